Context: an optimization exercise on an open-source flow, tuned for small area. The choices shown serve that exercise and are no tape-out recipe.
RTL that was checked went through simulation tests only; none was proved equivalent to the original.
The runs stand in the order in which they began. Some may have run side by side, so a run need not build on the results above it, and the first need not be the original design.
The series may have gaps, and a smaller design here may also do less where the tests do not look.
The RTL of run 8 was laid out without a check of its function.
Power and IR drop assume default switching activity.

==> design.v <==
 module eight_bit_exponential_decay_lookup (
   input wire [7:0] din,
   output wire [7:0] dout
 );
    assign dout = (
        (din == 8'b00000000) ? 8'hFF : (
        (din == 8'b00000001) ? 8'hF9 : (
        (din == 8'b00000010) ? 8'hF4 : (
        (din == 8'b00000011) ? 8'hEE : (
        (din == 8'b00000100) ? 8'hE9 : (
        (din == 8'b00000101) ? 8'hE4 : (
        (din == 8'b00000110) ? 8'hDF : (
        (din == 8'b00000111) ? 8'hDA : (
        (din == 8'b00001000) ? 8'hD6 : (
        (din == 8'b00001001) ? 8'hD1 : (
        (din == 8'b00001010) ? 8'hCD : (
        (din == 8'b00001011) ? 8'hC8 : (
        (din == 8'b00001100) ? 8'hC4 : (
        (din == 8'b00001101) ? 8'hC0 : (
        (din == 8'b00001110) ? 8'hBB : (
        (din == 8'b00001111) ? 8'hB7 : (
        (din == 8'b00010000) ? 8'hB3 : (
        (din == 8'b00010001) ? 8'hB0 : (
        (din == 8'b00010010) ? 8'hAC : (
        (din == 8'b00010011) ? 8'hA8 : (
        (din == 8'b00010100) ? 8'hA4 : (
        (din == 8'b00010101) ? 8'hA1 : (
        (din == 8'b00010110) ? 8'h9D : (
        (din == 8'b00010111) ? 8'h9A : (
        (din == 8'b00011000) ? 8'h97 : (
        (din == 8'b00011001) ? 8'h93 : (
        (din == 8'b00011010) ? 8'h90 : (
        (din == 8'b00011011) ? 8'h8D : (
        (din == 8'b00011100) ? 8'h8A : (
        (din == 8'b00011101) ? 8'h87 : (
        (din == 8'b00011110) ? 8'h84 : (
        (din == 8'b00011111) ? 8'h81 : (
        (din == 8'b00100000) ? 8'h7E : (
        (din == 8'b00100001) ? 8'h7C : (
        (din == 8'b00100010) ? 8'h79 : (
        (din == 8'b00100011) ? 8'h76 : (
        (din == 8'b00100100) ? 8'h74 : (
        (din == 8'b00100101) ? 8'h71 : (
        (din == 8'b00100110) ? 8'h6F : (
        (din == 8'b00100111) ? 8'h6D : (
        (din == 8'b00101000) ? 8'h6A : (
        (din == 8'b00101001) ? 8'h68 : (
        (din == 8'b00101010) ? 8'h66 : (
        (din == 8'b00101011) ? 8'h63 : (
        (din == 8'b00101100) ? 8'h61 : (
        (din == 8'b00101101) ? 8'h5F : (
        (din == 8'b00101110) ? 8'h5D : (
        (din == 8'b00101111) ? 8'h5B : (
        (din == 8'b00110000) ? 8'h59 : (
        (din == 8'b00110001) ? 8'h57 : (
        (din == 8'b00110010) ? 8'h55 : (
        (din == 8'b00110011) ? 8'h53 : (
        (din == 8'b00110100) ? 8'h52 : (
        (din == 8'b00110101) ? 8'h50 : (
        (din == 8'b00110110) ? 8'h4E : (
        (din == 8'b00110111) ? 8'h4C : (
        (din == 8'b00111000) ? 8'h4B : (
        (din == 8'b00111001) ? 8'h49 : (
        (din == 8'b00111010) ? 8'h48 : (
        (din == 8'b00111011) ? 8'h46 : (
        (din == 8'b00111100) ? 8'h44 : (
        (din == 8'b00111101) ? 8'h43 : (
        (din == 8'b00111110) ? 8'h42 : (
        (din == 8'b00111111) ? 8'h40 : (
        (din == 8'b01000000) ? 8'h3F : (
        (din == 8'b01000001) ? 8'h3D : (
        (din == 8'b01000010) ? 8'h3C : (
        (din == 8'b01000011) ? 8'h3B : (
        (din == 8'b01000100) ? 8'h39 : (
        (din == 8'b01000101) ? 8'h38 : (
        (din == 8'b01000110) ? 8'h37 : (
        (din == 8'b01000111) ? 8'h36 : (
        (din == 8'b01001000) ? 8'h35 : (
        (din == 8'b01001001) ? 8'h33 : (
        (din == 8'b01001010) ? 8'h32 : (
        (din == 8'b01001011) ? 8'h31 : (
        (din == 8'b01001100) ? 8'h30 : (
        (din == 8'b01001101) ? 8'h2F : (
        (din == 8'b01001110) ? 8'h2E : (
        (din == 8'b01001111) ? 8'h2D : (
        (din == 8'b01010000) ? 8'h2C : (
        (din == 8'b01010001) ? 8'h2B : (
        (din == 8'b01010010) ? 8'h2A : (
        (din == 8'b01010011) ? 8'h29 : (
        (din == 8'b01010100) ? 8'h28 : (
        (din == 8'b01010101) ? 8'h28 : (
        (din == 8'b01010110) ? 8'h27 : (
        (din == 8'b01010111) ? 8'h26 : (
        (din == 8'b01011000) ? 8'h25 : (
        (din == 8'b01011001) ? 8'h24 : (
        (din == 8'b01011010) ? 8'h23 : (
        (din == 8'b01011011) ? 8'h23 : (
        (din == 8'b01011100) ? 8'h22 : (
        (din == 8'b01011101) ? 8'h21 : (
        (din == 8'b01011110) ? 8'h20 : (
        (din == 8'b01011111) ? 8'h20 : (
        (din == 8'b01100000) ? 8'h1F : (
        (din == 8'b01100001) ? 8'h1E : (
        (din == 8'b01100010) ? 8'h1E : (
        (din == 8'b01100011) ? 8'h1D : (
        (din == 8'b01100100) ? 8'h1C : (
        (din == 8'b01100101) ? 8'h1C : (
        (din == 8'b01100110) ? 8'h1B : (
        (din == 8'b01100111) ? 8'h1B : (
        (din == 8'b01101000) ? 8'h1A : (
        (din == 8'b01101001) ? 8'h19 : (
        (din == 8'b01101010) ? 8'h19 : (
        (din == 8'b01101011) ? 8'h18 : (
        (din == 8'b01101100) ? 8'h18 : (
        (din == 8'b01101101) ? 8'h17 : (
        (din == 8'b01101110) ? 8'h17 : (
        (din == 8'b01101111) ? 8'h16 : (
        (din == 8'b01110000) ? 8'h16 : (
        (din == 8'b01110001) ? 8'h15 : (
        (din == 8'b01110010) ? 8'h15 : (
        (din == 8'b01110011) ? 8'h14 : (
        (din == 8'b01110100) ? 8'h14 : (
        (din == 8'b01110101) ? 8'h13 : (
        (din == 8'b01110110) ? 8'h13 : (
        (din == 8'b01110111) ? 8'h13 : (
        (din == 8'b01111000) ? 8'h12 : (
        (din == 8'b01111001) ? 8'h12 : (
        (din == 8'b01111010) ? 8'h11 : (
        (din == 8'b01111011) ? 8'h11 : (
        (din == 8'b01111100) ? 8'h11 : (
        (din == 8'b01111101) ? 8'h10 : (
        (din == 8'b01111110) ? 8'h10 : (
        (din == 8'b01111111) ? 8'h10 : (
        (din == 8'b10000000) ? 8'h0F : (
        (din == 8'b10000001) ? 8'h0F : (
        (din == 8'b10000010) ? 8'h0F : (
        (din == 8'b10000011) ? 8'h0E : (
        (din == 8'b10000100) ? 8'h0E : (
        (din == 8'b10000101) ? 8'h0E : (
        (din == 8'b10000110) ? 8'h0D : (
        (din == 8'b10000111) ? 8'h0D : (
        (din == 8'b10001000) ? 8'h0D : (
        (din == 8'b10001001) ? 8'h0C : (
        (din == 8'b10001010) ? 8'h0C : (
        (din == 8'b10001011) ? 8'h0C : (
        (din == 8'b10001100) ? 8'h0C : (
        (din == 8'b10001101) ? 8'h0B : (
        (din == 8'b10001110) ? 8'h0B : (
        (din == 8'b10001111) ? 8'h0B : (
        (din == 8'b10010000) ? 8'h0B : (
        (din == 8'b10010001) ? 8'h0A : (
        (din == 8'b10010010) ? 8'h0A : (
        (din == 8'b10010011) ? 8'h0A : (
        (din == 8'b10010100) ? 8'h0A : (
        (din == 8'b10010101) ? 8'h09 : (
        (din == 8'b10010110) ? 8'h09 : (
        (din == 8'b10010111) ? 8'h09 : (
        (din == 8'b10011000) ? 8'h09 : (
        (din == 8'b10011001) ? 8'h09 : (
        (din == 8'b10011010) ? 8'h08 : (
        (din == 8'b10011011) ? 8'h08 : (
        (din == 8'b10011100) ? 8'h08 : (
        (din == 8'b10011101) ? 8'h08 : (
        (din == 8'b10011110) ? 8'h08 : (
        (din == 8'b10011111) ? 8'h07 : (
        (din == 8'b10100000) ? 8'h07 : (
        (din == 8'b10100001) ? 8'h07 : (
        (din == 8'b10100010) ? 8'h07 : (
        (din == 8'b10100011) ? 8'h07 : (
        (din == 8'b10100100) ? 8'h07 : (
        (din == 8'b10100101) ? 8'h07 : (
        (din == 8'b10100110) ? 8'h06 : (
        (din == 8'b10100111) ? 8'h06 : (
        (din == 8'b10101000) ? 8'h06 : (
        (din == 8'b10101001) ? 8'h06 : (
        (din == 8'b10101010) ? 8'h06 : (
        (din == 8'b10101011) ? 8'h06 : (
        (din == 8'b10101100) ? 8'h06 : (
        (din == 8'b10101101) ? 8'h05 : (
        (din == 8'b10101110) ? 8'h05 : (
        (din == 8'b10101111) ? 8'h05 : (
        (din == 8'b10110000) ? 8'h05 : (
        (din == 8'b10110001) ? 8'h05 : (
        (din == 8'b10110010) ? 8'h05 : (
        (din == 8'b10110011) ? 8'h05 : (
        (din == 8'b10110100) ? 8'h05 : (
        (din == 8'b10110101) ? 8'h04 : (
        (din == 8'b10110110) ? 8'h04 : (
        (din == 8'b10110111) ? 8'h04 : (
        (din == 8'b10111000) ? 8'h04 : (
        (din == 8'b10111001) ? 8'h04 : (
        (din == 8'b10111010) ? 8'h04 : (
        (din == 8'b10111011) ? 8'h04 : (
        (din == 8'b10111100) ? 8'h04 : (
        (din == 8'b10111101) ? 8'h04 : (
        (din == 8'b10111110) ? 8'h04 : (
        (din == 8'b10111111) ? 8'h03 : (
        (din == 8'b11000000) ? 8'h03 : (
        (din == 8'b11000001) ? 8'h03 : (
        (din == 8'b11000010) ? 8'h03 : (
        (din == 8'b11000011) ? 8'h03 : (
        (din == 8'b11000100) ? 8'h03 : (
        (din == 8'b11000101) ? 8'h03 : (
        (din == 8'b11000110) ? 8'h03 : (
        (din == 8'b11000111) ? 8'h03 : (
        (din == 8'b11001000) ? 8'h03 : (
        (din == 8'b11001001) ? 8'h03 : (
        (din == 8'b11001010) ? 8'h03 : (
        (din == 8'b11001011) ? 8'h03 : (
        (din == 8'b11001100) ? 8'h02 : (
        (din == 8'b11001101) ? 8'h02 : (
        (din == 8'b11001110) ? 8'h02 : (
        (din == 8'b11001111) ? 8'h02 : (
        (din == 8'b11010000) ? 8'h02 : (
        (din == 8'b11010001) ? 8'h02 : (
        (din == 8'b11010010) ? 8'h02 : (
        (din == 8'b11010011) ? 8'h02 : (
        (din == 8'b11010100) ? 8'h02 : (
        (din == 8'b11010101) ? 8'h02 : (
        (din == 8'b11010110) ? 8'h02 : (
        (din == 8'b11010111) ? 8'h02 : (
        (din == 8'b11011000) ? 8'h02 : (
        (din == 8'b11011001) ? 8'h02 : (
        (din == 8'b11011010) ? 8'h02 : (
        (din == 8'b11011011) ? 8'h02 : (
        (din == 8'b11011100) ? 8'h02 : (
        (din == 8'b11011101) ? 8'h02 : (
        (din == 8'b11011110) ? 8'h02 : (
        (din == 8'b11011111) ? 8'h01 : (
        (din == 8'b11100000) ? 8'h01 : (
        (din == 8'b11100001) ? 8'h01 : (
        (din == 8'b11100010) ? 8'h01 : (
        (din == 8'b11100011) ? 8'h01 : (
        (din == 8'b11100100) ? 8'h01 : (
        (din == 8'b11100101) ? 8'h01 : (
        (din == 8'b11100110) ? 8'h01 : (
        (din == 8'b11100111) ? 8'h01 : (
        (din == 8'b11101000) ? 8'h01 : (
        (din == 8'b11101001) ? 8'h01 : (
        (din == 8'b11101010) ? 8'h01 : (
        (din == 8'b11101011) ? 8'h01 : (
        (din == 8'b11101100) ? 8'h01 : (
        (din == 8'b11101101) ? 8'h01 : (
        (din == 8'b11101110) ? 8'h01 : (
        (din == 8'b11101111) ? 8'h01 : (
        (din == 8'b11110000) ? 8'h01 : (
        (din == 8'b11110001) ? 8'h01 : (
        (din == 8'b11110010) ? 8'h01 : (
        (din == 8'b11110011) ? 8'h01 : (
        (din == 8'b11110100) ? 8'h01 : (
        (din == 8'b11110101) ? 8'h01 : (
        (din == 8'b11110110) ? 8'h01 : (
        (din == 8'b11110111) ? 8'h01 : (
        (din == 8'b11111000) ? 8'h01 : (
        (din == 8'b11111001) ? 8'h01 : (
        (din == 8'b11111010) ? 8'h01 : (
        (din == 8'b11111011) ? 8'h01 : (
        (din == 8'b11111100) ? 8'h01 : (
        (din == 8'b11111101) ? 8'h01 : (
        (din == 8'b11111110) ? 8'h01 : (
        (din == 8'b11111111) ? 8'h00 : 0
        ))))))))))))))))))))))))))))))))))))))))))))))))))))))))))))))))))))))))))))))))))))))))))))))))))))))))))))))))))))))))))))))))))))))))))))))))))))))))))))))))))))))))))))))))))))))))))))))))))))))))))))))))))))))))))))))))))))))))))))))))))))))))))))))));
endmodule
module ADSR_envelope #(
  parameter SAMPLE_CLK_FREQ = 48000,
  parameter ACCUMULATOR_BITS = 26
)
(
  input clk,
  input rst,
  input gate,
  input [3:0] a,
  input [3:0] d,
  input [3:0] s,
  input [3:0] r,
  output active,
  output reg [7:0] amplitude);
  localparam  ACCUMULATOR_SIZE = 2**ACCUMULATOR_BITS;
  localparam  ACCUMULATOR_MAX  = ACCUMULATOR_SIZE-1;
  reg [ACCUMULATOR_BITS:0] accumulator;
  reg [16:0] accumulator_inc;   
  function [16:0] attack_table;
    input [3:0] param;
    begin
      case(param)
        4'b0000: attack_table = 699050;
        4'b0001: attack_table = 174762;
        4'b0010: attack_table = 87381;
        4'b0011: attack_table = 58254;
        4'b0100: attack_table = 36792;
        4'b0101: attack_table = 24966;
        4'b0110: attack_table = 20560;
        4'b0111: attack_table = 17476;
        4'b1000: attack_table = 13981;
        4'b1001: attack_table = 5592;
        4'b1010: attack_table = 2796;
        4'b1011: attack_table = 1747;
        4'b1100: attack_table = 1398;
        4'b1101: attack_table = 466;
        4'b1110: attack_table = 279;
        4'b1111: attack_table = 174;
        default: attack_table = 65535;
      endcase
    end
  endfunction
  function [16:0] decay_release_table;
    input [3:0] param;
    begin
      case(param)
        4'b0000: decay_release_table = 233016;
        4'b0001: decay_release_table = 58254;
        4'b0010: decay_release_table = 29127;
        4'b0011: decay_release_table = 19418;
        4'b0100: decay_release_table = 12264;
        4'b0101: decay_release_table = 8322;
        4'b0110: decay_release_table = 6853;
        4'b0111: decay_release_table = 5825;
        4'b1000: decay_release_table = 4660;
        4'b1001: decay_release_table = 1864;
        4'b1010: decay_release_table = 932;
        4'b1011: decay_release_table = 582;
        4'b1100: decay_release_table = 466;
        4'b1101: decay_release_table = 155;
        4'b1110: decay_release_table = 93;
        4'b1111: decay_release_table = 58;
        default: decay_release_table = 65535;
      endcase
    end
  endfunction
  localparam OFF     = 3'd0;
  localparam ATTACK  = 3'd1;
  localparam DECAY   = 3'd2;
  localparam SUSTAIN = 3'd3;
  localparam RELEASE = 3'd4;
  reg[2:0] state;
  assign active = (state == OFF) ? 0 : 1;
  reg [16:0] attack_inc;
  always @(*) begin
    attack_inc <= attack_table(a);  
  end
  reg [16:0] decay_inc;
  always @(*) begin
      decay_inc <= decay_release_table(d);  
  end
  wire [7:0] sustain_volume;   
  wire [7:0] sustain_gap;      
  assign sustain_volume = { s, 4'b0000 };
  assign sustain_gap = 255 - sustain_volume;
  reg [16:0] release_inc;
  always @(*) begin
      release_inc <= decay_release_table(r);  
  end
  reg [16:0] dectmp;   
  reg [16:0] reltmp;   
  wire [7:0] exp_out;   
  eight_bit_exponential_decay_lookup exp_lookup(
      .din(accumulator[ACCUMULATOR_BITS-1 -: 8]),
      .dout(exp_out)
    );
  function [2:0] next_state;
    input [2:0] s;
    input g;
    begin
      case ({ s, g })
        { ATTACK,  1'b0 }: next_state = RELEASE;   
        { ATTACK,  1'b1 }: next_state = DECAY;     
        { DECAY,   1'b0 }: next_state = RELEASE;   
        { DECAY,   1'b1 }: next_state = SUSTAIN;   
        { SUSTAIN, 1'b0 }: next_state = RELEASE;   
        { SUSTAIN, 1'b1 }: next_state = SUSTAIN;   
        { RELEASE, 1'b0 }: next_state = OFF;       
        { RELEASE, 1'b1 }: next_state = ATTACK;    
        { OFF,     1'b0 }: next_state = OFF;       
        { OFF,     1'b1 }: next_state = ATTACK;    
        default: next_state = OFF;   
      endcase
    end
  endfunction
  wire overflow;
  assign overflow = accumulator[ACCUMULATOR_BITS];
  reg prev_gate;
  always @(posedge clk)
    if (rst)
      begin
        state <= OFF;
        amplitude <= 0;
        accumulator <= 0;
        prev_gate <= 0;
        dectmp <= 0;
        reltmp <= 0;
      end
    else
    begin
      prev_gate <= gate;
      if (gate && !prev_gate)
        begin
          accumulator <= 0;
          state <= ATTACK;
        end
      if (overflow)
        begin
          accumulator <= 0;
          dectmp <= 8'd255;
          state <= next_state(state, gate);
        end
      else begin
        case (state)
          ATTACK:
            begin
              accumulator <= accumulator + attack_inc;
              amplitude <= accumulator[ACCUMULATOR_BITS-1 -: 8];
            end
          DECAY:
            begin
              accumulator <= accumulator + decay_inc;
              dectmp <= ((exp_out * sustain_gap) >> 8) + sustain_volume;
              amplitude <= dectmp;
            end
          SUSTAIN:
          begin
            amplitude <= sustain_volume;
            state <= next_state(state, gate);
          end
          RELEASE:
            begin
              accumulator <= accumulator + release_inc;
              reltmp <= ((exp_out * sustain_volume) >> 8);
              amplitude <= reltmp;
              if (gate) begin
                amplitude <= 0;
                accumulator <= 0;
                state <= next_state(state, gate);
              end
            end
          default:
            begin
              amplitude <= 0;
              accumulator <= 0;
              state <= next_state(state, gate);
            end
        endcase
    end
  end
endmodule
==> run.sh <==
#!/bin/bash
# synth_recipe.tcl (not shown) runs the flow's synth.tcl, then flattens the netlist and writes it again
# the make line also repeats each setting of config.mk as NAME=value (left out here)
make -C /OpenROAD-flow-scripts/flow DESIGN_CONFIG=/design/flow/config.mk WORK_HOME=/design/flow/orfs CLKGATE_MAP_FILE= SYNTH_SCRIPT=/design/flow/synth_recipe.tcl finish
==> config.mk <==
export PLATFORM = sky130hd
export DESIGN_NAME = ADSR_envelope
export DESIGN_NICKNAME = ADSR_envelope
export VERILOG_FILES = /design/flow/design.v
export SDC_FILE = /design/flow/constraint.sdc
export NUM_CORES = 4
export LEC_CHECK = 0
export CAP_MARGIN = 20
export CORE_MARGIN = 2
export CORE_UTILIZATION = 40
export SLEW_MARGIN = 20
==> constraint.sdc <==
create_clock -name core_clock -period 10.0 [get_ports {clk}]
set_input_delay 2.0000 -clock core_clock [delete_from_list [all_inputs] [get_ports {clk}]]
set_output_delay 2.0000 -clock core_clock [all_outputs]
set_load 0.01 [all_outputs]
==> results of run 1 <==
[metal layers]
layer | vias to the layer above | GRT usage, %
met1 | 4806 | 30.08
met2 | 403 | 37.52
met5 | - | 0
met4 | 0 | 8.063
met3 | 76 | 2.536
li1 | 5017 | -
[cells in the final DEF, fill, tap and decap left out, types with 9 or more instances in the layout]
cell	Yosys	routed
a211oi_1	21	21
a21o_1	10	10
a21oi_1	122	122
a22oi_1	19	19
a31oi_1	19	19
and2_1	12	12
and3_1	13	13
buf_4	2	18
clkdlybuf4s50_1	0	27
dfxtp_1	55	52
fa_1	49	49
ha_1	106	106
inv_1	110	110
nand2_1	142	142
nand2b_1	22	22
nand3_1	30	30
nand4_1	9	9
nor2_1	148	148
nor2b_1	21	20
nor3_1	32	32
o211ai_1	10	10
o21a_1	11	11
o21ai_0	101	101
o22ai_1	13	13
o32ai_1	9	9
or3_1	9	9
xnor2_1	29	29
xor2_1	14	14
[through the flow]
step                area [µm²]  total power [mW]  std cells  util (%)
CTS                      10780            0.9698       1709     42.55
detailed placement       10630            0.7817       1701     41.96
global placement         10630            0.7795       1701     41.96
finish                   10780            0.9595       1709     42.55
global route             10780             1.057       1709     42.55
floorplan                10370            0.6634       1425         -
[worst paths after layout]
kind / startpoint / end / slack, ps / cells after the start
worst max-delay path: accumulator[24] / dectmp[7] / 1450 / 36
worst min-delay path: reltmp[0] / reltmp[0] / 460 / 2
worst max register to register: accumulator[24] / dectmp[7] / 1450 / 36
worst min register to register: reltmp[0] / reltmp[0] / 460 / 2
[cell families (layout without fill, tap and decap cells)]
kind of cell | Yosys count | in the layout | share of synthesized area, %
compound gates | 439 | 439 | 27.83
xor+xnor | 43 | 43 | 3.633
mux | 9 | 9 | 0.8932
fa+ha+maj | 156 | 156 | 22.35
buf+inv | 217 | 171 | 9.765
simple gates | 506 | 506 | 24.90
flops | 55 | 55 | 10.62
[state kept, by name, indices dropped and copies added, names as in the netlist]
signal	count
dectmp	8
prev_gate	1
reltmp	8
accumulator	27
amplitude	8
state	3
[power breakdown]
part	switching [mW]	internal, mW	total, mW
sequential	0.00559	0.223	0.228
clock	0.0863	0.0939	0.180
combinational	0.306	0.245	0.551
[final cells by class]
type | instances | share of cell area (%)
multi-input cells | 1153 | 76.66
flip-flops and latches | 55 | 10.25
inverters | 118 | 4.110
well taps | 330 | 3.831
repair buffers | 45 | 3.762
clock buffers | 5 | 1.161
clock inverters | 3 | 0.2206
[critical path, delay by kind of cell (launching register included)]
kind                     cells  cell delay (ps)
flip-flops                   1              860
XOR/XNOR                     2              380
adder cells (fa/ha/maj)      6             2060
buffers and inverters        6              770
AND/OR/NAND/NOR              6             1160
AO/OA/AOI/OAI               16             3170
==> impl_metrics.toml, run 1 <==
[run_status]
status = "complete, no violations"

[timing]
hold_slack_ps = 461.2
relSlewSlack_pct = 35.98
finalSetupViolations = 0
rsz0062_at_grt = "no"
skew_ps = 7.707
fmax_mhz = 117.0
hold_viol_final = 0
tns_ps = 0
min_period_ps = 8550
worst_pin_slew_ps = 960.2
maxSlewViolCount = 0
fin_ws_ps = 1450
timing.final.crit_share_pct = 85.50

[die]
ios = 28
rows = 58
initial_core_util_pct = 40.93
fp.coreArea_mm2 = 0.02533
die_w_um = 165.0
die_h_um = 165.0
die-area_mm2 = 0.02722

[placed_design]
io_buffers = 27
place.gp.congestion = 0.9380
place_ws_ps = 1427
dp_hpwl_um = 22900

[synthesis]
ys_ff_latch = 55
synth_top_flop_cell = "dfxtp_1"
yosysUniqueCellTypes = 105
synth_top_area_cell = "ha_1"
synth_nets = 1599
syn_area_mm2 = 0.01037
synth.yosys.seq_area_share_pct = 10.62
post_synth_inst_count = 1425
yosys-top-cells-area = "ha_1, dfxtp_1, fa_1"
ys_warn_count = 1
synthMostInstantiatedCell = "nor2_1"
yosysTopAreaCellShare_pct = 12.79
synth-async-reset-ratio_pct = 0
synth_common_cells = "nor2_1, nand2_1, a21oi_1"
synth_edf_count = 0
avgSynthCellArea_um2 = 7.275

[detailed_routing]
num_vias = 10300
routed_via_density = 6.028
firstDrtPassIters = 5
route.top_layer_used = "met4"
met3_length_um = 2040
wl_per_cell_um = 17.86
m1WireLength_um = 13470
dr_wl_met2_um = 14050
drt_iter0_drc = 994
wirelength_um = 30530
drc = 0
ant_nets = 0

[finish]
regArea_mm2 = 0.001105
drive_gt1_share_pct = 5.439
area_delta_synth_final_pct = 3.959
multi_input_area_mm2 = 0.008262
diodes = 0
nFillCells = 2584
nets = 1552

[power]
power.leakage_nw = 4.484
power_density_mw_per_mm2 = 89.04
vdd_drop_max_mv = 0.1190

[cts]
root_buffer = "clkbuf_16"
cts_sinks = 55
clockBufferDepth = 2
numCtsBuffers = 5
clk-insertion-delay-late_ps = 300
clkTransAtPathRegs_ps = 80
tritoncts = "built"
h-tree-depth = 2
post_cts_buffers = 0
cts_resized = 0
hold_buffers = 0

[global_route]
grt_pass1_wl_um = 49760
grt_pass1_vias = 9645
grt_overflow = 0
antenna_found_initial = 0
grt_max_degree = 50
grtUsageTotal_pct = 22.54

[worst_setup_path]
slowest_stage = "dfxtp_1"
critPathArrivalTime_ps = 8740
critPathKind = "flip-flop to flip-flop"
required_ps = 10190
crit_fanout = 21
cp-end-kind = "flip-flop"
slowest_delay_ps = 860
startpoint_type = "flip-flop"

[hold_path]
hold_path_class = "flip-flop to flip-flop"

[flow_run]
max_cap_violations = 0
==> run 2: changes to the inputs <==
==> design.v (replaced) <==
module eight_bit_exponential_decay_lookup (
  input wire [7:0] din,
  output wire [7:0] dout
);
  assign dout[0] = (din[7] ? (din[6] ? (din[5] ? (din[4] ? (din[3] ? (din[2] ? (din[1] ? (din[0] ? 1'b0 : 1'b1) : 1'b1) : 1'b1) : 1'b1) : 1'b1) : (din[4] ? (din[3] ? (din[2] ? (din[1] ? (din[0] ? 1'b1 : 1'b0) : 1'b0) : 1'b0) : 1'b0) : (din[3] ? (din[2] ? 1'b0 : 1'b1) : 1'b1))) : (din[5] ? (din[4] ? (din[3] ? (din[2] ? (din[1] ? (din[0] ? 1'b1 : 1'b0) : 1'b0) : 1'b0) : (din[2] ? (din[1] ? 1'b0 : (din[0] ? 1'b0 : 1'b1)) : 1'b1)) : (din[3] ? (din[2] ? (din[1] ? 1'b1 : (din[0] ? 1'b1 : 1'b0)) : 1'b0) : (din[2] ? (din[1] ? 1'b0 : 1'b1) : 1'b1))) : (din[4] ? (din[3] ? (din[2] ? (din[1] ? (din[0] ? 1'b1 : 1'b0) : 1'b0) : (din[1] ? 1'b0 : 1'b1)) : (din[2] ? (din[1] ? 1'b1 : (din[0] ? 1'b1 : 1'b0)) : (din[1] ? 1'b0 : (din[0] ? 1'b0 : 1'b1)))) : (din[3] ? (din[2] ? (din[1] ? 1'b1 : (din[0] ? 1'b1 : 1'b0)) : (din[1] ? 1'b0 : (din[0] ? 1'b0 : 1'b1))) : (din[2] ? (din[1] ? 1'b1 : 1'b0) : (din[1] ? (din[0] ? 1'b0 : 1'b1) : 1'b1)))))) : (din[6] ? (din[5] ? (din[4] ? (din[3] ? (din[2] ? (din[1] ? 1'b0 : (din[0] ? 1'b0 : 1'b1)) : (din[1] ? 1'b1 : 1'b0)) : (din[2] ? (din[1] ? 1'b1 : (din[0] ? 1'b1 : 1'b0)) : (din[1] ? (din[0] ? 1'b0 : 1'b1) : (din[0] ? 1'b1 : 1'b0)))) : (din[3] ? (din[2] ? (din[1] ? (din[0] ? 1'b0 : 1'b1) : (din[0] ? 1'b1 : 1'b0)) : (din[1] ? (din[0] ? 1'b0 : 1'b1) : (din[0] ? 1'b1 : 1'b0))) : (din[2] ? (din[1] ? 1'b1 : 1'b0) : (din[1] ? (din[0] ? 1'b1 : 1'b0) : (din[0] ? 1'b0 : 1'b1))))) : (din[4] ? (din[3] ? (din[2] ? (din[1] ? 1'b0 : (din[0] ? 1'b1 : 1'b0)) : (din[1] ? 1'b1 : (din[0] ? 1'b0 : 1'b1))) : (din[2] ? (din[1] ? (din[0] ? 1'b0 : 1'b1) : 1'b0) : (din[1] ? (din[0] ? 1'b1 : 1'b0) : (din[0] ? 1'b1 : 1'b0)))) : (din[3] ? (din[2] ? (din[1] ? (din[0] ? 1'b1 : 1'b0) : (din[0] ? 1'b1 : 1'b0)) : (din[1] ? (din[0] ? 1'b1 : 1'b0) : 1'b1)) : (din[2] ? (din[1] ? (din[0] ? 1'b0 : 1'b1) : (din[0] ? 1'b0 : 1'b1)) : (din[1] ? (din[0] ? 1'b1 : 1'b0) : 1'b1))))) : (din[5] ? (din[4] ? (din[3] ? (din[2] ? (din[1] ? 1'b0 : (din[0] ? 1'b1 : 1'b0)) : (din[1] ? 1'b0 : 1'b1)) : (din[2] ? 1'b0 : 1'b1)) : (din[3] ? (din[2] ? 1'b1 : (din[1] ? (din[0] ? 1'b1 : 1'b0) : 1'b0)) : (din[2] ? (din[1] ? 1'b1 : (din[0] ? 1'b1 : 1'b0)) : (din[1] ? (din[0] ? 1'b0 : 1'b1) : 1'b0)))) : (din[4] ? (din[3] ? (din[2] ? (din[1] ? (din[0] ? 1'b1 : 1'b0) : (din[0] ? 1'b1 : 1'b0)) : (din[1] ? (din[0] ? 1'b1 : 1'b0) : 1'b1)) : (din[2] ? (din[1] ? (din[0] ? 1'b0 : 1'b1) : (din[0] ? 1'b1 : 1'b0)) : (din[1] ? 1'b0 : (din[0] ? 1'b0 : 1'b1)))) : (din[3] ? (din[2] ? (din[1] ? 1'b1 : 1'b0) : (din[1] ? (din[0] ? 1'b0 : 1'b1) : (din[0] ? 1'b1 : 1'b0))) : (din[2] ? (din[1] ? (din[0] ? 1'b0 : 1'b1) : (din[0] ? 1'b0 : 1'b1)) : (din[1] ? 1'b0 : 1'b1)))))));
  assign dout[1] = (din[7] ? (din[6] ? (din[5] ? 1'b0 : (din[4] ? (din[3] ? (din[2] ? (din[1] ? (din[0] ? 1'b0 : 1'b1) : 1'b1) : 1'b1) : 1'b1) : 1'b1)) : (din[5] ? (din[4] ? (din[3] ? (din[2] ? (din[1] ? (din[0] ? 1'b1 : 1'b0) : 1'b0) : 1'b0) : 1'b0) : (din[3] ? (din[2] ? (din[1] ? 1'b0 : (din[0] ? 1'b0 : 1'b1)) : 1'b1) : 1'b1)) : (din[4] ? (din[3] ? (din[2] ? (din[1] ? (din[0] ? 1'b1 : 1'b0) : 1'b0) : 1'b0) : (din[2] ? (din[1] ? 1'b0 : (din[0] ? 1'b0 : 1'b1)) : 1'b1)) : (din[3] ? (din[2] ? (din[1] ? 1'b1 : (din[0] ? 1'b1 : 1'b0)) : 1'b0) : (din[2] ? (din[1] ? 1'b0 : 1'b1) : 1'b1))))) : (din[6] ? (din[5] ? (din[4] ? (din[3] ? (din[2] ? 1'b0 : (din[1] ? 1'b0 : 1'b1)) : (din[2] ? (din[1] ? 1'b1 : (din[0] ? 1'b1 : 1'b0)) : (din[1] ? 1'b0 : (din[0] ? 1'b0 : 1'b1)))) : (din[3] ? (din[2] ? (din[1] ? 1'b1 : (din[0] ? 1'b1 : 1'b0)) : (din[1] ? 1'b0 : (din[0] ? 1'b0 : 1'b1))) : (din[2] ? (din[1] ? 1'b1 : 1'b0) : (din[1] ? (din[0] ? 1'b0 : 1'b1) : 1'b1)))) : (din[4] ? (din[3] ? (din[2] ? (din[1] ? 1'b0 : (din[0] ? 1'b0 : 1'b1)) : (din[1] ? 1'b1 : 1'b0)) : (din[2] ? (din[1] ? 1'b1 : 1'b0) : (din[1] ? (din[0] ? 1'b0 : 1'b1) : (din[0] ? 1'b1 : 1'b0)))) : (din[3] ? (din[2] ? (din[1] ? (din[0] ? 1'b0 : 1'b1) : (din[0] ? 1'b1 : 1'b0)) : (din[1] ? (din[0] ? 1'b0 : 1'b1) : (din[0] ? 1'b1 : 1'b0))) : (din[2] ? (din[1] ? 1'b1 : 1'b0) : (din[1] ? (din[0] ? 1'b1 : 1'b0) : (din[0] ? 1'b0 : 1'b1)))))) : (din[5] ? (din[4] ? (din[3] ? (din[2] ? (din[1] ? (din[0] ? 1'b0 : 1'b1) : (din[0] ? 1'b1 : 1'b0)) : (din[1] ? (din[0] ? 1'b1 : 1'b0) : (din[0] ? 1'b0 : 1'b1))) : (din[2] ? (din[1] ? (din[0] ? 1'b0 : 1'b1) : (din[0] ? 1'b0 : 1'b1)) : (din[1] ? (din[0] ? 1'b1 : 1'b0) : (din[0] ? 1'b1 : 1'b0)))) : (din[3] ? (din[2] ? (din[1] ? (din[0] ? 1'b1 : 1'b0) : (din[0] ? 1'b1 : 1'b0)) : (din[1] ? 1'b1 : (din[0] ? 1'b0 : 1'b1))) : (din[2] ? (din[1] ? (din[0] ? 1'b0 : 1'b1) : 1'b0) : (din[1] ? (din[0] ? 1'b1 : 1'b0) : (din[0] ? 1'b0 : 1'b1))))) : (din[4] ? (din[3] ? (din[2] ? (din[1] ? 1'b0 : 1'b1) : (din[1] ? 1'b0 : 1'b1)) : (din[2] ? (din[1] ? (din[0] ? 1'b1 : 1'b0) : 1'b0) : (din[1] ? 1'b0 : (din[0] ? 1'b0 : 1'b1)))) : (din[3] ? (din[2] ? (din[1] ? 1'b1 : 1'b0) : (din[1] ? 1'b0 : (din[0] ? 1'b0 : 1'b1))) : (din[2] ? (din[1] ? 1'b1 : 1'b0) : (din[1] ? (din[0] ? 1'b1 : 1'b0) : (din[0] ? 1'b0 : 1'b1))))))));
  assign dout[2] = (din[7] ? (din[6] ? 1'b0 : (din[5] ? (din[4] ? (din[3] ? (din[2] ? (din[1] ? (din[0] ? 1'b0 : 1'b1) : 1'b1) : 1'b1) : 1'b1) : 1'b1) : (din[4] ? (din[3] ? (din[2] ? (din[1] ? (din[0] ? 1'b1 : 1'b0) : 1'b0) : 1'b0) : 1'b0) : (din[3] ? (din[2] ? (din[1] ? 1'b0 : (din[0] ? 1'b0 : 1'b1)) : 1'b1) : 1'b1)))) : (din[6] ? (din[5] ? (din[4] ? (din[3] ? 1'b0 : (din[2] ? (din[1] ? 1'b0 : (din[0] ? 1'b0 : 1'b1)) : 1'b1)) : (din[3] ? (din[2] ? (din[1] ? 1'b1 : (din[0] ? 1'b1 : 1'b0)) : 1'b0) : (din[2] ? (din[1] ? 1'b0 : 1'b1) : 1'b1))) : (din[4] ? (din[3] ? (din[2] ? 1'b0 : (din[1] ? 1'b0 : 1'b1)) : (din[2] ? (din[1] ? 1'b1 : 1'b0) : (din[1] ? 1'b0 : (din[0] ? 1'b0 : 1'b1)))) : (din[3] ? (din[2] ? (din[1] ? 1'b1 : (din[0] ? 1'b1 : 1'b0)) : (din[1] ? 1'b0 : (din[0] ? 1'b0 : 1'b1))) : (din[2] ? (din[1] ? 1'b1 : 1'b0) : (din[1] ? (din[0] ? 1'b0 : 1'b1) : 1'b1))))) : (din[5] ? (din[4] ? (din[3] ? (din[2] ? (din[1] ? 1'b0 : (din[0] ? 1'b0 : 1'b1)) : (din[1] ? (din[0] ? 1'b1 : 1'b0) : 1'b0)) : (din[2] ? (din[1] ? 1'b1 : 1'b0) : (din[1] ? (din[0] ? 1'b0 : 1'b1) : (din[0] ? 1'b1 : 1'b0)))) : (din[3] ? (din[2] ? (din[1] ? (din[0] ? 1'b0 : 1'b1) : (din[0] ? 1'b1 : 1'b0)) : (din[1] ? (din[0] ? 1'b0 : 1'b1) : 1'b0)) : (din[2] ? (din[1] ? 1'b1 : (din[0] ? 1'b0 : 1'b1)) : (din[1] ? (din[0] ? 1'b1 : 1'b0) : 1'b1)))) : (din[4] ? (din[3] ? (din[2] ? (din[1] ? (din[0] ? 1'b0 : 1'b1) : (din[0] ? 1'b1 : 1'b0)) : (din[1] ? (din[0] ? 1'b1 : 1'b0) : (din[0] ? 1'b0 : 1'b1))) : (din[2] ? (din[1] ? (din[0] ? 1'b0 : 1'b1) : (din[0] ? 1'b0 : 1'b1)) : (din[1] ? (din[0] ? 1'b0 : 1'b1) : 1'b0))) : (din[3] ? (din[2] ? (din[1] ? (din[0] ? 1'b1 : 1'b0) : (din[0] ? 1'b0 : 1'b1)) : (din[1] ? (din[0] ? 1'b0 : 1'b1) : (din[0] ? 1'b0 : 1'b1))) : (din[2] ? (din[1] ? (din[0] ? 1'b0 : 1'b1) : (din[0] ? 1'b1 : 1'b0)) : (din[1] ? 1'b1 : (din[0] ? 1'b0 : 1'b1))))))));
  assign dout[3] = (din[7] ? (din[6] ? 1'b0 : (din[5] ? 1'b0 : (din[4] ? (din[3] ? (din[2] ? (din[1] ? (din[0] ? 1'b0 : 1'b1) : 1'b1) : 1'b1) : 1'b1) : 1'b1))) : (din[6] ? (din[5] ? (din[4] ? 1'b0 : (din[3] ? (din[2] ? (din[1] ? 1'b0 : (din[0] ? 1'b0 : 1'b1)) : 1'b1) : 1'b1)) : (din[4] ? (din[3] ? 1'b0 : (din[2] ? (din[1] ? 1'b0 : 1'b1) : 1'b1)) : (din[3] ? (din[2] ? (din[1] ? 1'b1 : (din[0] ? 1'b1 : 1'b0)) : 1'b0) : (din[2] ? (din[1] ? 1'b0 : 1'b1) : 1'b1)))) : (din[5] ? (din[4] ? (din[3] ? (din[2] ? 1'b0 : (din[1] ? (din[0] ? 1'b0 : 1'b1) : 1'b1)) : (din[2] ? (din[1] ? 1'b1 : 1'b0) : (din[1] ? 1'b0 : (din[0] ? 1'b0 : 1'b1)))) : (din[3] ? (din[2] ? (din[1] ? 1'b1 : (din[0] ? 1'b1 : 1'b0)) : (din[1] ? 1'b0 : 1'b1)) : (din[2] ? (din[1] ? 1'b1 : 1'b0) : (din[1] ? (din[0] ? 1'b0 : 1'b1) : 1'b1)))) : (din[4] ? (din[3] ? (din[2] ? (din[1] ? 1'b0 : (din[0] ? 1'b0 : 1'b1)) : (din[1] ? (din[0] ? 1'b1 : 1'b0) : 1'b0)) : (din[2] ? (din[1] ? 1'b1 : 1'b0) : (din[1] ? 1'b1 : 1'b0))) : (din[3] ? (din[2] ? (din[1] ? (din[0] ? 1'b0 : 1'b1) : 1'b0) : (din[1] ? 1'b1 : 1'b0)) : (din[2] ? (din[1] ? 1'b1 : (din[0] ? 1'b0 : 1'b1)) : (din[1] ? (din[0] ? 1'b1 : 1'b0) : 1'b1)))))));
  assign dout[4] = (din[7] ? 1'b0 : (din[6] ? (din[5] ? 1'b1 : (din[4] ? 1'b0 : (din[3] ? (din[2] ? (din[1] ? 1'b0 : (din[0] ? 1'b0 : 1'b1)) : 1'b1) : 1'b1))) : (din[5] ? (din[4] ? (din[3] ? 1'b0 : (din[2] ? (din[1] ? 1'b0 : 1'b1) : 1'b1)) : (din[3] ? (din[2] ? (din[1] ? 1'b1 : (din[0] ? 1'b1 : 1'b0)) : 1'b0) : (din[2] ? (din[1] ? 1'b0 : 1'b1) : 1'b1))) : (din[4] ? (din[3] ? (din[2] ? 1'b0 : (din[1] ? (din[0] ? 1'b0 : 1'b1) : 1'b1)) : (din[2] ? (din[1] ? 1'b1 : 1'b0) : (din[1] ? 1'b0 : 1'b1))) : (din[3] ? (din[2] ? (din[1] ? 1'b1 : 1'b0) : (din[1] ? 1'b0 : 1'b1)) : (din[2] ? (din[1] ? 1'b1 : 1'b0) : (din[1] ? (din[0] ? 1'b0 : 1'b1) : 1'b1)))))));
  assign dout[5] = (din[7] ? 1'b0 : (din[6] ? (din[5] ? 1'b0 : 1'b1) : (din[5] ? (din[4] ? 1'b0 : (din[3] ? (din[2] ? (din[1] ? 1'b0 : (din[0] ? 1'b0 : 1'b1)) : 1'b1) : 1'b1)) : (din[4] ? (din[3] ? 1'b0 : (din[2] ? (din[1] ? 1'b0 : 1'b1) : 1'b1)) : (din[3] ? (din[2] ? (din[1] ? 1'b1 : 1'b0) : 1'b0) : (din[2] ? (din[1] ? 1'b0 : 1'b1) : 1'b1))))));
  assign dout[6] = (din[7] ? 1'b0 : (din[6] ? 1'b0 : (din[5] ? 1'b1 : (din[4] ? 1'b0 : (din[3] ? (din[2] ? (din[1] ? 1'b0 : 1'b1) : 1'b1) : 1'b1)))));
  assign dout[7] = (din[7] ? 1'b0 : (din[6] ? 1'b0 : (din[5] ? 1'b0 : 1'b1)));
endmodule
module ADSR_envelope (
  input clk,
  input rst,
  input gate,
  input [3:0] a,
  input [3:0] d,
  input [3:0] s,
  input [3:0] r,
  output active,
  output reg [7:0] amplitude);
  localparam OFF     = 3'd0;
  localparam ATTACK  = 3'd1;
  localparam DECAY   = 3'd2;
  localparam SUSTAIN = 3'd3;
  localparam RELEASE = 3'd4;
  reg [2:0]  state;
  reg [26:0] accumulator;
  reg        prev_gate;
  reg [7:0]  dectmp;
  reg [7:0]  reltmp;
  function [16:0] attack_table;
    input [3:0] p;
    case (p)
      4'd0:  attack_table = 17'd43690;
      4'd1:  attack_table = 17'd43690;
      4'd2:  attack_table = 17'd87381;
      4'd3:  attack_table = 17'd58254;
      4'd4:  attack_table = 17'd36792;
      4'd5:  attack_table = 17'd24966;
      4'd6:  attack_table = 17'd20560;
      4'd7:  attack_table = 17'd17476;
      4'd8:  attack_table = 17'd13981;
      4'd9:  attack_table = 17'd5592;
      4'd10: attack_table = 17'd2796;
      4'd11: attack_table = 17'd1747;
      4'd12: attack_table = 17'd1398;
      4'd13: attack_table = 17'd466;
      4'd14: attack_table = 17'd279;
      default: attack_table = 17'd174;
    endcase
  endfunction
  function [16:0] decay_release_table;
    input [3:0] p;
    case (p)
      4'd0:  decay_release_table = 17'd101944;
      4'd1:  decay_release_table = 17'd58254;
      4'd2:  decay_release_table = 17'd29127;
      4'd3:  decay_release_table = 17'd19418;
      4'd4:  decay_release_table = 17'd12264;
      4'd5:  decay_release_table = 17'd8322;
      4'd6:  decay_release_table = 17'd6853;
      4'd7:  decay_release_table = 17'd5825;
      4'd8:  decay_release_table = 17'd4660;
      4'd9:  decay_release_table = 17'd1864;
      4'd10: decay_release_table = 17'd932;
      4'd11: decay_release_table = 17'd582;
      4'd12: decay_release_table = 17'd466;
      4'd13: decay_release_table = 17'd155;
      4'd14: decay_release_table = 17'd93;
      default: decay_release_table = 17'd58;
    endcase
  endfunction
  wire st_off = (state == OFF);
  wire st_a   = (state == ATTACK);
  wire st_d   = (state == DECAY);
  wire st_r   = (state == RELEASE);
  assign active = !st_off;
  wire overflow = accumulator[26];
  wire rise = gate & ~prev_gate;
  wire [16:0] inc = st_a ? attack_table(a) : decay_release_table(st_d ? d : r);
  wire acc_add = (st_a | st_d | (st_r & ~gate)) & ~overflow;
  wire [17:0] acc_lo;    
  wire [9:0] ones;
  assign ones[0] = 1'b1;
  genvar gk;
  generate for (gk = 0; gk < 9; gk = gk + 1) begin : g_ones
    assign ones[gk+1] = ones[gk] & accumulator[17+gk];
  end endgenerate
  wire [9:0] cy = {10{acc_lo[17]}} & ones;
  wire [26:0] acc_sum = {cy[9], accumulator[25:17] ^ cy[8:0], acc_lo[16:0]};
  wire [7:0] e;
  eight_bit_exponential_decay_lookup exp_lookup(.din(accumulator[25:18]), .dout(e));
  wire [3:0]  u   = s ^ {4{st_d}};
  wire [31:0] pp;
  genvar gi, gj;
  generate for (gi = 0; gi < 8; gi = gi + 1) begin : g_pp
    for (gj = 0; gj < 4; gj = gj + 1) begin : g_ppj
      assign pp[gi*4+gj] = e[gi] & u[gj];
    end
  end endgenerate
  wire [7:0] de  = e & {8{st_d}};
  wire       dnz = st_d & (|e[3:0]);
  wire [3:0] ds  = s & {4{st_d}};
  wire [7:0] g;
  wire ac_1;
  wire ac_2;
  wire ac_3;
  wire ac_4;
  wire ac_5;
  wire ac_6;
  wire ac_7;
  wire ac_8;
  wire ac_9;
  wire ac_10;
  wire ac_11;
  wire ac_12;
  wire ac_13;
  wire ac_14;
  wire ac_15;
  wire ac_16;
  wire ac_17;
  wire ac_18;
  wire ac_19;
  wire ac_20;
  wire ac_21;
  wire ac_22;
  wire ac_23;
  wire ac_24;
  wire ac_25;
  wire ac_26;
  wire ac_27;
  wire ac_28;
  wire ac_29;
  wire ac_30;
  wire ac_31;
  wire ac_32;
  wire ac_33;
  wire ac_34;
  assign ac_1 = accumulator[0] ^ inc[0];
  assign ac_2 = accumulator[0] & inc[0];
  assign ac_3 = accumulator[1] ^ inc[1] ^ ac_2;
  assign ac_4 = (accumulator[1] & inc[1]) | (accumulator[1] & ac_2) | (inc[1] & ac_2);
  assign ac_5 = accumulator[2] ^ inc[2] ^ ac_4;
  assign ac_6 = (accumulator[2] & inc[2]) | (accumulator[2] & ac_4) | (inc[2] & ac_4);
  assign ac_7 = accumulator[3] ^ inc[3] ^ ac_6;
  assign ac_8 = (accumulator[3] & inc[3]) | (accumulator[3] & ac_6) | (inc[3] & ac_6);
  assign ac_9 = accumulator[4] ^ inc[4] ^ ac_8;
  assign ac_10 = (accumulator[4] & inc[4]) | (accumulator[4] & ac_8) | (inc[4] & ac_8);
  assign ac_11 = accumulator[5] ^ inc[5] ^ ac_10;
  assign ac_12 = (accumulator[5] & inc[5]) | (accumulator[5] & ac_10) | (inc[5] & ac_10);
  assign ac_13 = accumulator[6] ^ inc[6] ^ ac_12;
  assign ac_14 = (accumulator[6] & inc[6]) | (accumulator[6] & ac_12) | (inc[6] & ac_12);
  assign ac_15 = accumulator[7] ^ inc[7] ^ ac_14;
  assign ac_16 = (accumulator[7] & inc[7]) | (accumulator[7] & ac_14) | (inc[7] & ac_14);
  assign ac_17 = accumulator[8] ^ inc[8] ^ ac_16;
  assign ac_18 = (accumulator[8] & inc[8]) | (accumulator[8] & ac_16) | (inc[8] & ac_16);
  assign ac_19 = accumulator[9] ^ inc[9] ^ ac_18;
  assign ac_20 = (accumulator[9] & inc[9]) | (accumulator[9] & ac_18) | (inc[9] & ac_18);
  assign ac_21 = accumulator[10] ^ inc[10] ^ ac_20;
  assign ac_22 = (accumulator[10] & inc[10]) | (accumulator[10] & ac_20) | (inc[10] & ac_20);
  assign ac_23 = accumulator[11] ^ inc[11] ^ ac_22;
  assign ac_24 = (accumulator[11] & inc[11]) | (accumulator[11] & ac_22) | (inc[11] & ac_22);
  assign ac_25 = accumulator[12] ^ inc[12] ^ ac_24;
  assign ac_26 = (accumulator[12] & inc[12]) | (accumulator[12] & ac_24) | (inc[12] & ac_24);
  assign ac_27 = accumulator[13] ^ inc[13] ^ ac_26;
  assign ac_28 = (accumulator[13] & inc[13]) | (accumulator[13] & ac_26) | (inc[13] & ac_26);
  assign ac_29 = accumulator[14] ^ inc[14] ^ ac_28;
  assign ac_30 = (accumulator[14] & inc[14]) | (accumulator[14] & ac_28) | (inc[14] & ac_28);
  assign ac_31 = accumulator[15] ^ inc[15] ^ ac_30;
  assign ac_32 = (accumulator[15] & inc[15]) | (accumulator[15] & ac_30) | (inc[15] & ac_30);
  assign ac_33 = accumulator[16] ^ inc[16] ^ ac_32;
  assign ac_34 = (accumulator[16] & inc[16]) | (accumulator[16] & ac_32) | (inc[16] & ac_32);
  assign acc_lo = {ac_34, ac_33, ac_31, ac_29, ac_27, ac_25, ac_23, ac_21, ac_19, ac_17, ac_15, ac_13, ac_11, ac_9, ac_7, ac_5, ac_3, ac_1};
  wire mu_1;
  wire mu_2;
  wire mu_3;
  wire mu_4;
  wire mu_5;
  wire mu_6;
  wire mu_7;
  wire mu_8;
  wire mu_9;
  wire mu_10;
  wire mu_11;
  wire mu_12;
  wire mu_13;
  wire mu_14;
  wire mu_15;
  wire mu_16;
  wire mu_17;
  wire mu_18;
  wire mu_19;
  wire mu_20;
  wire mu_21;
  wire mu_22;
  wire mu_23;
  wire mu_24;
  wire mu_25;
  wire mu_26;
  wire mu_27;
  wire mu_28;
  wire mu_29;
  wire mu_30;
  wire mu_31;
  wire mu_32;
  wire mu_33;
  wire mu_34;
  wire mu_35;
  wire mu_36;
  wire mu_37;
  wire mu_38;
  wire mu_39;
  wire mu_40;
  wire mu_41;
  wire mu_42;
  wire mu_43;
  wire mu_44;
  wire mu_45;
  wire mu_46;
  wire mu_47;
  wire mu_48;
  wire mu_49;
  wire mu_50;
  wire mu_51;
  wire mu_52;
  wire mu_53;
  wire mu_54;
  wire mu_55;
  wire mu_56;
  wire mu_57;
  wire mu_58;
  wire mu_59;
  wire mu_60;
  wire mu_61;
  wire mu_62;
  wire mu_63;
  wire mu_64;
  wire mu_65;
  wire mu_66;
  wire mu_67;
  wire mu_68;
  wire mu_69;
  wire mu_70;
  wire mu_71;
  wire mu_72;
  wire mu_73;
  wire mu_74;
  wire mu_75;
  wire mu_76;
  wire mu_77;
  wire mu_78;
  wire mu_79;
  wire mu_80;
  wire mu_81;
  wire mu_82;
  wire mu_83;
  wire mu_84;
  wire mu_85;
  wire mu_86;
  wire mu_87;
  wire mu_88;
  wire mu_89;
  wire mu_90;
  wire mu_91;
  wire mu_92;
  wire mu_93;
  wire mu_94;
  wire mu_95;
  wire mu_96;
  assign mu_1 = pp[0] ^ de[0] ^ ~de[4];
  assign mu_2 = (pp[0] & de[0]) | (pp[0] & ~de[4]) | (de[0] & ~de[4]);
  assign mu_3 = pp[1] ^ pp[4] ^ de[1];
  assign mu_4 = (pp[1] & pp[4]) | (pp[1] & de[1]) | (pp[4] & de[1]);
  assign mu_5 = pp[2] ^ pp[5] ^ pp[8];
  assign mu_6 = (pp[2] & pp[5]) | (pp[2] & pp[8]) | (pp[5] & pp[8]);
  assign mu_7 = pp[3] ^ pp[6] ^ pp[9];
  assign mu_8 = (pp[3] & pp[6]) | (pp[3] & pp[9]) | (pp[6] & pp[9]);
  assign mu_9 = pp[12] ^ de[3] ^ ~de[7];
  assign mu_10 = (pp[12] & de[3]) | (pp[12] & ~de[7]) | (de[3] & ~de[7]);
  assign mu_11 = pp[7] ^ pp[10] ^ pp[13];
  assign mu_12 = (pp[7] & pp[10]) | (pp[7] & pp[13]) | (pp[10] & pp[13]);
  assign mu_13 = ~(pp[16] ^ de[4]);
  assign mu_14 = pp[16] | de[4];
  assign mu_15 = pp[11] ^ pp[14] ^ pp[17];
  assign mu_16 = (pp[11] & pp[14]) | (pp[11] & pp[17]) | (pp[14] & pp[17]);
  assign mu_17 = ~(pp[20] ^ de[5]);
  assign mu_18 = pp[20] | de[5];
  assign mu_19 = pp[15] ^ pp[18] ^ pp[21];
  assign mu_20 = (pp[15] & pp[18]) | (pp[15] & pp[21]) | (pp[18] & pp[21]);
  assign mu_21 = ~(pp[24] ^ de[6]);
  assign mu_22 = pp[24] | de[6];
  assign mu_23 = pp[19] ^ pp[22] ^ pp[25];
  assign mu_24 = (pp[19] & pp[22]) | (pp[19] & pp[25]) | (pp[22] & pp[25]);
  assign mu_25 = ~(pp[28] ^ de[7]);
  assign mu_26 = pp[28] | de[7];
  assign mu_27 = pp[23] ^ pp[26] ^ pp[29];
  assign mu_28 = (pp[23] & pp[26]) | (pp[23] & pp[29]) | (pp[26] & pp[29]);
  assign mu_29 = pp[27] ^ pp[30] ^ ds[1];
  assign mu_30 = (pp[27] & pp[30]) | (pp[27] & ds[1]) | (pp[30] & ds[1]);
  assign mu_31 = ~(pp[31] ^ ds[2]);
  assign mu_32 = pp[31] | ds[2];
  assign mu_33 = ~de[5] ^ mu_2 ^ mu_3;
  assign mu_34 = (~de[5] & mu_2) | (~de[5] & mu_3) | (mu_2 & mu_3);
  assign mu_35 = de[2] ^ ~de[6] ^ mu_4;
  assign mu_36 = (de[2] & ~de[6]) | (de[2] & mu_4) | (~de[6] & mu_4);
  assign mu_37 = mu_6 ^ mu_7 ^ mu_9;
  assign mu_38 = (mu_6 & mu_7) | (mu_6 & mu_9) | (mu_7 & mu_9);
  assign mu_39 = mu_8 ^ mu_10 ^ mu_11;
  assign mu_40 = (mu_8 & mu_10) | (mu_8 & mu_11) | (mu_10 & mu_11);
  assign mu_41 = mu_12 ^ mu_14 ^ mu_15;
  assign mu_42 = (mu_12 & mu_14) | (mu_12 & mu_15) | (mu_14 & mu_15);
  assign mu_43 = mu_16 ^ mu_18 ^ mu_19;
  assign mu_44 = (mu_16 & mu_18) | (mu_16 & mu_19) | (mu_18 & mu_19);
  assign mu_45 = mu_20 ^ mu_22 ^ mu_23;
  assign mu_46 = (mu_20 & mu_22) | (mu_20 & mu_23) | (mu_22 & mu_23);
  assign mu_47 = ~(ds[0] ^ mu_24);
  assign mu_48 = ds[0] | mu_24;
  assign mu_49 = ~(mu_29 ^ mu_28);
  assign mu_50 = mu_29 | mu_28;
  assign mu_51 = ~(ds[3] ^ mu_32);
  assign mu_52 = ds[3] | mu_32;
  assign mu_53 = mu_5 ^ mu_34 ^ mu_35;
  assign mu_54 = (mu_5 & mu_34) | (mu_5 & mu_35) | (mu_34 & mu_35);
  assign mu_55 = mu_13 ^ mu_38 ^ mu_39;
  assign mu_56 = (mu_13 & mu_38) | (mu_13 & mu_39) | (mu_38 & mu_39);
  assign mu_57 = mu_17 ^ mu_40 ^ mu_41;
  assign mu_58 = (mu_17 & mu_40) | (mu_17 & mu_41) | (mu_40 & mu_41);
  assign mu_59 = mu_21 ^ mu_42 ^ mu_43;
  assign mu_60 = (mu_21 & mu_42) | (mu_21 & mu_43) | (mu_42 & mu_43);
  assign mu_61 = mu_25 ^ mu_44 ^ mu_45;
  assign mu_62 = (mu_25 & mu_44) | (mu_25 & mu_45) | (mu_44 & mu_45);
  assign mu_63 = mu_26 ^ mu_27 ^ mu_46;
  assign mu_64 = (mu_26 & mu_27) | (mu_26 & mu_46) | (mu_27 & mu_46);
  assign mu_65 = mu_30 ^ mu_31 ^ mu_50;
  assign mu_66 = (mu_30 & mu_31) | (mu_30 & mu_50) | (mu_31 & mu_50);
  assign mu_67 = mu_36 ^ mu_37 ^ mu_54;
  assign mu_68 = (mu_36 & mu_37) | (mu_36 & mu_54) | (mu_37 & mu_54);
  assign mu_69 = mu_47 ^ mu_62 ^ mu_63;
  assign mu_70 = (mu_47 & mu_62) | (mu_47 & mu_63) | (mu_62 & mu_63);
  assign mu_71 = mu_48 ^ mu_49 ^ mu_64;
  assign mu_72 = (mu_48 & mu_49) | (mu_48 & mu_64) | (mu_49 & mu_64);
  assign mu_73 = ~dnz ^ mu_1;
  assign mu_74 = ~dnz & mu_1;
  assign mu_75 = mu_33 ^ mu_74;
  assign mu_76 = mu_33 & mu_74;
  assign mu_77 = mu_53 ^ mu_76;
  assign mu_78 = mu_53 & mu_76;
  assign mu_79 = mu_67 ^ mu_78;
  assign mu_80 = mu_67 & mu_78;
  assign mu_81 = mu_55 ^ mu_68 ^ mu_80;
  assign mu_82 = (mu_55 & mu_68) | (mu_55 & mu_80) | (mu_68 & mu_80);
  assign mu_83 = mu_56 ^ mu_57 ^ mu_82;
  assign mu_84 = (mu_56 & mu_57) | (mu_56 & mu_82) | (mu_57 & mu_82);
  assign mu_85 = mu_58 ^ mu_59 ^ mu_84;
  assign mu_86 = (mu_58 & mu_59) | (mu_58 & mu_84) | (mu_59 & mu_84);
  assign mu_87 = mu_60 ^ mu_61 ^ mu_86;
  assign mu_88 = (mu_60 & mu_61) | (mu_60 & mu_86) | (mu_61 & mu_86);
  assign mu_89 = mu_69 ^ mu_88;
  assign mu_90 = mu_69 & mu_88;
  assign mu_91 = mu_70 ^ mu_71 ^ mu_90;
  assign mu_92 = (mu_70 & mu_71) | (mu_70 & mu_90) | (mu_71 & mu_90);
  assign mu_93 = mu_65 ^ mu_72 ^ mu_92;
  assign mu_94 = (mu_65 & mu_72) | (mu_65 & mu_92) | (mu_72 & mu_92);
  assign mu_95 = mu_51 ^ mu_66 ^ mu_94;
  assign mu_96 = (mu_51 & mu_66) | (mu_51 & mu_94) | (mu_66 & mu_94);
  assign g = {mu_95, mu_93, mu_91, mu_89, mu_87, mu_85, mu_83, mu_81};
  always @(posedge clk) begin
    prev_gate <= gate;
    if (rst) begin
      state <= OFF;
      amplitude <= 8'd0;
      accumulator <= 27'd0;
      dectmp <= 8'd0;
      reltmp <= 8'd0;
    end else begin
      accumulator <= acc_add ? acc_sum : 27'd0;
      dectmp <= (st_d & ~overflow) ? g : 8'd255;
      if (st_r & ~overflow) reltmp <= g;
      if (overflow) begin
        case (state)
          ATTACK:  state <= gate ? DECAY : RELEASE;
          DECAY:   state <= gate ? SUSTAIN : RELEASE;
          default: state <= gate ? ATTACK : OFF;
        endcase
      end else begin
        case (state)
          ATTACK:  amplitude <= accumulator[25:18];
          DECAY:   begin amplitude <= dectmp; if (rise) state <= ATTACK; end
          SUSTAIN: begin amplitude <= {s, 4'b0000}; if (!gate) state <= RELEASE; end
          RELEASE: begin amplitude <= gate ? 8'd0 : reltmp; if (gate) state <= ATTACK; end
          default: begin amplitude <= 8'd0; if (gate) state <= ATTACK; end
        endcase
      end
    end
  end
endmodule
--- a/config.mk
+++ b/config.mk
@@ -7,2 +7,3 @@
 export LEC_CHECK = 0
+export ABC_AREA = 1
 export CAP_MARGIN = 20
==> impl_metrics.toml, run 2 <==
[worst_setup_path]
slowest_delay_ps = 390
slowest_stage = "clkdlybuf4s50_1"
required_ps = 10150
critPathArrivalTime_ps = 9810
cp-end-kind = "flip-flop"
crit_path_start = "r[0]"
critPathKind = "input pin to flip-flop"
worstReg2RegStart = "state[0]"
crit_fanout = 3
crit_path_frequent_cell = "fa_2"
startpoint_type = "input pin"

[detailed_routing]
drc = 0
m1WireLength_um = 6792
ant_nets = 0
dr_wl_met2_um = 6804
wl_per_cell_um = 13.52
firstDrtPassIters = 5
drt_iter0_drc = 335
routed_via_density = 4.916
wirelength_um = 14310
route.top_layer_used = "met4"
num_vias = 5201
met3_length_um = 552

[cts]
numCtsBuffers = 5
clockBufferDepth = 2
h-tree-depth = 2
cts_sinks = 55
clk-insertion-delay-late_ps = 300
clkTransAtPathRegs_ps = 70
tritoncts = "built"
root_buffer = "clkbuf_16"

[synthesis]
yosysUniqueCellTypes = 42
synthSimpleGateAreaFrac_pct = 29.42
synth_top_area_cell = "dfxtp_1"
yosys-top-cells-area = "dfxtp_1, fa_1, nand2_1"
synth_compound_area_share_pct = 11.98
synth_top_family_by_area = "simple AND/OR/NAND/NOR gates"
post_synth_inst_count = 832
yosysTopAreaCellShare_pct = 19.42
synth_top_flop_cell = "dfxtp_1"
synthMostInstantiatedCell = "nand2_1"
synth_adder_area_share_pct = 26.04
synth_edf_count = 0
synth-async-reset-ratio_pct = 0
muxShareOfSynthArea_pct = 0
syn_area_mm2 = 0.005669
synth-xor-area-share_pct = 0.6180
ys_ff_latch = 55
ys_warn_count = 1
synth.yosys.seq_area_share_pct = 19.42
synth_common_cells = "nand2_1, inv_1, nand3_1, nor2_1, dfxtp_1"
avgSynthCellArea_um2 = 6.814
synth_nets = 939

[global_route]
antenna_found_initial = 0
grt_pass1_vias = 4865
grtUsageTotal_pct = 19.49
grt_pass1_wl_um = 23570
grt_max_degree = 28
grt_overflow = 0

[timing]
hold_slack_ps = 450.6
timing.final.crit_share_pct = 96.56
maxSlewViolCount = 0
finalSetupViolations = 0
worst_pin_slew_ps = 758.0
min_period_ps = 9656
relSlewSlack_pct = 49.22
tns_ps = 0
fmax_mhz = 103.6
hold_viol_final = 0
skew_ps = 8.762

[flow_run]
max_cap_violations = 0

[hold_path]
hold_path_class = "flip-flop to flip-flop"
holdCritStartpoint = "reltmp[3]"

[finish]
regMostFlops = "accumulator"
area_delta_synth_final_pct = 15.38
largest_reg_flops = 27
layout_commonest_cell = "nand2_1"
diodes = 0
drive_gt1_share_pct = 10.48
nets = 984
final_cell_mix = "nand2_1, inv_1, nand3_1, nor2_1, dfxtp_1"

[power]
power.total_uw = 686.4
vdd_drop_max_mv = 0.08929
power_density_mw_per_mm2 = 104.9
power.leakage_nw = 3.061

[placed_design]
place.gp.congestion = 0.9668
dp_hpwl_um = 11140
io_buffers = 27

[die]
die_h_um = 123.1
die-area_mm2 = 0.01514
initial_core_util_pct = 40.84
rows = 43
die_w_um = 123.1
fp.coreArea_mm2 = 0.01388
ios = 28

[run_status]
status = "complete, no violations"
## run 2: cell type report
class / instances / area [µm²]
tap: 180 / 225.2
multi-input combinational: 600 / 3908
sequential: 55 / 1101
fill: 1457 / 7340
clock buffer: 5 / 125.1
timing repair buffer: 69 / 585.6
clock inverter: 3 / 47.55
inverter: 146 / 549.3
## run 2: critical path: cells and delay by family
kind / cells / cell delay, ps
adder cells (fa/ha/maj): 18 / 5560
AO/OA/AOI/OAI: 4 / 450
AND/OR/NAND/NOR: 8 / 1000
buffers and inverters: 8 / 810
## run 2: power breakdown
| group | total (mW) | internal [mW] | switching, mW |
|---|---|---|---|
| clock | 0.202 | 0.120 | 0.0827 |
| sequential | 0.234 | 0.230 | 0.00446 |
| combinational | 0.250 | 0.103 | 0.147 |
## run 2: worst paths after layout
path / end / depth (start not counted) / slack (ps)
max reg2reg: accumulator[25] / 40 / 1260
max: accumulator[25] / 38 / 340
min: reltmp[3] / 2 / 450
min reg2reg: reltmp[3] / 2 / 450
## run 2: cell families (layout without fill, tap and decap cells)
group,Yosys count,after routing
compound gates,114,114
xor+xnor,4,4
fa+ha+maj,88,88
buf+inv,177,223
flops,55,55
simple gates,394,394
## run 2: metal layers
| layer | global-route usage [%] | up-vias |
|---|---|---|
| met5 | 0 | - |
| met4 | 3.196 | 0 |
| met2 | 32.80 | 118 |
| li1 | - | 2696 |
| met1 | 27.08 | 2377 |
| met3 | 2.768 | 10 |
## run 2: repair_timing
item / CTS / global route
hold buffers: 0 / 0
setup endpoints to repair: 5 / 7
gates resized for setup: 4 / 16
pin swaps: 2 / 3
setup buffers: 4 / 2
## run 2: metrics by stage
step | std cells | util, % | area (µm²) | setup WS (ps)
4_1_cts | 1056 | 46.75 | 6489 | 0.1483
6_report | 1058 | 47.12 | 6541 | 343.8
3_3_place_gp | 1044 | 45.20 | 6275 | -364.1
3_5_place_dp | 1044 | 45.20 | 6275 | -466.3
5_1_grt | 1058 | 47.12 | 6541 | -4.310
2_1_floorplan | 832 | - | 5669 | 222.3
==> run 3: changes to the inputs <==
--- a/config.mk
+++ b/config.mk
@@ -11,2 +11,3 @@
 export CORE_UTILIZATION = 40
+export GPL_TIMING_DRIVEN = 0
 export SLEW_MARGIN = 20
==> impl_metrics.toml, run 3 <==
[timing]
hold_slack_ps = 448.8
fmax_mhz = 103.3
tns_ps = 0
relSlewSlack_pct = 55.43
hold_viol_final = 0
timing.final.crit_share_pct = 96.82
min_period_ps = 9682
skew_ps = 9.036
fin_ws_ps = 318.1
worst_pin_slew_ps = 663.6
maxSlewViolCount = 0
finalSetupViolations = 0

[synthesis]
synth_top_flop_cell = "dfxtp_1"
yosys-top-cells-area = "dfxtp_1, fa_1, nand2_1"
synth_edf_count = 0
synth-async-reset-ratio_pct = 0
post_synth_inst_count = 832
yosysUniqueCellTypes = 42
synth.yosys.seq_area_share_pct = 19.42
avgSynthCellArea_um2 = 6.814
synth_nets = 939
synth_top_area_cell = "dfxtp_1"
ys_ff_latch = 55
yosysTopAreaCellShare_pct = 19.42
syn_area_mm2 = 0.005669
ys_warn_count = 1
synth_common_cells = "nand2_1, inv_1, nand3_1, nor2_1, dfxtp_1"
synthMostInstantiatedCell = "nand2_1"

[finish]
layout_commonest_cell = "nand2_1"
area_delta_synth_final_pct = 14.63
final_cell_mix = "nand2_1, inv_1, nand3_1, nor2_1, dfxtp_1"
diodes = 0
drive_gt1_share_pct = 9.829
regMostFlops = "accumulator"
stdcell_count = 1055
nets = 981
regArea_mm2 = 0.001101
nFillCells = 1456
largest_reg_flops = 27
design_area_mm2 = 0.006499
multi_input_area_mm2 = 0.003945
final_core_util_pct = 46.82

[global_route]
grtUsageTotal_pct = 19.99
use_met3_pct = 3.736
use_met1_pct = 29.41
grt_pass1_wl_um = 24150
grt_overflow = 0
antenna_found_initial = 0
grtUsageMet2_pct = 31.11
grt_max_degree = 20
grt_pass1_vias = 4884
grt.busiest_layer = "met2"

[placed_design]
dp_hpwl_um = 11590
place.gp.congestion = 0.9326
dp.cells = 1038
placed_area_mm2 = 0.006155
place_ws_ps = -850.5
io_buffers = 26

[detailed_routing]
wl_per_cell_um = 13.82
drc = 0
num_vias = 5317
ant_nets = 0
firstDrtPassIters = 5
drt_iter0_drc = 354
routed_via_density = 5.040
wirelength_um = 14590

[die]
ios = 28
die-area_mm2 = 0.01514
initial_core_util_pct = 40.84
fp.coreArea_mm2 = 0.01388
die_h_um = 123.1
rows = 43
die_w_um = 123.1

[cts]
hold_buffers = 0
numCtsBuffers = 5
clk-insertion-delay-late_ps = 300
cts_sinks = 55
root_buffer = "clkbuf_16"
tritoncts = "built"
h-tree-depth = 2
clkTransAtPathRegs_ps = 80
clockBufferDepth = 2

[worst_setup_path]
required_ps = 10180
critPathKind = "input pin to flip-flop"
slowest_delay_ps = 400
slowest_stage = "clkdlybuf4s50_1"
startpoint_type = "input pin"
critPathArrivalTime_ps = 9860
crit_fanout = 4
crit_path_frequent_cell = "fa_2"
cp-end-kind = "flip-flop"

[power]
power_density_mw_per_mm2 = 107.4
p_sw_uw = 244.2
comb_power_share_pct = 36.7
power.total_uw = 698.0
internal-power_uw = 453.8
vdd_drop_max_mv = 0.09207
power.leakage_nw = 3.013
p_clk_share_pct = 29.8
seqPwrFrac_pct = 33.5
p_sw_share_pct = 34.99

[flow_run]
max_cap_violations = 0

[run_status]
status = "complete, no violations"

[hold_path]
hold_path_class = "flip-flop to flip-flop"
## run 3: routing by layer
metal / up-vias / part of all wire, % / wire (µm)
met4: 0 / 0.66 / 96
met1: 2466 / 48 / 6933
li1: 2692 / - / -
met3: 8 / 5.7 / 833
met5: - / 0 / 0
met2: 151 / 46 / 6721
## run 3: critical path, delay by kind of cell
| family | cells | cell delay [ps] |
|---|---|---|
| adder cells (fa/ha/maj) | 18 | 5550 |
| AND/OR/NAND/NOR | 8 | 960 |
| buffers and inverters | 8 | 920 |
| AO/OA/AOI/OAI | 4 | 440 |
## run 3: final timing paths
check                  from              end  slack, ps  depth (start not counted)
setup / recovery       r[0]  accumulator[25]        320                         38
hold / removal    reltmp[4]        reltmp[4]        450                          2
hold reg to reg   reltmp[4]        reltmp[4]        450                          2
setup reg to reg   state[1]  accumulator[25]       1630                         41
## run 3: cells by family (layout without fill, tap and decap cells)
| group | Yosys count | after routing | share of synthesized area, % |
|---|---|---|---|
| AOI/OAI and AO/OA | 114 | 114 | 11.98 |
| xor gates and xnor gates | 4 | 4 | 0.6181 |
| adders and majority gates | 88 | 88 | 26.04 |
| buffers and inverters | 177 | 220 | 12.51 |
| DFF | 55 | 55 | 19.42 |
| and+or+nand+nor | 394 | 394 | 29.42 |
## run 3: power by group through the flow
stage	combinational [mW]	sequential (mW)	clock, mW
after floorplan	0.165	0.238	0
after global placement	0.251	0.239	0
after detailed placement	0.253	0.239	0
after CTS	0.258	0.234	0.213
after global routing	0.297	0.235	0.220
final	0.256	0.234	0.208
## run 3: layout make-up
class | instances | share of cell area, %
Tap cell | 180 | 3.466
Buffer | 31 | 2.484
Sequential cell | 55 | 16.94
Clock inverter | 3 | 0.7701
Multi-Input combinational cell | 600 | 60.70
Clock buffer | 5 | 1.925
Inverter | 146 | 8.452
Timing Repair Buffer | 35 | 5.256
## run 3: what timing repair did
action                                  in CTS  in global routing
setup buffers                                3                  6
endpoints found under the setup margin       7                  6
pin swaps                                    3                  6
gates resized for setup                     13                 21
==> run 4: changes to the inputs <==
==> flow/run.sh (new file) <==
#!/bin/bash
# Own layout flow: the standard synthesis, then an area-oriented re-mapping
# of the combinational logic (flip-flops, their names and cell types untouched;
# full adders kept), checked for equivalence with the standard netlist, then
# the standard ORFS flow from floorplan to finish.
set -uo pipefail
W=$(pwd)
R=$W/orfs/results/${FLOW_PLATFORM}/ADSR_envelope/base
YOSYS=yosys
[ -x "$FLOW_HOME/../tools/install/yosys/bin/yosys" ] && YOSYS=$FLOW_HOME/../tools/install/yosys/bin/yosys
export LIB=$FLOW_HOME/platforms/${FLOW_PLATFORM}/lib/sky130_fd_sc_hd__tt_025C_1v80.lib
export TOP=$FLOW_TOP
export DONTUSE="$(cat $W/flow/dontuse.txt)"

bash standard.sh synth > synth.log 2>&1 || { echo "standard synth failed"; exit 1; }
cp $R/1_2_yosys.v $W/std_netlist.v

use_post=0
for S in "$(cat $W/flow/abc1.script)" "$(cat $W/flow/abc2.script)"; do
  IN=$W/std_netlist.v OUT=$W/post_netlist.v KEEP="sky130_fd_sc_hd__fa_1" SCRIPT="$S" \
    $YOSYS -c $W/flow/post.tcl > post.log 2>&1 || continue
  A=$W/std_netlist.v B=$W/post_netlist.v $YOSYS -c $W/flow/equiv.tcl > equiv.log 2>&1 || continue
  use_post=1; break
done
if [ $use_post = 1 ]; then
  echo "using re-mapped netlist"
  cp $W/post_netlist.v $R/1_2_yosys.v
  rm -f $R/1_synth.odb $R/1_synth.sdc
else
  echo "re-mapping failed or not proven equivalent; using the standard netlist"
fi
bash standard.sh finish > finish.log 2>&1 || { echo "finish failed"; tail -30 finish.log; exit 1; }
echo done
==> flow/abc1.script (new file) <==
strash;&get -n;&deepsyn -T 60;&put;dch -f;map -a;topo
==> flow/abc2.script (new file) <==
strash;dch -f;amap;topo
==> flow/dontuse.txt (new file) <==
-dont_use sky130_fd_sc_hd__lpflow_bleeder_1 -dont_use sky130_fd_sc_hd__lpflow_clkbufkapwr_1 -dont_use sky130_fd_sc_hd__lpflow_clkbufkapwr_16 -dont_use sky130_fd_sc_hd__lpflow_clkbufkapwr_2 -dont_use sky130_fd_sc_hd__lpflow_clkbufkapwr_4 -dont_use sky130_fd_sc_hd__lpflow_clkbufkapwr_8 -dont_use sky130_fd_sc_hd__lpflow_clkinvkapwr_1 -dont_use sky130_fd_sc_hd__lpflow_clkinvkapwr_16 -dont_use sky130_fd_sc_hd__lpflow_clkinvkapwr_2 -dont_use sky130_fd_sc_hd__lpflow_clkinvkapwr_4 -dont_use sky130_fd_sc_hd__lpflow_clkinvkapwr_8 -dont_use sky130_fd_sc_hd__lpflow_decapkapwr_12 -dont_use sky130_fd_sc_hd__lpflow_decapkapwr_3 -dont_use sky130_fd_sc_hd__lpflow_decapkapwr_4 -dont_use sky130_fd_sc_hd__lpflow_decapkapwr_6 -dont_use sky130_fd_sc_hd__lpflow_decapkapwr_8 -dont_use sky130_fd_sc_hd__lpflow_inputiso0n_1 -dont_use sky130_fd_sc_hd__lpflow_inputiso0p_1 -dont_use sky130_fd_sc_hd__lpflow_inputiso1n_1 -dont_use sky130_fd_sc_hd__lpflow_inputiso1p_1 -dont_use sky130_fd_sc_hd__lpflow_inputisolatch_1 -dont_use sky130_fd_sc_hd__lpflow_isobufsrc_1 -dont_use sky130_fd_sc_hd__lpflow_isobufsrc_16 -dont_use sky130_fd_sc_hd__lpflow_isobufsrc_2 -dont_use sky130_fd_sc_hd__lpflow_isobufsrc_4 -dont_use sky130_fd_sc_hd__lpflow_isobufsrc_8 -dont_use sky130_fd_sc_hd__lpflow_isobufsrckapwr_16 -dont_use sky130_fd_sc_hd__lpflow_lsbuf_lh_hl_isowell_tap_1 -dont_use sky130_fd_sc_hd__lpflow_lsbuf_lh_hl_isowell_tap_2 -dont_use sky130_fd_sc_hd__lpflow_lsbuf_lh_hl_isowell_tap_4 -dont_use sky130_fd_sc_hd__lpflow_lsbuf_lh_isowell_4 -dont_use sky130_fd_sc_hd__lpflow_lsbuf_lh_isowell_tap_1 -dont_use sky130_fd_sc_hd__lpflow_lsbuf_lh_isowell_tap_2 -dont_use sky130_fd_sc_hd__lpflow_lsbuf_lh_isowell_tap_4 -dont_use sky130_fd_sc_hd__probe_p_8 -dont_use sky130_fd_sc_hd__probec_p_8 
==> flow/equiv.tcl (new file) <==
# env: A, B (netlists), TOP
yosys -import
set lib $::env(LIB)
read_liberty -ignore_miss_func $lib
read_verilog $::env(A)
yosys rename $::env(TOP) gold
read_verilog $::env(B)
yosys rename $::env(TOP) gate
flatten
opt_clean
equiv_make gold gate eq
hierarchy -top eq
equiv_simple -seq 1
equiv_induct
equiv_status -assert
==> flow/post.tcl (new file) <==
# post-synthesis re-mapping of the combinational logic; flip-flops untouched
# env: IN, OUT, SCRIPT, KEEP (cells kept as boxes besides flip-flops), DONTUSE
yosys -import
set lib $::env(LIB)
read_liberty -ignore_miss_func $lib
read_verilog $::env(IN)
hierarchy -top $::env(TOP)
set keep [concat $::env(KEEP)]
foreach m [concat sky130_fd_sc_hd__dfxtp_1 sky130_fd_sc_hd__dfxtp_2 sky130_fd_sc_hd__dfxtp_4 sky130_fd_sc_hd__conb_1 $keep] {
  catch { setattr -mod -set keep_hierarchy 1 $m }
}
flatten
opt_clean -purge
abc -liberty $lib {*}$::env(DONTUSE) -script "+$::env(SCRIPT)"
opt_clean -purge
hilomap -singleton -hicell sky130_fd_sc_hd__conb_1 HI -locell sky130_fd_sc_hd__conb_1 LO
setattr -mod -unset keep_hierarchy
splitnets
opt_clean -purge
select $::env(TOP)
write_verilog -noattr -nohex -nodec -selected $::env(OUT)
==> standard.sh (new file) <==
#!/bin/bash
# synth_recipe.tcl (not shown) runs the flow's synth.tcl, then flattens the netlist and writes it again
# the make line also repeats each setting of config.mk as NAME=value (left out here)
make -C /OpenROAD-flow-scripts/flow DESIGN_CONFIG=/design/flow/config.mk WORK_HOME=/design/flow/orfs CLKGATE_MAP_FILE= SYNTH_SCRIPT=/design/flow/synth_recipe.tcl "${@:-finish}"
--- a/config.mk
+++ b/config.mk
@@ -11,3 +11,2 @@
 export CORE_UTILIZATION = 40
-export GPL_TIMING_DRIVEN = 0
 export SLEW_MARGIN = 20
removed: run.sh
==> impl_metrics.toml, run 4 <==
[finish]
layout_commonest_cell = "nor2_1"
stdcell_count = 891
area_delta_synth_final_pct = 24.92
final_core_util_pct = 50.81
regMostFlops = "accumulator"
diodes = 0
final_cell_mix = "nor2_1, clkinv_1, nand2_1, buf_4, dfxtp_1"
nets = 816
drive_gt1_share_pct = 14.44
largest_reg_flops = 27

[worst_setup_path]
cp-end-kind = "flip-flop"
critPathArrivalTime_ps = 9790
startpoint_type = "input pin"
required_ps = 10180
crit_fanout = 3
slowest_stage = "fa_2"
critPathKind = "input pin to flip-flop"
slowest_delay_ps = 410
crit_path_frequent_cell = "fa_2"

[detailed_routing]
wirelength_um = 13460
firstDrtPassIters = 11
wl_per_cell_um = 15.11
num_vias = 4720
drt_iter0_drc = 333
routed_via_density = 5.297
drc = 0
ant_nets = 0

[timing]
fmax_mhz = 104.0
min_period_ps = 9618
relSlewSlack_pct = 55.09
timing.final.crit_share_pct = 96.18
skew_ps = 5.642
worst_pin_slew_ps = 671.1
hold_viol_final = 0
maxSlewViolCount = 0
finalSetupViolations = 0

[synthesis]
avgSynthCellArea_um2 = 7.019
syn_area_mm2 = 0.004604
ys_warn_count = 1
post_synth_inst_count = 656
synth_nets = 725

[global_route]
grt_pass1_wl_um = 22590
grt_pass1_vias = 4661
grt_overflow = 0
grt_max_degree = 28
grtUsageTotal_pct = 22.21
antenna_found_initial = 0

[flow_run]
max_cap_violations = 0

[die]
die_h_um = 111.3
rows = 39
fp.coreArea_mm2 = 0.01132
die_w_um = 111.3
die-area_mm2 = 0.01239
initial_core_util_pct = 40.67
ios = 28

[cts]
clkTransAtPathRegs_ps = 70
tritoncts = "built"
cts_sinks = 55
h-tree-depth = 2
hold_buffers = 0
root_buffer = "clkbuf_16"
numCtsBuffers = 5
clk-insertion-delay-late_ps = 300
clockBufferDepth = 2

[power]
power.leakage_nw = 2.199
p_clk_share_pct = 28.0
comb_power_share_pct = 36.5
vdd_drop_max_mv = 0.07501
p_sw_share_pct = 33.88
seqPwrFrac_pct = 35.5
power_density_mw_per_mm2 = 111.3
internal-power_uw = 423.2
power.total_uw = 640.1
p_sw_uw = 216.9

[run_status]
status = "complete, no violations"

[placed_design]
dp_hpwl_um = 10890
dp.cells = 877
place.gp.congestion = 0.9416
io_buffers = 27

[hold_path]
hold_path_class = "flip-flop to flip-flop"
## run 4: final cells by class
cell class / count / area, µm²
flip-flops and latches: 55 / 1101
clock buffers: 5 / 125.1
multi-input cells: 479 / 3167
inverters: 122 / 459.2
clock inverters: 3 / 22.52
fillers: 1151 / 5569
repair buffers: 84 / 698.2
well taps: 143 / 178.9
## run 4: power groups by stage
stage	clock (mW)	sequential, mW	combinational, mW
floorplan	0	0.232	0.153
global placement	0	0.233	0.226
detailed placement	0	0.233	0.229
CTS	0.181	0.228	0.233
global route	0.190	0.228	0.269
finish	0.179	0.228	0.234
## run 4: worst paths after layout
check                                     start              end  slack (ps)  cells after the start
worst max register to register  accumulator[21]        reltmp[7]        1280                     39
worst min register to register        prev_gate         state[0]         440                      1
worst max-delay path                       d[1]  accumulator[25]         380                     44
worst min-delay path                  prev_gate         state[0]         440                      1
## run 4: routing by layer
layer,GRT usage [%],vias to the layer above,routed length (µm)
met3,2.515,23,634
met2,38.66,153,6731
met4,4.774,0,167
met5,0,-,0
met1,29.92,2212,5930
li1,-,2332,-
## run 4: per-stage QoR
| step | hold WS [ps] | TNS, ps | setup WS (ps) | cell area [µm²] |
|---|---|---|---|---|
| 5_1_grt | 471.7 | -15.91 | -15.91 | 5752 |
| 3_3_place_gp | 425.1 | -3366 | -504.0 | 5458 |
| 3_5_place_dp | 433.3 | -5746 | -734.8 | 5458 |
| 4_1_cts | 444.2 | 0 | 3.741 | 5645 |
| 6_report | 445.0 | 0 | 382.2 | 5752 |
| 2_1_floorplan | 414.4 | 0 | 33.86 | 4621 |
## run 4: what timing repair did
action                                  4_1_cts  5_1_grt
pin swaps                                     4       13
gates resized for setup                      11       29
hold endpoints to repair                      0        0
endpoints found under the setup margin       10       10
buffers inserted                              2        4
## run 4: worst max-delay path: cells and delay by family
family,cells,cell delay (ps)
buffers and inverters,7,890
AND/OR/NAND/NOR,17,1470
adder cells (fa/ha/maj),16,5080
AO/OA/AOI/OAI,4,330
==> run 5: changes to the inputs <==
--- a/design.v
+++ b/design.v
@@ -84,3 +84,9 @@
   wire acc_add = (st_a | st_d | (st_r & ~gate)) & ~overflow;
-  wire [17:0] acc_lo;    
+  wire [16:0] acc_lo;    
+  wire        c9;        
+  wire [7:0] gg = accumulator[16:9] & inc[16:9];
+  wire [7:0] tt = accumulator[16:9] | inc[16:9];
+  wire       g9_16 = gg[7] | tt[7] & (gg[6] | tt[6] & (gg[5] | tt[5] & (gg[4] |
+                     tt[4] & (gg[3] | tt[3] & (gg[2] | tt[2] & (gg[1] | tt[1] & gg[0]))))));
+  wire       c17 = g9_16 | (&tt) & c9;
   wire [9:0] ones;
@@ -91,3 +97,3 @@
   end endgenerate
-  wire [9:0] cy = {10{acc_lo[17]}} & ones;
+  wire [9:0] cy = {10{c17}} & ones;
   wire [26:0] acc_sum = {cy[9], accumulator[25:17] ^ cy[8:0], acc_lo[16:0]};
@@ -159,4 +165,4 @@
   assign ac_18 = (accumulator[8] & inc[8]) | (accumulator[8] & ac_16) | (inc[8] & ac_16);
-  assign ac_19 = accumulator[9] ^ inc[9] ^ ac_18;
-  assign ac_20 = (accumulator[9] & inc[9]) | (accumulator[9] & ac_18) | (inc[9] & ac_18);
+  assign ac_19 = accumulator[9] ^ inc[9] ^ c9;
+  assign ac_20 = (accumulator[9] & inc[9]) | (accumulator[9] & c9) | (inc[9] & c9);
   assign ac_21 = accumulator[10] ^ inc[10] ^ ac_20;
@@ -175,3 +181,4 @@
   assign ac_34 = (accumulator[16] & inc[16]) | (accumulator[16] & ac_32) | (inc[16] & ac_32);
-  assign acc_lo = {ac_34, ac_33, ac_31, ac_29, ac_27, ac_25, ac_23, ac_21, ac_19, ac_17, ac_15, ac_13, ac_11, ac_9, ac_7, ac_5, ac_3, ac_1};
+  assign c9 = ac_18;
+  assign acc_lo = {ac_33, ac_31, ac_29, ac_27, ac_25, ac_23, ac_21, ac_19, ac_17, ac_15, ac_13, ac_11, ac_9, ac_7, ac_5, ac_3, ac_1};
   wire mu_1;
--- a/flow/run.sh
+++ b/flow/run.sh
@@ -31,3 +31,3 @@
 fi
-bash standard.sh finish > finish.log 2>&1 || { echo "finish failed"; tail -30 finish.log; exit 1; }
+bash standard.sh BUFFER_PORTS_ARGS="-buffer_cell sky130_fd_sc_hd__buf_1" finish > finish.log 2>&1 || { echo "finish failed"; tail -30 finish.log; exit 1; }
 echo done
==> impl_metrics.toml, run 5 <==
[finish]
area_delta_synth_final_pct = 12.34
regMostFlops = "accumulator"
final_core_util_pct = 46.39
drive_gt1_share_pct = 4.711
layout_commonest_cell = "nor2_1"
nets = 810
final_cell_mix = "nor2_1, clkinv_1, nand2_1, dfxtp_1, fa_1"
diodes = 0
largest_reg_flops = 27
stdcell_count = 886
design_area_mm2 = 0.005320

[worst_setup_path]
critPathKind = "input pin to flip-flop"
slowest_delay_ps = 420
crit_fanout = 3
startpoint_type = "input pin"
critPathArrivalTime_ps = 9690
required_ps = 10180
cp-end-kind = "flip-flop"
crit_path_frequent_cell = "fa_1"
slowest_stage = "fa_1"

[global_route]
grt_pass1_wl_um = 22270
grt_overflow = 0
antenna_found_initial = 0
grt_pass1_vias = 4661
grtUsageTotal_pct = 21.29
grt_max_degree = 25

[synthesis]
avgSynthCellArea_um2 = 6.854
synth_nets = 759
post_synth_inst_count = 691
syn_area_mm2 = 0.004736
ys_warn_count = 1

[cts]
root_buffer = "clkbuf_16"
h-tree-depth = 2
tritoncts = "built"
cts_sinks = 55
clkTransAtPathRegs_ps = 70
hold_buffers = 0
clk-insertion-delay-late_ps = 300
numCtsBuffers = 5
clockBufferDepth = 2

[timing]
skew_ps = 10.48
rsz0062_at_grt = "no"
min_period_ps = 9505
fmax_mhz = 105.2
tns_ps = 0
worst_pin_slew_ps = 873.4
hold_viol_final = 0
finalSetupViolations = 0
timing.final.crit_share_pct = 95.05
relSlewSlack_pct = 41.24
maxSlewViolCount = 0

[run_status]
status = "complete, no violations"

[die]
fp.coreArea_mm2 = 0.01147
rows = 39
die_h_um = 112.8
initial_core_util_pct = 41.30
ios = 28
die-area_mm2 = 0.01273
die_w_um = 112.8

[detailed_routing]
met3_length_um = 667
ant_nets = 0
num_vias = 4863
wl_per_cell_um = 14.92
m1WireLength_um = 6386
drt_iter0_drc = 389
dr_wl_met2_um = 5879
drc = 0
wirelength_um = 13220
route.top_layer_used = "met4"
routed_via_density = 5.489
firstDrtPassIters = 5

[power]
power_density_mw_per_mm2 = 121.8
power.leakage_nw = 1.900
vdd_drop_max_mv = 0.1181

[placed_design]
dp.cells = 877
io_buffers = 27
placed_area_mm2 = 0.005141
place.gp.congestion = 0.9417
dp_hpwl_um = 10590

[flow_run]
max_cap_violations = 0

[hold_path]
hold_path_class = "flip-flop to flip-flop"
[run 5: metal layers]
metal | track usage [%] | up-vias
met2 | 34.01 | 189
met5 | 0 | -
met1 | 30.97 | 2292
li1 | - | 2353
met4 | 5.935 | 0
met3 | 1.928 | 29
[run 5: stage by stage]
step / power (mW) / setup WS (ps) / hold WS (ps)
6_report: 0.6479 / 494.9 / 447.4
4_1_cts: 0.6476 / 201.8 / 453.9
2_1_floorplan: 0.4046 / 471.3 / 416.1
3_3_place_gp: 0.4726 / 167.7 / 423.3
3_5_place_dp: 0.4710 / -79.88 / 443.2
5_1_grt: 0.6939 / 22.21 / 479.9
[run 5: worst paths after layout]
| kind | startpoint | end | slack, ps | depth (start not counted) |
|---|---|---|---|---|
| max | a[1] | accumulator[15] | 490 | 39 |
| min | accumulator[0] | accumulator[0] | 450 | 2 |
| max reg2reg | state[0] | accumulator[15] | 1600 | 32 |
| min reg2reg | accumulator[0] | accumulator[0] | 450 | 2 |
[run 5: final cells by class]
cell class	instances	area [µm²]
Clock buffer	5	125.1
Clock inverter	3	25.02
Fill cell	1188	6147
Inverter	138	518.0
Multi-Input combinational cell	498	3143
Sequential cell	55	1101
Tap cell	143	178.9
Timing Repair Buffer	44	229.0
[run 5: worst max-delay path: cells and delay by family]
family,cells,cell delay (ps)
AND/OR/NAND/NOR,11,1040
AO/OA/AOI/OAI,5,750
buffers and inverters,8,640
adder cells (fa/ha/maj),15,5260
[run 5: where the power goes]
| group | total (mW) | switching, mW | leakage [nW] | internal (mW) |
|---|---|---|---|---|
| clock network | 0.177 | 0.0829 | 0.0700 | 0.0938 |
| registers | 0.230 | 0.00355 | 0.448 | 0.227 |
| logic | 0.241 | 0.144 | 1.38 | 0.0967 |
| total | 0.648 | 0.231 | 1.90 | 0.417 |
[run 5: what timing repair did]
action	CTS	global route
buffers inserted	0	1
setup endpoints to repair	0	6
gates resized for setup	0	9
==> run 6: changes to the inputs <==
--- a/config.mk
+++ b/config.mk
@@ -11,2 +11,3 @@
 export CORE_UTILIZATION = 40
+export CTS_BUF_LIST = sky130_fd_sc_hd__clkbuf_4 sky130_fd_sc_hd__clkbuf_8
 export SLEW_MARGIN = 20
==> impl_metrics.toml, run 6 <==
[placed_design]
place.gp.congestion = 0.9417
placed_area_mm2 = 0.005141
io_buffers = 27
dp_hpwl_um = 10590
dp.cells = 877
place_ws_ps = -79.88

[finish]
design_area_mm2 = 0.005260
stdcell_count = 886
layout_commonest_cell = "nor2_1"
nets = 810
diodes = 0
final_core_util_pct = 45.87
area_delta_synth_final_pct = 11.07
final_cell_mix = "nor2_1, clkinv_1, nand2_1, dfxtp_1, fa_1"
nFillCells = 1193
drive_gt1_share_pct = 4.576
regMostFlops = "accumulator"
largest_reg_flops = 27

[cts]
cts_sinks = 55
clockBufferDepth = 2
clk-insertion-delay-late_ps = 320
h-tree-depth = 2
clkTransAtPathRegs_ps = 100
numCtsBuffers = 5
tritoncts = "built"
root_buffer = "clkbuf_8"
hold_buffers = 0

[timing]
min_period_ps = 9550
fin_ws_ps = 450.4
skew_ps = 13.77
fmax_mhz = 104.7
relSlewSlack_pct = 43.42
maxSlewViolCount = 0
rsz0062_at_grt = "no"
finalSetupViolations = 0
timing.final.crit_share_pct = 95.50
hold_viol_final = 0
worst_pin_slew_ps = 840.9
hold_slack_ps = 451.4

[worst_setup_path]
slowest_stage = "fa_1"
crit_buf_inv = 8
cp-end-kind = "flip-flop"
startpoint_type = "input pin"
crit_fanout = 3
critPathKind = "input pin to flip-flop"
path_depth = 39
required_ps = 10200
critPathTopFamily = "adder cells"
crit_path_frequent_cell = "fa_1"
critPathArrivalTime_ps = 9750
slowest_delay_ps = 420
rr_worst_depth = 32
r2r_slack_ps = 1590

[synthesis]
synth_nets = 759
syn_area_mm2 = 0.004736
ys_warn_count = 1
post_synth_inst_count = 691
avgSynthCellArea_um2 = 6.854

[detailed_routing]
routed_via_density = 5.495
firstDrtPassIters = 5
ant_nets = 0
num_vias = 4869
drt_iter0_drc = 439
drc = 0
wirelength_um = 13230
wl_per_cell_um = 14.93

[global_route]
grt_pass1_vias = 4655
grtUsageTotal_pct = 21.26
grt_pass1_wl_um = 22260
grt_max_degree = 25
grt_overflow = 0
antenna_found_initial = 0

[power]
power.leakage_nw = 1.875
power_density_mw_per_mm2 = 113.7
vdd_drop_max_mv = 0.07133

[die]
die_h_um = 112.8
fp.coreArea_mm2 = 0.01147
die_w_um = 112.8
ios = 28
rows = 39
die-area_mm2 = 0.01273
initial_core_util_pct = 41.30

[hold_path]
hold_path_class = "flip-flop to flip-flop"
holdPathStages = 2

[run_status]
status = "complete, no violations"

[flow_run]
max_cap_violations = 0
run 6: per-layer routing:
| layer | vias to the layer above | part of all wire (%) | global-route usage, % |
|---|---|---|---|
| met5 | - | 0 | 0 |
| met4 | 0 | 2.2 | 5.935 |
| met1 | 2282 | 48 | 30.91 |
| li1 | 2360 | - | - |
| met2 | 194 | 45 | 34.09 |
| met3 | 33 | 5.5 | 1.768 |
run 6: worst paths after layout:
check	startpoint	to
hold / removal	accumulator[0]	accumulator[0]
hold reg to reg	accumulator[0]	accumulator[0]
setup / recovery	a[1]	accumulator[15]
setup reg to reg	state[0]	accumulator[15]
run 6: where the power goes:
group / internal, mW / switching (mW)
logic: 0.0966 / 0.144
registers: 0.227 / 0.00359
clock network: 0.0503 / 0.0764
total: 0.374 / 0.224
run 6: timing repair:
| item | in CTS | in global routing |
|---|---|---|
| setup endpoints to repair | 0 | 6 |
| setup buffers | 0 | 1 |
| resized for setup | 0 | 8 |
run 6: tightest hold or removal path: cells and delay by family (launching register included):
kind | cells | cell delay (ps)
AOI/OAI and AO/OA | 1 | 60
DFF | 1 | 310
buffers and inverters | 1 | 50
run 6: final cells by class:
class                           count  area [µm²]  area share [%]
Sequential cell                    55        1101           20.93
Inverter                          138       518.0           9.848
Multi-Input combinational cell    498        3139           59.68
Clock buffer                        5       68.82           1.308
Timing Repair Buffer               44       229.0           4.353
Clock inverter                      3       25.02          0.4757
Tap cell                          143       178.9           3.402
run 6: stage by stage:
stage / power (mW) / setup TNS, ps
final: 0.5980 / 0
after global routing: 0.6442 / 0
after CTS: 0.5977 / 0
after detailed placement: 0.4710 / -79.88
after global placement: 0.4726 / 0
after floorplan: 0.4046 / 0
==> run 7: changes to the inputs <==
==> flow/run.sh (replaced) <==
#!/bin/bash
# Own layout flow: the standard synthesis, then an area-oriented re-mapping
# of the combinational logic with ABC (flip-flops, their names and cell types
# untouched; full-adder cells kept). Each candidate netlist must be proven
# equivalent to the standard netlist (yosys equiv_*); the smallest proven one
# is used, else the standard netlist. Then the standard ORFS flow to finish,
# with ports buffered by buf_1 cells.
set -uo pipefail
W=$(pwd)
R=$W/orfs/results/${FLOW_PLATFORM}/ADSR_envelope/base
YOSYS=yosys
[ -x "$FLOW_HOME/../tools/install/yosys/bin/yosys" ] && YOSYS=$FLOW_HOME/../tools/install/yosys/bin/yosys
export LIB=$FLOW_HOME/platforms/${FLOW_PLATFORM}/lib/sky130_fd_sc_hd__tt_025C_1v80.lib
export TOP=$FLOW_TOP
export DONTUSE="$(cat $W/flow/dontuse.txt)"

bash standard.sh synth > synth.log 2>&1 || { echo "standard synth failed"; exit 1; }
cp $R/1_2_yosys.v $W/std_netlist.v

mkdir -p $W/post
n=0
while read -r S; do
  [ -z "$S" ] && continue
  n=$((n+1))
  (
    IN=$W/std_netlist.v OUT=$W/post/cand$n.v KEEP="sky130_fd_sc_hd__fa_1" SCRIPT="$S" \
      timeout 600 $YOSYS -c $W/flow/post.tcl > post$n.log 2>&1 &&
    A=$W/std_netlist.v B=$W/post/cand$n.v timeout 900 $YOSYS -c $W/flow/equiv.tcl > equiv$n.log 2>&1 &&
    echo "$(python3 $W/flow/area.py $W/post/cand$n.v | awk '{print $2}') $n" > $W/post/ok$n
  ) &
done < $W/flow/abc.scripts
wait
best=$(cat $W/post/ok* 2>/dev/null | sort -g | head -1 | awk '{print $2}')
if [ -n "$best" ]; then
  echo "using re-mapped netlist $best: $(cat $W/post/ok$best)"
  cp $W/post/cand$best.v $R/1_2_yosys.v
  rm -f $R/1_synth.odb $R/1_synth.sdc
else
  echo "no re-mapped netlist proven equivalent; using the standard netlist"
fi
bash standard.sh BUFFER_PORTS_ARGS="-buffer_cell sky130_fd_sc_hd__buf_1" finish > finish.log 2>&1 || { echo "finish failed"; tail -30 finish.log; exit 1; }
echo done
==> flow/abc.scripts (new file) <==
strash;&get -n;&deepsyn -S 1 -T 60;&put;dch -f;map -a;topo
strash;&get -n;&deepsyn -S 2 -T 60;&put;dch -f;map -a;topo
strash;&get -n;&deepsyn -S 3 -T 60;&put;dch -f;map -a;topo
strash;dch -f;amap;topo
==> flow/area.py (new file) <==
import re,sys
import os
lib=open(os.environ['LIB']).read()
A={}
for m in re.finditer(r'cell\s*\(\s*"?(\w+)"?\s*\)\s*\{(.*?)area\s*:\s*([\d.]+)',lib,re.S):
    A[m.group(1)]=float(m.group(3))
from collections import Counter
c=Counter(re.findall(r'^\s*(sky130_fd_sc_hd__\w+)\s',open(sys.argv[1]).read(),re.M))
tot=sum(A[k]*v for k,v in c.items())
print("total %.1f  cells %d"%(tot,sum(c.values())))
if len(sys.argv)>2:
    for k,v in sorted(c.items(),key=lambda kv:-A[kv[0]]*kv[1])[:15]: print("  %-32s %4d %8.1f"%(k,v,A[k]*v))
--- a/config.mk
+++ b/config.mk
@@ -10,4 +10,5 @@
 export CORE_MARGIN = 2
-export CORE_UTILIZATION = 40
+export CORE_UTILIZATION = 60
 export CTS_BUF_LIST = sky130_fd_sc_hd__clkbuf_4 sky130_fd_sc_hd__clkbuf_8
+export GPL_TIMING_DRIVEN = 0
 export SLEW_MARGIN = 20
removed: flow/abc1.script
removed: flow/abc2.script
==> impl_metrics.toml, run 7 <==
[detailed_routing]
wirelength_um = 12360
num_vias = 4720
drc = 0
wl_per_cell_um = 15.24
ant_nets = 0
firstDrtPassIters = 5
drt_iter0_drc = 378
routed_via_density = 5.820

[cts]
clkTransAtPathRegs_ps = 90
root_buffer = "clkbuf_8"
cts_resized = 0
cts_sinks = 55
clk-insertion-delay-late_ps = 300
hold_buffers = 0
numCtsBuffers = 5
tritoncts = "built"
h-tree-depth = 2
clockBufferDepth = 2
post_cts_buffers = 0

[synthesis]
avgSynthCellArea_um2 = 6.906
post_synth_inst_count = 672
synth_nets = 740
ys_warn_count = 1
syn_area_mm2 = 0.004641

[worst_setup_path]
worstReg2RegStart = "state[1]"
slowest_stage = "fa_1"
rr_worst_depth = 36
startpoint_type = "input pin"
r2r_slack_ps = 710
cp-end-kind = "flip-flop"
critPathKind = "input pin to flip-flop"
critPathTopFamily = "adder cells"
crit_path_frequent_cell = "fa_1"
regToRegEndpoint = "accumulator[15]"
slowest_delay_ps = 480
crit_fanout = 7
critPathArrivalTime_ps = 9680
crit_buf_inv = 8
required_ps = 10210

[placed_design]
dp_hpwl_um = 9908
place.gp.congestion = 0.9599
io_buffers = 27

[die]
die_w_um = 91.95
ios = 28
fp.coreArea_mm2 = 0.007607
rows = 32
die_h_um = 91.95
initial_core_util_pct = 61.00
die-area_mm2 = 0.008454

[global_route]
grt_pass1_wl_um = 20880
grt_overflow = 0
grtUsageTotal_pct = 30.56
grt_max_degree = 19
grt_pass1_vias = 4557
antenna_found_initial = 0

[finish]
layout_commonest_cell = "nor2_1"
regMostFlops = "accumulator"
nets = 776
largest_reg_flops = 27
nFillCells = 704
diodes = 0
final_cell_mix = "nor2_1, clkinv_1, nand2_1, dfxtp_1, o21ai_0"
drive_gt1_share_pct = 2.257
area_delta_synth_final_pct = 7.630

[timing]
min_period_ps = 9476
worst_pin_slew_ps = 840.7
relSlewSlack_pct = 43.36
rsz0062_at_grt = "no"
hold_viol_final = 0
skew_ps = 4.048
timing.final.crit_share_pct = 94.76
finalSetupViolations = 0
maxSlewViolCount = 0
hold_slack_ps = 455.1
fmax_mhz = 105.5

[flow_run]
max_cap_violations = 0

[power]
power.leakage_nw = 1.825
power.total_uw = 571.3
power_density_mw_per_mm2 = 114.4
vdd_drop_max_mv = 0.07611

[hold_path]
holdPathStages = 1
holdPathEnd = "accumulator[0]"
holdCritStartpoint = "accumulator[0]"
hold_path_class = "flip-flop to flip-flop"

[run_status]
status = "complete, no violations"
run 7: stage by stage:
step | setup slack, ps | instances | utilization (%) | TNS [ps] | instance area [µm²]
global placement | -100.3 | 801 | 64.01 | -100.3 | 4870
floorplan | 949.0 | 672 | - | 0 | 4641
global route | 96.74 | 811 | 65.66 | 0 | 4995
finish | 523.5 | 811 | 65.66 | 0 | 4995
CTS | 480.1 | 811 | 65.66 | 0 | 4995
detailed placement | 182.5 | 803 | 64.44 | 0 | 4902
run 7: metal layers:
layer  share of wire (%)  GRT usage, %  vias to the layer above
li1                    -             -                     2251
met1                  43         41.73                     2199
met2                  46         50.31                      232
met3                 7.2         2.301                       38
met4                 3.9         13.18                        0
met5                   0             0                        -
run 7: worst max-delay path by stage:
stage,depth (start not counted),to,slack (ps),start
global placement,35,accumulator[15],-100,state[1]
detailed placement,32,accumulator[15],180,r[0]
floorplan,31,accumulator[15],950,r[0]
finish,33,accumulator[15],520,d[3]
global route,33,accumulator[15],100,d[3]
CTS,32,accumulator[15],480,r[0]
run 7: worst reg2reg max path, delay by kind of cell (launching register included):
kind | cells | cell delay, ps
DFF | 1 | 360
AOI/OAI and AO/OA | 3 | 660
and+or+nand+nor | 8 | 1430
buffers and inverters | 10 | 1310
adders and majority gates | 15 | 5410
run 7: final cells by class:
type	count	area, µm²	area share, %
clock buffer	7	83.83	1.678
clock inverter	1	8.758	0.1754
inverter	136	510.5	10.22
multi-input combinational	481	3035	60.77
sequential	55	1101	22.04
tap	102	127.6	2.555
timing repair buffer	29	127.6	2.555
run 7: power by group:
group / leakage, nW / internal [mW] / switching (mW) / total, mW
Sequential: 0.447 / 0.224 / 0.00232 / 0.227
Clock: 0.0497 / 0.0562 / 0.0711 / 0.127
Combinational: 1.33 / 0.0837 / 0.134 / 0.217
==> run 8: changes to the inputs <==
--- a/design.v
+++ b/design.v
@@ -33,44 +33,2 @@
   reg [7:0]  reltmp;
-  function [16:0] attack_table;
-    input [3:0] p;
-    case (p)
-      4'd0:  attack_table = 17'd43690;
-      4'd1:  attack_table = 17'd43690;
-      4'd2:  attack_table = 17'd87381;
-      4'd3:  attack_table = 17'd58254;
-      4'd4:  attack_table = 17'd36792;
-      4'd5:  attack_table = 17'd24966;
-      4'd6:  attack_table = 17'd20560;
-      4'd7:  attack_table = 17'd17476;
-      4'd8:  attack_table = 17'd13981;
-      4'd9:  attack_table = 17'd5592;
-      4'd10: attack_table = 17'd2796;
-      4'd11: attack_table = 17'd1747;
-      4'd12: attack_table = 17'd1398;
-      4'd13: attack_table = 17'd466;
-      4'd14: attack_table = 17'd279;
-      default: attack_table = 17'd174;
-    endcase
-  endfunction
-  function [16:0] decay_release_table;
-    input [3:0] p;
-    case (p)
-      4'd0:  decay_release_table = 17'd101944;
-      4'd1:  decay_release_table = 17'd58254;
-      4'd2:  decay_release_table = 17'd29127;
-      4'd3:  decay_release_table = 17'd19418;
-      4'd4:  decay_release_table = 17'd12264;
-      4'd5:  decay_release_table = 17'd8322;
-      4'd6:  decay_release_table = 17'd6853;
-      4'd7:  decay_release_table = 17'd5825;
-      4'd8:  decay_release_table = 17'd4660;
-      4'd9:  decay_release_table = 17'd1864;
-      4'd10: decay_release_table = 17'd932;
-      4'd11: decay_release_table = 17'd582;
-      4'd12: decay_release_table = 17'd466;
-      4'd13: decay_release_table = 17'd155;
-      4'd14: decay_release_table = 17'd93;
-      default: decay_release_table = 17'd58;
-    endcase
-  endfunction
   wire st_off = (state == OFF);
@@ -82,3 +40,5 @@
   wire rise = gate & ~prev_gate;
-  wire [16:0] inc = st_a ? attack_table(a) : decay_release_table(st_d ? d : r);
+  wire [3:0]  rate = st_a ? a : (st_d ? d : r);
+  wire [4:0]  incsel = {st_a, rate};
+  wire [16:0] inc;    
   wire acc_add = (st_a | st_d | (st_r & ~gate)) & ~overflow;
@@ -113,2 +73,19 @@
   wire [7:0] g;
+  assign inc[0] = (incsel[4] ? (incsel[3] ? (incsel[2] ? (incsel[1] ? (incsel[0] ? 1'b0 : 1'b1) : 1'b0) : (incsel[1] ? (incsel[0] ? 1'b1 : 1'b0) : (incsel[0] ? 1'b0 : 1'b1))) : (incsel[2] ? 1'b0 : (incsel[1] ? (incsel[0] ? 1'b0 : 1'b1) : 1'b0))) : (incsel[3] ? (incsel[2] ? (incsel[1] ? (incsel[0] ? 1'b0 : 1'b1) : (incsel[0] ? 1'b1 : 1'b0)) : 1'b0) : (incsel[2] ? (incsel[1] ? 1'b1 : 1'b0) : (incsel[1] ? (incsel[0] ? 1'b0 : 1'b1) : 1'b0))));
+  assign inc[1] = (incsel[4] ? (incsel[3] ? (incsel[2] ? 1'b1 : (incsel[1] ? (incsel[0] ? 1'b1 : 1'b0) : 1'b0)) : (incsel[2] ? (incsel[1] ? 1'b0 : (incsel[0] ? 1'b1 : 1'b0)) : (incsel[1] ? (incsel[0] ? 1'b1 : 1'b0) : 1'b1))) : (incsel[3] ? (incsel[2] ? (incsel[1] ? (incsel[0] ? 1'b1 : 1'b0) : 1'b1) : (incsel[1] ? (incsel[0] ? 1'b1 : 1'b0) : 1'b0)) : (incsel[2] ? (incsel[1] ? 1'b0 : (incsel[0] ? 1'b1 : 1'b0)) : (incsel[1] ? 1'b1 : (incsel[0] ? 1'b1 : 1'b0)))));
+  assign inc[2] = (incsel[4] ? (incsel[3] ? (incsel[2] ? (incsel[1] ? 1'b1 : (incsel[0] ? 1'b0 : 1'b1)) : (incsel[1] ? (incsel[0] ? 1'b0 : 1'b1) : (incsel[0] ? 1'b0 : 1'b1))) : (incsel[2] ? (incsel[1] ? (incsel[0] ? 1'b1 : 1'b0) : (incsel[0] ? 1'b1 : 1'b0)) : (incsel[1] ? 1'b1 : 1'b0))) : (incsel[3] ? (incsel[2] ? (incsel[1] ? (incsel[0] ? 1'b0 : 1'b1) : 1'b0) : (incsel[1] ? 1'b1 : (incsel[0] ? 1'b0 : 1'b1))) : (incsel[2] ? (incsel[1] ? (incsel[0] ? 1'b0 : 1'b1) : 1'b0) : (incsel[1] ? (incsel[0] ? 1'b0 : 1'b1) : (incsel[0] ? 1'b1 : 1'b0)))));
+  assign inc[3] = (incsel[4] ? (incsel[3] ? (incsel[2] ? (incsel[1] ? (incsel[0] ? 1'b1 : 1'b0) : 1'b0) : (incsel[1] ? (incsel[0] ? 1'b0 : 1'b1) : 1'b1)) : (incsel[2] ? (incsel[1] ? 1'b0 : (incsel[0] ? 1'b0 : 1'b1)) : (incsel[1] ? (incsel[0] ? 1'b1 : 1'b0) : 1'b1))) : (incsel[3] ? (incsel[2] ? (incsel[1] ? 1'b1 : (incsel[0] ? 1'b1 : 1'b0)) : (incsel[1] ? 1'b0 : (incsel[0] ? 1'b1 : 1'b0))) : (incsel[2] ? (incsel[1] ? 1'b0 : (incsel[0] ? 1'b0 : 1'b1)) : (incsel[1] ? (incsel[0] ? 1'b1 : 1'b0) : 1'b1))));
+  assign inc[4] = (incsel[4] ? (incsel[3] ? (incsel[2] ? (incsel[1] ? (incsel[0] ? 1'b0 : 1'b1) : 1'b1) : (incsel[1] ? (incsel[0] ? 1'b1 : 1'b0) : 1'b1)) : (incsel[2] ? (incsel[1] ? (incsel[0] ? 1'b0 : 1'b1) : (incsel[0] ? 1'b0 : 1'b1)) : (incsel[1] ? (incsel[0] ? 1'b0 : 1'b1) : 1'b0))) : (incsel[3] ? (incsel[2] ? 1'b1 : (incsel[1] ? 1'b0 : (incsel[0] ? 1'b0 : 1'b1))) : (incsel[2] ? 1'b0 : (incsel[1] ? (incsel[0] ? 1'b1 : 1'b0) : (incsel[0] ? 1'b0 : 1'b1)))));
+  assign inc[5] = (incsel[4] ? (incsel[3] ? (incsel[2] ? (incsel[1] ? (incsel[0] ? 1'b1 : 1'b0) : (incsel[0] ? 1'b0 : 1'b1)) : (incsel[1] ? (incsel[0] ? 1'b0 : 1'b1) : 1'b0)) : (incsel[2] ? (incsel[1] ? 1'b0 : (incsel[0] ? 1'b0 : 1'b1)) : (incsel[1] ? 1'b0 : 1'b1))) : (incsel[3] ? (incsel[2] ? (incsel[1] ? (incsel[0] ? 1'b1 : 1'b0) : 1'b0) : (incsel[1] ? (incsel[0] ? 1'b0 : 1'b1) : (incsel[0] ? 1'b0 : 1'b1))) : (incsel[2] ? (incsel[1] ? 1'b0 : (incsel[0] ? 1'b0 : 1'b1)) : (incsel[1] ? 1'b0 : (incsel[0] ? 1'b0 : 1'b1)))));
+  assign inc[6] = (incsel[4] ? (incsel[3] ? (incsel[2] ? (incsel[1] ? 1'b0 : 1'b1) : (incsel[1] ? 1'b1 : (incsel[0] ? 1'b1 : 1'b0))) : (incsel[2] ? (incsel[1] ? 1'b1 : 1'b0) : (incsel[1] ? (incsel[0] ? 1'b0 : 1'b1) : 1'b0))) : (incsel[3] ? (incsel[2] ? (incsel[1] ? (incsel[0] ? 1'b0 : 1'b1) : (incsel[0] ? 1'b0 : 1'b1)) : (incsel[1] ? (incsel[0] ? 1'b1 : 1'b0) : (incsel[0] ? 1'b1 : 1'b0))) : (incsel[2] ? (incsel[1] ? 1'b1 : (incsel[0] ? 1'b0 : 1'b1)) : (incsel[1] ? 1'b1 : 1'b0))));
+  assign inc[7] = (incsel[4] ? (incsel[3] ? (incsel[2] ? (incsel[1] ? (incsel[0] ? 1'b1 : 1'b0) : (incsel[0] ? 1'b1 : 1'b0)) : 1'b1) : (incsel[2] ? (incsel[1] ? 1'b0 : 1'b1) : (incsel[1] ? (incsel[0] ? 1'b1 : 1'b0) : 1'b1))) : (incsel[3] ? (incsel[2] ? (incsel[1] ? 1'b0 : 1'b1) : (incsel[1] ? (incsel[0] ? 1'b0 : 1'b1) : 1'b0)) : (incsel[2] ? 1'b1 : (incsel[1] ? 1'b1 : (incsel[0] ? 1'b1 : 1'b0)))));
+  assign inc[8] = (incsel[4] ? (incsel[3] ? (incsel[2] ? (incsel[1] ? (incsel[0] ? 1'b0 : 1'b1) : 1'b1) : (incsel[1] ? 1'b0 : (incsel[0] ? 1'b1 : 1'b0))) : (incsel[2] ? (incsel[1] ? 1'b0 : 1'b1) : (incsel[1] ? 1'b1 : 1'b0))) : (incsel[3] ? (incsel[2] ? (incsel[1] ? 1'b0 : (incsel[0] ? 1'b0 : 1'b1)) : (incsel[1] ? (incsel[0] ? 1'b0 : 1'b1) : (incsel[0] ? 1'b1 : 1'b0))) : (incsel[2] ? (incsel[1] ? 1'b0 : (incsel[0] ? 1'b0 : 1'b1)) : (incsel[1] ? 1'b1 : (incsel[0] ? 1'b1 : 1'b0)))));
+  assign inc[9] = (incsel[4] ? (incsel[3] ? (incsel[2] ? 1'b0 : (incsel[1] ? 1'b1 : (incsel[0] ? 1'b0 : 1'b1))) : (incsel[2] ? (incsel[1] ? 1'b0 : (incsel[0] ? 1'b0 : 1'b1)) : (incsel[1] ? (incsel[0] ? 1'b1 : 1'b0) : 1'b1))) : (incsel[3] ? (incsel[2] ? 1'b0 : 1'b1) : (incsel[2] ? (incsel[1] ? 1'b1 : (incsel[0] ? 1'b0 : 1'b1)) : (incsel[1] ? (incsel[0] ? 1'b1 : 1'b0) : 1'b1))));
+  assign inc[10] = (incsel[4] ? (incsel[3] ? (incsel[2] ? (incsel[1] ? 1'b0 : (incsel[0] ? 1'b0 : 1'b1)) : (incsel[1] ? (incsel[0] ? 1'b1 : 1'b0) : 1'b1)) : (incsel[2] ? (incsel[1] ? (incsel[0] ? 1'b1 : 1'b0) : (incsel[0] ? 1'b0 : 1'b1)) : (incsel[1] ? (incsel[0] ? 1'b0 : 1'b1) : 1'b0))) : (incsel[3] ? (incsel[2] ? 1'b0 : (incsel[1] ? 1'b0 : (incsel[0] ? 1'b1 : 1'b0))) : (incsel[2] ? (incsel[1] ? (incsel[0] ? 1'b1 : 1'b0) : (incsel[0] ? 1'b0 : 1'b1)) : (incsel[1] ? 1'b0 : (incsel[0] ? 1'b0 : 1'b1)))));
+  assign inc[11] = (incsel[4] ? (incsel[3] ? (incsel[2] ? 1'b0 : (incsel[1] ? (incsel[0] ? 1'b0 : 1'b1) : 1'b0)) : (incsel[2] ? (incsel[1] ? 1'b0 : (incsel[0] ? 1'b0 : 1'b1)) : (incsel[1] ? 1'b0 : 1'b1))) : (incsel[3] ? 1'b0 : (incsel[2] ? (incsel[1] ? (incsel[0] ? 1'b0 : 1'b1) : (incsel[0] ? 1'b0 : 1'b1)) : (incsel[1] ? (incsel[0] ? 1'b1 : 1'b0) : (incsel[0] ? 1'b0 : 1'b1)))));
+  assign inc[12] = (incsel[4] ? (incsel[3] ? (incsel[2] ? 1'b0 : (incsel[1] ? 1'b0 : 1'b1)) : (incsel[2] ? (incsel[1] ? (incsel[0] ? 1'b0 : 1'b1) : 1'b0) : (incsel[1] ? (incsel[0] ? 1'b0 : 1'b1) : 1'b0))) : (incsel[3] ? (incsel[2] ? 1'b0 : (incsel[1] ? 1'b0 : (incsel[0] ? 1'b0 : 1'b1))) : (incsel[2] ? (incsel[1] ? 1'b1 : 1'b0) : (incsel[1] ? (incsel[0] ? 1'b0 : 1'b1) : 1'b0))));
+  assign inc[13] = (incsel[4] ? (incsel[3] ? (incsel[2] ? 1'b0 : (incsel[1] ? 1'b0 : (incsel[0] ? 1'b0 : 1'b1))) : (incsel[2] ? (incsel[1] ? 1'b0 : (incsel[0] ? 1'b1 : 1'b0)) : (incsel[1] ? (incsel[0] ? 1'b1 : 1'b0) : 1'b1))) : (incsel[3] ? 1'b0 : (incsel[2] ? (incsel[1] ? 1'b0 : 1'b1) : (incsel[1] ? (incsel[0] ? 1'b0 : 1'b1) : (incsel[0] ? 1'b1 : 1'b0)))));
+  assign inc[14] = (incsel[4] ? (incsel[3] ? 1'b0 : (incsel[2] ? (incsel[1] ? 1'b1 : (incsel[0] ? 1'b1 : 1'b0)) : (incsel[1] ? 1'b1 : 1'b0))) : (incsel[3] ? 1'b0 : (incsel[2] ? 1'b0 : (incsel[1] ? 1'b1 : (incsel[0] ? 1'b1 : 1'b0)))));
+  assign inc[15] = (incsel[4] ? (incsel[3] ? 1'b0 : (incsel[2] ? (incsel[1] ? 1'b0 : (incsel[0] ? 1'b0 : 1'b1)) : (incsel[1] ? (incsel[0] ? 1'b1 : 1'b0) : 1'b1))) : (incsel[3] ? 1'b0 : (incsel[2] ? 1'b0 : (incsel[1] ? 1'b0 : 1'b1))));
+  assign inc[16] = (incsel[4] ? (incsel[3] ? 1'b0 : (incsel[2] ? 1'b0 : (incsel[1] ? (incsel[0] ? 1'b0 : 1'b1) : 1'b0))) : (incsel[3] ? 1'b0 : (incsel[2] ? 1'b0 : (incsel[1] ? 1'b0 : (incsel[0] ? 1'b0 : 1'b1)))));
   wire ac_1;
==> impl_metrics.toml, run 8 <==
[global_route]
antenna_found_initial = 0
grt_pass1_wl_um = 22000
grt_overflow = 0
grt_pass1_vias = 4691
grt_max_degree = 18
grtUsageTotal_pct = 32.61

[cts]
numCtsBuffers = 5
h-tree-depth = 2
tritoncts = "built"
clk-insertion-delay-late_ps = 320
clockBufferDepth = 2
root_buffer = "clkbuf_8"
clkTransAtPathRegs_ps = 100
cts_sinks = 55

[finish]
layout_commonest_cell = "nor2_1"
final_cell_mix = "nor2_1, clkinv_1, nand2_1, dfxtp_1, o21ai_0"
regMostFlops = "accumulator"
diodes = 0
area_delta_synth_final_pct = 16.83
nFillCells = 624
largest_reg_flops = 27
nets = 802
multi_input_area_mm2 = 0.003276
regArea_mm2 = 0.001101
final_core_util_pct = 71.58
drive_gt1_share_pct = 14.15

[timing]
hold_viol_final = 0
min_period_ps = 9742
maxSlewViolCount = 0
relSlewSlack_pct = 52.22
timing.final.crit_share_pct = 97.42
fmax_mhz = 102.6
finalSetupViolations = 0
worst_pin_slew_ps = 714.1
skew_ps = 7.535
fin_ws_ps = 258.0

[detailed_routing]
firstDrtPassIters = 7
routed_via_density = 5.973
drt_iter0_drc = 378
drc = 0
wl_per_cell_um = 16.81
wirelength_um = 14070
ant_nets = 0
num_vias = 4999

[placed_design]
place.gp.congestion = 0.9605
io_buffers = 27
place_ws_ps = -997.8
dp_hpwl_um = 10440

[worst_setup_path]
crit_buf_inv = 14
crit_path_frequent_cell = "fa_2"
critPathArrivalTime_ps = 9960
rr_worst_depth = 50
cp-end-kind = "flip-flop"
slowest_delay_ps = 400
r2r_slack_ps = 420
critPathKind = "input pin to flip-flop"
startpoint_type = "input pin"
crit_fanout = 3
slowest_stage = "fa_2"
required_ps = 10220
worstReg2RegStart = "state[0]"
regToRegEndpoint = "accumulator[16]"
critPathTopFamily = "adder cells"

[die]
initial_core_util_pct = 61.27
rows = 32
die-area_mm2 = 0.008489
die_w_um = 92.14
die_h_um = 92.14
fp.coreArea_mm2 = 0.007607
ios = 28

[flow_run]
max_cap_violations = 0

[synthesis]
synth_nets = 741
ys_warn_count = 1
post_synth_inst_count = 673
syn_area_mm2 = 0.004661
avgSynthCellArea_um2 = 6.925

[hold_path]
holdCritStartpoint = "dectmp[2]"
holdPathStages = 2
hold_path_class = "flip-flop to flip-flop"
holdPathEnd = "amplitude[2]"

[run_status]
status = "complete, no violations"

[power]
power_density_mw_per_mm2 = 131.6
vdd_drop_max_mv = 0.07437
power.leakage_nw = 2.058
[run 8: what timing repair did]
item | CTS | global route
buffers inserted | 17 | 9
hold buffers | 0 | 0
endpoints found under the setup margin | 12 | 11
pin swaps | 21 | 26
gates resized for setup | 38 | 28
endpoints found under the hold margin | 0 | 0
[run 8: through the flow]
step                power [mW]  hold WS, ps  instances  cell area [µm²]  TNS, ps
floorplan               0.4384        419.0        673             4703        0
global placement        0.4979        425.6        802             4932    -4894
detailed placement      0.5098        429.8        803             4947    -4355
CTS                     0.6904        454.1        828             5305        0
global route            0.7638        475.6        837             5445   -91.37
finish                  0.7166        452.1        837             5445        0
[run 8: cell type report]
type	count	share of cell area [%]
Timing Repair Buffer	54	5.653
Multi-Input combinational cell	484	60.16
Tap cell	102	2.344
Clock buffer	6	1.402
Clock inverter	2	0.7123
Inverter	134	9.513
Sequential cell	55	20.22
[run 8: worst max-delay path by stage]
stage,slack (ps),end,startpoint,cells after the start
6_report,260,accumulator[16],a[2],48
5_1_grt,-50,accumulator[16],d[1],48
4_1_cts,20,accumulator[16],d[1],48
3_5_place_dp,-1000,accumulator[16],d[3],44
3_3_place_gp,-1020,accumulator[16],d[3],44
2_1_floorplan,10,accumulator[16],d[1],45
[run 8: metal layers]
layer / share of wire [%] / global-route usage (%) / vias to the layer above
li1: - / - / 2304
met1: 39 / 41.74 / 2347
met2: 49 / 56.68 / 301
met3: 8.7 / 3.615 / 47
met4: 3.5 / 12.69 / 0
met5: 0 / 0 / -
[run 8: tightest hold or removal path: cells and delay by family (launching register included)]
kind | cells | cell delay (ps)
flops | 1 | 320
simple gates | 2 | 110
[run 8: power breakdown]
| part | internal (mW) | leakage (nW) | switching, mW |
|---|---|---|---|
| logic | 0.134 | 1.55 | 0.196 |
| clock network | 0.0785 | 0.0592 | 0.0751 |
| registers | 0.228 | 0.448 | 0.00467 |
==> run 9: changes to the inputs <==
==> design.v (replaced) <==
module eight_bit_exponential_decay_lookup(din, dout);
  input [7:0] din;
  wire [7:0] din;
  output [7:0] dout;
  wire [7:0] dout;
  wire _0168_;
  wire _0169_;
  wire _0170_;
  wire _0171_;
  wire _0172_;
  wire _0173_;
  wire _0174_;
  wire _0175_;
  wire _0176_;
  wire _0177_;
  wire _0178_;
  wire _0179_;
  wire _0180_;
  wire _0181_;
  wire _0182_;
  wire _0183_;
  wire _0184_;
  wire _0185_;
  wire _0186_;
  wire _0187_;
  wire _0188_;
  wire _0189_;
  wire _0190_;
  wire _0191_;
  wire _0192_;
  wire _0193_;
  wire _0194_;
  wire _0195_;
  wire _0196_;
  wire _0197_;
  wire _0198_;
  wire _0199_;
  wire _0200_;
  wire _0201_;
  wire _0202_;
  wire _0203_;
  wire _0204_;
  wire _0205_;
  wire _0206_;
  wire _0207_;
  wire _0208_;
  wire _0209_;
  wire _0210_;
  wire _0211_;
  wire _0212_;
  wire _0213_;
  wire _0214_;
  wire _0215_;
  wire _0216_;
  wire _0217_;
  wire _0218_;
  wire _0219_;
  wire _0220_;
  wire _0221_;
  wire _0222_;
  wire _0223_;
  wire _0224_;
  wire _0225_;
  wire _0226_;
  wire _0227_;
  wire _0228_;
  wire _0229_;
  wire _0230_;
  wire _0231_;
  wire _0232_;
  wire _0233_;
  wire _0234_;
  wire _0235_;
  wire _0236_;
  wire _0237_;
  wire _0238_;
  wire _0239_;
  wire _0240_;
  wire _0241_;
  wire _0242_;
  wire _0243_;
  wire _0244_;
  wire _0245_;
  wire _0246_;
  wire _0247_;
  wire _0248_;
  wire _0249_;
  wire _0250_;
  wire _0251_;
  wire _0252_;
  wire _0253_;
  wire _0254_;
  wire _0255_;
  wire _0256_;
  wire _0257_;
  wire _0258_;
  wire _0259_;
  wire _0260_;
  wire _0261_;
  wire _0262_;
  wire _0263_;
  wire _0264_;
  wire _0265_;
  wire _0266_;
  wire _0267_;
  wire _0268_;
  wire _0269_;
  wire _0270_;
  wire _0271_;
  wire _0272_;
  wire _0273_;
  wire _0274_;
  wire _0275_;
  wire _0276_;
  wire _0277_;
  wire _0278_;
  wire _0279_;
  wire _0280_;
  wire _0281_;
  wire _0282_;
  wire _0283_;
  wire _0284_;
  wire _0285_;
  wire _0286_;
  wire _0287_;
  wire _0288_;
  wire _0289_;
  wire _0290_;
  wire _0291_;
  wire _0292_;
  wire _0293_;
  wire _0294_;
  wire _0295_;
  wire _0296_;
  wire _0297_;
  wire _0298_;
  wire _0299_;
  wire _0300_;
  wire _0301_;
  wire _0302_;
  wire _0303_;
  wire _0304_;
  wire _0305_;
  wire _0306_;
  wire _0307_;
  wire _0308_;
  wire _0309_;
  wire _0310_;
  wire _0311_;
  wire _0312_;
  wire _0313_;
  wire _0314_;
  wire _0315_;
  wire _0316_;
  wire _0317_;
  wire _0318_;
  wire _0319_;
  wire _0320_;
  wire _0321_;
  wire _0322_;
  wire _0323_;
  wire _0324_;
  wire _0325_;
  wire _0326_;
  wire _0327_;
  wire _0328_;
  wire _0329_;
  wire _0330_;
  wire _0331_;
  wire _0332_;
  wire _0333_;
  wire _0334_;
  wire _0335_;
  wire _0336_;
  wire _0337_;
  wire _0338_;
  wire _0339_;
  wire _0340_;
  wire _0341_;
  wire _0342_;
  wire _0343_;
  wire _0344_;
  wire _0345_;
  wire _0346_;
  wire _0347_;
  wire _0348_;
  wire _0349_;
  wire _0350_;
  wire _0351_;
  wire _0352_;
  wire _0353_;
  wire _0354_;
  wire _0355_;
  wire _0356_;
  wire _0357_;
  wire _0358_;
  wire _0359_;
  wire _0360_;
  wire _0361_;
  wire _0362_;
  wire _0363_;
  wire _0364_;
  wire _0365_;
  wire _0366_;
  wire _0367_;
  wire _0368_;
  wire _0369_;
  wire _0370_;
  wire _0371_;
  wire _0372_;
  wire _0373_;
  wire _0374_;
  wire _0375_;
  wire _0376_;
  wire _0377_;
  wire _0378_;
  wire _0379_;
  wire _0380_;
  wire _0381_;
  wire _0382_;
  wire _0383_;
  wire _0384_;
  wire _0385_;
  wire _0386_;
  wire _0387_;
  wire _0388_;
  wire _0389_;
  wire _0390_;
  wire _0391_;
  wire _0392_;
  wire _0393_;
  wire _0394_;
  wire _0395_;
  wire _0396_;
  wire _0397_;
  wire _0398_;
  wire _0399_;
  wire _0400_;
  wire _0401_;
  wire _0402_;
  wire _0403_;
  wire _0404_;
  wire _0405_;
  wire _0406_;
  wire _0407_;
  wire _0408_;
  wire _0409_;
  wire _0410_;
  wire _0411_;
  wire _0412_;
  wire _0413_;
  wire _0414_;
  wire _0415_;
  wire _0416_;
  wire _0417_;
  wire _0418_;
  wire _0419_;
  wire _0420_;
  wire _0421_;
  wire _0422_;
  wire _0423_;
  wire _0424_;
  wire _0425_;
  wire _0426_;
  wire _0427_;
  wire _0428_;
  wire _0429_;
  wire _0430_;
  wire _0431_;
  wire _0432_;
  wire _0433_;
  wire _0434_;
  wire _0435_;
  wire _0436_;
  wire _0437_;
  wire _0438_;
  wire _0439_;
  wire _0440_;
  wire _0441_;
  wire _0442_;
  wire _0443_;
  wire _0444_;
  wire _0445_;
  wire _0446_;
  wire _0447_;
  wire _0448_;
  wire _0449_;
  wire _0450_;
  wire _0451_;
  wire _0452_;
  wire _0453_;
  wire _0454_;
  wire _0455_;
  wire _0456_;
  wire _0457_;
  wire _0458_;
  wire _0459_;
  wire _0460_;
  wire _0461_;
  wire _0462_;
  wire _0463_;
  wire _0464_;
  wire _0465_;
  wire _0466_;
  wire _0467_;
  wire _0468_;
  wire _0469_;
  wire _0470_;
  wire _0471_;
  wire _0472_;
  wire _0473_;
  wire _0474_;
  wire _0475_;
  wire _0476_;
  wire _0477_;
  wire _0478_;
  wire _0479_;
  wire _0480_;
  wire _0481_;
  wire _0482_;
  wire _0483_;
  wire _0484_;
  wire _0485_;
  wire _0486_;
  wire _0487_;
  wire _0488_;
  wire _0489_;
  wire _0490_;
  wire _0491_;
  wire _0492_;
  wire _0493_;
  wire _0494_;
  wire _0495_;
  wire _0496_;
  wire _0497_;
  wire _0498_;
  wire _0499_;
  wire _0500_;
  wire _0501_;
  wire _0502_;
  wire _0503_;
  wire _0504_;
  wire _0505_;
  wire _0506_;
  wire _0507_;
  wire _0508_;
  wire _0509_;
  wire _0510_;
  wire _0511_;
  wire _0512_;
  wire _0513_;
  wire _0514_;
  wire _0515_;
  wire _0516_;
  wire _0517_;
  wire _0518_;
  wire _0519_;
  wire _0520_;
  wire _0521_;
  wire _0522_;
  wire _0523_;
  wire _0524_;
  wire _0525_;
  wire _0526_;
  wire _0527_;
  wire _0528_;
  wire _0529_;
  wire _0530_;
  wire _0531_;
  wire _0532_;
  wire _0533_;
  wire _0534_;
  wire _0535_;
  wire _0536_;
  wire _0537_;
  wire _0538_;
  wire _0539_;
  wire _0540_;
  wire _0541_;
  wire _0542_;
  wire _0543_;
  wire _0544_;
  wire _0545_;
  wire _0546_;
  wire _0547_;
  wire _0548_;
  wire _0549_;
  wire _0550_;
  wire _0551_;
  wire _0552_;
  wire _0553_;
  wire _0554_;
  wire _0555_;
  wire _0556_;
  wire _0557_;
  wire _0558_;
  wire _0559_;
  wire _0560_;
  wire _0561_;
  wire _0562_;
  wire _0563_;
  wire _0564_;
  wire _0565_;
  wire _0566_;
  wire _0567_;
  wire _0568_;
  wire _0569_;
  wire _0570_;
  wire _0571_;
  wire _0572_;
  wire _0573_;
  wire _0574_;
  wire _0575_;
  wire _0576_;
  wire _0577_;
  wire _0578_;
  wire _0579_;
  wire _0580_;
  wire _0581_;
  wire _0582_;
  wire _0583_;
  wire _0584_;
  wire _0585_;
  wire _0586_;
  wire _0587_;
  wire _0588_;
  wire _0589_;
  wire _0590_;
  wire _0591_;
  wire _0592_;
  wire _0593_;
  wire _0594_;
  wire _0595_;
  wire _0596_;
  wire _0597_;
  wire _160_;
  wire _161_;
  wire _162_;
  wire _163_;
  wire _164_;
  wire _167_;
  wire \_278_.A ;
  wire \_279_.A ;
  wire \_279_.B ;
  wire \_279_.C ;
  wire \_280_.A1 ;
  wire \_280_.A2 ;
  wire \_280_.B1 ;
  wire \_280_.B2 ;
  wire \_281_.A ;
  wire \_281_.B ;
  wire \_282_.B1 ;
  wire \_282_.B2 ;
  wire \_286_.A1 ;
  wire \_286_.A2 ;
  wire \_286_.B1 ;
  wire \_287_.A1 ;
  wire \_287_.A2 ;
  wire \_287_.B1 ;
  wire \_288_.A ;
  wire \_289_.A ;
  wire \_290_.B ;
  wire \_291_.A ;
  wire \_291_.B ;
  wire \_292_.B2 ;
  wire \_296_.B ;
  wire \_299_.A ;
  wire \_299_.B ;
  wire \_300_.A1 ;
  wire \_300_.A2 ;
  wire \_300_.B1 ;
  wire \_300_.B2 ;
  wire \_302_.A1 ;
  wire \_302_.A2 ;
  wire \_308_.B ;
  wire \_309_.A ;
  wire \_309_.B ;
  wire \_311_.A ;
  wire \_311_.C ;
  wire \_313_.B ;
  wire \_314_.B1 ;
  wire \_314_.C1 ;
  wire \_316_.A ;
  wire \_317_.A ;
  wire \_318_.A ;
  wire \_318_.B ;
  wire \_320_.C1 ;
  wire \_325_.A ;
  wire \_325_.B ;
  wire \_326_.A3 ;
  wire \_326_.B1 ;
  wire \_327_.A1 ;
  wire \_327_.A2 ;
  wire \_328_.B1 ;
  wire \_328_.C1 ;
  wire \_329_.D1 ;
  wire \_333_.B ;
  wire \_334_.B ;
  wire \_335_.A ;
  wire \_335_.B ;
  wire \_338_.A2 ;
  wire \_338_.B1 ;
  wire \_339_.B ;
  wire \_340_.A1 ;
  wire \_340_.B1 ;
  wire \_341_.B1 ;
  wire \_341_.B2 ;
  wire \_344_.A ;
  wire \_345_.C1 ;
  wire \_345_.D1 ;
  wire \_346_.A ;
  wire \_346_.B ;
  wire \_351_.A ;
  wire \_351_.B ;
  wire \_352_.A ;
  wire \_352_.B ;
  wire \_353_.A ;
  wire \_354_.B2 ;
  wire \_355_.C ;
  wire \_356_.A ;
  wire \_358_.A ;
  wire \_358_.B ;
  wire \_360_.A ;
  wire \_360_.B ;
  wire \_361_.B ;
  wire \_364_.A ;
  wire \_364_.B ;
  wire \_367_.B ;
  wire \_368_.B1 ;
  wire \_371_.A ;
  wire \_371_.B ;
  wire \_371_.C ;
  wire \_373_.B ;
  wire \_374_.B ;
  wire \_376_.A1 ;
  wire \_378_.A2 ;
  wire \_379_.B1 ;
  wire \_380_.A3 ;
  wire \_380_.C1 ;
  wire \_381_.B ;
  wire \_382_.A2 ;
  wire \_382_.B1 ;
  wire \_383_.A1 ;
  wire \_383_.B2 ;
  wire \_385_.B ;
  wire \_390_.A2 ;
  wire \_390_.B2 ;
  wire \_390_.C1 ;
  wire \_391_.A ;
  wire \_391_.B ;
  wire \_393_.C1 ;
  wire \_395_.A2 ;
  wire \_395_.B1 ;
  assign \_279_.C  = ~\_278_.A ;
  assign _0171_ = _0168_ & _0169_;
  assign \_280_.B2  = _0171_ & _0170_;
  assign _0168_ = ~\_279_.A ;
  assign _0169_ = ~\_279_.B ;
  assign _0170_ = ~\_279_.C ;
  assign _0176_ = _0172_ & _0173_;
  assign _0177_ = _0174_ & _0175_;
  assign \_282_.B1  = _0176_ | _0177_;
  assign _0172_ = ~\_280_.B1 ;
  assign _0173_ = ~\_280_.B2 ;
  assign _0174_ = ~\_280_.A1 ;
  assign _0175_ = ~\_280_.A2 ;
  assign \_282_.B2  = _0178_ | _0179_;
  assign _0178_ = ~\_281_.A ;
  assign _0179_ = ~\_281_.B ;
  assign _0188_ = _0180_ & _0181_;
  assign _0189_ = _0182_ & _0183_;
  assign _0190_ = _0184_ & _0185_;
  assign _0191_ = _0186_ & _0187_;
  assign _0192_ = _0188_ | _0189_;
  assign _0193_ = _0192_ | _0190_;
  assign _162_ = _0193_ | _0191_;
  assign _0180_ = ~\_280_.B1 ;
  assign _0181_ = ~\_282_.B1 ;
  assign _0182_ = ~\_280_.B1 ;
  assign _0183_ = ~\_282_.B2 ;
  assign _0184_ = ~\_278_.A ;
  assign _0185_ = ~\_282_.B1 ;
  assign _0186_ = ~\_278_.A ;
  assign _0187_ = ~\_282_.B2 ;
  assign \_286_.A1  = _0194_ & _0195_;
  assign _0194_ = ~\_280_.B1 ;
  assign _0195_ = ~\_280_.B2 ;
  assign \_286_.A2  = _0196_ | _0197_;
  assign _0196_ = ~\_279_.C ;
  assign _0197_ = ~\_279_.A ;
  assign \_286_.B1  = _0198_ & _0199_;
  assign _0198_ = ~din[5];
  assign _0199_ = ~\_279_.B ;
  assign _0204_ = _0200_ & _0201_;
  assign _0205_ = _0202_ & _0203_;
  assign _161_ = _0204_ | _0205_;
  assign _0200_ = ~\_286_.A1 ;
  assign _0201_ = ~\_286_.B1 ;
  assign _0202_ = ~\_286_.A2 ;
  assign _0203_ = ~\_286_.B1 ;
  assign _0210_ = _0206_ & _0207_;
  assign _0211_ = _0208_ & _0209_;
  assign \_288_.A  = _0210_ | _0211_;
  assign _0206_ = ~\_287_.A1 ;
  assign _0207_ = ~\_287_.B1 ;
  assign _0208_ = ~\_287_.A2 ;
  assign _0209_ = ~\_287_.B1 ;
  assign \_289_.A  = _0212_ | _0213_;
  assign _0212_ = ~\_288_.A ;
  assign _0213_ = ~din[5];
  assign _0216_ = _0214_ & _0215_;
  assign _0217_ = \_289_.A  & \_282_.B1 ;
  assign _163_ = _0216_ | _0217_;
  assign _0214_ = ~\_289_.A ;
  assign _0215_ = ~\_282_.B1 ;
  assign _167_ = _0218_ & _0219_;
  assign _0218_ = ~din[5];
  assign _0219_ = ~\_290_.B ;
  assign \_292_.B2  = _0220_ | _0221_;
  assign _0220_ = ~\_291_.A ;
  assign _0221_ = ~\_291_.B ;
  assign _0230_ = _0222_ & _0223_;
  assign _0231_ = _0224_ & _0225_;
  assign _0232_ = _0226_ & _0227_;
  assign _0233_ = _0228_ & _0229_;
  assign _0234_ = _0230_ | _0231_;
  assign _0235_ = _0234_ | _0232_;
  assign _164_ = _0235_ | _0233_;
  assign _0222_ = ~\_280_.B1 ;
  assign _0223_ = ~\_286_.A1 ;
  assign _0224_ = ~\_280_.B1 ;
  assign _0225_ = ~\_292_.B2 ;
  assign _0226_ = ~\_288_.A ;
  assign _0227_ = ~\_286_.A1 ;
  assign _0228_ = ~\_288_.A ;
  assign _0229_ = ~\_292_.B2 ;
  assign \_300_.A1  = ~din[0];
  assign \_300_.A2  = ~din[3];
  assign \_296_.B  = ~din[2];
  assign \_299_.B  = _0236_ & _0237_;
  assign _0236_ = ~din[1];
  assign _0237_ = ~\_296_.B ;
  assign \_300_.B1  = ~din[4];
  assign \_299_.A  = _0238_ & _0239_;
  assign _0238_ = ~din[1];
  assign _0239_ = ~din[0];
  assign \_300_.B2  = _0240_ & _0241_;
  assign _0240_ = ~\_299_.A ;
  assign _0241_ = ~\_299_.B ;
  assign _0247_ = _0242_ & _0243_;
  assign _0248_ = _0247_ & _0244_;
  assign _0249_ = _0245_ & _0246_;
  assign \_302_.A1  = _0248_ | _0249_;
  assign _0242_ = ~\_300_.A1 ;
  assign _0243_ = ~\_300_.A2 ;
  assign _0244_ = ~\_299_.B ;
  assign _0245_ = ~\_300_.B1 ;
  assign _0246_ = ~\_300_.B2 ;
  assign \_302_.A2  = ~din[6];
  assign _0254_ = _0250_ & _0251_;
  assign _0255_ = _0252_ & _0253_;
  assign \_383_.A1  = _0254_ | _0255_;
  assign _0250_ = ~\_302_.A1 ;
  assign _0251_ = ~din[5];
  assign _0252_ = ~\_302_.A2 ;
  assign _0253_ = ~din[5];
  assign \_325_.A  = _0256_ & _0257_;
  assign _0256_ = ~din[3];
  assign _0257_ = ~\_296_.B ;
  assign \_291_.B  = ~din[7];
  assign \_314_.B1  = _0258_ & _0259_;
  assign _0258_ = ~\_300_.A2 ;
  assign _0259_ = ~\_300_.B1 ;
  assign \_309_.A  = _0260_ & _0261_;
  assign _0260_ = ~\_296_.B ;
  assign _0261_ = ~\_300_.A2 ;
  assign \_308_.B  = ~din[1];
  assign \_309_.B  = _0262_ & _0263_;
  assign _0262_ = ~din[4];
  assign _0263_ = ~\_308_.B ;
  assign \_311_.A  = _0264_ | _0265_;
  assign _0264_ = ~\_309_.A ;
  assign _0265_ = ~\_309_.B ;
  assign _0269_ = _0266_ & _0267_;
  assign \_311_.C  = _0269_ | _0268_;
  assign _0266_ = ~\_308_.B ;
  assign _0267_ = ~\_296_.B ;
  assign _0268_ = ~\_300_.A2 ;
  assign _0273_ = _0270_ | _0271_;
  assign \_291_.A  = _0273_ | _0272_;
  assign _0270_ = ~\_311_.A ;
  assign _0271_ = ~\_302_.A2 ;
  assign _0272_ = ~\_311_.C ;
  assign \_313_.B  = ~\_299_.A ;
  assign \_314_.C1  = _0274_ | _0275_;
  assign _0274_ = ~\_309_.A ;
  assign _0275_ = ~\_313_.B ;
  assign _0280_ = _0276_ & _0277_;
  assign _0281_ = _0280_ | _0278_;
  assign \_318_.A  = _0281_ | _0279_;
  assign _0276_ = ~din[1];
  assign _0277_ = ~din[2];
  assign _0278_ = ~\_314_.B1 ;
  assign _0279_ = ~\_314_.C1 ;
  assign \_316_.A  = _0282_ & _0283_;
  assign _0282_ = ~\_308_.B ;
  assign _0283_ = ~\_300_.A1 ;
  assign \_317_.A  = _0284_ | _0285_;
  assign _0284_ = ~\_316_.A ;
  assign _0285_ = ~\_314_.B1 ;
  assign \_318_.B  = _0286_ | _0287_;
  assign _0286_ = ~\_317_.A ;
  assign _0287_ = ~din[7];
  assign \_327_.A1  = _0288_ | _0289_;
  assign _0288_ = ~\_318_.A ;
  assign _0289_ = ~\_318_.B ;
  assign \_320_.C1  = _0290_ & _0291_;
  assign _0290_ = ~din[3];
  assign _0291_ = ~din[4];
  assign _0296_ = _0292_ & _0293_;
  assign _0297_ = _0296_ | _0294_;
  assign \_328_.B1  = _0297_ | _0295_;
  assign _0292_ = ~\_299_.A ;
  assign _0293_ = ~\_316_.A ;
  assign _0294_ = ~din[6];
  assign _0295_ = ~\_320_.C1 ;
  assign \_287_.A2  = _0298_ & _0299_;
  assign _0298_ = ~din[6];
  assign _0299_ = ~din[7];
  assign \_290_.B  = ~\_287_.A2 ;
  assign \_326_.A3  = _0300_ & _0301_;
  assign _0300_ = ~\_299_.B ;
  assign _0301_ = ~\_309_.A ;
  assign \_325_.B  = _0302_ & _0303_;
  assign _0302_ = ~din[7];
  assign _0303_ = ~\_308_.B ;
  assign _0307_ = _0304_ | _0305_;
  assign \_326_.B1  = _0307_ | _0306_;
  assign _0304_ = ~\_325_.A ;
  assign _0305_ = ~\_325_.B ;
  assign _0306_ = ~din[6];
  assign _0312_ = _0308_ & _0309_;
  assign _0313_ = _0312_ & _0310_;
  assign \_327_.A2  = _0313_ | _0311_;
  assign _0308_ = ~\_300_.A1 ;
  assign _0309_ = ~\_290_.B ;
  assign _0310_ = ~\_326_.A3 ;
  assign _0311_ = ~\_326_.B1 ;
  assign _0317_ = _0314_ & _0315_;
  assign \_328_.C1  = _0317_ | _0316_;
  assign _0314_ = ~\_327_.A1 ;
  assign _0315_ = ~\_327_.A2 ;
  assign _0316_ = ~\_291_.A ;
  assign _0318_ = \_291_.A  & \_328_.B1 ;
  assign _0319_ = _0318_ & \_328_.C1 ;
  assign _0320_ = \_327_.A1  & \_328_.B1 ;
  assign _0321_ = _0320_ & \_328_.C1 ;
  assign \_329_.D1  = _0319_ | _0321_;
  assign _0327_ = _0322_ & _0323_;
  assign _0328_ = _0327_ | _0324_;
  assign _0329_ = _0328_ | _0325_;
  assign \_341_.B1  = _0329_ | _0326_;
  assign _0322_ = ~\_300_.A1 ;
  assign _0323_ = ~\_291_.B ;
  assign _0324_ = ~\_300_.B2 ;
  assign _0325_ = ~\_314_.B1 ;
  assign _0326_ = ~\_329_.D1 ;
  assign _0333_ = _0330_ & _0331_;
  assign \_335_.A  = _0333_ | _0332_;
  assign _0330_ = ~din[5];
  assign _0331_ = ~\_291_.A ;
  assign _0332_ = ~\_291_.B ;
  assign \_280_.B1  = ~din[5];
  assign \_333_.B  = _0334_ | _0335_;
  assign _0334_ = ~\_314_.C1 ;
  assign _0335_ = ~\_300_.B1 ;
  assign \_334_.B  = _0336_ & _0337_;
  assign _0336_ = ~din[6];
  assign _0337_ = ~\_333_.B ;
  assign \_335_.B  = _0338_ & _0339_;
  assign _0338_ = ~\_280_.B1 ;
  assign _0339_ = ~\_334_.B ;
  assign \_340_.A1  = _0340_ & _0341_;
  assign _0340_ = ~\_335_.A ;
  assign _0341_ = ~\_335_.B ;
  assign \_338_.A2  = _0342_ & _0343_;
  assign _0342_ = ~\_320_.C1 ;
  assign _0343_ = ~\_314_.B1 ;
  assign \_338_.B1  = _0344_ | _0345_;
  assign _0344_ = ~\_309_.B ;
  assign _0345_ = ~din[3];
  assign _0349_ = _0346_ & _0347_;
  assign \_339_.B  = _0349_ | _0348_;
  assign _0346_ = ~din[1];
  assign _0347_ = ~\_338_.A2 ;
  assign _0348_ = ~\_338_.B1 ;
  assign \_340_.B1  = _0350_ & _0351_;
  assign _0350_ = ~\_290_.B ;
  assign _0351_ = ~\_339_.B ;
  assign _0356_ = _0352_ & _0353_;
  assign _0357_ = _0354_ & _0355_;
  assign \_341_.B2  = _0356_ | _0357_;
  assign _0352_ = ~\_340_.A1 ;
  assign _0353_ = ~\_340_.B1 ;
  assign _0354_ = ~\_325_.A ;
  assign _0355_ = ~\_340_.B1 ;
  assign _0366_ = _0358_ & _0359_;
  assign _0367_ = _0360_ & _0361_;
  assign _0368_ = _0362_ & _0363_;
  assign _0369_ = _0364_ & _0365_;
  assign _0370_ = _0366_ | _0367_;
  assign _0371_ = _0370_ | _0368_;
  assign \_346_.A  = _0371_ | _0369_;
  assign _0358_ = ~\_300_.A1 ;
  assign _0359_ = ~\_341_.B1 ;
  assign _0360_ = ~\_300_.A1 ;
  assign _0361_ = ~\_341_.B2 ;
  assign _0362_ = ~\_325_.A ;
  assign _0363_ = ~\_341_.B1 ;
  assign _0364_ = ~\_325_.A ;
  assign _0365_ = ~\_341_.B2 ;
  assign \_345_.C1  = _0372_ | _0373_;
  assign _0372_ = ~\_300_.B1 ;
  assign _0373_ = ~din[2];
  assign \_344_.A  = _0374_ & _0375_;
  assign _0374_ = ~din[2];
  assign _0375_ = ~din[3];
  assign \_345_.D1  = _0376_ | _0377_;
  assign _0376_ = ~\_344_.A ;
  assign _0377_ = ~din[4];
  assign _0383_ = _0378_ & _0379_;
  assign _0384_ = _0383_ | _0380_;
  assign _0385_ = _0384_ | _0381_;
  assign \_346_.B  = _0385_ | _0382_;
  assign _0378_ = ~din[0];
  assign _0379_ = ~din[3];
  assign _0380_ = ~din[5];
  assign _0381_ = ~\_345_.C1 ;
  assign _0382_ = ~\_345_.D1 ;
  assign \_279_.A  = _0386_ | _0387_;
  assign _0386_ = ~\_346_.A ;
  assign _0387_ = ~\_346_.B ;
  assign \_355_.C  = ~\_338_.A2 ;
  assign \_351_.A  = ~\_327_.A1 ;
  assign \_352_.A  = _0388_ & _0389_;
  assign _0388_ = ~din[6];
  assign _0389_ = ~\_308_.B ;
  assign \_351_.B  = _0390_ | _0391_;
  assign _0390_ = ~\_333_.B ;
  assign _0391_ = ~din[6];
  assign \_352_.B  = _0392_ | _0393_;
  assign _0392_ = ~\_351_.A ;
  assign _0393_ = ~\_351_.B ;
  assign \_353_.A  = _0394_ & _0395_;
  assign _0394_ = ~\_352_.A ;
  assign _0395_ = ~\_352_.B ;
  assign \_354_.B2  = ~\_353_.A ;
  assign _0400_ = _0396_ & _0397_;
  assign _0401_ = _0398_ & _0399_;
  assign \_280_.A2  = _0400_ | _0401_;
  assign _0396_ = ~\_320_.C1 ;
  assign _0397_ = ~\_354_.B2 ;
  assign _0398_ = ~\_302_.A2 ;
  assign _0399_ = ~\_351_.A ;
  assign _0405_ = _0402_ & _0403_;
  assign \_356_.A  = _0405_ & _0404_;
  assign _0402_ = ~\_299_.A ;
  assign _0403_ = ~\_316_.A ;
  assign _0404_ = ~\_355_.C ;
  assign \_358_.A  = ~\_356_.A ;
  assign \_358_.B  = _0406_ & _0407_;
  assign _0406_ = ~\_309_.B ;
  assign _0407_ = ~\_326_.A3 ;
  assign \_360_.A  = _0408_ | _0409_;
  assign _0408_ = ~\_358_.A ;
  assign _0409_ = ~\_358_.B ;
  assign _0413_ = _0410_ & _0411_;
  assign \_360_.B  = _0413_ | _0412_;
  assign _0410_ = ~\_316_.A ;
  assign _0411_ = ~\_356_.A ;
  assign _0412_ = ~\_296_.B ;
  assign \_361_.B  = _0414_ | _0415_;
  assign _0414_ = ~\_360_.A ;
  assign _0415_ = ~\_360_.B ;
  assign \_287_.A1  = _0416_ & _0417_;
  assign _0416_ = ~\_353_.A ;
  assign _0417_ = ~\_361_.B ;
  assign _0421_ = _0418_ | _0419_;
  assign \_364_.A  = _0421_ | _0420_;
  assign _0418_ = ~\_287_.A1 ;
  assign _0419_ = ~\_296_.B ;
  assign _0420_ = ~\_325_.B ;
  assign _0426_ = _0422_ & _0423_;
  assign _0427_ = _0424_ & _0425_;
  assign \_364_.B  = _0426_ | _0427_;
  assign _0422_ = ~\_351_.A ;
  assign _0423_ = ~\_327_.A2 ;
  assign _0424_ = ~\_314_.B1 ;
  assign _0425_ = ~\_327_.A2 ;
  assign \_280_.A1  = _0428_ | _0429_;
  assign _0428_ = ~\_364_.A ;
  assign _0429_ = ~\_364_.B ;
  assign \_281_.B  = _0430_ & _0431_;
  assign _0430_ = ~\_280_.A2 ;
  assign _0431_ = ~\_280_.A1 ;
  assign _0438_ = _0432_ & _0433_;
  assign _0439_ = _0438_ & _0434_;
  assign _0440_ = _0435_ & _0436_;
  assign _0441_ = _0440_ & _0437_;
  assign \_367_.B  = _0439_ | _0441_;
  assign _0432_ = ~\_358_.A ;
  assign _0433_ = ~\_309_.A ;
  assign _0434_ = ~\_344_.A ;
  assign _0435_ = ~\_302_.A2 ;
  assign _0436_ = ~\_309_.A ;
  assign _0437_ = ~\_344_.A ;
  assign \_368_.B1  = _0442_ | _0443_;
  assign _0442_ = ~\_281_.B ;
  assign _0443_ = ~\_367_.B ;
  assign _0447_ = _0444_ & _0445_;
  assign \_371_.A  = _0447_ | _0446_;
  assign _0444_ = ~din[2];
  assign _0445_ = ~\_355_.C ;
  assign _0446_ = ~\_368_.B1 ;
  assign \_371_.B  = _0448_ & _0449_;
  assign _0448_ = ~din[7];
  assign _0449_ = ~\_300_.A1 ;
  assign \_371_.C  = _0450_ | _0451_;
  assign _0450_ = ~\_361_.B ;
  assign _0451_ = ~din[6];
  assign _0455_ = _0452_ | _0453_;
  assign \_281_.A  = _0455_ | _0454_;
  assign _0452_ = ~\_371_.A ;
  assign _0453_ = ~\_371_.B ;
  assign _0454_ = ~\_371_.C ;
  assign \_373_.B  = _0456_ | _0457_;
  assign _0456_ = ~\_329_.D1 ;
  assign _0457_ = ~\_358_.A ;
  assign \_374_.B  = _0458_ | _0459_;
  assign _0458_ = ~\_368_.B1 ;
  assign _0459_ = ~\_373_.B ;
  assign \_382_.A2  = _0460_ | _0461_;
  assign _0460_ = ~\_281_.A ;
  assign _0461_ = ~\_374_.B ;
  assign \_376_.A1  = _0462_ | _0463_;
  assign _0462_ = ~\_311_.A ;
  assign _0463_ = ~\_300_.B1 ;
  assign _0468_ = _0464_ & _0465_;
  assign _0469_ = _0466_ & _0467_;
  assign \_380_.A3  = _0468_ | _0469_;
  assign _0464_ = ~\_376_.A1 ;
  assign _0465_ = ~\_290_.B ;
  assign _0466_ = ~\_280_.B1 ;
  assign _0467_ = ~\_290_.B ;
  assign _0473_ = _0470_ & _0471_;
  assign \_378_.A2  = _0473_ & _0472_;
  assign _0470_ = ~din[4];
  assign _0471_ = ~\_325_.B ;
  assign _0472_ = ~\_309_.A ;
  assign _0477_ = _0474_ & _0475_;
  assign \_379_.B1  = _0477_ | _0476_;
  assign _0474_ = ~\_371_.B ;
  assign _0475_ = ~\_378_.A2 ;
  assign _0476_ = ~din[6];
  assign _0481_ = _0478_ & _0479_;
  assign \_380_.C1  = _0481_ | _0480_;
  assign _0478_ = ~din[6];
  assign _0479_ = ~\_361_.B ;
  assign _0480_ = ~\_379_.B1 ;
  assign _0491_ = _0482_ & _0483_;
  assign _0492_ = _0491_ & _0484_;
  assign _0493_ = _0485_ & _0486_;
  assign _0494_ = _0493_ & _0487_;
  assign _0495_ = _0488_ & _0489_;
  assign _0496_ = _0495_ & _0490_;
  assign _0497_ = _0492_ | _0494_;
  assign \_381_.B  = _0497_ | _0496_;
  assign _0482_ = ~\_281_.A ;
  assign _0483_ = ~\_280_.A1 ;
  assign _0484_ = ~\_380_.C1 ;
  assign _0485_ = ~\_374_.B ;
  assign _0486_ = ~\_280_.A1 ;
  assign _0487_ = ~\_380_.C1 ;
  assign _0488_ = ~\_380_.A3 ;
  assign _0489_ = ~\_280_.A1 ;
  assign _0490_ = ~\_380_.C1 ;
  assign \_382_.B1  = _0498_ & _0499_;
  assign _0498_ = ~din[5];
  assign _0499_ = ~\_381_.B ;
  assign _0504_ = _0500_ & _0501_;
  assign _0505_ = _0502_ & _0503_;
  assign \_383_.B2  = _0504_ | _0505_;
  assign _0500_ = ~din[5];
  assign _0501_ = ~\_382_.B1 ;
  assign _0502_ = ~\_382_.A2 ;
  assign _0503_ = ~\_382_.B1 ;
  assign _0510_ = _0506_ & _0507_;
  assign _0511_ = _0508_ & _0509_;
  assign _160_ = _0510_ | _0511_;
  assign _0506_ = ~\_346_.A ;
  assign _0507_ = ~\_383_.B2 ;
  assign _0508_ = ~\_383_.A1 ;
  assign _0509_ = ~\_279_.A ;
  assign _0515_ = _0512_ & _0513_;
  assign \_385_.B  = _0515_ & _0514_;
  assign _0512_ = ~\_300_.A1 ;
  assign _0513_ = ~\_290_.B ;
  assign _0514_ = ~\_339_.B ;
  assign \_391_.A  = _0516_ | _0517_;
  assign _0516_ = ~\_382_.A2 ;
  assign _0517_ = ~\_385_.B ;
  assign _0521_ = _0518_ & _0519_;
  assign \_390_.A2  = _0521_ & _0520_;
  assign _0518_ = ~din[0];
  assign _0519_ = ~\_296_.B ;
  assign _0520_ = ~\_290_.B ;
  assign _0526_ = _0522_ & _0523_;
  assign _0527_ = _0524_ & _0525_;
  assign \_287_.B1  = _0526_ | _0527_;
  assign _0522_ = ~din[2];
  assign _0523_ = ~\_354_.B2 ;
  assign _0524_ = ~\_287_.A2 ;
  assign _0525_ = ~\_354_.B2 ;
  assign _0531_ = _0528_ & _0529_;
  assign \_390_.B2  = _0531_ | _0530_;
  assign _0528_ = ~\_300_.A1 ;
  assign _0529_ = ~\_290_.B ;
  assign _0530_ = ~\_345_.D1 ;
  assign _0538_ = _0532_ & _0533_;
  assign _0539_ = _0538_ & _0534_;
  assign _0540_ = _0535_ & _0536_;
  assign _0541_ = _0540_ & _0537_;
  assign \_390_.C1  = _0539_ | _0541_;
  assign _0532_ = ~\_371_.C ;
  assign _0533_ = ~\_334_.B ;
  assign _0534_ = ~\_385_.B ;
  assign _0535_ = ~\_351_.A ;
  assign _0536_ = ~\_334_.B ;
  assign _0537_ = ~\_385_.B ;
  assign _0554_ = _0542_ & _0543_;
  assign _0555_ = _0554_ & _0544_;
  assign _0556_ = _0545_ & _0546_;
  assign _0557_ = _0556_ & _0547_;
  assign _0558_ = _0548_ & _0549_;
  assign _0559_ = _0558_ & _0550_;
  assign _0560_ = _0551_ & _0552_;
  assign _0561_ = _0560_ & _0553_;
  assign _0562_ = _0555_ | _0557_;
  assign _0563_ = _0562_ | _0559_;
  assign \_391_.B  = _0563_ | _0561_;
  assign _0542_ = ~\_339_.B ;
  assign _0543_ = ~\_287_.B1 ;
  assign _0544_ = ~\_390_.C1 ;
  assign _0545_ = ~\_339_.B ;
  assign _0546_ = ~\_390_.B2 ;
  assign _0547_ = ~\_390_.C1 ;
  assign _0548_ = ~\_390_.A2 ;
  assign _0549_ = ~\_287_.B1 ;
  assign _0550_ = ~\_390_.C1 ;
  assign _0551_ = ~\_390_.A2 ;
  assign _0552_ = ~\_390_.B2 ;
  assign _0553_ = ~\_390_.C1 ;
  assign \_278_.A  = _0564_ | _0565_;
  assign _0564_ = ~\_391_.A ;
  assign _0565_ = ~\_391_.B ;
  assign \_393_.C1  = _0566_ & _0567_;
  assign _0566_ = ~din[2];
  assign _0567_ = ~\_313_.B ;
  assign _0580_ = _0568_ & _0569_;
  assign _0581_ = _0580_ & _0570_;
  assign _0582_ = _0571_ & _0572_;
  assign _0583_ = _0582_ & _0573_;
  assign _0584_ = _0574_ & _0575_;
  assign _0585_ = _0584_ & _0576_;
  assign _0586_ = _0577_ & _0578_;
  assign _0587_ = _0586_ & _0579_;
  assign _0588_ = _0581_ | _0583_;
  assign _0589_ = _0588_ | _0585_;
  assign \_395_.A2  = _0589_ | _0587_;
  assign _0568_ = ~\_308_.B ;
  assign _0569_ = ~\_316_.A ;
  assign _0570_ = ~\_393_.C1 ;
  assign _0571_ = ~\_308_.B ;
  assign _0572_ = ~\_320_.C1 ;
  assign _0573_ = ~\_393_.C1 ;
  assign _0574_ = ~\_314_.B1 ;
  assign _0575_ = ~\_316_.A ;
  assign _0576_ = ~\_393_.C1 ;
  assign _0577_ = ~\_314_.B1 ;
  assign _0578_ = ~\_320_.C1 ;
  assign _0579_ = ~\_393_.C1 ;
  assign \_395_.B1  = _0590_ & _0591_;
  assign _0590_ = ~\_290_.B ;
  assign _0591_ = ~\_287_.A1 ;
  assign _0596_ = _0592_ & _0593_;
  assign _0597_ = _0594_ & _0595_;
  assign \_279_.B  = _0596_ | _0597_;
  assign _0592_ = ~\_395_.B1 ;
  assign _0593_ = ~\_374_.B ;
  assign _0594_ = ~\_290_.B ;
  assign _0595_ = ~\_395_.A2 ;
  assign dout = { _167_, \_380_.A3 , \_340_.A1 , _164_, _163_, _162_, _161_, _160_ };
endmodule
module ADSR_envelope (
  input clk,
  input rst,
  input gate,
  input [3:0] a,
  input [3:0] d,
  input [3:0] s,
  input [3:0] r,
  output active,
  output reg [7:0] amplitude);
  localparam OFF     = 3'd0;
  localparam ATTACK  = 3'd1;
  localparam DECAY   = 3'd2;
  localparam SUSTAIN = 3'd3;
  localparam RELEASE = 3'd4;
  reg [2:0]  state;
  reg [26:0] accumulator;
  reg        prev_gate;
  reg [7:0]  dectmp;
  reg [7:0]  reltmp;
  function [16:0] attack_table;
    input [3:0] p;
    case (p)
      4'd0:  attack_table = 17'd43690;
      4'd1:  attack_table = 17'd43690;
      4'd2:  attack_table = 17'd87381;
      4'd3:  attack_table = 17'd58254;
      4'd4:  attack_table = 17'd36792;
      4'd5:  attack_table = 17'd24966;
      4'd6:  attack_table = 17'd20560;
      4'd7:  attack_table = 17'd17476;
      4'd8:  attack_table = 17'd13981;
      4'd9:  attack_table = 17'd5592;
      4'd10: attack_table = 17'd2796;
      4'd11: attack_table = 17'd1747;
      4'd12: attack_table = 17'd1398;
      4'd13: attack_table = 17'd466;
      4'd14: attack_table = 17'd279;
      default: attack_table = 17'd174;
    endcase
  endfunction
  function [16:0] decay_release_table;
    input [3:0] p;
    case (p)
      4'd0:  decay_release_table = 17'd101944;
      4'd1:  decay_release_table = 17'd58254;
      4'd2:  decay_release_table = 17'd29127;
      4'd3:  decay_release_table = 17'd19418;
      4'd4:  decay_release_table = 17'd12264;
      4'd5:  decay_release_table = 17'd8322;
      4'd6:  decay_release_table = 17'd6853;
      4'd7:  decay_release_table = 17'd5825;
      4'd8:  decay_release_table = 17'd4660;
      4'd9:  decay_release_table = 17'd1864;
      4'd10: decay_release_table = 17'd932;
      4'd11: decay_release_table = 17'd582;
      4'd12: decay_release_table = 17'd466;
      4'd13: decay_release_table = 17'd155;
      4'd14: decay_release_table = 17'd93;
      default: decay_release_table = 17'd58;
    endcase
  endfunction
  wire st_off = (state == OFF);
  wire st_a   = (state == ATTACK);
  wire st_d   = (state == DECAY);
  wire st_r   = (state == RELEASE);
  assign active = !st_off;
  wire overflow = accumulator[26];
  wire rise = gate & ~prev_gate;
  wire [16:0] inc = st_a ? attack_table(a) : decay_release_table(st_d ? d : r);
  wire acc_add = (st_a | st_d | (st_r & ~gate)) & ~overflow;
  wire [16:0] acc_lo;    
  wire        c9;        
  wire [7:0] gg = accumulator[16:9] & inc[16:9];
  wire [7:0] tt = accumulator[16:9] | inc[16:9];
  wire       g9_16 = gg[7] | tt[7] & (gg[6] | tt[6] & (gg[5] | tt[5] & (gg[4] |
                     tt[4] & (gg[3] | tt[3] & (gg[2] | tt[2] & (gg[1] | tt[1] & gg[0]))))));
  wire       c17 = g9_16 | (&tt) & c9;
  wire [9:0] ones;
  assign ones[0] = 1'b1;
  genvar gk;
  generate for (gk = 0; gk < 9; gk = gk + 1) begin : g_ones
    assign ones[gk+1] = ones[gk] & accumulator[17+gk];
  end endgenerate
  wire [9:0] cy = {10{c17}} & ones;
  wire [26:0] acc_sum = {cy[9], accumulator[25:17] ^ cy[8:0], acc_lo[16:0]};
  wire [7:0] e;
  eight_bit_exponential_decay_lookup exp_lookup(.din(accumulator[25:18]), .dout(e));
  wire [3:0]  u   = s ^ {4{st_d}};
  wire [31:0] pp;
  genvar gi, gj;
  generate for (gi = 0; gi < 8; gi = gi + 1) begin : g_pp
    for (gj = 0; gj < 4; gj = gj + 1) begin : g_ppj
      assign pp[gi*4+gj] = e[gi] & u[gj];
    end
  end endgenerate
  wire [7:0] de  = e & {8{st_d}};
  wire       dnz = st_d & (|e[3:0]);
  wire [3:0] ds  = s & {4{st_d}};
  wire [7:0] g;
  wire ac_1;
  wire ac_2;
  wire ac_3;
  wire ac_4;
  wire ac_5;
  wire ac_6;
  wire ac_7;
  wire ac_8;
  wire ac_9;
  wire ac_10;
  wire ac_11;
  wire ac_12;
  wire ac_13;
  wire ac_14;
  wire ac_15;
  wire ac_16;
  wire ac_17;
  wire ac_18;
  wire ac_19;
  wire ac_20;
  wire ac_21;
  wire ac_22;
  wire ac_23;
  wire ac_24;
  wire ac_25;
  wire ac_26;
  wire ac_27;
  wire ac_28;
  wire ac_29;
  wire ac_30;
  wire ac_31;
  wire ac_32;
  wire ac_33;
  wire ac_34;
  assign ac_1 = accumulator[0] ^ inc[0];
  assign ac_2 = accumulator[0] & inc[0];
  assign ac_3 = accumulator[1] ^ inc[1] ^ ac_2;
  assign ac_4 = (accumulator[1] & inc[1]) | (accumulator[1] & ac_2) | (inc[1] & ac_2);
  assign ac_5 = accumulator[2] ^ inc[2] ^ ac_4;
  assign ac_6 = (accumulator[2] & inc[2]) | (accumulator[2] & ac_4) | (inc[2] & ac_4);
  assign ac_7 = accumulator[3] ^ inc[3] ^ ac_6;
  assign ac_8 = (accumulator[3] & inc[3]) | (accumulator[3] & ac_6) | (inc[3] & ac_6);
  assign ac_9 = accumulator[4] ^ inc[4] ^ ac_8;
  assign ac_10 = (accumulator[4] & inc[4]) | (accumulator[4] & ac_8) | (inc[4] & ac_8);
  assign ac_11 = accumulator[5] ^ inc[5] ^ ac_10;
  assign ac_12 = (accumulator[5] & inc[5]) | (accumulator[5] & ac_10) | (inc[5] & ac_10);
  assign ac_13 = accumulator[6] ^ inc[6] ^ ac_12;
  assign ac_14 = (accumulator[6] & inc[6]) | (accumulator[6] & ac_12) | (inc[6] & ac_12);
  assign ac_15 = accumulator[7] ^ inc[7] ^ ac_14;
  assign ac_16 = (accumulator[7] & inc[7]) | (accumulator[7] & ac_14) | (inc[7] & ac_14);
  assign ac_17 = accumulator[8] ^ inc[8] ^ ac_16;
  assign ac_18 = (accumulator[8] & inc[8]) | (accumulator[8] & ac_16) | (inc[8] & ac_16);
  assign ac_19 = accumulator[9] ^ inc[9] ^ c9;
  assign ac_20 = (accumulator[9] & inc[9]) | (accumulator[9] & c9) | (inc[9] & c9);
  assign ac_21 = accumulator[10] ^ inc[10] ^ ac_20;
  assign ac_22 = (accumulator[10] & inc[10]) | (accumulator[10] & ac_20) | (inc[10] & ac_20);
  assign ac_23 = accumulator[11] ^ inc[11] ^ ac_22;
  assign ac_24 = (accumulator[11] & inc[11]) | (accumulator[11] & ac_22) | (inc[11] & ac_22);
  assign ac_25 = accumulator[12] ^ inc[12] ^ ac_24;
  assign ac_26 = (accumulator[12] & inc[12]) | (accumulator[12] & ac_24) | (inc[12] & ac_24);
  assign ac_27 = accumulator[13] ^ inc[13] ^ ac_26;
  assign ac_28 = (accumulator[13] & inc[13]) | (accumulator[13] & ac_26) | (inc[13] & ac_26);
  assign ac_29 = accumulator[14] ^ inc[14] ^ ac_28;
  assign ac_30 = (accumulator[14] & inc[14]) | (accumulator[14] & ac_28) | (inc[14] & ac_28);
  assign ac_31 = accumulator[15] ^ inc[15] ^ ac_30;
  assign ac_32 = (accumulator[15] & inc[15]) | (accumulator[15] & ac_30) | (inc[15] & ac_30);
  assign ac_33 = accumulator[16] ^ inc[16] ^ ac_32;
  assign ac_34 = (accumulator[16] & inc[16]) | (accumulator[16] & ac_32) | (inc[16] & ac_32);
  assign c9 = ac_18;
  assign acc_lo = {ac_33, ac_31, ac_29, ac_27, ac_25, ac_23, ac_21, ac_19, ac_17, ac_15, ac_13, ac_11, ac_9, ac_7, ac_5, ac_3, ac_1};
  wire mu_1;
  wire mu_2;
  wire mu_3;
  wire mu_4;
  wire mu_5;
  wire mu_6;
  wire mu_7;
  wire mu_8;
  wire mu_9;
  wire mu_10;
  wire mu_11;
  wire mu_12;
  wire mu_13;
  wire mu_14;
  wire mu_15;
  wire mu_16;
  wire mu_17;
  wire mu_18;
  wire mu_19;
  wire mu_20;
  wire mu_21;
  wire mu_22;
  wire mu_23;
  wire mu_24;
  wire mu_25;
  wire mu_26;
  wire mu_27;
  wire mu_28;
  wire mu_29;
  wire mu_30;
  wire mu_31;
  wire mu_32;
  wire mu_33;
  wire mu_34;
  wire mu_35;
  wire mu_36;
  wire mu_37;
  wire mu_38;
  wire mu_39;
  wire mu_40;
  wire mu_41;
  wire mu_42;
  wire mu_43;
  wire mu_44;
  wire mu_45;
  wire mu_46;
  wire mu_47;
  wire mu_48;
  wire mu_49;
  wire mu_50;
  wire mu_51;
  wire mu_52;
  wire mu_53;
  wire mu_54;
  wire mu_55;
  wire mu_56;
  wire mu_57;
  wire mu_58;
  wire mu_59;
  wire mu_60;
  wire mu_61;
  wire mu_62;
  wire mu_63;
  wire mu_64;
  wire mu_65;
  wire mu_66;
  wire mu_67;
  wire mu_68;
  wire mu_69;
  wire mu_70;
  wire mu_71;
  wire mu_72;
  wire mu_73;
  wire mu_74;
  wire mu_75;
  wire mu_76;
  wire mu_77;
  wire mu_78;
  wire mu_79;
  wire mu_80;
  wire mu_81;
  wire mu_82;
  wire mu_83;
  wire mu_84;
  wire mu_85;
  wire mu_86;
  wire mu_87;
  wire mu_88;
  wire mu_89;
  wire mu_90;
  wire mu_91;
  wire mu_92;
  wire mu_93;
  wire mu_94;
  wire mu_95;
  wire mu_96;
  assign mu_1 = pp[0] ^ de[0] ^ ~de[4];
  assign mu_2 = (pp[0] & de[0]) | (pp[0] & ~de[4]) | (de[0] & ~de[4]);
  assign mu_3 = pp[1] ^ pp[4] ^ de[1];
  assign mu_4 = (pp[1] & pp[4]) | (pp[1] & de[1]) | (pp[4] & de[1]);
  assign mu_5 = pp[2] ^ pp[5] ^ pp[8];
  assign mu_6 = (pp[2] & pp[5]) | (pp[2] & pp[8]) | (pp[5] & pp[8]);
  assign mu_7 = pp[3] ^ pp[6] ^ pp[9];
  assign mu_8 = (pp[3] & pp[6]) | (pp[3] & pp[9]) | (pp[6] & pp[9]);
  assign mu_9 = pp[12] ^ de[3] ^ ~de[7];
  assign mu_10 = (pp[12] & de[3]) | (pp[12] & ~de[7]) | (de[3] & ~de[7]);
  assign mu_11 = pp[7] ^ pp[10] ^ pp[13];
  assign mu_12 = (pp[7] & pp[10]) | (pp[7] & pp[13]) | (pp[10] & pp[13]);
  assign mu_13 = ~(pp[16] ^ de[4]);
  assign mu_14 = pp[16] | de[4];
  assign mu_15 = pp[11] ^ pp[14] ^ pp[17];
  assign mu_16 = (pp[11] & pp[14]) | (pp[11] & pp[17]) | (pp[14] & pp[17]);
  assign mu_17 = ~(pp[20] ^ de[5]);
  assign mu_18 = pp[20] | de[5];
  assign mu_19 = pp[15] ^ pp[18] ^ pp[21];
  assign mu_20 = (pp[15] & pp[18]) | (pp[15] & pp[21]) | (pp[18] & pp[21]);
  assign mu_21 = ~(pp[24] ^ de[6]);
  assign mu_22 = pp[24] | de[6];
  assign mu_23 = pp[19] ^ pp[22] ^ pp[25];
  assign mu_24 = (pp[19] & pp[22]) | (pp[19] & pp[25]) | (pp[22] & pp[25]);
  assign mu_25 = ~(pp[28] ^ de[7]);
  assign mu_26 = pp[28] | de[7];
  assign mu_27 = pp[23] ^ pp[26] ^ pp[29];
  assign mu_28 = (pp[23] & pp[26]) | (pp[23] & pp[29]) | (pp[26] & pp[29]);
  assign mu_29 = pp[27] ^ pp[30] ^ ds[1];
  assign mu_30 = (pp[27] & pp[30]) | (pp[27] & ds[1]) | (pp[30] & ds[1]);
  assign mu_31 = ~(pp[31] ^ ds[2]);
  assign mu_32 = pp[31] | ds[2];
  assign mu_33 = ~de[5] ^ mu_2 ^ mu_3;
  assign mu_34 = (~de[5] & mu_2) | (~de[5] & mu_3) | (mu_2 & mu_3);
  assign mu_35 = de[2] ^ ~de[6] ^ mu_4;
  assign mu_36 = (de[2] & ~de[6]) | (de[2] & mu_4) | (~de[6] & mu_4);
  assign mu_37 = mu_6 ^ mu_7 ^ mu_9;
  assign mu_38 = (mu_6 & mu_7) | (mu_6 & mu_9) | (mu_7 & mu_9);
  assign mu_39 = mu_8 ^ mu_10 ^ mu_11;
  assign mu_40 = (mu_8 & mu_10) | (mu_8 & mu_11) | (mu_10 & mu_11);
  assign mu_41 = mu_12 ^ mu_14 ^ mu_15;
  assign mu_42 = (mu_12 & mu_14) | (mu_12 & mu_15) | (mu_14 & mu_15);
  assign mu_43 = mu_16 ^ mu_18 ^ mu_19;
  assign mu_44 = (mu_16 & mu_18) | (mu_16 & mu_19) | (mu_18 & mu_19);
  assign mu_45 = mu_20 ^ mu_22 ^ mu_23;
  assign mu_46 = (mu_20 & mu_22) | (mu_20 & mu_23) | (mu_22 & mu_23);
  assign mu_47 = ~(ds[0] ^ mu_24);
  assign mu_48 = ds[0] | mu_24;
  assign mu_49 = ~(mu_29 ^ mu_28);
  assign mu_50 = mu_29 | mu_28;
  assign mu_51 = ~(ds[3] ^ mu_32);
  assign mu_52 = ds[3] | mu_32;
  assign mu_53 = mu_5 ^ mu_34 ^ mu_35;
  assign mu_54 = (mu_5 & mu_34) | (mu_5 & mu_35) | (mu_34 & mu_35);
  assign mu_55 = mu_13 ^ mu_38 ^ mu_39;
  assign mu_56 = (mu_13 & mu_38) | (mu_13 & mu_39) | (mu_38 & mu_39);
  assign mu_57 = mu_17 ^ mu_40 ^ mu_41;
  assign mu_58 = (mu_17 & mu_40) | (mu_17 & mu_41) | (mu_40 & mu_41);
  assign mu_59 = mu_21 ^ mu_42 ^ mu_43;
  assign mu_60 = (mu_21 & mu_42) | (mu_21 & mu_43) | (mu_42 & mu_43);
  assign mu_61 = mu_25 ^ mu_44 ^ mu_45;
  assign mu_62 = (mu_25 & mu_44) | (mu_25 & mu_45) | (mu_44 & mu_45);
  assign mu_63 = mu_26 ^ mu_27 ^ mu_46;
  assign mu_64 = (mu_26 & mu_27) | (mu_26 & mu_46) | (mu_27 & mu_46);
  assign mu_65 = mu_30 ^ mu_31 ^ mu_50;
  assign mu_66 = (mu_30 & mu_31) | (mu_30 & mu_50) | (mu_31 & mu_50);
  assign mu_67 = mu_36 ^ mu_37 ^ mu_54;
  assign mu_68 = (mu_36 & mu_37) | (mu_36 & mu_54) | (mu_37 & mu_54);
  assign mu_69 = mu_47 ^ mu_62 ^ mu_63;
  assign mu_70 = (mu_47 & mu_62) | (mu_47 & mu_63) | (mu_62 & mu_63);
  assign mu_71 = mu_48 ^ mu_49 ^ mu_64;
  assign mu_72 = (mu_48 & mu_49) | (mu_48 & mu_64) | (mu_49 & mu_64);
  assign mu_73 = ~dnz ^ mu_1;
  assign mu_74 = ~dnz & mu_1;
  assign mu_75 = mu_33 ^ mu_74;
  assign mu_76 = mu_33 & mu_74;
  assign mu_77 = mu_53 ^ mu_76;
  assign mu_78 = mu_53 & mu_76;
  assign mu_79 = mu_67 ^ mu_78;
  assign mu_80 = mu_67 & mu_78;
  assign mu_81 = mu_55 ^ mu_68 ^ mu_80;
  assign mu_82 = (mu_55 & mu_68) | (mu_55 & mu_80) | (mu_68 & mu_80);
  assign mu_83 = mu_56 ^ mu_57 ^ mu_82;
  assign mu_84 = (mu_56 & mu_57) | (mu_56 & mu_82) | (mu_57 & mu_82);
  assign mu_85 = mu_58 ^ mu_59 ^ mu_84;
  assign mu_86 = (mu_58 & mu_59) | (mu_58 & mu_84) | (mu_59 & mu_84);
  assign mu_87 = mu_60 ^ mu_61 ^ mu_86;
  assign mu_88 = (mu_60 & mu_61) | (mu_60 & mu_86) | (mu_61 & mu_86);
  assign mu_89 = mu_69 ^ mu_88;
  assign mu_90 = mu_69 & mu_88;
  assign mu_91 = mu_70 ^ mu_71 ^ mu_90;
  assign mu_92 = (mu_70 & mu_71) | (mu_70 & mu_90) | (mu_71 & mu_90);
  assign mu_93 = mu_65 ^ mu_72 ^ mu_92;
  assign mu_94 = (mu_65 & mu_72) | (mu_65 & mu_92) | (mu_72 & mu_92);
  assign mu_95 = mu_51 ^ mu_66 ^ mu_94;
  assign mu_96 = (mu_51 & mu_66) | (mu_51 & mu_94) | (mu_66 & mu_94);
  assign g = {mu_95, mu_93, mu_91, mu_89, mu_87, mu_85, mu_83, mu_81};
  always @(posedge clk) begin
    prev_gate <= gate;
    if (rst) begin
      state <= OFF;
      amplitude <= 8'd0;
      accumulator <= 27'd0;
      dectmp <= 8'd0;
      reltmp <= 8'd0;
    end else begin
      accumulator <= acc_add ? acc_sum : 27'd0;
      dectmp <= (st_d & ~overflow) ? g : 8'd255;
      if (st_r & ~overflow) reltmp <= g;
      if (overflow) begin
        case (state)
          ATTACK:  state <= gate ? DECAY : RELEASE;
          DECAY:   state <= gate ? SUSTAIN : RELEASE;
          default: state <= gate ? ATTACK : OFF;
        endcase
      end else begin
        case (state)
          ATTACK:  amplitude <= accumulator[25:18];
          DECAY:   begin amplitude <= dectmp; if (rise) state <= ATTACK; end
          SUSTAIN: begin amplitude <= {s, 4'b0000}; if (!gate) state <= RELEASE; end
          RELEASE: begin amplitude <= gate ? 8'd0 : reltmp; if (gate) state <= ATTACK; end
          default: begin amplitude <= 8'd0; if (gate) state <= ATTACK; end
        endcase
      end
    end
  end
endmodule
==> flow/abc.scripts (replaced) <==
strash;&get -n;&deepsyn -S 3 -T 120;&put;dch -f;map -a;topo
strash;&get -n;&deepsyn -S 1 -T 120;&put;dch -f;map -a;topo
strash;&get -n;&deepsyn -S 5 -T 120;&put;dch -f;map -a;topo
strash;dch -f;map -a;topo
--- a/config.mk
+++ b/config.mk
@@ -10,3 +10,3 @@
 export CORE_MARGIN = 2
-export CORE_UTILIZATION = 60
+export CORE_UTILIZATION = 70
 export CTS_BUF_LIST = sky130_fd_sc_hd__clkbuf_4 sky130_fd_sc_hd__clkbuf_8
==> impl_metrics.toml, run 9 <==
[timing]
fin_ws_ps = 485.2
fmax_mhz = 105.1
relSlewSlack_pct = 47.29
rsz0062_at_grt = "no"
tns_ps = 0
skew_ps = 12.09
worst_pin_slew_ps = 782.3
hold_viol_final = 0
timing.final.crit_share_pct = 95.15
maxSlewViolCount = 0
hold_slack_ps = 464.9
finalSetupViolations = 0
min_period_ps = 9515

[worst_setup_path]
crit_fanout = 6
startpoint_type = "input pin"
critPathKind = "input pin to flip-flop"
required_ps = 10210
rr_worst_depth = 40
crit_path_frequent_cell = "fa_1"
worstReg2RegStart = "accumulator[19]"
r2r_slack_ps = 610
slowest_delay_ps = 460
crit_path_start = "a[2]"
regToRegEndpoint = "dectmp[7]"
slowest_stage = "fa_1"
critPathArrivalTime_ps = 9730
cp-end-kind = "flip-flop"

[global_route]
grt_overflow = 0
grt_max_degree = 20
grt_pass1_wl_um = 19980
grt_pass1_vias = 4402
antenna_found_initial = 0
grtUsageTotal_pct = 34.01

[detailed_routing]
num_vias = 4552
wirelength_um = 11950
routed_via_density = 5.966
drc = 0
drt_iter0_drc = 383
firstDrtPassIters = 6
wl_per_cell_um = 15.66
ant_nets = 0

[run_status]
status = "complete, no violations"

[cts]
root_buffer = "clkbuf_8"
cts_sinks = 55
hold_buffers = 0
tritoncts = "built"
numCtsBuffers = 5
clockBufferDepth = 2
h-tree-depth = 2
clkTransAtPathRegs_ps = 110
clk-insertion-delay-late_ps = 320

[synthesis]
post_synth_inst_count = 645
syn_area_mm2 = 0.004543
synth_nets = 713
avgSynthCellArea_um2 = 7.044
ys_warn_count = 1

[placed_design]
placed_area_mm2 = 0.004765
place_ws_ps = -88.25
io_buffers = 27
dp_hpwl_um = 9375
place.gp.congestion = 1.025

[finish]
final_cell_mix = "nor2_1, clkinv_1, nand2_1, dfxtp_1, fa_1"
regMostFlops = "accumulator"
diodes = 0
layout_commonest_cell = "nor2_1"
design_area_mm2 = 0.004918
largest_reg_flops = 27
area_delta_synth_final_pct = 8.262
drive_gt1_share_pct = 4.227
nets = 753

[power]
power_density_mw_per_mm2 = 121.4
power.total_uw = 597.0
power.leakage_nw = 1.831
vdd_drop_max_mv = 0.07825

[hold_path]
holdPathStages = 1
holdPathEnd = "state[0]"
holdCritStartpoint = "prev_gate"
hold_path_class = "flip-flop to flip-flop"

[die]
die_w_um = 84.56
die_h_um = 84.56
rows = 29
fp.coreArea_mm2 = 0.006314
ios = 28
die-area_mm2 = 0.007150
initial_core_util_pct = 71.96

[flow_run]
max_cap_violations = 0
==> run 9: cell count changes in the layout (fill, tap and decap cells not counted), sizes merged, moves of 4 or more <==
| cell | previous run | this run |
|---|---|---|
| a21oi | 46 | 39 |
| a31oi | 7 | 3 |
| buf | 54 | 32 |
| clkinvlp | 0 | 4 |
| inv | 12 | 4 |
| nand2 | 85 | 81 |
| nand3 | 30 | 13 |
| nor2 | 141 | 145 |
| nor3 | 15 | 20 |
==> run 9: how the worst max path moves through the flow <==
| stage | end | slack (ps) | cells past startpoint |
|---|---|---|---|
| after global routing | dectmp[7] | 20 | 40 |
| after detailed placement | accumulator[16] | -90 | 33 |
| after CTS | accumulator[16] | 240 | 33 |
| after global placement | accumulator[16] | -4 | 33 |
| after floorplan | accumulator[16] | 740 | 30 |
| final | accumulator[16] | 490 | 33 |
==> run 9: layout make-up <==
type	count	area, µm²
Tap cell	77	96.34
Inverter	125	480.5
Sequential cell	55	1105
Clock buffer	5	68.82
Fill cell	484	1395
Multi-Input combinational cell	465	2989
Timing Repair Buffer	33	151.4
Clock inverter	3	27.53
==> run 9: critical path, delay by kind of cell <==
family / cells / cell delay (ps)
xor+xnor: 2 / 330
simple gates: 6 / 610
compound gates: 3 / 500
buf+inv: 7 / 780
fa+ha+maj: 15 / 5500
==> run 9: metal layers <==
layer  vias up  routed length (µm)  GRT usage (%)
met5         -                   0              0
met4         0                 219          10.82
met3        31                 921          4.228
met2       248                5867          58.20
met1      2105                4939          45.17
li1       2168                   -              -
==> run 9: power breakdown <==
| group | internal [mW] | switching, mW |
|---|---|---|
| combinational | 0.0920 | 0.138 |
| clock | 0.0522 | 0.0817 |
| sequential | 0.229 | 0.00455 |
| total | 0.373 | 0.224 |
==> run 9: metrics by stage <==
stage | util [%] | std cells
5_1_grt | 77.90 | 763
2_1_floorplan | - | 645
4_1_cts | 76.99 | 759
3_3_place_gp | 75.09 | 749
6_report | 77.90 | 763
3_5_place_dp | 75.47 | 751
==> run 9: timing repair <==
| action | CTS | global route |
|---|---|---|
| buffers inserted | 0 | 4 |
| endpoints found under the setup margin | 0 | 10 |
| resized for setup | 0 | 17 |
==> run 10: changes to the inputs <==
--- a/design.v
+++ b/design.v
@@ -1172,3 +1172,4 @@
   wire rise = gate & ~prev_gate;
-  wire [16:0] inc = st_a ? attack_table(a) : decay_release_table(st_d ? d : r);
+  wire [16:0] inc;
+  adsr_inc_table inc_lookup(.a(a), .d(d), .r(r), .st_a(st_a), .st_d(st_d), .inc(inc));
   wire acc_add = (st_a | st_d | (st_r & ~gate)) & ~overflow;
@@ -1176,7 +1177,9 @@
   wire        c9;        
-  wire [7:0] gg = accumulator[16:9] & inc[16:9];
-  wire [7:0] tt = accumulator[16:9] | inc[16:9];
-  wire       g9_16 = gg[7] | tt[7] & (gg[6] | tt[6] & (gg[5] | tt[5] & (gg[4] |
-                     tt[4] & (gg[3] | tt[3] & (gg[2] | tt[2] & (gg[1] | tt[1] & gg[0]))))));
-  wire       c17 = g9_16 | (&tt) & c9;
+  wire [16:0] gg = accumulator[16:0] & inc;
+  wire [16:0] tt = accumulator[16:0] | inc;
+  assign c9 = gg[8] | tt[8] & (gg[7] | tt[7] & (gg[6] | tt[6] & (gg[5] | tt[5] & (gg[4] |
+              tt[4] & (gg[3] | tt[3] & (gg[2] | tt[2] & (gg[1] | tt[1] & gg[0])))))));
+  wire       g9_16 = gg[16] | tt[16] & (gg[15] | tt[15] & (gg[14] | tt[14] & (gg[13] |
+                     tt[13] & (gg[12] | tt[12] & (gg[11] | tt[11] & (gg[10] | tt[10] & gg[9]))))));
+  wire       c17 = g9_16 | (&tt[16:9]) & c9;
   wire [9:0] ones;
@@ -1271,3 +1274,2 @@
   assign ac_34 = (accumulator[16] & inc[16]) | (accumulator[16] & ac_32) | (inc[16] & ac_32);
-  assign c9 = ac_18;
   assign acc_lo = {ac_33, ac_31, ac_29, ac_27, ac_25, ac_23, ac_21, ac_19, ac_17, ac_15, ac_13, ac_11, ac_9, ac_7, ac_5, ac_3, ac_1};
@@ -1496 +1498,852 @@
 endmodule
+module adsr_inc_table(a, d, r, st_a, st_d, inc);
+  input [3:0] a;
+  wire [3:0] a;
+  input [3:0] d;
+  wire [3:0] d;
+  input [3:0] r;
+  wire [3:0] r;
+  input st_a;
+  wire st_a;
+  input st_d;
+  wire st_d;
+  output [16:0] inc;
+  wire [16:0] inc;
+  wire _138_;
+  wire _139_;
+  wire _140_;
+  wire _141_;
+  wire _142_;
+  wire _143_;
+  wire _144_;
+  wire _145_;
+  wire _146_;
+  wire _147_;
+  wire _148_;
+  wire _149_;
+  wire _150_;
+  wire _151_;
+  wire _152_;
+  wire _153_;
+  wire _154_;
+  wire _155_;
+  wire _156_;
+  wire _157_;
+  wire _158_;
+  wire _159_;
+  wire _160_;
+  wire _161_;
+  wire _162_;
+  wire _163_;
+  wire _164_;
+  wire _165_;
+  wire _166_;
+  wire _167_;
+  wire _168_;
+  wire _169_;
+  wire _170_;
+  wire _171_;
+  wire _172_;
+  wire _173_;
+  wire _174_;
+  wire _175_;
+  wire _176_;
+  wire _177_;
+  wire _178_;
+  wire _179_;
+  wire _180_;
+  wire _181_;
+  wire _182_;
+  wire _183_;
+  wire _184_;
+  wire _185_;
+  wire _186_;
+  wire _187_;
+  wire _188_;
+  wire _189_;
+  wire _190_;
+  wire _191_;
+  wire _192_;
+  wire _193_;
+  wire _194_;
+  wire _195_;
+  wire _196_;
+  wire _197_;
+  wire _198_;
+  wire _199_;
+  wire _200_;
+  wire _201_;
+  wire _202_;
+  wire _203_;
+  wire _204_;
+  wire _205_;
+  wire _206_;
+  wire _207_;
+  wire _208_;
+  wire _209_;
+  wire _210_;
+  wire _211_;
+  wire _212_;
+  wire _213_;
+  wire _214_;
+  wire _215_;
+  wire _216_;
+  wire _217_;
+  wire _218_;
+  wire _219_;
+  wire _220_;
+  wire _221_;
+  wire _222_;
+  wire _223_;
+  wire _224_;
+  wire _225_;
+  wire _226_;
+  wire _227_;
+  wire _228_;
+  wire _229_;
+  wire _230_;
+  wire _231_;
+  wire _232_;
+  wire _233_;
+  wire _234_;
+  wire _235_;
+  wire _236_;
+  wire _237_;
+  wire _238_;
+  wire _239_;
+  wire _240_;
+  wire _241_;
+  wire _242_;
+  wire _243_;
+  wire _244_;
+  wire _245_;
+  wire _246_;
+  wire _247_;
+  wire _248_;
+  wire _249_;
+  wire _250_;
+  wire _251_;
+  wire _252_;
+  wire _253_;
+  wire _254_;
+  wire _255_;
+  wire _256_;
+  wire _257_;
+  wire _258_;
+  wire _259_;
+  wire _260_;
+  wire _261_;
+  wire _262_;
+  wire _263_;
+  wire _264_;
+  wire _265_;
+  wire _266_;
+  wire _267_;
+  wire _268_;
+  wire _269_;
+  wire _270_;
+  wire _271_;
+  wire _272_;
+  wire _273_;
+  wire _274_;
+  wire _275_;
+  wire _276_;
+  wire _277_;
+  wire _278_;
+  wire _279_;
+  wire _280_;
+  wire _281_;
+  wire _282_;
+  wire _283_;
+  wire _284_;
+  wire _285_;
+  wire _286_;
+  wire _287_;
+  wire _288_;
+  wire _289_;
+  wire _290_;
+  wire _291_;
+  wire _292_;
+  wire _293_;
+  wire _294_;
+  wire _295_;
+  wire _296_;
+  wire _297_;
+  wire _298_;
+  wire _299_;
+  wire _300_;
+  wire _301_;
+  wire _302_;
+  wire _303_;
+  wire _304_;
+  wire _305_;
+  wire _306_;
+  wire _307_;
+  wire _308_;
+  wire _309_;
+  wire _310_;
+  wire _311_;
+  wire _312_;
+  wire _313_;
+  wire _314_;
+  wire _315_;
+  wire _316_;
+  wire _317_;
+  wire _318_;
+  wire _319_;
+  wire _320_;
+  wire _321_;
+  wire _322_;
+  wire _323_;
+  wire _324_;
+  wire _325_;
+  wire _326_;
+  wire _327_;
+  wire _328_;
+  wire _329_;
+  wire _330_;
+  wire _331_;
+  wire _332_;
+  wire _333_;
+  wire _334_;
+  wire _335_;
+  wire _336_;
+  wire _337_;
+  wire _338_;
+  wire _339_;
+  wire _340_;
+  wire _341_;
+  wire _342_;
+  wire _343_;
+  wire _344_;
+  wire _345_;
+  wire _346_;
+  wire _347_;
+  wire _348_;
+  wire _349_;
+  wire _350_;
+  wire _351_;
+  wire _352_;
+  wire _353_;
+  wire _354_;
+  wire _355_;
+  wire _356_;
+  wire _357_;
+  wire _358_;
+  wire _359_;
+  wire _360_;
+  wire _361_;
+  wire _362_;
+  wire _363_;
+  wire _364_;
+  wire _365_;
+  wire _366_;
+  wire _367_;
+  wire _368_;
+  wire _369_;
+  wire _370_;
+  wire _371_;
+  wire _372_;
+  wire _373_;
+  wire _374_;
+  wire _375_;
+  wire _376_;
+  wire _377_;
+  wire _378_;
+  wire _379_;
+  wire _380_;
+  wire _381_;
+  wire _382_;
+  wire _383_;
+  wire _384_;
+  wire _385_;
+  wire _386_;
+  wire _387_;
+  wire _388_;
+  wire _389_;
+  wire _390_;
+  wire _391_;
+  wire _392_;
+  wire _393_;
+  wire _394_;
+  wire _395_;
+  wire _396_;
+  wire _397_;
+  wire _398_;
+  wire _399_;
+  wire _400_;
+  wire _401_;
+  wire _402_;
+  wire _403_;
+  wire _404_;
+  wire _405_;
+  wire _406_;
+  wire _407_;
+  wire _408_;
+  wire _409_;
+  wire _410_;
+  wire _411_;
+  wire _412_;
+  wire _413_;
+  wire _414_;
+  wire _415_;
+  wire _416_;
+  wire _417_;
+  wire _418_;
+  wire _419_;
+  wire _420_;
+  wire _421_;
+  wire _422_;
+  wire _423_;
+  wire _424_;
+  wire _425_;
+  wire _426_;
+  wire _427_;
+  wire _428_;
+  wire _429_;
+  wire _430_;
+  wire _431_;
+  wire _432_;
+  wire _433_;
+  wire _434_;
+  wire _435_;
+  wire _436_;
+  wire _437_;
+  wire _438_;
+  wire _123_;
+  wire _124_;
+  wire _131_;
+  wire _135_;
+  wire _136_;
+  wire _137_;
+  wire \_247_.B ;
+  wire \_248_.B1 ;
+  wire \_249_.A ;
+  wire \_250_.B ;
+  wire \_251_.A1 ;
+  wire \_251_.B1 ;
+  wire \_253_.B ;
+  wire \_254_.A ;
+  wire \_255_.B ;
+  wire \_256_.A ;
+  wire \_257_.A ;
+  wire \_257_.B ;
+  wire \_260_.A ;
+  wire \_260_.B ;
+  wire \_261_.B ;
+  wire \_262_.A ;
+  wire \_264_.A ;
+  wire \_267_.A ;
+  wire \_267_.B ;
+  wire \_268_.A1 ;
+  wire \_268_.A2 ;
+  wire \_268_.B1 ;
+  wire \_269_.A ;
+  wire \_269_.B ;
+  wire \_270_.A ;
+  wire \_272_.A ;
+  wire \_274_.B1 ;
+  wire \_276_.B ;
+  wire \_276_.C ;
+  wire \_280_.A2 ;
+  wire \_281_.A1 ;
+  wire \_281_.A2 ;
+  wire \_281_.B1 ;
+  wire \_283_.A2 ;
+  wire \_283_.B1 ;
+  wire \_284_.A ;
+  wire \_286_.A1 ;
+  wire \_286_.A2 ;
+  wire \_289_.B1 ;
+  wire \_289_.B2 ;
+  wire \_291_.B ;
+  wire \_292_.A ;
+  wire \_292_.B ;
+  wire \_293_.A ;
+  wire \_293_.B ;
+  wire \_294_.A ;
+  wire \_294_.B ;
+  wire \_296_.A ;
+  wire \_298_.B ;
+  wire \_299_.A3 ;
+  wire \_299_.B1 ;
+  wire \_300_.B ;
+  wire \_301_.A ;
+  wire \_302_.A2 ;
+  wire \_302_.A3 ;
+  wire \_302_.B1 ;
+  wire \_303_.A ;
+  wire \_306_.A ;
+  wire \_308_.A ;
+  wire \_308_.B ;
+  wire \_309_.A1 ;
+  wire \_309_.B1 ;
+  wire \_312_.B1 ;
+  wire \_313_.A2 ;
+  wire \_313_.B1 ;
+  wire \_314_.A ;
+  wire \_314_.B ;
+  wire \_315_.B ;
+  wire \_316_.B1 ;
+  wire \_319_.A ;
+  wire \_319_.B ;
+  wire \_319_.C ;
+  wire \_321_.A ;
+  wire \_321_.B ;
+  wire \_322_.A ;
+  wire \_323_.A ;
+  wire \_323_.B ;
+  wire \_324_.A ;
+  wire \_324_.B ;
+  wire \_325_.A2 ;
+  wire \_326_.A ;
+  wire \_328_.A ;
+  wire \_328_.B ;
+  wire \_329_.A ;
+  wire \_330_.A ;
+  wire \_331_.A ;
+  wire \_334_.A ;
+  wire \_335_.A2 ;
+  wire \_336_.B ;
+  wire \_337_.A ;
+  wire \_338_.B ;
+  wire \_339_.B ;
+  wire \_341_.A ;
+  wire \_342_.A ;
+  wire \_343_.B ;
+  wire \_344_.A2 ;
+  wire \_345_.A0 ;
+  wire \_345_.S ;
+  wire \_346_.B1 ;
+  wire \_346_.C1 ;
+  wire \_347_.A ;
+  wire \_351_.B1 ;
+  wire \_351_.C1 ;
+  wire \_352_.C ;
+  wire \_353_.A2 ;
+  wire \_353_.B1_N ;
+  wire \_357_.B ;
+  wire \_358_.B ;
+  wire \_359_.A1 ;
+  wire \_359_.B1 ;
+  wire \_361_.B1 ;
+  assign \_251_.A1  = ~a[2];
+  assign \_247_.B  = ~st_d;
+  assign \_248_.B1  = d[1] | \_247_.B ;
+  assign _141_ = _138_ & _139_;
+  assign \_249_.A  = _141_ | _140_;
+  assign _138_ = ~st_d;
+  assign _139_ = ~r[1];
+  assign _140_ = ~\_248_.B1 ;
+  assign \_250_.B  = ~\_249_.A ;
+  assign \_251_.B1  = _142_ & _143_;
+  assign _142_ = ~st_a;
+  assign _143_ = ~\_250_.B ;
+  assign _150_ = _144_ & _145_;
+  assign _151_ = _146_ & _147_;
+  assign _152_ = _148_ & _149_;
+  assign _153_ = _150_ | _151_;
+  assign \_257_.A  = _153_ | _152_;
+  assign _144_ = ~\_251_.A1 ;
+  assign _145_ = ~\_251_.B1 ;
+  assign _146_ = ~a[0];
+  assign _147_ = ~\_251_.B1 ;
+  assign _148_ = ~st_a;
+  assign _149_ = ~\_251_.B1 ;
+  assign \_253_.B  = ~st_a;
+  assign \_254_.A  = _154_ & _155_;
+  assign _154_ = ~a[1];
+  assign _155_ = ~\_253_.B ;
+  assign \_255_.B  = ~\_254_.A ;
+  assign \_256_.A  = _156_ & _157_;
+  assign _156_ = ~a[0];
+  assign _157_ = ~\_255_.B ;
+  assign \_257_.B  = ~\_256_.A ;
+  assign \_269_.A  = _158_ | _159_;
+  assign _158_ = ~\_257_.A ;
+  assign _159_ = ~\_257_.B ;
+  assign \_260_.A  = _160_ & _161_;
+  assign _160_ = ~st_d;
+  assign _161_ = ~r[2];
+  assign \_260_.B  = _162_ & _163_;
+  assign _162_ = ~d[2];
+  assign _163_ = ~\_247_.B ;
+  assign \_261_.B  = _164_ & _165_;
+  assign _164_ = ~\_260_.A ;
+  assign _165_ = ~\_260_.B ;
+  assign \_262_.A  = _166_ & _167_;
+  assign _166_ = ~st_a;
+  assign _167_ = ~\_261_.B ;
+  assign \_268_.A1  = ~\_262_.A ;
+  assign \_264_.A  = ~a[3];
+  assign \_268_.A2  = _168_ | _169_;
+  assign _168_ = ~\_264_.A ;
+  assign _169_ = ~st_a;
+  assign _173_ = _170_ & _171_;
+  assign \_267_.A  = _173_ | _172_;
+  assign _170_ = ~st_d;
+  assign _171_ = ~r[3];
+  assign _172_ = ~\_253_.B ;
+  assign \_267_.B  = _174_ & _175_;
+  assign _174_ = ~d[3];
+  assign _175_ = ~\_247_.B ;
+  assign \_268_.B1  = _176_ & _177_;
+  assign _176_ = ~\_267_.A ;
+  assign _177_ = ~\_267_.B ;
+  assign _182_ = _178_ & _179_;
+  assign _183_ = _180_ & _181_;
+  assign \_269_.B  = _182_ | _183_;
+  assign _178_ = ~\_268_.A1 ;
+  assign _179_ = ~\_268_.B1 ;
+  assign _180_ = ~\_268_.A2 ;
+  assign _181_ = ~\_268_.B1 ;
+  assign \_270_.A  = _184_ | _185_;
+  assign _184_ = ~\_269_.A ;
+  assign _185_ = ~\_269_.B ;
+  assign \_319_.A  = ~\_270_.A ;
+  assign \_272_.A  = _186_ & _187_;
+  assign _186_ = ~\_264_.A ;
+  assign _187_ = ~\_253_.B ;
+  assign \_283_.A2  = ~\_272_.A ;
+  assign \_274_.B1  = d[0] | \_247_.B ;
+  assign _191_ = _188_ & _189_;
+  assign \_276_.B  = _191_ | _190_;
+  assign _188_ = ~r[0];
+  assign _189_ = ~st_d;
+  assign _190_ = ~\_274_.B1 ;
+  assign \_276_.C  = ~\_268_.B1 ;
+  assign _195_ = _192_ & _193_;
+  assign \_302_.A2  = _195_ & _194_;
+  assign _192_ = ~\_249_.A ;
+  assign _193_ = ~\_276_.B ;
+  assign _194_ = ~\_276_.C ;
+  assign \_281_.A1  = ~a[0];
+  assign \_281_.A2  = _196_ & _197_;
+  assign _196_ = ~\_251_.A1 ;
+  assign _197_ = ~\_253_.B ;
+  assign \_280_.A2  = ~\_276_.B ;
+  assign _202_ = _198_ & _199_;
+  assign _203_ = _200_ & _201_;
+  assign \_281_.B1  = _202_ | _203_;
+  assign _198_ = ~\_249_.A ;
+  assign _199_ = ~\_268_.A1 ;
+  assign _200_ = ~\_280_.A2 ;
+  assign _201_ = ~\_268_.A1 ;
+  assign _208_ = _204_ & _205_;
+  assign _209_ = _206_ & _207_;
+  assign \_294_.A  = _208_ | _209_;
+  assign _204_ = ~\_281_.A1 ;
+  assign _205_ = ~\_281_.B1 ;
+  assign _206_ = ~\_281_.A2 ;
+  assign _207_ = ~\_281_.B1 ;
+  assign \_283_.B1  = _210_ & _211_;
+  assign _210_ = ~\_264_.A ;
+  assign _211_ = ~\_255_.B ;
+  assign _216_ = _212_ & _213_;
+  assign _217_ = _214_ & _215_;
+  assign \_284_.A  = _216_ | _217_;
+  assign _212_ = ~\_255_.B ;
+  assign _213_ = ~\_283_.B1 ;
+  assign _214_ = ~\_283_.A2 ;
+  assign _215_ = ~\_283_.B1 ;
+  assign \_286_.A1  = ~\_284_.A ;
+  assign \_286_.A2  = _218_ | _219_;
+  assign _218_ = ~\_280_.A2 ;
+  assign _219_ = ~\_253_.B ;
+  assign _224_ = _220_ & _221_;
+  assign _225_ = _222_ & _223_;
+  assign \_293_.A  = _224_ | _225_;
+  assign _220_ = ~\_286_.A1 ;
+  assign _221_ = ~\_262_.A ;
+  assign _222_ = ~\_286_.A2 ;
+  assign _223_ = ~\_262_.A ;
+  assign \_289_.B1  = ~\_283_.B1 ;
+  assign \_289_.B2  = _226_ | _227_;
+  assign _226_ = ~\_281_.A2 ;
+  assign _227_ = ~\_281_.A1 ;
+  assign _236_ = _228_ & _229_;
+  assign _237_ = _230_ & _231_;
+  assign _238_ = _232_ & _233_;
+  assign _239_ = _234_ & _235_;
+  assign _240_ = _236_ | _237_;
+  assign _241_ = _240_ | _238_;
+  assign \_292_.A  = _241_ | _239_;
+  assign _228_ = ~\_281_.A1 ;
+  assign _229_ = ~\_289_.B1 ;
+  assign _230_ = ~\_281_.A1 ;
+  assign _231_ = ~\_289_.B2 ;
+  assign _232_ = ~a[3];
+  assign _233_ = ~\_289_.B1 ;
+  assign _234_ = ~a[3];
+  assign _235_ = ~\_289_.B2 ;
+  assign _246_ = _242_ & _243_;
+  assign _247_ = _244_ & _245_;
+  assign \_291_.B  = _246_ | _247_;
+  assign _242_ = ~\_253_.B ;
+  assign _243_ = ~\_269_.A ;
+  assign _244_ = ~\_280_.A2 ;
+  assign _245_ = ~\_269_.A ;
+  assign \_292_.B  = _248_ & _249_;
+  assign _248_ = ~\_283_.B1 ;
+  assign _249_ = ~\_291_.B ;
+  assign \_293_.B  = _250_ & _251_;
+  assign _250_ = ~\_292_.A ;
+  assign _251_ = ~\_292_.B ;
+  assign \_294_.B  = _252_ & _253_;
+  assign _252_ = ~\_293_.A ;
+  assign _253_ = ~\_293_.B ;
+  assign _256_ = _254_ & _255_;
+  assign _257_ = \_294_.A  & \_294_.B ;
+  assign \_302_.A3  = _256_ | _257_;
+  assign _254_ = ~\_294_.A ;
+  assign _255_ = ~\_294_.B ;
+  assign \_296_.A  = _258_ & _259_;
+  assign _258_ = ~\_281_.A1 ;
+  assign _259_ = ~\_268_.A2 ;
+  assign \_299_.A3  = ~\_296_.A ;
+  assign _264_ = _260_ | _261_;
+  assign _265_ = _264_ | _262_;
+  assign \_298_.B  = _265_ | _263_;
+  assign _260_ = ~\_251_.A1 ;
+  assign _261_ = ~a[0];
+  assign _262_ = ~a[3];
+  assign _263_ = ~st_a;
+  assign _269_ = _266_ | _267_;
+  assign \_299_.B1  = _269_ | _268_;
+  assign _266_ = ~\_276_.C ;
+  assign _267_ = ~\_298_.B ;
+  assign _268_ = ~\_289_.B2 ;
+  assign _276_ = _270_ & _271_;
+  assign _277_ = _272_ & _273_;
+  assign _278_ = _274_ & _275_;
+  assign _279_ = _276_ | _277_;
+  assign \_300_.B  = _279_ | _278_;
+  assign _270_ = ~\_286_.A1 ;
+  assign _271_ = ~\_299_.B1 ;
+  assign _272_ = ~st_a;
+  assign _273_ = ~\_299_.B1 ;
+  assign _274_ = ~\_299_.A3 ;
+  assign _275_ = ~\_299_.B1 ;
+  assign \_301_.A  = _280_ & _281_;
+  assign _280_ = ~\_262_.A ;
+  assign _281_ = ~\_300_.B ;
+  assign \_302_.B1  = ~\_301_.A ;
+  assign _286_ = _282_ & _283_;
+  assign _287_ = _286_ & _284_;
+  assign \_303_.A  = _287_ | _285_;
+  assign _282_ = ~\_268_.A1 ;
+  assign _283_ = ~\_302_.A2 ;
+  assign _284_ = ~\_302_.A3 ;
+  assign _285_ = ~\_302_.B1 ;
+  assign \_324_.A  = ~\_303_.A ;
+  assign \_309_.A1  = ~\_257_.A ;
+  assign \_306_.A  = _288_ & _289_;
+  assign _288_ = ~\_254_.A ;
+  assign _289_ = ~\_262_.A ;
+  assign \_308_.B  = ~\_306_.A ;
+  assign \_308_.A  = ~\_300_.B ;
+  assign \_309_.B1  = _290_ | _291_;
+  assign _290_ = ~\_308_.A ;
+  assign _291_ = ~\_308_.B ;
+  assign _295_ = _292_ & _293_;
+  assign \_314_.A  = _295_ | _294_;
+  assign _292_ = ~\_309_.A1 ;
+  assign _293_ = ~\_308_.B ;
+  assign _294_ = ~\_309_.B1 ;
+  assign _299_ = _296_ & _297_;
+  assign \_313_.A2  = _299_ | _298_;
+  assign _296_ = ~\_251_.B1 ;
+  assign _297_ = ~\_308_.A ;
+  assign _298_ = ~\_276_.B ;
+  assign _304_ = _300_ & _301_;
+  assign _305_ = _302_ & _303_;
+  assign \_312_.B1  = _304_ | _305_;
+  assign _300_ = ~\_251_.A1 ;
+  assign _301_ = ~\_262_.A ;
+  assign _302_ = ~st_a;
+  assign _303_ = ~\_262_.A ;
+  assign _309_ = _306_ & _307_;
+  assign \_313_.B1  = _309_ | _308_;
+  assign _306_ = ~\_256_.A ;
+  assign _307_ = ~\_302_.A2 ;
+  assign _308_ = ~\_312_.B1 ;
+  assign _313_ = _310_ & _311_;
+  assign \_314_.B  = _313_ | _312_;
+  assign _310_ = ~\_301_.A ;
+  assign _311_ = ~\_313_.A2 ;
+  assign _312_ = ~\_313_.B1 ;
+  assign \_315_.B  = _314_ & _315_;
+  assign _314_ = ~\_314_.A ;
+  assign _315_ = ~\_314_.B ;
+  assign \_316_.B1  = _316_ & _317_;
+  assign _316_ = ~\_302_.A2 ;
+  assign _317_ = ~\_315_.B ;
+  assign _321_ = _318_ & _319_;
+  assign \_323_.A  = _321_ | _320_;
+  assign _318_ = ~\_251_.A1 ;
+  assign _319_ = ~\_283_.A2 ;
+  assign _320_ = ~\_316_.B1 ;
+  assign \_319_.B  = _322_ & _323_;
+  assign _322_ = ~\_276_.C ;
+  assign _323_ = ~\_281_.B1 ;
+  assign _327_ = _324_ & _325_;
+  assign \_319_.C  = _327_ & _326_;
+  assign _324_ = ~\_293_.A ;
+  assign _325_ = ~\_314_.A ;
+  assign _326_ = ~\_293_.B ;
+  assign _328_ = \_319_.A  | \_319_.B ;
+  assign \_321_.A  = _328_ | \_319_.C ;
+  assign \_321_.B  = _329_ | _330_;
+  assign _329_ = ~\_319_.C ;
+  assign _330_ = ~\_319_.B ;
+  assign \_322_.A  = _331_ | _332_;
+  assign _331_ = ~\_321_.A ;
+  assign _332_ = ~\_321_.B ;
+  assign \_323_.B  = ~\_322_.A ;
+  assign \_324_.B  = _333_ & _334_;
+  assign _333_ = ~\_323_.A ;
+  assign _334_ = ~\_323_.B ;
+  assign \_325_.A2  = _335_ & _336_;
+  assign _335_ = ~\_324_.A ;
+  assign _336_ = ~\_324_.B ;
+  assign _340_ = _337_ & _338_;
+  assign \_326_.A  = _340_ | _339_;
+  assign _337_ = ~\_283_.A2 ;
+  assign _338_ = ~\_325_.A2 ;
+  assign _339_ = ~\_322_.A ;
+  assign \_328_.A  = _341_ | _342_;
+  assign _341_ = ~\_326_.A ;
+  assign _342_ = ~\_284_.A ;
+  assign \_328_.B  = ~\_314_.B ;
+  assign \_329_.A  = _343_ | _344_;
+  assign _343_ = ~\_328_.A ;
+  assign _344_ = ~\_328_.B ;
+  assign \_330_.A  = ~\_329_.A ;
+  assign \_331_.A  = _345_ | _346_;
+  assign _345_ = ~\_330_.A ;
+  assign _346_ = ~\_269_.B ;
+  assign \_343_.B  = ~\_331_.A ;
+  assign _351_ = _347_ & _348_;
+  assign _352_ = _349_ & _350_;
+  assign \_357_.B  = _351_ | _352_;
+  assign _347_ = ~\_257_.B ;
+  assign _348_ = ~\_325_.A2 ;
+  assign _349_ = ~\_314_.A ;
+  assign _350_ = ~\_325_.A2 ;
+  assign \_334_.A  = _353_ & _354_;
+  assign _353_ = ~st_a;
+  assign _354_ = ~\_249_.A ;
+  assign \_335_.A2  = ~\_334_.A ;
+  assign _359_ = _355_ & _356_;
+  assign _360_ = _357_ & _358_;
+  assign \_336_.B  = _359_ | _360_;
+  assign _355_ = ~\_300_.B ;
+  assign _356_ = ~\_294_.B ;
+  assign _357_ = ~\_335_.A2 ;
+  assign _358_ = ~\_294_.B ;
+  assign \_337_.A  = _361_ | _362_;
+  assign _361_ = ~\_330_.A ;
+  assign _362_ = ~\_336_.B ;
+  assign \_338_.B  = ~\_337_.A ;
+  assign \_339_.B  = _363_ & _364_;
+  assign _363_ = ~\_303_.A ;
+  assign _364_ = ~\_338_.B ;
+  assign \_345_.S  = _365_ & _366_;
+  assign _365_ = ~\_325_.A2 ;
+  assign _366_ = ~\_339_.B ;
+  assign _371_ = _367_ & _368_;
+  assign _372_ = _369_ & _370_;
+  assign \_341_.A  = _371_ | _372_;
+  assign _367_ = ~\_291_.B ;
+  assign _368_ = ~\_281_.B1 ;
+  assign _369_ = ~\_299_.A3 ;
+  assign _370_ = ~\_281_.B1 ;
+  assign \_342_.A  = ~\_341_.A ;
+  assign \_346_.B1  = _373_ | _374_;
+  assign _373_ = ~\_342_.A ;
+  assign _374_ = ~\_308_.A ;
+  assign \_344_.A2  = _375_ & _376_;
+  assign _375_ = ~\_302_.A3 ;
+  assign _376_ = ~\_343_.B ;
+  assign _380_ = _377_ & _378_;
+  assign \_345_.A0  = _380_ | _379_;
+  assign _377_ = ~\_322_.A ;
+  assign _378_ = ~\_344_.A2 ;
+  assign _379_ = ~\_312_.B1 ;
+  assign _382_ = \_345_.A0  & _381_;
+  assign _383_ = \_344_.A2  & \_345_.S ;
+  assign \_346_.C1  = _382_ | _383_;
+  assign _381_ = ~\_345_.S ;
+  assign _388_ = _384_ & _385_;
+  assign _389_ = _388_ | _386_;
+  assign \_347_.A  = _389_ | _387_;
+  assign _384_ = ~\_329_.A ;
+  assign _385_ = ~\_342_.A ;
+  assign _386_ = ~\_346_.B1 ;
+  assign _387_ = ~\_346_.C1 ;
+  assign _124_ = ~\_347_.A ;
+  assign \_353_.A2  = _390_ & _391_;
+  assign _390_ = ~\_272_.A ;
+  assign _391_ = ~\_316_.B1 ;
+  assign \_351_.B1  = _392_ | _393_;
+  assign _392_ = ~\_324_.B ;
+  assign _393_ = ~\_334_.A ;
+  assign _397_ = _394_ | _395_;
+  assign \_351_.C1  = _397_ | _396_;
+  assign _394_ = ~\_331_.A ;
+  assign _395_ = ~\_268_.A1 ;
+  assign _396_ = ~\_335_.A2 ;
+  assign _402_ = _398_ & _399_;
+  assign _403_ = _402_ | _400_;
+  assign \_352_.C  = _403_ | _401_;
+  assign _398_ = ~\_324_.B ;
+  assign _399_ = ~\_331_.A ;
+  assign _400_ = ~\_351_.B1 ;
+  assign _401_ = ~\_351_.C1 ;
+  assign _407_ = _404_ & _405_;
+  assign \_353_.B1_N  = _407_ & _406_;
+  assign _404_ = ~\_268_.B1 ;
+  assign _405_ = ~\_281_.A2 ;
+  assign _406_ = ~\_352_.C ;
+  assign _410_ = _408_ & _409_;
+  assign _123_ = _410_ | \_353_.B1_N ;
+  assign _408_ = ~\_342_.A ;
+  assign _409_ = ~\_353_.A2 ;
+  assign _415_ = _411_ & _412_;
+  assign _416_ = _413_ & _414_;
+  assign _137_ = _415_ | _416_;
+  assign _411_ = ~\_281_.A2 ;
+  assign _412_ = ~\_344_.A2 ;
+  assign _413_ = ~\_324_.B ;
+  assign _414_ = ~\_344_.A2 ;
+  assign _417_ = \_264_.A  & \_352_.C ;
+  assign _418_ = \_289_.B2  & \_352_.C ;
+  assign _136_ = _417_ | _418_;
+  assign \_359_.A1  = _419_ | _420_;
+  assign _419_ = ~\_286_.A1 ;
+  assign _420_ = ~\_286_.A2 ;
+  assign _423_ = \_328_.B  & _421_;
+  assign _424_ = _422_ & \_357_.B ;
+  assign \_358_.B  = _423_ | _424_;
+  assign _421_ = ~\_357_.B ;
+  assign _422_ = ~\_328_.B ;
+  assign \_359_.B1  = _425_ | _426_;
+  assign _425_ = ~\_346_.C1 ;
+  assign _426_ = ~\_358_.B ;
+  assign _430_ = _427_ & _428_;
+  assign _135_ = _430_ | _429_;
+  assign _427_ = ~\_359_.A1 ;
+  assign _428_ = ~\_346_.C1 ;
+  assign _429_ = ~\_359_.B1 ;
+  assign _434_ = _431_ & _432_;
+  assign \_361_.B1  = _434_ | _433_;
+  assign _431_ = ~\_319_.A ;
+  assign _432_ = ~\_281_.B1 ;
+  assign _433_ = ~\_347_.A ;
+  assign _438_ = _435_ & _436_;
+  assign _131_ = _438_ | _437_;
+  assign _435_ = ~\_292_.A ;
+  assign _436_ = ~\_292_.B ;
+  assign _437_ = ~\_361_.B1 ;
+  assign inc = { \_353_.B1_N , \_319_.A , \_343_.B , \_357_.B , \_345_.S , _124_, _123_, \_346_.C1 , _137_, _136_, _135_, \_329_.A , \_303_.A , \_326_.A , _131_, \_323_.A , \_338_.B  };
+endmodule
==> impl_metrics.toml, run 10 <==
[detailed_routing]
ant_nets = 0
dr_wl_met2_um = 5596
routed_via_density = 5.882
wirelength_um = 11130
m1WireLength_um = 4477
firstDrtPassIters = 5
wl_per_cell_um = 15.03
route.top_layer_used = "met4"
met3_length_um = 742
drt_iter0_drc = 413
drc = 0
num_vias = 4353

[worst_setup_path]
critPathArrivalTime_ps = 9590
required_ps = 10190
slowest_delay_ps = 500
crit_path_start = "accumulator[21]"
cp-end-kind = "flip-flop"
crit_fanout = 9
crit_path_frequent_cell = "fa_1"
startpoint_type = "flip-flop"
r2r_slack_ps = 600
critPathKind = "flip-flop to flip-flop"
slowest_stage = "fa_1"
worstReg2RegStart = "accumulator[21]"

[synthesis]
avgSynthCellArea_um2 = 7.192
synth_nets = 694
ys_warn_count = 1
syn_area_mm2 = 0.004509
post_synth_inst_count = 627

[finish]
diodes = 0
regMostFlops = "accumulator"
final_cell_mix = "clkinv_1, nor2_1, nand2_1, dfxtp_1, fa_1"
final_core_util_pct = 77.40
area_delta_synth_final_pct = 7.741
drive_gt1_share_pct = 4.072
largest_reg_flops = 27
nets = 729
layout_commonest_cell = "clkinv_1"
nFillCells = 506

[timing]
fmax_mhz = 106.4
skew_ps = 9.201
min_period_ps = 9400
tns_ps = 0
relSlewSlack_pct = 34.20
hold_viol_final = 0
timing.final.crit_share_pct = 94.00
maxSlewViolCount = 0
worst_pin_slew_ps = 976.7
finalSetupViolations = 0
hold_slack_ps = 468.4

[die]
initial_core_util_pct = 71.84
die_w_um = 84.26
die_h_um = 84.26
ios = 28
fp.coreArea_mm2 = 0.006277
rows = 29
die-area_mm2 = 0.007100

[global_route]
grt_max_degree = 28
grt_pass1_wl_um = 19040
grtUsageTotal_pct = 32.72
grt_pass1_vias = 4243
grt_overflow = 0
antenna_found_initial = 0

[run_status]
status = "complete, no violations"

[cts]
tritoncts = "built"
hold_buffers = 0
h-tree-depth = 2
cts_sinks = 55
numCtsBuffers = 5
root_buffer = "clkbuf_8"
clockBufferDepth = 2
clkTransAtPathRegs_ps = 110
clk-insertion-delay-late_ps = 320

[power]
power_density_mw_per_mm2 = 137.5
power.leakage_nw = 1.786
power.total_uw = 667.9
vdd_drop_max_mv = 0.1253

[placed_design]
io_buffers = 27
place.gp.congestion = 0.9462
dp_hpwl_um = 8985

[flow_run]
max_cap_violations = 0

[hold_path]
hold_path_class = "flip-flop to flip-flop"
holdCritStartpoint = "reltmp[1]"
## run 10: where the power goes
| part | leakage, nW | switching (mW) | internal (mW) |
|---|---|---|---|
| Combinational | 1.29 | 0.184 | 0.116 |
| Clock | 0.0491 | 0.0796 | 0.0517 |
| Sequential | 0.448 | 0.00701 | 0.230 |
## run 10: per-layer routing
layer,vias to the layer above,GRT usage (%)
met5,-,0
met2,195,57.94
li1,2110,-
met3,28,3.245
met1,2020,41.91
met4,0,11.44
## run 10: layout make-up
| type | instances | area [µm²] | area share (%) |
|---|---|---|---|
| multi-input combinational | 439 | 2958 | 60.88 |
| clock inverter | 3 | 26.28 | 0.5408 |
| sequential | 55 | 1101 | 22.66 |
| clock buffer | 5 | 68.82 | 1.416 |
| tap | 77 | 96.34 | 1.983 |
| timing repair buffer | 28 | 108.9 | 2.241 |
| inverter | 133 | 499.2 | 10.28 |
## run 10: worst max-delay path: cells and delay by family, from the launching register on
| kind | cells | cell delay [ps] |
|---|---|---|
| AO/OA/AOI/OAI | 7 | 1520 |
| XOR/XNOR | 2 | 460 |
| adder cells (fa/ha/maj) | 10 | 4190 |
| buffers and inverters | 3 | 580 |
| flip-flops | 1 | 440 |
| AND/OR/NAND/NOR | 13 | 2070 |
## run 10: final timing paths
| path | to | cells past startpoint |
|---|---|---|
| worst max-delay path | dectmp[7] | 35 |
| worst min-delay path | reltmp[1] | 2 |
| worst min register to register | reltmp[1] | 2 |
| worst max register to register | dectmp[7] | 35 |
## run 10: repair_timing
item / CTS / global route
resized for setup: 0 / 12
setup buffers: 0 / 1
setup endpoints to repair: 0 / 14
## run 10: metrics by stage
stage / area, µm² / instances / worst slack (ps)
floorplan: 4509 / 627 / 1283
global placement: 4707 / 731 / -14.52
detailed placement: 4721 / 731 / -126.5
CTS: 4816 / 739 / 177.6
global route: 4858 / 740 / -5.854
finish: 4858 / 740 / 599.8
==> run 11: changes to the inputs <==
==> flow/abc.scripts (replaced) <==
strash;&get -n;&deepsyn -S 1 -T 120;&put;dch -f;amap;topo
strash;&get -n;&deepsyn -S 2 -T 120;&put;dch -f;amap;topo
strash;&get -n;&deepsyn -S 3 -T 120;&put;dch -f;amap;topo
strash;&get -n;&deepsyn -S 1 -T 120;&put;dch -f;map -a;topo
==> impl_metrics.toml, run 11 <==
[timing]
fmax_mhz = 105.6
tns_ps = 0
timing.final.crit_share_pct = 94.68
relSlewSlack_pct = 33.10
worst_pin_slew_ps = 993.0
skew_ps = 12.61
hold_viol_final = 0
min_period_ps = 9468
maxSlewViolCount = 0
finalSetupViolations = 0

[finish]
layout_commonest_cell = "nor2_1"
final_cell_mix = "nor2_1, clkinv_1, dfxtp_1, fa_1, o21ai_0"
area_delta_synth_final_pct = 12.91
design_area_mm2 = 0.004970
drive_gt1_share_pct = 9.149
regMostFlops = "accumulator"
diodes = 0
largest_reg_flops = 27
nets = 689
final_core_util_pct = 82.96

[detailed_routing]
drt_iter0_drc = 496
drc = 0
firstDrtPassIters = 6
routed_via_density = 6.474
num_vias = 4519
wirelength_um = 12040
wl_per_cell_um = 17.24
ant_nets = 0

[power]
power.leakage_nw = 1.707
power_density_mw_per_mm2 = 135.7
vdd_drop_max_mv = 0.1519

[flow_run]
max_cap_violations = 0

[placed_design]
place.gp.congestion = 0.9981
io_buffers = 27
placed_area_mm2 = 0.004597
dp_hpwl_um = 8969

[hold_path]
holdPathStages = 2
hold_path_class = "flip-flop to flip-flop"
holdPathEnd = "amplitude[5]"
holdCritStartpoint = "dectmp[5]"

[global_route]
grtUsageTotal_pct = 34.30
grt_max_degree = 22
grt_pass1_wl_um = 19530
grt_pass1_vias = 4201
antenna_found_initial = 1
grt_overflow = 0

[cts]
hold_buffers = 0
numCtsBuffers = 5
clkTransAtPathRegs_ps = 110
cts_sinks = 55
tritoncts = "built"
clk-insertion-delay-late_ps = 320
h-tree-depth = 2
root_buffer = "clkbuf_8"
clockBufferDepth = 2

[die]
die_w_um = 83.30
initial_core_util_pct = 73.48
ios = 28
die_h_um = 83.30
rows = 28
die-area_mm2 = 0.006939
fp.coreArea_mm2 = 0.005991

[worst_setup_path]
regToRegEndpoint = "dectmp[7]"
critPathArrivalTime_ps = 9710
slowest_stage = "fa_1"
crit_fanout = 6
startpoint_type = "input pin"
cp-end-kind = "flip-flop"
slowest_delay_ps = 400
rr_worst_depth = 37
crit_path_frequent_cell = "fa_1"
r2r_slack_ps = 800
critPathKind = "input pin to flip-flop"
worstReg2RegStart = "accumulator[20]"
required_ps = 10240

[synthesis]
post_synth_inst_count = 575
avgSynthCellArea_um2 = 7.655
ys_warn_count = 1
syn_area_mm2 = 0.004402
synth_nets = 642

[run_status]
status = "complete, no violations"
==> run 11: worst max path at each step <==
stage | depth (start not counted) | startpoint | end | slack, ps
global route | 48 | a[0] | accumulator[25] | -110
detailed placement | 50 | a[3] | accumulator[25] | -1130
finish | 42 | a[0] | accumulator[16] | 530
CTS | 50 | a[3] | accumulator[25] | 20
floorplan | 42 | a[3] | accumulator[15] | 650
global placement | 50 | a[3] | accumulator[25] | -920
==> run 11: where the power goes <==
| group | switching, mW | leakage, nW | internal, mW |
|---|---|---|---|
| sequential | 0.00639 | 0.450 | 0.230 |
| clock | 0.0760 | 0.0485 | 0.0504 |
| combinational | 0.190 | 1.21 | 0.122 |
| total | 0.273 | 1.71 | 0.402 |
==> run 11: through the flow <==
stage | hold WS (ps) | cells | power (mW) | worst slack [ps]
after floorplan | 423.6 | 575 | 0.4472 | 646.6
after global placement | 436.2 | 677 | 0.4953 | -920.2
after detailed placement | 448.4 | 677 | 0.5095 | -1131
after CTS | 474.2 | 685 | 0.6457 | 17.19
after global routing | 495.2 | 698 | 0.7266 | -108.5
final | 474.1 | 698 | 0.6746 | 531.6
==> run 11: what timing repair did <==
action	in CTS	in global routing
setup endpoints to repair	12	19
buffers inserted	0	12
pin swaps	1	3
endpoints found under the hold margin	0	0
gates resized for setup	9	41
==> run 11: layer usage <==
metal  share of wire (%)  GRT usage (%)
met1                  40          47.69
met2                  48          56.52
met3                  11          4.771
met4                 1.6          9.389
met5                0.11              0
==> run 11: critical path: cells and delay by family <==
kind / cells / cell delay, ps
fa+ha+maj: 7 / 2100
compound gates: 18 / 3160
simple gates: 9 / 1390
buf+inv: 8 / 1050
==> run 11: layout make-up <==
type | instances | area [µm²]
Sequential cell | 55 | 1105
Timing Repair Buffer | 40 | 196.4
Clock inverter | 3 | 22.52
Multi-Input combinational cell | 415 | 3070
Inverter | 105 | 412.9
Fill cell | 404 | 1021
Tap cell | 75 | 93.84
Clock buffer | 5 | 68.82
==> run 12: changes to the inputs <==
--- a/config.mk
+++ b/config.mk
@@ -12,2 +12,3 @@
 export CTS_BUF_LIST = sky130_fd_sc_hd__clkbuf_4 sky130_fd_sc_hd__clkbuf_8
+export CTS_CLUSTER_SIZE = 30
 export GPL_TIMING_DRIVEN = 0
==> impl_metrics.toml, run 12 <==
[run_status]
status = "complete, no violations"

[synthesis]
post_synth_inst_count = 575
ys_warn_count = 1
syn_area_mm2 = 0.004402
synth_nets = 642
avgSynthCellArea_um2 = 7.655

[placed_design]
io_buffers = 27
placed_area_mm2 = 0.004597
dp_hpwl_um = 8969
place.gp.congestion = 0.9981
place_ws_ps = -1131
dp.cells = 677

[global_route]
grtUsageTotal_pct = 34.30
grt_max_degree = 22
grt_pass1_wl_um = 19530
grt_pass1_vias = 4201
use_met3_pct = 4.771
antenna_found_initial = 1
grt.busiest_layer = "met2"
grt_overflow = 0
grtUsageMet2_pct = 56.52
use_met1_pct = 47.69

[finish]
nFillCells = 404
layout_commonest_cell = "nor2_1"
area_delta_synth_final_pct = 12.91
multi_input_area_mm2 = 0.003070
diodes = 0
stdcell_count = 698
design_area_mm2 = 0.004970
final_core_util_pct = 82.96
nets = 689
regMostFlops = "accumulator"
regArea_mm2 = 0.001105
largest_reg_flops = 27
drive_gt1_share_pct = 9.149
final_cell_mix = "nor2_1, clkinv_1, dfxtp_1, fa_1, o21ai_0"

[cts]
clkTransAtPathRegs_ps = 110
root_buffer = "clkbuf_8"
h-tree-depth = 2
cts_sinks = 55
clk-insertion-delay-late_ps = 320
clockBufferDepth = 2
numCtsBuffers = 5
tritoncts = "built"

[detailed_routing]
firstDrtPassIters = 6
num_vias = 4519
routed_via_density = 6.474
ant_nets = 0
wirelength_um = 12040
drc = 0
drt_iter0_drc = 496
wl_per_cell_um = 17.24

[timing]
relSlewSlack_pct = 33.10
worst_pin_slew_ps = 993.0
min_period_ps = 9468
hold_slack_ps = 474.1
finalSetupViolations = 0
skew_ps = 12.61
hold_viol_final = 0
fin_ws_ps = 531.6
maxSlewViolCount = 0
tns_ps = 0
timing.final.crit_share_pct = 94.68
fmax_mhz = 105.6

[worst_setup_path]
critPathArrivalTime_ps = 9710
required_ps = 10240
startpoint_type = "input pin"
critPathKind = "input pin to flip-flop"
crit_path_frequent_cell = "fa_1"
slowest_delay_ps = 400
crit_fanout = 6
slowest_stage = "fa_1"
cp-end-kind = "flip-flop"

[die]
die-area_mm2 = 0.006939
fp.coreArea_mm2 = 0.005991
ios = 28
die_w_um = 83.30
rows = 28
initial_core_util_pct = 73.48
die_h_um = 83.30

[power]
comb_power_share_pct = 46.3
internal-power_uw = 401.9
power_density_mw_per_mm2 = 135.7
power.total_uw = 674.6
p_sw_share_pct = 40.42
seqPwrFrac_pct = 35.0
p_sw_uw = 272.7
vdd_drop_max_mv = 0.1519
p_clk_share_pct = 18.7
power.leakage_nw = 1.707

[flow_run]
max_cap_violations = 0

[hold_path]
hold_path_class = "flip-flop to flip-flop"
## run 12: power groups by stage
stage	clock (mW)	sequential (mW)	combinational [mW]
CTS	0.126	0.236	0.284
global placement	0	0.240	0.255
global route	0.135	0.237	0.354
detailed placement	0	0.241	0.269
floorplan	0	0.240	0.208
finish	0.126	0.236	0.312
## run 12: path summary, 6_finish.rpt
kind                   startpoint         endpoint  slack [ps]  depth (start not counted)
setup reg to reg  accumulator[20]        dectmp[7]         800                         37
hold / removal          dectmp[5]     amplitude[5]         470                          2
hold reg to reg         dectmp[5]     amplitude[5]         470                          2
setup / recovery             a[0]  accumulator[16]         530                         42
## run 12: final cells by class
cell class,instances,area share [%]
inverter,105,8.308
clock inverter,3,0.4532
timing repair buffer,40,3.953
tap,75,1.888
multi-input combinational,415,61.78
sequential,55,22.23
clock buffer,5,1.385
## run 12: worst max-delay path: cells and delay by family
family          cells  cell delay [ps]
compound gates     18             3160
fa+ha+maj           7             2100
buf+inv             8             1050
simple gates        9             1390
## run 12: layer usage
layer	share of wire [%]	wire, µm	up-vias
met5	0.11	13	-
li1	-	-	2064
met2	48	5759	285
met4	1.6	194	2
met1	40	4777	2136
met3	11	1291	32
## run 12: timing repair
action | in CTS | in global routing
hold buffers | 0 | 0
cloned | 0 | 0
setup endpoints to repair | 12 | 19
setup buffers | 0 | 12
gates resized for setup | 9 | 41
pin swaps | 1 | 3

-- port drivers added, routing unchanged --
The flow's constraints put no driver on any port. The routed layouts listed below were extracted and timed again, unchanged, in two steps.
Step 1 assumes that a clkbuf_16 drives the clock port and a buf_2 every other input.
Step 2 times the ports against the registers' clock, not the clock port: input delays grow and output delays shrink by t, the midpoint of the rising clock arrivals with the driver on.
Three values: no drivers, after step 1, after step 2; two values: the first two.
| run | t, ns | setup WS [ns] | cell pins on the clock port's net |
|---|---|---|---|
| run 1 | 0.335 | 1.450 / 1.450 / 1.450 | 1 |
| run 2 | 0.330 | 0.344 / 0.361 / 0.031 | 1 |
| run 3 | 0.336 | 0.318 / 0.335 / -0.001 | 1 |
| run 4 | 0.336 | 0.382 / 0.398 / 0.062 | 1 |
| run 5 | 0.333 | 0.495 / 0.507 / 0.174 | 1 |
| run 6 | 0.345 | 0.450 / 0.458 / 0.113 | 1 |
| run 7 | 0.333 | 0.524 / 0.533 / 0.200 | 1 |
| run 8 | 0.340 | 0.258 / 0.264 / -0.076 | 1 |
| run 9 | 0.344 | 0.485 / 0.495 / 0.151 | 1 |
| run 10 | 0.340 | 0.600 / 0.600 / 0.438 | 1 |
| run 11 | 0.343 | 0.532 / 0.493 / 0.151 | 1 |
| run 12 | 0.343 | 0.532 / 0.493 / 0.151 | 1 |
With both steps, setup timing fails in run 3 and run 8, where it was met with ideal ports.
